Background: an optimization exercise with open tools, aiming at small area, a short achievable clock period and few clock cycles. Do not read the settings as production practice.
In this exercise RTL edits were held to simulation tests only and were not proved equivalent to the original.
Runs are listed by start time; runs that overlapped did not see each other's results, and the first one shown may already differ from the original design.
Not every run is shown, and edits may drop behaviour that the tests do not exercise.
No activity file was given, so power comes from the tool's default toggle rates.

<file path="flow/config.mk">
export PLATFORM = sky130hd
export DESIGN_NAME = MipsProcessor
export DESIGN_NICKNAME = MipsProcessor
export VERILOG_FILES = /design/flow/design.v
export SDC_FILE = /design/flow/constraint.sdc
export NUM_CORES = 8
export LEC_CHECK = 0
export CAP_MARGIN = 20
export CORE_MARGIN = 2
export CORE_UTILIZATION = 45
export PLACE_DENSITY = 0.6
export SLEW_MARGIN = 20
</file>
<file path="flow/constraint.sdc">
create_clock -name core_clock -period 12.0 [get_ports {clk}]
set_input_delay 2.4000 -clock core_clock [delete_from_list [all_inputs] [get_ports {clk}]]
set_output_delay 2.4000 -clock core_clock [all_outputs]
set_load 0.01 [all_outputs]
</file>
<file path="flow/design.v">
module Controller(input zero, EqualFlag, input [5:0]opc, func, output reg FlushFlag, MemtoReg, toReg, MemRead, MemWrite,
				  output PCsrc, output reg RegWrite, Jal, RegDst, toPC_1, toPC_2, ALUsrc, output reg [2:0]ALUop);
	parameter [5:0] R_Type = 6'b000000, j = 6'b000001, jr = 6'b000011, jal = 6'b000111, addi = 6'b001111,
					beq = 6'b011111, slti = 6'b111111, sw = 6'b111110, lw = 6'b111100, nop = 6'b100000;
	parameter [5:0] Add = 6'b100000, Sub = 6'b010000, And = 6'b001000, Or = 6'b000100, Slt = 6'b000010;
	always @(opc, func, EqualFlag) begin
		MemtoReg = 1'b0; toReg = 1'b0; MemRead = 1'b0; MemWrite = 1'b0; RegWrite = 1'b0;
		Jal = 1'b0; RegDst = 1'b0; toPC_1 = 1'b1; toPC_2 = 1'b0; ALUsrc = 1'b0; ALUop = 3'b0; FlushFlag = 1'b0;
		case(opc)
			R_Type: begin
				RegWrite = 1'b1; toReg = 1'b1; RegDst = 1'b1; toPC_1 = 1'b1;
				case(func)
					Add: begin ALUop = 3'b010; end
					Sub: begin ALUop = 3'b110; end
					And: begin ALUop = 3'b000; end
					Or: begin ALUop = 3'b001; end
					Slt: begin ALUop = 3'b111; end
				endcase
			end
			j: begin toPC_2 = 1'b1; FlushFlag = 1'b1; end
			jr: begin toPC_2 = 1'b0; FlushFlag = 1'b1; end
			jal: begin RegWrite = 1'b1; Jal = 1'b1; toPC_2 = 1'b1; FlushFlag = 1'b1; end
			beq: begin ALUop = 3'b110; toPC_1 = 1'b1; FlushFlag = EqualFlag; end
			sw: begin MemWrite = 1'b1; ALUop = 3'b010; ALUsrc = 1'b1; toPC_1 = 1'b1; end
			lw: begin MemtoReg = 1'b1; MemRead = 1'b1; ALUop = 3'b010; ALUsrc = 1'b1; RegWrite = 1'b1; toReg = 1'b1; toPC_1 = 1'b1; end
			addi: begin ALUop = 3'b010; ALUsrc = 1'b1; RegWrite = 1'b1; toReg = 1'b1; toPC_1 = 1'b1; end
			slti: begin ALUop = 3'b111; ALUsrc = 1'b1; RegWrite = 1'b1; toReg = 1'b1; toPC_1 = 1'b1; end
			nop: begin MemtoReg = 1'b0; toReg = 1'b0; MemRead = 1'b0; MemWrite = 1'b0; RegWrite = 1'b0;
					   Jal = 1'b0; RegDst = 1'b0; toPC_1 = 1'b1; toPC_2 = 1'b0; ALUsrc = 1'b0; ALUop = 3'b0; FlushFlag = 1'b0; end
		endcase
	end
	assign PCsrc = EqualFlag ? ((opc == beq) ? 1'b1 : 1'b0) : 1'b0;
endmodule
module HazardUnit(input IDEX_MemRead, input [4:0]IDEX_Rt, IFID_Rs, IFID_Rt, output reg PCwrite, IFIDwrite, HazardSel);
	always @(IDEX_MemRead, IDEX_Rt, IFID_Rs, IFID_Rt) begin
		HazardSel = 1'b0; PCwrite = 1'b1; IFIDwrite = 1'b1;
		case(IDEX_Rt)
			IFID_Rs: begin
						if ((IDEX_MemRead == 1'b1) && (IDEX_Rt != 5'd0)) begin HazardSel = 1'b1; PCwrite = 1'b0; IFIDwrite = 1'b0; end
					 end
			IFID_Rt: begin
						if ((IDEX_MemRead == 1'b1) && (IDEX_Rt != 5'd0)) begin HazardSel = 1'b1; PCwrite = 1'b0; IFIDwrite = 1'b0; end
					 end
			default: begin HazardSel = 1'b0; PCwrite = 1'b1; IFIDwrite = 1'b1; end
		endcase
	end
endmodule
module ForwardUnit(input EXMEM_RegWrite, MEMWB_RegWrite, input [4:0]IDEX_Rt, IDEX_Rs, EXMEM_Rd, MEMWB_Rd, output reg [1:0]ForwardA, ForwardB);
	always @(EXMEM_RegWrite, MEMWB_RegWrite, IDEX_Rt, IDEX_Rs, EXMEM_Rd, MEMWB_Rd) begin
		ForwardA = ((EXMEM_RegWrite) && (EXMEM_Rd == IDEX_Rs) && (EXMEM_Rd != 5'd0)) ? 2'b01 :
							((MEMWB_RegWrite) && (MEMWB_Rd == IDEX_Rs) && (MEMWB_Rd != 5'd0)) ? 2'b10 : 2'b0;
		ForwardB = ((EXMEM_RegWrite) && (EXMEM_Rd == IDEX_Rt) && (EXMEM_Rd != 5'd0)) ? 2'b01 :
							((MEMWB_RegWrite) && (MEMWB_Rd == IDEX_Rt) && (MEMWB_Rd != 5'd0)) ? 2'b10 : 2'b0;
	end
endmodule
module DataPath (input clk, rst, HazardSel, IF_Flush, IFID_Write, PCwrite, MemtoReg, toReg, MemRead, MemWrite, PCsrc, RegWrite, Jal, RegDst, toPC_1, toPC_2, ALUsrc,
				 input [1:0]ForwardA, ForwardB, input [2:0]ALUop, output [2:0] HalaOP, output zero, equal, MemReadIDEX, RegWriteEXMEM, RegWriteMEMWB, output [31:0] imem_addr, input [31:0] imem_data, output [31:0] dmem_addr, dmem_wdata, output dmem_we, dmem_re, input [31:0] dmem_rdata, output [4:0]RsIFID, RtIFID, RsIDEX, RtIDEX, RdEXMEM, RdMEMWB, output [5:0]opc, func,
				 output [31:0] CompA, CompB, A,B,ALUout, PCinit, PC4IFID, Inst_IF, IF_Inst, PCOUTTTT, IFID_PC4, MuxPCsrcOut, Muxto_pc1out);
	wire [31:0] Inst;
	wire [31:0] PC2_PCin;
	wire [31:0] PCout;
	wire [31:0] toReg_WriteData;
	wire [31:0] RegOut1_IDEX, IDEX_RegOut1;
	wire [31:0] RegOut2_IDEX, IDEX_RegOut2;
	wire [31:0] MEMout_MEMWB, MEMWB_MEMout;
	wire [31:0] ALUresult, EXMEM_ALUresult_MEMWB, MEMWB_ALUresult;
	wire [31:0] SignEX_IDEX, IDEX_SignEX;
	wire [31:0] SHL26_PC2;
	wire [31:0] SHL32_Adder;
	wire [31:0] AdderOut1;
	wire [31:0] AdderOut2;
	wire [31:0] Mux1_4;
	wire [31:0] Mux2_8;
	wire [31:0] Mux8_7;
	wire [31:0] Mux3_ALU;
	wire [31:0] PC4_IFID, IFID_PC4_IDEX, IDEX_PC4_EXMEM, EXMEM_PC4_MEMWB, MEMWB_PC4;
	wire [31:0] Inst_IFID, IFID_Inst, InstOut, HazardInstOut;
	wire [31:0] ForwardB_Out, ForwardA_Out, EXMEM_ForwardB;
	wire [4:0] Mux6_5, Jal_EXMEM, IDEX_Rt, IDEX_Rs, IDEX_Rd, EXMEM_R_MEMWB, MEMWB_R;
	wire [2:0] IDEX_ALUop;
	wire alu_zero, CompOut;
	wire IDEX_MemtoReg_EXMEM, IDEX_toReg_EXMEM, IDEX_MemRead_EXMEM, IDEX_MemWrite_EXMEM, IDEX_RegWrite_EXMEM, IDEX_Jal, IDEX_RegDst, IDEX_ALUsrc;
	wire EXMEM_Zero_MEMWB, EXMEM_MemtoReg_MEMWB, EXMEM_toReg_MEMWB, EXMEM_MemRead, EXMEM_MemWrite, EXMEM_RegWrite_MEMWB;
	wire MEMWB_MemtoReg, MEMWB_toReg, MEMWB_RegWrite;
	assign PC4IFID = PC4_IFID;
	assign IFID_PC4 = IFID_PC4_IDEX;
	assign Inst_IF = Inst_IFID;
	assign PCinit = PC2_PCin;
	assign PCOUTTTT = PCout;
	assign opc = HazardInstOut[31:26];
	assign func = HazardInstOut[5:0];
	assign RsIFID = IFID_Inst[25:21];
	assign RtIFID = IFID_Inst[20:16];
	assign RsIDEX = IDEX_Rs;
	assign RtIDEX = IDEX_Rt;
	assign zero = alu_zero;
	assign equal = CompOut;
	assign MemReadIDEX = IDEX_MemRead_EXMEM;
	assign RegWriteEXMEM = EXMEM_RegWrite_MEMWB;
	assign RegWriteMEMWB = MEMWB_RegWrite;
	assign RdEXMEM = EXMEM_R_MEMWB;
	assign RdMEMWB = MEMWB_R;
	assign IF_Inst = IFID_Inst;
	assign MuxPCsrcOut = Mux2_8;
	assign Muxto_pc1out = Mux8_7;
	assign A = ForwardA_Out;
	assign B = Mux3_ALU;
	assign ALUout = ALUresult;
	assign HalaOP = IDEX_ALUop;
	assign CompA = RegOut1_IDEX;
	assign CompB = RegOut2_IDEX;
	HazardMux My_HazardMux(.HazardSel(HazardSel), .inst(IFID_Inst), .instOut(HazardInstOut));
	IF_ID_Reg My_IF_ID(.clk(clk), .rst(rst), .IF_Flush(IF_Flush), .IF_ID_Write(IFID_Write), .InstIn(Inst_IFID), .PC4In(PC4_IFID), .InstOut(IFID_Inst), .PC4Out(IFID_PC4_IDEX));
	ID_EX_Reg My_ID_EX(.clk(clk), .rst(rst), .MemtoRegIn(MemtoReg), .toRegIn(toReg), .MemReadIn(MemRead), .MemWriteIn(MemWrite), .RegWriteIn(RegWrite), .JalIn(Jal), .RegDstIn(RegDst), .ALUsrcIn(ALUsrc),
					   .ALUopIn(ALUop), .RtIn(HazardInstOut[20:16]), .RsIn(HazardInstOut[25:21]), .RdIn(HazardInstOut[15:11]), .ExtendedIn(SignEX_IDEX), .Data1In(RegOut1_IDEX), .Data2In(RegOut2_IDEX),
					   .PC4In(IFID_PC4_IDEX), .MemtoRegOut(IDEX_MemtoReg_EXMEM), .toRegOut(IDEX_toReg_EXMEM), .MemReadOut(IDEX_MemRead_EXMEM), .MemWriteOut(IDEX_MemWrite_EXMEM),
					   .RegWriteOut(IDEX_RegWrite_EXMEM), .JalOut(IDEX_Jal), .RegDstOut(IDEX_RegDst), .ALUsrcOut(IDEX_ALUsrc), .ALUopOut(IDEX_ALUop), .RtOut(IDEX_Rt),
					   .RsOut(IDEX_Rs), .RdOut(IDEX_Rd), .PC4Out(IDEX_PC4_EXMEM), .ExtendedOut(IDEX_SignEX), .Data1Out(IDEX_RegOut1), .Data2Out(IDEX_RegOut2));
	EX_MEM_Reg My_EX_MEM(.clk(clk), .rst(rst), .MemtoRegIn(IDEX_MemtoReg_EXMEM), .toRegIn(IDEX_toReg_EXMEM), .MemReadIn(IDEX_MemRead_EXMEM), .MemWriteIn(IDEX_MemWrite_EXMEM), .RegWriteIn(IDEX_RegWrite_EXMEM),
						 .ZeroIn(alu_zero), .RIn(Jal_EXMEM), .ALUresultIn(ALUresult), .BIn(ForwardB_Out), .PC4In(IDEX_PC4_EXMEM), .ZeroOut(EXMEM_Zero_MEMWB), .MemtoRegOut(EXMEM_MemtoReg_MEMWB),
						 .toRegOut(EXMEM_toReg_MEMWB), .MemReadOut(EXMEM_MemRead), .MemWriteOut(EXMEM_MemWrite), .RegWriteOut(EXMEM_RegWrite_MEMWB), .ROut(EXMEM_R_MEMWB), .PC4Out(EXMEM_PC4_MEMWB),
						 .ALUresultOut(EXMEM_ALUresult_MEMWB), .BOut(EXMEM_ForwardB));
	MEM_WB_Reg My_MEM_WB(.clk(clk), .rst(rst), .MemtoRegIn(EXMEM_MemtoReg_MEMWB), .toRegIn(EXMEM_toReg_MEMWB), .RegWriteIn(EXMEM_RegWrite_MEMWB), .ZeroIn(EXMEM_Zero_MEMWB), .RIn(EXMEM_R_MEMWB),
						 .ALUresultIn(EXMEM_ALUresult_MEMWB), .PC4In(EXMEM_PC4_MEMWB), .DataMemIn(MEMout_MEMWB), .MemtoRegOut(MEMWB_MemtoReg), .toRegOut(MEMWB_toReg), .RegWriteOut(MEMWB_RegWrite), .ROut(MEMWB_R),
						 .PC4Out(MEMWB_PC4), .ALUresultOut(MEMWB_ALUresult), .DataMemOut(MEMWB_MEMout));
	PC My_PC(.clk(clk), .PCwrite(PCwrite), .rst(rst), .PCin(PC2_PCin), .PCout(PCout));
	assign imem_addr = PCout;
	assign Inst_IFID = imem_data;
	RegFile My_RegFile(.clk(clk), .RegWrite(MEMWB_RegWrite), .ReadReg1(HazardInstOut[25:21]), .ReadReg2(HazardInstOut[20:16]), .WriteReg(MEMWB_R), .WriteData(toReg_WriteData), .ReadData1(RegOut1_IDEX), .ReadData2(RegOut2_IDEX));
	assign dmem_addr = EXMEM_ALUresult_MEMWB;
	assign dmem_wdata = EXMEM_ForwardB;
	assign dmem_we = EXMEM_MemWrite;
	assign dmem_re = EXMEM_MemRead;
	assign MEMout_MEMWB = EXMEM_MemRead ? dmem_rdata : 32'b0;
	ALU My_ALU(.op(IDEX_ALUop), .a(ForwardA_Out), .b(Mux3_ALU), .out(ALUresult), .zero(alu_zero));
	SignExtend My_SignExtend(.a(HazardInstOut[15:0]), .out(SignEX_IDEX));
	ShiftLeft32bit My_ShiftLeft32bit(.a(SignEX_IDEX), .out(SHL32_Adder));
	ShiftLeft26bit My_ShiftLeft26bit(.a(HazardInstOut[25:0]), .out(SHL26_PC2));
	Adder My_Adder1(.a(32'd1), .b(PCout), .out(PC4_IFID));
	Adder My_Adder2(.a(IFID_PC4_IDEX), .b(SignEX_IDEX), .out(AdderOut2));
	Comparator My_Comparator(.a(RegOut1_IDEX), .b(RegOut2_IDEX), .Equal(CompOut));
	Mux3 #(32) My_ForwardA(.s(ForwardA), .a(IDEX_RegOut1), .b(EXMEM_ALUresult_MEMWB), .c(Mux1_4), .out(ForwardA_Out));
	Mux3 #(32) My_ForwardB(.s(ForwardB), .a(IDEX_RegOut2), .b(EXMEM_ALUresult_MEMWB), .c(Mux1_4), .out(ForwardB_Out));
	Mux2 #(32) My_Mux1(.s(MEMWB_MemtoReg), .a(MEMWB_ALUresult), .b(MEMWB_MEMout), .out(Mux1_4));
	Mux2 #(32) My_Mux2(.s(PCsrc), .a(PC4_IFID), .b(AdderOut2), .out(Mux2_8));
	Mux2 #(32) My_Mux3(.s(IDEX_ALUsrc), .a(ForwardB_Out), .b(IDEX_SignEX), .out(Mux3_ALU));
	Mux2 #(32) My_Mux4(.s(MEMWB_toReg), .a(MEMWB_PC4), .b(Mux1_4), .out(toReg_WriteData));
	Mux2 #(5) My_Mux5(.s(IDEX_Jal), .a(Mux6_5), .b(5'd31), .out(Jal_EXMEM));
	Mux2 #(5) My_Mux6(.s(IDEX_RegDst), .a(IDEX_Rt), .b(IDEX_Rd), .out(Mux6_5));
	Mux2 #(32) My_Mux7(.s(toPC_2), .a(Mux8_7), .b({PCout[31:26], IFID_Inst[25:0]}), .out(PC2_PCin));
	Mux2 #(32) My_Mux8(.s(toPC_1), .a(RegOut1_IDEX), .b(Mux2_8), .out(Mux8_7));
endmodule
module Mux2 #(parameter N) (input s, input [N-1:0]a, b, output [N-1:0]out);
	assign out = s ? b : a;
endmodule
module Mux3 #(parameter N) (input [1:0]s, input [N-1:0]a, b, c, output [N-1:0]out);
	assign out = (s == 2'b10) ? c : ((s == 2'b01) ? b : a);
endmodule
module Adder (input [31:0]a, b, output [31:0]out);
	wire Cout;
	assign {Cout, out} = a + b;
endmodule
module PC (input clk, rst, PCwrite, input [31:0]PCin, output [31:0]PCout);
	reg [31:0] PCreg;
	always @(posedge clk, posedge rst) begin
		if (rst)
			PCreg <= 32'b0;
		else if (PCwrite)
			PCreg <= PCin;
	end
	assign PCout = PCreg;
endmodule
module ALU (input [2:0]op, input [31:0]a, b, output reg [31:0]out, output zero);
	always @(op, a, b) begin
		case (op)
			3'b000 : out = a & b;
			3'b001 : out = a | b;
			3'b010 : out = a + b;
			3'b110 : out = a - b;
			3'b111 : out = (b>a) ? 32'd1 : 32'd0;
			default : out = 32'b0;
		endcase
	end
	assign zero = (out == 32'b0) ? 1'b1 : 1'b0;
endmodule
module SignExtend (input [15:0]a, output [31:0]out);
	assign out = (a[15]) ? {16'b1, a} : {16'b0, a};
endmodule
module ShiftLeft32bit (input [31:0]a, output [31:0]out);
	assign out = a << 2;
endmodule
module ShiftLeft26bit (input [25:0]a, output [27:0]out);
	assign out = a << 2;
endmodule
module RegFile (input clk, RegWrite, input [4:0]ReadReg1, ReadReg2, WriteReg, input [31:0]WriteData, output [31:0]ReadData1, ReadData2);
	reg [31:0] R [0:31];
	always @(negedge clk) begin
		if ((RegWrite) & (WriteReg != 1'b0))
			R[WriteReg] <= WriteData;
	end
	assign ReadData1 = (ReadReg1 == 5'd0) ? 32'b0 : R[ReadReg1];
	assign ReadData2 = (ReadReg2 == 5'd0) ? 32'b0 : R[ReadReg2];
endmodule
module IF_ID_Reg (input clk, rst, IF_Flush, IF_ID_Write, input [31:0]InstIn, PC4In, output reg [31:0]InstOut, PC4Out);
	always @(posedge clk, posedge rst) begin
		if (rst) begin
			InstOut <= {1'b1, 31'b0};
			PC4Out <= 32'b0;
		end
		else if (IF_Flush == 1'b1) begin
			InstOut <= {1'b1, 31'b0};
			PC4Out <= PC4In;
		end
		else begin
			if (IF_ID_Write == 1'b1) begin
				InstOut <= InstIn;
				PC4Out <= PC4In;
			end
		end
	end
endmodule
module ID_EX_Reg (input clk, rst, MemtoRegIn, toRegIn, MemReadIn, MemWriteIn, RegWriteIn, JalIn, RegDstIn, ALUsrcIn, input [2:0]ALUopIn,
				  input [4:0]RtIn, RsIn, RdIn, input [31:0]ExtendedIn, Data1In, Data2In, PC4In, output reg MemtoRegOut, toRegOut, MemReadOut, MemWriteOut,
				  RegWriteOut, JalOut, RegDstOut, ALUsrcOut, output reg [2:0]ALUopOut, output reg [4:0]RtOut, RsOut, RdOut, output reg [31:0]PC4Out, ExtendedOut, Data1Out, Data2Out);
	always @(posedge clk, posedge rst) begin
		if (rst) begin
			MemReadOut <= 1'b0;
			MemWriteOut <= 1'b0;
			RegWriteOut <= 1'b0;
		end
		else begin
			MemReadOut <= MemReadIn;
			MemWriteOut <= MemWriteIn;
			RegWriteOut <= RegWriteIn;
		end
	end
	always @(posedge clk) begin
		MemtoRegOut <= MemtoRegIn;
		toRegOut <= toRegIn;
		JalOut <= JalIn;
		RegDstOut <= RegDstIn;
		ALUsrcOut <= ALUsrcIn;
		ALUopOut <= ALUopIn;
		RtOut <= RtIn;
		RsOut <= RsIn;
		RdOut <= RdIn;
		ExtendedOut <= ExtendedIn;
		Data1Out <= Data1In;
		Data2Out <= Data2In;
		PC4Out <= PC4In;
	end
endmodule
module EX_MEM_Reg (input clk, rst, MemtoRegIn, toRegIn, MemReadIn, MemWriteIn, RegWriteIn, ZeroIn, input [4:0]RIn, 
				   input [31:0] ALUresultIn, BIn, PC4In, output reg ZeroOut, MemtoRegOut, toRegOut, MemReadOut,
				   MemWriteOut, RegWriteOut, output reg [4:0]ROut, output reg [31:0]PC4Out, ALUresultOut, BOut);
	always @(posedge clk, posedge rst) begin
		if (rst) begin
			MemReadOut <= 1'b0;
			MemWriteOut <= 1'b0;
			RegWriteOut <= 1'b0;
		end
		else begin
			MemReadOut <= MemReadIn;
			MemWriteOut <= MemWriteIn;
			RegWriteOut <= RegWriteIn;
		end
	end
	always @(posedge clk) begin
		MemtoRegOut <= MemtoRegIn;
		toRegOut <= toRegIn;
		ROut <= RIn;
		BOut <= BIn;
		ALUresultOut <= ALUresultIn;
		ZeroOut <= ZeroIn;
		PC4Out <= PC4In;
	end
endmodule
module MEM_WB_Reg (input clk, rst, MemtoRegIn, toRegIn, RegWriteIn, ZeroIn, input [4:0]RIn, 
				   input [31:0] ALUresultIn, PC4In, DataMemIn, output reg MemtoRegOut, toRegOut,
				   RegWriteOut, output reg [4:0]ROut, output reg [31:0]PC4Out, ALUresultOut, DataMemOut);
	always @(posedge clk, posedge rst) begin
		if (rst)
			RegWriteOut <= 1'b0;
		else
			RegWriteOut <= RegWriteIn;
	end
	always @(posedge clk) begin
		DataMemOut <= DataMemIn;
		MemtoRegOut <= MemtoRegIn;
		toRegOut <= toRegIn;
		ROut <= RIn;
		ALUresultOut <= ALUresultIn;
		PC4Out <= PC4In;
	end
endmodule
module Comparator(input [31:0]a, b, output reg Equal);
	always @(a,b) begin
		Equal = 1'b0;
		case(a)
			b: begin Equal = 1'b1; end
			default: Equal = 1'b0;
		endcase
	end
endmodule
module HazardMux (input HazardSel, input [31:0]inst, output reg [31:0]instOut);
	always @(HazardSel, inst) begin
		instOut = (HazardSel) ? {1'b1, 31'b0} : inst;
	end
endmodule
module MipsProcessor(input clk, rst, output [31:0] imem_addr, input [31:0] imem_data, output [31:0] dmem_addr, dmem_wdata, output dmem_we, dmem_re, input [31:0] dmem_rdata);
	wire myMemtoReg, mytoReg, myMemRead, myMemWrite, myPCsrc, myRegWrite, myJal, myRegDst, mytoPC_1, mytoPC_2, myALUsrc, myzero;
	wire Hazard, Equal, Flush, IFID_write, PC_write;
	wire IDEXmemread, EXMEMregwrite, MEMWBregwrite;
	wire [1:0] myForwardA, myForwardB;
	wire [2:0] myALUop, HalaOP;
	wire [5:0] myopc, myfunc;
	wire [4:0] IFIDrs, IFIDrt, IDEXrs, IDEXrt, EXMEMrd, MEMWBrd;
	wire [31:0] CompA,CompB, PCinit, PC4IFID,IF_Inst,Inst_IF, PPCCCC, IFID_PC4, MuxPCsrcOut, Muxto_pc1out, ALUout, A,B;
	DataPath My_DataPath(.CompB(CompB), .CompA(CompA), .HalaOP(HalaOP), .A(A), .B(B), .ALUout(ALUout), .Muxto_pc1out(Muxto_pc1out), .MuxPCsrcOut(MuxPCsrcOut), .IFID_PC4(IFID_PC4), .IF_Inst(IF_Inst), .Inst_IF(Inst_IF), .PC4IFID(PC4IFID), .PCinit(PCinit),.clk(clk), .rst(rst), .PCOUTTTT(PPCCCC), .HazardSel(Hazard), .IF_Flush(Flush), .IFID_Write(IFID_write), .PCwrite(PC_write), .MemtoReg(myMemtoReg),
						 .toReg(mytoReg), .MemRead(myMemRead), .MemWrite(myMemWrite), .PCsrc(myPCsrc), .RegWrite(myRegWrite), .Jal(myJal), .RegDst(myRegDst),
						 .toPC_1(mytoPC_1), .toPC_2(mytoPC_2), .ALUsrc(myALUsrc), .ForwardA(myForwardA), .ForwardB(myForwardB), .ALUop(myALUop),
						 .zero(myzero), .equal(Equal), .MemReadIDEX(IDEXmemread), .RegWriteEXMEM(EXMEMregwrite), .RegWriteMEMWB(MEMWBregwrite), .imem_addr(imem_addr), .imem_data(imem_data), .dmem_addr(dmem_addr), .dmem_wdata(dmem_wdata), .dmem_we(dmem_we), .dmem_re(dmem_re), .dmem_rdata(dmem_rdata),
						 .RsIFID(IFIDrs), .RtIFID(IFIDrt), .RsIDEX(IDEXrs), .RtIDEX(IDEXrt), .RdEXMEM(EXMEMrd), .RdMEMWB(MEMWBrd), .opc(myopc), .func(myfunc));
	Controller My_Controller(.zero(myzero), .EqualFlag(Equal), .opc(myopc), .func(myfunc), .FlushFlag(Flush), .MemtoReg(myMemtoReg),
							 .toReg(mytoReg), .MemRead(myMemRead), .MemWrite(myMemWrite), .PCsrc(myPCsrc), .RegWrite(myRegWrite),
							 .Jal(myJal), .RegDst(myRegDst), .toPC_1(mytoPC_1), .toPC_2(mytoPC_2), .ALUsrc(myALUsrc), .ALUop(myALUop));
	HazardUnit My_HazardUnit(.IDEX_MemRead(IDEXmemread), .IDEX_Rt(IDEXrt), .IFID_Rs(IFIDrs), .IFID_Rt(IFIDrt), .PCwrite(PC_write), .IFIDwrite(IFID_write), .HazardSel(Hazard));
	ForwardUnit My_ForwardUnit(.EXMEM_RegWrite(EXMEMregwrite), .MEMWB_RegWrite(MEMWBregwrite), .IDEX_Rt(IDEXrt), .IDEX_Rs(IDEXrs),
							   .EXMEM_Rd(EXMEMrd), .MEMWB_Rd(MEMWBrd), .ForwardA(myForwardA), .ForwardB(myForwardB));
endmodule
</file>
<file path="flow/run.sh">
#!/bin/bash
# synth_recipe.tcl (not shown) runs the flow's synth.tcl, then flattens the netlist and writes it again
# the make line also repeats each setting of config.mk as NAME=value (left out here)
make -C /OpenROAD-flow-scripts/flow DESIGN_CONFIG=/design/flow/config.mk WORK_HOME=/design/flow/orfs CLKGATE_MAP_FILE= SYNTH_SCRIPT=/design/flow/synth_recipe.tcl finish
</file>
==> results of run 1 <==
## kinds of logic after synthesis
family | after synthesis
compound gates | 1482
xor+xnor | 140
fa+ha+maj | 131
buf+inv | 564
flops | 1445
mux | 697
other cells | 1
simple gates | 1187
## cells in the mapped netlist (all sizes together) (23+ instances only)
cell type and n:
nor3 84, nor4 24, inv 155, a211oi 125, o221ai 58, nor2b 61
mux2i 376, nand2 358, a311oi 25, clkbuf 195, dfrtp 102, xnor2 90
a221oi 55, nand2b 42, mux4 154, a21oi 331, a211o 24, o22ai 103
xor2 50, ha 128, and3 24, nand3 80, o211ai 66, o2111ai 23
o21ai 263, a221o 27, mux2 167, a22oi 81, a32o 24, a21o 36
or2 25, a31oi 43, buf 209, dfxtp 336, edfxtp 1006, nor2 367
and2 58
## where the power goes
group / internal, uW / leakage (uW) / total [uW] / switching, uW
Sequential: 6040 / 0.0131 / 6380 / 334
Combinational: 987 / 0.0124 / 3000 / 2020
Clock: 3650 / 0.00817 / 6740 / 3090
## layout by cell type (no fill, tap or decap), drive strengths merged, types with 27 or more instances in the layout
cell,synthesis,final
nand2,358,358
xor2,50,50
dfrtp,102,102
mux2,167,167
nand2b,42,42
o22ai,103,103
a221oi,55,55
a211oi,125,125
mux2i,376,376
nor3,84,84
a22oi,81,81
a21oi,331,331
clkbuf,195,197
o211ai,66,66
and2,58,58
a31oi,43,43
xnor2,90,90
nor2b,61,61
a221o,27,27
o221ai,58,58
nor2,367,367
clkinv,5,29
dfxtp,336,336
buf,209,222
a21o,36,36
edfxtp,1006,1006
inv,155,1186
ha,128,128
o21ai,263,263
nand3,80,80
clkdlybuf4s50,0,163
mux4,154,154
## path summary, 6_finish.rpt
kind	to	slack, ns
max in group asynchronous	My_DataPath.My_IF_ID.InstOut[23]	8.75
setup / recovery	My_DataPath.My_PC.PCreg[6]	1.12
min in group asynchronous	My_DataPath.My_PC.PCreg[14]	2.10
hold / removal	My_DataPath.My_EX_MEM.PC4Out[6]	0.31
setup reg to reg	My_DataPath.My_PC.PCreg[6]	1.12
hold reg to reg	My_DataPath.My_EX_MEM.PC4Out[6]	0.31
## flip-flops by register name (all words and copies together), names as in the netlist, 32 cells and up
| register | flops |
|---|---|
| My_DataPath.My_ID_EX.Data1Out | 32 |
| My_DataPath.My_MEM_WB.DataMemOut | 32 |
| My_DataPath.My_ID_EX.Data2Out | 32 |
| My_DataPath.My_MEM_WB.ALUresultOut | 32 |
| My_DataPath.My_EX_MEM.BOut | 32 |
| My_DataPath.My_ID_EX.PC4Out | 32 |
| My_DataPath.My_IF_ID.InstOut | 32 |
| My_DataPath.My_EX_MEM.ALUresultOut | 32 |
| My_DataPath.My_PC.PCreg | 32 |
| My_DataPath.My_EX_MEM.PC4Out | 32 |
| My_DataPath.My_RegFile.R | 1006 |
| My_DataPath.My_MEM_WB.PC4Out | 32 |
| My_DataPath.My_IF_ID.PC4Out | 32 |
## layer usage
layer / vias up / wire length [um] / track usage [%]
met4: 30 / 24200 / 27.6
met2: 5079 / 128000 / 53.4
met5: - / 209 / 0.0605
met1: 28900 / 110000 / 48.0
li1: 24000 / - / -
met3: 1271 / 43700 / 13.8
## critical path: cells and delay by family, from the launching register on
kind | cells | cell delay [ns]
compound gates | 5 | 1.85
xor+xnor | 1 | 0.44
buf+inv | 1 | 0.28
flops | 1 | 0.37
mux | 1 | 0.27
simple gates | 4 | 1.55
## final cells by class
cell class / count / area share (%)
tap: 2044 / 3.04
clock buffer: 197 / 5.35
clock inverter: 1104 / 6.00
multi-input combinational: 3651 / 33.8
inverter: 159 / 0.713
sequential: 1445 / 47.0
timing repair buffer: 385 / 4.06
antenna: 25 / 0.0744
## metrics by stage
stage          std cells  util [%]
2_1_floorplan       5660         -
3_3_place_gp        7682      48.4
3_5_place_dp        7684      48.4
4_1_cts             8984      54.6
5_1_grt             8985      54.6
6_report            9010      54.7
==> results.toml, run 1 <==
[synthesis]
netlist_instances = 5647
ys_seq_elements = 1445
synth.area.top_cells = "edfxtp_1, dfxtp_1, mux2i_1, mux4_2, dfrtp_1"
synth_compound_area_share_pct = 14.6
synth_xor_area_share_pct = 1.76
postSynthAreaPerCell_um2 = 12.3
syn_area_um2 = 69700
yosys_warnings = 13
synth.distinct_cells = 102
synth_top_area_cell = "edfxtp_1"
synth_top_area_share_pct = 43.3
synth-async-reset-ratio_pct = 7.13
synthMuxAreaShare_pct = 13.1
yosys.area_share.simple_pct = 7.87
ys_seq_area_share_pct = 56.7
synthFlopType = "edfxtp_1"
synth_top_family_by_area = "compound AO/OA/AOI/OAI gates"
synth_edf_count = 1006
synth-adder-area-share_pct = 2.38

[worst_setup_path]
cpMostUsedCell = "o22ai_1"
start_kind = "flop"
slowest_stage = "and4_1"
rr_worst_depth = 12
cp.required_ns = 12.73
worstPathArrival_ns = 11.61
critPathKind = "flop to flop"
crit_chain = "mux2_2 -> o21ai_0 -> o22ai_1 -> a311oi_1 -> o22ai_1 -> xnor2_1 -> nand4_1 -> nor3_1 -> and4_1 -> buf_4 -> nor3_2 -> a311oi_2"
cp_max_fo = 13
crit_start = "My_DataPath.My_RegFile.R[17][11]"
cpPeakStageDelay_ns = 0.94
endpoint_kind = "flop"
timing.rr.start = "My_DataPath.My_RegFile.R[17][11]"

[floorplan]
coreArea_um2 = 154000
start_util_pct = 45.3
num_rows = 144
chipWidth_um = 398
die_y_um = 398
die_area_um2 = 158000
ios = 164

[global_route]
antenna_found_initial = 34
grt_pass1_wl_mm = 420
grt_max_degree = 100
grt_use_total_pct = 38.0
grt_pass1_vias = 57200
grt-ovfl-total = 0

[place]
post-place-ws_ns = 1.33
place_congestion = 1.01
port_buffers = 163
hpwlAfterDp_mm = 191
place_area_um2 = 74500

[timing]
setup_viol_count_final = 0
relSlewSlack_pct = 13.5
hold-worst-slack_ns = 0.312
grt_setup_unrepaired = "no"
drv_slew = 0
finalSetupTns_ns = 0
fin_worst_skew_ns = 0.0648
worst_pin_slew_ns = 1.29
hold_violations = 0
worst_slack_ns = 1.12

[clock_tree]
tritoncts = "done"
cts_buffer_depth = 3
path_clk_slew_ns = 0.07
h-tree-depth = 4
post-cts-setup-buffers = 0
clock-sinks = 1445
ctsResizeCount = 0
hold_buffers = 0
insertion_delay_ns = 0.85
clockRootBuffer = "clkbuf_16"
numCtsBuffers = 163

[hold_path]
hp-class = "flop to flop"
hold_start = "My_DataPath.My_ID_EX.PC4Out[6]"
whs_path_depth = 0

[power_and_ir_drop]
p_leak_uw = 0.0337
power_density_nw_per_um2 = 192
ir_worst_vdd_v = 0.000151
p_total_uw = 16100

[cells_and_area]
n_fill_cell = 13400
seq_area_um2 = 39500
nets = 7008
stdcell_area_um2 = 84100
drive_gt1_share_pct = 14.1
syn_to_final_growth_pct = 20.7
multi_input_area_um2 = 28400

[detailed_routing]
drt-total-wl_mm = 307
via_count = 59400
routedWlPerCell_um = 34.1
drtIter0Drc = 10500
via_per_inst = 6.59
drtPass1Iterations = 9
postRouteAntennaNets = 0
drc = 0

[job]
timing.max_cap.violations = 0

[run_status]
outcome = "finished clean"
Testbench counts, summed over its fixed seeds: cycles 53,520.
==> inputs of run 2 (changes only) <==
==> flow/design.v (replaced) <==
module IfDecode(input [5:0] op, output jt, jal, jr);
	assign jt  = !op[5] && op[0] && !op[3] && (!op[1] || op[2]);    
	assign jal = !op[5] && op[2] && !op[3];
	assign jr  = !op[5] && op[1] && !op[2];
endmodule
module Controller(input [5:0] op, func, input jal, output rtype, useimm, regwrite, memread, memwrite, beq,
                  rdrs, rdrt, sub, andop, orop, slt);
	wire addi = !jal && !op[5] && op[3] && !op[4];
	wire slti = !jal && op[5] && op[0];
	wire lw   = !jal && op[5] && op[2] && !op[1];
	wire sw   = !jal && op[5] && op[1] && !op[0];
	assign beq    = !jal && !op[5] && op[4];
	assign rtype  = !jal && !op[5] && !op[0];
	assign useimm = addi || slti || lw || sw || jal;
	assign regwrite = rtype || addi || slti || lw || jal;
	assign memread  = lw;
	assign memwrite = sw;
	assign rdrs = rtype || addi || slti || lw || sw || beq;
	assign rdrt = rtype || sw || beq;
	assign sub   = rtype && func[4];
	assign andop = rtype && func[3];
	assign orop  = rtype && func[2];
	assign slt   = (rtype && func[1]) || slti;
endmodule
module HazardUnit(input d_valid, rdrs, rdrt, input [4:0] rs, rt, input e_memread, input [4:0] e_rd, output stall);
	assign stall = d_valid && e_memread && ((rdrs && rs == e_rd) || (rdrt && rt == e_rd));
endmodule
module ForwardUnit(input e_regwrite, input [4:0] e_rd, rs, rt, input jal, output fa, ft);
	assign fa = e_regwrite && (e_rd == rs) && !jal;
	assign ft = e_regwrite && (e_rd == rt);
endmodule
module RegFile(input clk, we, input [4:0] wa, input [31:0] wd, input [4:0] ra1, ra2, output reg [31:0] rd1, rd2);
	wire [32*32-1:0] q;
	assign q[31:0] = 32'd0;
	genvar k;
	generate
		for (k = 1; k < 32; k = k + 1) begin : r
			reg [31:0] v;
			always @(posedge clk)
				if (we && wa == k)
					v <= wd;
			assign q[k*32 +: 32] = v;
		end
	endgenerate
	integer i;
	always @(*) begin
		rd1 = 32'd0;
		rd2 = 32'd0;
		for (i = 1; i < 32; i = i + 1) begin
			rd1 = rd1 | ({32{ra1 == i}} & q[i*32 +: 32]);
			rd2 = rd2 | ({32{ra2 == i}} & q[i*32 +: 32]);
		end
	end
endmodule
module ALU(input [31:0] a, b, input sub, andop, orop, slt, output [31:0] out);
	wire [32:0] s = {1'b0, a} + {1'b0, b ^ {32{sub}}} + {32'd0, sub};
	wire lt = !s[32];
	assign out = andop ? (a & b) : orop ? (a | b) : slt ? {31'd0, lt} : s[31:0];
endmodule
module MipsProcessor(input clk, rst, output [31:0] imem_addr, input [31:0] imem_data,
                     output [31:0] dmem_addr, dmem_wdata, output dmem_we, dmem_re, input [31:0] dmem_rdata);
	reg  [31:0] pc;
	wire [31:0] pc1 = pc + 32'd1;
	wire [31:0] pc2 = {pc[31:1] + 31'd1, pc[0]};
	wire [5:0]  iop = imem_data[31:26];
	wire if_jt, if_jal, if_jr;
	IfDecode My_IfDecode(.op(iop), .jt(if_jt), .jal(if_jal), .jr(if_jr));
	wire stall, br_taken;
	wire [31:0] br_target;
	always @(posedge clk, posedge rst) begin
		if (rst)
			pc <= 32'd0;
		else if (!stall) begin
			if (br_taken)    pc <= br_target;
			else if (if_jt)  pc <= {pc1[31:26], imem_data[25:0]};
			else if (if_jr)  pc <= pc2;
			else             pc <= pc1;
		end
	end
	assign imem_addr = pc;
	reg        d_valid;
	reg        d_jal;
	reg [31:0] d_w;
	always @(posedge clk, posedge rst) begin
		if (rst)
			d_valid <= 1'b0;
		else if (!stall)
			d_valid <= !br_taken;
	end
	always @(posedge clk) begin
		if (!stall) begin
			d_jal <= if_jal;
			d_w   <= if_jal ? pc1 : imem_data;
		end
	end
	wire [4:0] d_rs = d_w[25:21];
	wire [4:0] d_rt = d_w[20:16];
	wire [4:0] d_rd = d_w[15:11];
	wire c_rtype, c_useimm, c_regwrite, c_memread, c_memwrite, c_beq, c_rdrs, c_rdrt, c_sub, c_and, c_or, c_slt;
	Controller My_Controller(.op(d_w[31:26]), .func(d_w[5:0]), .jal(d_jal), .rtype(c_rtype), .useimm(c_useimm),
	                         .regwrite(c_regwrite), .memread(c_memread), .memwrite(c_memwrite), .beq(c_beq),
	                         .rdrs(c_rdrs), .rdrt(c_rdrt), .sub(c_sub), .andop(c_and), .orop(c_or), .slt(c_slt));
	wire [4:0] d_dst = d_jal ? 5'd31 : (c_rtype ? d_rd : d_rt);
	wire        m_regwrite;
	wire [4:0]  m_rd;
	wire [31:0] m_wd;
	wire [31:0] rf1, rf2;
	RegFile My_RegFile(.clk(clk), .we(m_regwrite), .wa(m_rd), .wd(m_wd), .ra1(d_rs), .ra2(d_rt), .rd1(rf1), .rd2(rf2));
	wire byp1 = m_regwrite && (m_rd == d_rs);
	wire byp2 = m_regwrite && (m_rd == d_rt);
	wire [31:0] opa = d_jal ? d_w : (byp1 ? m_wd : rf1);
	wire [31:0] opb = byp2 ? m_wd : rf2;
	assign br_taken  = d_valid && c_beq && (rf1 == rf2) && !stall;
	assign br_target = pc + {15'd0, d_w[15], d_w[15:0]};
	reg        e_regwrite, e_memread, e_memwrite;
	reg [4:0]  e_rd;
	HazardUnit My_HazardUnit(.d_valid(d_valid), .rdrs(c_rdrs), .rdrt(c_rdrt), .rs(d_rs), .rt(d_rt),
	                         .e_memread(e_memread), .e_rd(e_rd), .stall(stall));
	wire fa, ft;
	ForwardUnit My_ForwardUnit(.e_regwrite(e_regwrite), .e_rd(e_rd), .rs(d_rs), .rt(d_rt), .jal(d_jal), .fa(fa), .ft(ft));
	reg [31:0] e_a, e_b;
	reg [16:0] e_imm;
	reg        e_fa, e_ra, e_fb, e_rb, e_ib, e_ft;
	reg        e_sub, e_and, e_or, e_slt;
	wire d_go = d_valid && !stall;
	always @(posedge clk, posedge rst) begin
		if (rst) begin
			e_regwrite <= 1'b0; e_memread <= 1'b0; e_memwrite <= 1'b0;
		end else begin
			e_regwrite <= d_go && c_regwrite && (d_dst != 5'd0);
			e_memread  <= d_go && c_memread;
			e_memwrite <= d_go && c_memwrite;
		end
	end
	always @(posedge clk) begin
		e_rd  <= d_dst;
		e_a   <= opa;
		e_b   <= opb;
		e_imm <= {d_w[15], d_w[15:0]};
		e_fa  <= fa;
		e_ra  <= !fa;
		e_ft  <= ft;
		e_fb  <= ft && !c_useimm;
		e_rb  <= !ft && !c_useimm;
		e_ib  <= c_useimm && !d_jal;
		e_sub <= c_sub | c_slt;
		e_and <= c_and;
		e_or  <= c_or;
		e_slt <= c_slt;
	end
	reg [31:0] m_res, m_sd;
	wire [31:0] a = ({32{e_fa}} & m_res) | ({32{e_ra}} & e_a);
	wire [31:0] b = ({32{e_fb}} & m_res) | ({32{e_rb}} & e_b) | ({32{e_ib}} & {15'd0, e_imm});
	wire [31:0] sd = e_ft ? m_res : e_b;
	wire [31:0] res;
	ALU My_ALU(.a(a), .b(b), .sub(e_sub), .andop(e_and), .orop(e_or), .slt(e_slt), .out(res));
	reg m_regwrite_r, m_memread, m_memwrite;
	reg [4:0] m_rd_r;
	always @(posedge clk, posedge rst) begin
		if (rst) begin
			m_regwrite_r <= 1'b0; m_memread <= 1'b0; m_memwrite <= 1'b0;
		end else begin
			m_regwrite_r <= e_regwrite; m_memread <= e_memread; m_memwrite <= e_memwrite;
		end
	end
	always @(posedge clk) begin
		m_rd_r <= e_rd;
		m_res  <= res;
		m_sd   <= sd;
	end
	assign m_regwrite = m_regwrite_r;
	assign m_rd = m_rd_r;
	assign m_wd = m_memread ? dmem_rdata : m_res;
	assign dmem_addr  = m_res;
	assign dmem_wdata = m_sd;
	assign dmem_we    = m_memwrite;
	assign dmem_re    = m_memread;
endmodule
==> results.toml, run 2 <==
[clock_tree]
clock-sinks = 1228
cts_buffer_depth = 3
clockRootBuffer = "clkbuf_16"
insertion_delay_ns = 0.84
path_clk_slew_ns = 0.07
h-tree-depth = 4
post-cts-setup-buffers = 0
tritoncts = "done"
ctsResizeCount = 0
numCtsBuffers = 135
hold_buffers = 0

[power_and_ir_drop]
sequentialPowerShare_pct = 42.7
switching_share_pct = 34.3
ir_worst_vdd_v = 0.000153
p_sw_uw = 4670
intPower_uw = 8940
power_density_nw_per_um2 = 204
power_frac_comb_pct = 25.6
power_frac_clock_pct = 31.8
p_leak_uw = 0.0235

[timing]
fin_crit_ns = 6.62
worst_pin_slew_ns = 1.39
hold-worst-slack_ns = 0.355
relSlewSlack_pct = 6.32
min_period_over_period_pct = 55.2
setup_viol_count_final = 0
fin_worst_skew_ns = 0.0539
finalSetupTns_ns = 0
drv_slew = 0
grt_setup_unrepaired = "no"
fmax_ghz = 0.151
hold_violations = 0

[floorplan]
die_area_um2 = 131000
ios = 164
chipWidth_um = 362
num_rows = 131
coreArea_um2 = 127000
start_util_pct = 45.2
die_y_um = 362

[cells_and_area]
n_fill_cell = 10800
regMostFlops = "My_RegFile.r.v"
largest_reg_flops = 992
drive_gt1_share_pct = 12.9
nets = 4961
multi_input_area_um2 = 21600
final_core_util_pct = 52.3
stdcell_area_um2 = 66600
layout_common_cells = "edfxtp_1, a22oi_1, and3_1"
syn_to_final_growth_pct = 15.6
seq_area_um2 = 35000
final_common_cell = "edfxtp_1"

[worst_setup_path]
cpPeakStageDelay_ns = 1.03
start_kind = "flop"
rr_worst_depth = 15
slowest_stage = "nor2_4"
critPathKind = "flop to flop"
cp.required_ns = 12.71
cpMostUsedCell = "buf_4"
worstPathArrival_ns = 7.34
endpoint_kind = "flop"
cp_max_fo = 37
crit_chain = "buf_4 -> buf_4 -> nand2_1 -> nor2_4 -> buf_4 -> a22oi_1 -> nand4_1 -> nor4_1 -> xnor2_1 -> nor4_1 -> nand4_1 -> nor4_4 -> buf_4 -> mux2_2 -> o21ai_0"
rrSetupSlack_ns = 5.38

[detailed_routing]
drtPass1Iterations = 12
via_count = 53200
via_per_inst = 7.97
drtIter0Drc = 14200
postRouteAntennaNets = 0
drc = 0
drt-total-wl_mm = 310
routedWlPerCell_um = 46.5

[place]
hpwlAfterDp_mm = 188
place_area_um2 = 61900
place_congestion = 1.04
port_buffers = 163

[synthesis]
netlist_instances = 4719
yosys_warnings = 2
ys_seq_elements = 1228
synthFlopType = "edfxtp_1"
synth.distinct_cells = 84
synth_commonest_cells = "edfxtp_1, a22oi_1, and3_1"
synth_edf_count = 1025
yosysMostFrequentCell = "edfxtp_1"
synth-async-reset-ratio_pct = 3.18
synth.area.top_cells = "edfxtp_1, a22oi_1, dfxtp_1, and3_1, mux2_2"
synth_top_area_share_pct = 53.4
synth_top_area_cell = "edfxtp_1"
syn_area_um2 = 57600
postSynthAreaPerCell_um2 = 12.2
ys_seq_area_share_pct = 60.8

[global_route]
grt_pass1_vias = 47500
grt_max_degree = 75
grt-ovfl-total = 0
grt_use_total_pct = 46.0
grt_pass1_wl_mm = 409
antenna_found_initial = 40

[job]
timing.max_cap.violations = 0

[hold_path]
hp-class = "flop to flop"
whs_path_depth = 0

[run_status]
outcome = "finished clean"
-- run 2: power groups by stage --
stage	Clock [uW]	Sequential, uW	Combinational [uW]
6_report	4320	5810	3480
5_1_grt	4450	5830	3580
4_1_cts	4280	5790	3280
3_5_place_dp	0	5880	3270
3_3_place_gp	0	5880	3260
2_1_floorplan	0	5720	1800
-- run 2: cell type report --
type / instances / area share [%]
sequential: 1228 / 52.6
multi-input combinational: 3067 / 32.5
clock buffer: 158 / 5.34
timing repair buffer: 336 / 4.42
tap: 1662 / 3.12
clock inverter: 89 / 1.40
inverter: 75 / 0.423
antenna: 59 / 0.222
-- run 2: cells by family (layout without fill, tap and decap cells) --
family | Yosys count | in the layout | share of synthesized area (%)
muxes | 151 | 151 | 2.84
AOI/OAI and AO/OA | 1272 | 1272 | 16.2
buffers and inverters | 424 | 658 | 3.05
adders and majority gates | 52 | 52 | 1.16
xor gates and xnor gates | 171 | 171 | 2.60
other | 0 | 59 | 0
DFF | 1228 | 1228 | 60.8
and+or+nand+nor | 1421 | 1421 | 13.4
-- run 2: critical path: cells and delay by family, from the launching register on --
family                    cells  cell delay (ns)
and+or+nand+nor               7             3.19
buffers and inverters         4             1.84
muxes                         1             0.39
AOI/OAI and AO/OA             2             0.33
DFF                           1             0.32
xor gates and xnor gates      1             0.32
-- run 2: per-layer routing --
layer  wire length [um]  share of wire (%)  GRT usage, %
met5                453               0.15          1.04
met4              29400                9.5          31.4
met3              56500                 18          24.0
met2             118000                 38          60.5
met1             106000                 34          57.9
-- run 2: final timing paths --
| kind | start | to |
|---|---|---|
| max in group asynchronous | rst | m_memread |
| worst min register to register | e_memwrite | m_memwrite |
| min in group asynchronous | rst | pc[16] |
| worst min-delay path | e_memwrite | m_memwrite |
| worst max-delay path | d_w[16] | pc[1] |
| worst max register to register | d_w[16] | pc[1] |
-- run 2: per-stage QoR --
step                      total power, uW  instances  worst slack (ns)
after floorplan                      7520       4719              7.24
after global placement               9140       6366              5.93
after detailed placement             9150       6367              5.87
after CTS                           13400       6614              5.83
after global routing                13900       6619              5.62
final                               13600       6674              5.38
Testbench counts for the RTL of run 2, summed over its fixed seeds: cycles 49,457.
==> inputs of run 3 (changes only) <==
--- a/flow/design.v
+++ b/flow/design.v
@@ -31,5 +31,7 @@
 endmodule
-module RegFile(input clk, we, input [4:0] wa, input [31:0] wd, input [4:0] ra1, ra2, output reg [31:0] rd1, rd2);
-	wire [32*32-1:0] q;
-	assign q[31:0] = 32'd0;
+module RegFile(input clk, we, input [4:0] wa, input [31:0] wd, input [31:1] s1, s2,
+               output [31:0] rd1_n, rd2_n);
+	wire [32*31-1:0] q;
+	wire [31:1] wsel;
+	Dec5 My_WDec(.a(wa), .en(we), .y(wsel));
 	genvar k;
@@ -39,21 +41,330 @@
 			always @(posedge clk)
-				if (we && wa == k)
+				if (wsel[k])
 					v <= wd;
-			assign q[k*32 +: 32] = v;
+			assign q[(k-1)*32 +: 32] = v;
 		end
 	endgenerate
-	integer i;
-	always @(*) begin
-		rd1 = 32'd0;
-		rd2 = 32'd0;
-		for (i = 1; i < 32; i = i + 1) begin
-			rd1 = rd1 | ({32{ra1 == i}} & q[i*32 +: 32]);
-			rd2 = rd2 | ({32{ra2 == i}} & q[i*32 +: 32]);
+	ReadPort My_RP1(.s(s1), .q(q), .y_n(rd1_n));
+	ReadPort My_RP2(.s(s2), .q(q), .y_n(rd2_n));
+endmodule
+module Dec5(input [4:0] a, input en, output [31:1] y);
+	genvar k;
+	generate
+		for (k = 1; k < 32; k = k + 1) begin : d
+			assign y[k] = en && (a == k);
 		end
-	end
+	endgenerate
+endmodule
+module ReadPort(input [31:1] s, input [32*31-1:0] q, output [31:0] y_n);
+	genvar b, g;
+	generate
+		for (b = 0; b < 32; b = b + 1) begin : bt
+			wire [10:0] n;
+			wire [2:0] t;
+			for (g = 0; g < 10; g = g + 1) begin : grp
+				C_AOI222 My_G(.a1(s[3*g+1]), .a2(q[(3*g)*32 + b]), .b1(s[3*g+2]), .b2(q[(3*g+1)*32 + b]),
+				              .c1(s[3*g+3]), .c2(q[(3*g+2)*32 + b]), .y(n[g]));
+			end
+			C_NAND2 My_G10(.a(s[31]), .b(q[30*32 + b]), .y(n[10]));
+			C_NAND4 My_T0(.a(n[0]), .b(n[1]), .c(n[2]), .d(n[3]), .y(t[0]));
+			C_NAND4 My_T1(.a(n[4]), .b(n[5]), .c(n[6]), .d(n[7]), .y(t[1]));
+			C_NAND3 My_T2(.a(n[8]), .b(n[9]), .c(n[10]), .y(t[2]));
+			C_NOR3 My_Y(.a(t[0]), .b(t[1]), .c(t[2]), .y(y_n[b]));
+		end
+	endgenerate
+endmodule
+module BrCmp(input [31:0] a_n, b_n, input go, output taken);
+	assign taken = go && (a_n == b_n);
+endmodule
+module ALU(input [31:0] m, ea, eb, input [16:0] imm, input fa, ra, fb, rb, ib, sub, ssum, andop, orop, slt,
+           output [31:0] out);
+	wire [31:0] a_n, b_n, bx_n, g0, p0, o0, s;
+	genvar i;
+	generate
+		for (i = 0; i < 32; i = i + 1) begin : op
+			C_AOI22 My_A(.a1(fa), .a2(m[i]), .b1(ra), .b2(ea[i]), .y(a_n[i]));
+			if (i < 17) begin : lo
+				C_AOI222 My_B(.a1(fb), .a2(m[i]), .b1(rb), .b2(eb[i]), .c1(ib), .c2(imm[i]), .y(b_n[i]));
+			end else begin : hi
+				C_AOI22 My_B(.a1(fb), .a2(m[i]), .b1(rb), .b2(eb[i]), .y(b_n[i]));
+			end
+			C_XOR2 My_X(.a(b_n[i]), .b(sub), .y(bx_n[i]));
+			C_NOR2 My_G(.a(a_n[i]), .b(bx_n[i]), .y(g0[i]));
+			C_XOR2 My_P(.a(a_n[i]), .b(bx_n[i]), .y(p0[i]));
+			C_NAND2 My_O(.a(a_n[i]), .b(bx_n[i]), .y(o0[i]));
+		end
+	endgenerate
+	wire pg_1;
+	C_AOI21 My_AOI21_2(.a1(p0[0]), .a2(sub), .b1(g0[0]), .y(pg_1));
+	wire pi_3;
+	C_INV My_INV_4(.a(pg_1), .y(pi_3));
+	wire pg_5;
+	C_AOI21 My_AOI21_6(.a1(p0[1]), .a2(pi_3), .b1(g0[1]), .y(pg_5));
+	wire pg_7;
+	C_AOI21 My_AOI21_8(.a1(p0[3]), .a2(g0[2]), .b1(g0[3]), .y(pg_7));
+	wire pp_9;
+	C_NAND2 My_NAND2_10(.a(p0[3]), .b(p0[2]), .y(pp_9));
+	wire pg_11;
+	C_AOI21 My_AOI21_12(.a1(p0[5]), .a2(g0[4]), .b1(g0[5]), .y(pg_11));
+	wire pp_13;
+	C_NAND2 My_NAND2_14(.a(p0[5]), .b(p0[4]), .y(pp_13));
+	wire pg_15;
+	C_AOI21 My_AOI21_16(.a1(p0[7]), .a2(g0[6]), .b1(g0[7]), .y(pg_15));
+	wire pp_17;
+	C_NAND2 My_NAND2_18(.a(p0[7]), .b(p0[6]), .y(pp_17));
+	wire pg_19;
+	C_AOI21 My_AOI21_20(.a1(p0[9]), .a2(g0[8]), .b1(g0[9]), .y(pg_19));
+	wire pp_21;
+	C_NAND2 My_NAND2_22(.a(p0[9]), .b(p0[8]), .y(pp_21));
+	wire pg_23;
+	C_AOI21 My_AOI21_24(.a1(p0[11]), .a2(g0[10]), .b1(g0[11]), .y(pg_23));
+	wire pp_25;
+	C_NAND2 My_NAND2_26(.a(p0[11]), .b(p0[10]), .y(pp_25));
+	wire pg_27;
+	C_AOI21 My_AOI21_28(.a1(p0[13]), .a2(g0[12]), .b1(g0[13]), .y(pg_27));
+	wire pp_29;
+	C_NAND2 My_NAND2_30(.a(p0[13]), .b(p0[12]), .y(pp_29));
+	wire pg_31;
+	C_AOI21 My_AOI21_32(.a1(p0[15]), .a2(g0[14]), .b1(g0[15]), .y(pg_31));
+	wire pp_33;
+	C_NAND2 My_NAND2_34(.a(p0[15]), .b(p0[14]), .y(pp_33));
+	wire pg_35;
+	C_AOI21 My_AOI21_36(.a1(p0[17]), .a2(g0[16]), .b1(g0[17]), .y(pg_35));
+	wire pp_37;
+	C_NAND2 My_NAND2_38(.a(p0[17]), .b(p0[16]), .y(pp_37));
+	wire pg_39;
+	C_AOI21 My_AOI21_40(.a1(p0[19]), .a2(g0[18]), .b1(g0[19]), .y(pg_39));
+	wire pp_41;
+	C_NAND2 My_NAND2_42(.a(p0[19]), .b(p0[18]), .y(pp_41));
+	wire pg_43;
+	C_AOI21 My_AOI21_44(.a1(p0[21]), .a2(g0[20]), .b1(g0[21]), .y(pg_43));
+	wire pp_45;
+	C_NAND2 My_NAND2_46(.a(p0[21]), .b(p0[20]), .y(pp_45));
+	wire pg_47;
+	C_AOI21 My_AOI21_48(.a1(p0[23]), .a2(g0[22]), .b1(g0[23]), .y(pg_47));
+	wire pp_49;
+	C_NAND2 My_NAND2_50(.a(p0[23]), .b(p0[22]), .y(pp_49));
+	wire pg_51;
+	C_AOI21 My_AOI21_52(.a1(p0[25]), .a2(g0[24]), .b1(g0[25]), .y(pg_51));
+	wire pp_53;
+	C_NAND2 My_NAND2_54(.a(p0[25]), .b(p0[24]), .y(pp_53));
+	wire pg_55;
+	C_AOI21 My_AOI21_56(.a1(p0[27]), .a2(g0[26]), .b1(g0[27]), .y(pg_55));
+	wire pp_57;
+	C_NAND2 My_NAND2_58(.a(p0[27]), .b(p0[26]), .y(pp_57));
+	wire pg_59;
+	C_AOI21 My_AOI21_60(.a1(p0[29]), .a2(g0[28]), .b1(g0[29]), .y(pg_59));
+	wire pp_61;
+	C_NAND2 My_NAND2_62(.a(p0[29]), .b(p0[28]), .y(pp_61));
+	wire pg_63;
+	C_AOI21 My_AOI21_64(.a1(p0[31]), .a2(g0[30]), .b1(g0[31]), .y(pg_63));
+	wire pp_65;
+	C_NAND2 My_NAND2_66(.a(p0[31]), .b(p0[30]), .y(pp_65));
+	wire pg_67;
+	C_OAI21 My_OAI21_68(.a1(pp_9), .a2(pg_5), .b1(pg_7), .y(pg_67));
+	wire pg_69;
+	C_OAI21 My_OAI21_70(.a1(pp_17), .a2(pg_11), .b1(pg_15), .y(pg_69));
+	wire pp_71;
+	C_NOR2 My_NOR2_72(.a(pp_17), .b(pp_13), .y(pp_71));
+	wire pg_73;
+	C_OAI21 My_OAI21_74(.a1(pp_25), .a2(pg_19), .b1(pg_23), .y(pg_73));
+	wire pp_75;
+	C_NOR2 My_NOR2_76(.a(pp_25), .b(pp_21), .y(pp_75));
+	wire pg_77;
+	C_OAI21 My_OAI21_78(.a1(pp_33), .a2(pg_27), .b1(pg_31), .y(pg_77));
+	wire pp_79;
+	C_NOR2 My_NOR2_80(.a(pp_33), .b(pp_29), .y(pp_79));
+	wire pg_81;
+	C_OAI21 My_OAI21_82(.a1(pp_41), .a2(pg_35), .b1(pg_39), .y(pg_81));
+	wire pp_83;
+	C_NOR2 My_NOR2_84(.a(pp_41), .b(pp_37), .y(pp_83));
+	wire pg_85;
+	C_OAI21 My_OAI21_86(.a1(pp_49), .a2(pg_43), .b1(pg_47), .y(pg_85));
+	wire pp_87;
+	C_NOR2 My_NOR2_88(.a(pp_49), .b(pp_45), .y(pp_87));
+	wire pg_89;
+	C_OAI21 My_OAI21_90(.a1(pp_57), .a2(pg_51), .b1(pg_55), .y(pg_89));
+	wire pp_91;
+	C_NOR2 My_NOR2_92(.a(pp_57), .b(pp_53), .y(pp_91));
+	wire pg_93;
+	C_OAI21 My_OAI21_94(.a1(pp_65), .a2(pg_59), .b1(pg_63), .y(pg_93));
+	wire pp_95;
+	C_NOR2 My_NOR2_96(.a(pp_65), .b(pp_61), .y(pp_95));
+	wire pg_97;
+	C_AOI21 My_AOI21_98(.a1(pp_71), .a2(pg_67), .b1(pg_69), .y(pg_97));
+	wire pg_99;
+	C_AOI21 My_AOI21_100(.a1(pp_79), .a2(pg_73), .b1(pg_77), .y(pg_99));
+	wire pp_101;
+	C_NAND2 My_NAND2_102(.a(pp_79), .b(pp_75), .y(pp_101));
+	wire pg_103;
+	C_AOI21 My_AOI21_104(.a1(pp_87), .a2(pg_81), .b1(pg_85), .y(pg_103));
+	wire pp_105;
+	C_NAND2 My_NAND2_106(.a(pp_87), .b(pp_83), .y(pp_105));
+	wire pg_107;
+	C_AOI21 My_AOI21_108(.a1(pp_95), .a2(pg_89), .b1(pg_93), .y(pg_107));
+	wire pp_109;
+	C_NAND2 My_NAND2_110(.a(pp_95), .b(pp_91), .y(pp_109));
+	wire pg_111;
+	C_OAI21 My_OAI21_112(.a1(pp_101), .a2(pg_97), .b1(pg_99), .y(pg_111));
+	wire pg_113;
+	C_OAI21 My_OAI21_114(.a1(pp_109), .a2(pg_103), .b1(pg_107), .y(pg_113));
+	wire pp_115;
+	C_NOR2 My_NOR2_116(.a(pp_109), .b(pp_105), .y(pp_115));
+	wire pg_117;
+	C_AOI21 My_AOI21_118(.a1(pp_115), .a2(pg_111), .b1(pg_113), .y(pg_117));
+	wire pi_119;
+	C_INV My_INV_120(.a(pg_111), .y(pi_119));
+	wire pg_121;
+	C_OAI21 My_OAI21_122(.a1(pp_105), .a2(pi_119), .b1(pg_103), .y(pg_121));
+	wire pi_123;
+	C_INV My_INV_124(.a(pg_97), .y(pi_123));
+	wire pg_125;
+	C_AOI21 My_AOI21_126(.a1(pp_75), .a2(pi_123), .b1(pg_73), .y(pg_125));
+	wire pg_127;
+	C_AOI21 My_AOI21_128(.a1(pp_83), .a2(pg_111), .b1(pg_81), .y(pg_127));
+	wire pg_129;
+	C_AOI21 My_AOI21_130(.a1(pp_91), .a2(pg_121), .b1(pg_89), .y(pg_129));
+	wire pi_131;
+	C_INV My_INV_132(.a(pg_67), .y(pi_131));
+	wire pg_133;
+	C_OAI21 My_OAI21_134(.a1(pp_13), .a2(pi_131), .b1(pg_11), .y(pg_133));
+	wire pg_135;
+	C_OAI21 My_OAI21_136(.a1(pp_21), .a2(pg_97), .b1(pg_19), .y(pg_135));
+	wire pg_137;
+	C_OAI21 My_OAI21_138(.a1(pp_29), .a2(pg_125), .b1(pg_27), .y(pg_137));
+	wire pg_139;
+	C_OAI21 My_OAI21_140(.a1(pp_37), .a2(pi_119), .b1(pg_35), .y(pg_139));
+	wire pg_141;
+	C_OAI21 My_OAI21_142(.a1(pp_45), .a2(pg_127), .b1(pg_43), .y(pg_141));
+	wire pi_143;
+	C_INV My_INV_144(.a(pg_121), .y(pi_143));
+	wire pg_145;
+	C_OAI21 My_OAI21_146(.a1(pp_53), .a2(pi_143), .b1(pg_51), .y(pg_145));
+	wire pg_147;
+	C_OAI21 My_OAI21_148(.a1(pp_61), .a2(pg_129), .b1(pg_59), .y(pg_147));
+	wire pi_149;
+	C_INV My_INV_150(.a(pg_5), .y(pi_149));
+	wire pg_151;
+	C_AOI21 My_AOI21_152(.a1(p0[2]), .a2(pi_149), .b1(g0[2]), .y(pg_151));
+	wire pg_153;
+	C_AOI21 My_AOI21_154(.a1(p0[4]), .a2(pg_67), .b1(g0[4]), .y(pg_153));
+	wire pg_155;
+	C_AOI21 My_AOI21_156(.a1(p0[6]), .a2(pg_133), .b1(g0[6]), .y(pg_155));
+	wire pg_157;
+	C_AOI21 My_AOI21_158(.a1(p0[8]), .a2(pi_123), .b1(g0[8]), .y(pg_157));
+	wire pg_159;
+	C_AOI21 My_AOI21_160(.a1(p0[10]), .a2(pg_135), .b1(g0[10]), .y(pg_159));
+	wire pi_161;
+	C_INV My_INV_162(.a(pg_125), .y(pi_161));
+	wire pg_163;
+	C_AOI21 My_AOI21_164(.a1(p0[12]), .a2(pi_161), .b1(g0[12]), .y(pg_163));
+	wire pg_165;
+	C_AOI21 My_AOI21_166(.a1(p0[14]), .a2(pg_137), .b1(g0[14]), .y(pg_165));
+	wire pg_167;
+	C_AOI21 My_AOI21_168(.a1(p0[16]), .a2(pg_111), .b1(g0[16]), .y(pg_167));
+	wire pg_169;
+	C_AOI21 My_AOI21_170(.a1(p0[18]), .a2(pg_139), .b1(g0[18]), .y(pg_169));
+	wire pi_171;
+	C_INV My_INV_172(.a(pg_127), .y(pi_171));
+	wire pg_173;
+	C_AOI21 My_AOI21_174(.a1(p0[20]), .a2(pi_171), .b1(g0[20]), .y(pg_173));
+	wire pg_175;
+	C_AOI21 My_AOI21_176(.a1(p0[22]), .a2(pg_141), .b1(g0[22]), .y(pg_175));
+	wire pg_177;
+	C_AOI21 My_AOI21_178(.a1(p0[24]), .a2(pg_121), .b1(g0[24]), .y(pg_177));
+	wire pg_179;
+	C_AOI21 My_AOI21_180(.a1(p0[26]), .a2(pg_145), .b1(g0[26]), .y(pg_179));
+	wire pi_181;
+	C_INV My_INV_182(.a(pg_129), .y(pi_181));
+	wire pg_183;
+	C_AOI21 My_AOI21_184(.a1(p0[28]), .a2(pi_181), .b1(g0[28]), .y(pg_183));
+	wire pg_185;
+	C_AOI21 My_AOI21_186(.a1(p0[30]), .a2(pg_147), .b1(g0[30]), .y(pg_185));
+	C_XNOR2 My_XNOR2_187(.a(p0[1]), .b(pg_1), .y(s[1]));
+	C_XNOR2 My_XNOR2_188(.a(p0[2]), .b(pg_5), .y(s[2]));
+	C_XNOR2 My_XNOR2_189(.a(p0[3]), .b(pg_151), .y(s[3]));
+	C_XOR2 My_XOR2_190(.a(p0[4]), .b(pg_67), .y(s[4]));
+	C_XNOR2 My_XNOR2_191(.a(p0[5]), .b(pg_153), .y(s[5]));
+	C_XOR2 My_XOR2_192(.a(p0[6]), .b(pg_133), .y(s[6]));
+	C_XNOR2 My_XNOR2_193(.a(p0[7]), .b(pg_155), .y(s[7]));
+	C_XNOR2 My_XNOR2_194(.a(p0[8]), .b(pg_97), .y(s[8]));
+	C_XNOR2 My_XNOR2_195(.a(p0[9]), .b(pg_157), .y(s[9]));
+	C_XOR2 My_XOR2_196(.a(p0[10]), .b(pg_135), .y(s[10]));
+	C_XNOR2 My_XNOR2_197(.a(p0[11]), .b(pg_159), .y(s[11]));
+	C_XNOR2 My_XNOR2_198(.a(p0[12]), .b(pg_125), .y(s[12]));
+	C_XNOR2 My_XNOR2_199(.a(p0[13]), .b(pg_163), .y(s[13]));
+	C_XOR2 My_XOR2_200(.a(p0[14]), .b(pg_137), .y(s[14]));
+	C_XNOR2 My_XNOR2_201(.a(p0[15]), .b(pg_165), .y(s[15]));
+	C_XOR2 My_XOR2_202(.a(p0[16]), .b(pg_111), .y(s[16]));
+	C_XNOR2 My_XNOR2_203(.a(p0[17]), .b(pg_167), .y(s[17]));
+	C_XOR2 My_XOR2_204(.a(p0[18]), .b(pg_139), .y(s[18]));
+	C_XNOR2 My_XNOR2_205(.a(p0[19]), .b(pg_169), .y(s[19]));
+	C_XNOR2 My_XNOR2_206(.a(p0[20]), .b(pg_127), .y(s[20]));
+	C_XNOR2 My_XNOR2_207(.a(p0[21]), .b(pg_173), .y(s[21]));
+	C_XOR2 My_XOR2_208(.a(p0[22]), .b(pg_141), .y(s[22]));
+	C_XNOR2 My_XNOR2_209(.a(p0[23]), .b(pg_175), .y(s[23]));
+	C_XOR2 My_XOR2_210(.a(p0[24]), .b(pg_121), .y(s[24]));
+	C_XNOR2 My_XNOR2_211(.a(p0[25]), .b(pg_177), .y(s[25]));
+	C_XOR2 My_XOR2_212(.a(p0[26]), .b(pg_145), .y(s[26]));
+	C_XNOR2 My_XNOR2_213(.a(p0[27]), .b(pg_179), .y(s[27]));
+	C_XNOR2 My_XNOR2_214(.a(p0[28]), .b(pg_129), .y(s[28]));
+	C_XNOR2 My_XNOR2_215(.a(p0[29]), .b(pg_183), .y(s[29]));
+	C_XOR2 My_XOR2_216(.a(p0[30]), .b(pg_147), .y(s[30]));
+	C_XNOR2 My_XNOR2_217(.a(p0[31]), .b(pg_185), .y(s[31]));
+	wire lt_218;
+	assign lt_218 = pg_117;
+	wire lt = lt_218;
+	C_XOR2 My_XOR2_219(.a(p0[0]), .b(sub), .y(s[0]));
+	wire [31:0] lg;
+	assign lg = ({32{andop}} & g0) | ({32{orop}} & o0);
+	generate
+		for (i = 1; i < 32; i = i + 1) begin : rs
+			C_A21O My_R(.a1(ssum), .a2(s[i]), .b1(lg[i]), .y(out[i]));
+		end
+	endgenerate
+	wire r0;
+	C_A21O My_R0(.a1(ssum), .a2(s[0]), .b1(lg[0]), .y(r0));
+	C_A21O My_R0s(.a1(slt), .a2(lt), .b1(r0), .y(out[0]));
+endmodule
+module C_INV(input a, output y);
+	assign y = !a;
 endmodule
-module ALU(input [31:0] a, b, input sub, andop, orop, slt, output [31:0] out);
-	wire [32:0] s = {1'b0, a} + {1'b0, b ^ {32{sub}}} + {32'd0, sub};
-	wire lt = !s[32];
-	assign out = andop ? (a & b) : orop ? (a | b) : slt ? {31'd0, lt} : s[31:0];
+module C_NAND2(input a, b, output y);
+	assign y = !(a && b);
+endmodule
+module C_NOR2(input a, b, output y);
+	assign y = !(a || b);
+endmodule
+module C_XOR2(input a, b, output y);
+	assign y = a ^ b;
+endmodule
+module C_XNOR2(input a, b, output y);
+	assign y = !(a ^ b);
+endmodule
+module C_NAND3(input a, b, c, output y);
+	assign y = !(a && b && c);
+endmodule
+module C_NAND4(input a, b, c, d, output y);
+	assign y = !(a && b && c && d);
+endmodule
+module C_NOR3(input a, b, c, output y);
+	assign y = !(a || b || c);
+endmodule
+module C_AOI21(input a1, a2, b1, output y);
+	assign y = !((a1 && a2) || b1);
+endmodule
+module C_OAI21(input a1, a2, b1, output y);
+	assign y = !((a1 || a2) && b1);
+endmodule
+module C_A21O(input a1, a2, b1, output y);
+	assign y = (a1 && a2) || b1;
+endmodule
+module C_AOI22(input a1, a2, b1, b2, output y);
+	assign y = !((a1 && a2) || (b1 && b2));
+endmodule
+module C_AOI222(input a1, a2, b1, b2, c1, c2, output y);
+	assign y = !((a1 && a2) || (b1 && b2) || (c1 && c2));
+endmodule
+module C_MUX2(input a0, a1, s, output y);
+	assign y = s ? a1 : a0;
 endmodule
@@ -69,2 +380,11 @@
 	wire [31:0] br_target;
+	wire [31:0] pc_seq = if_jt ? {pc1[31:26], imem_data[25:0]} : (if_jr ? pc2 : pc1);
+	wire [31:0] pc_hold = stall ? pc : pc_seq;
+	wire [31:0] pc_next;
+	genvar i;
+	generate
+		for (i = 0; i < 32; i = i + 1) begin : pcm
+			C_MUX2 My_M(.a0(pc_hold[i]), .a1(br_target[i]), .s(br_taken), .y(pc_next[i]));
+		end
+	endgenerate
 	always @(posedge clk, posedge rst) begin
@@ -72,8 +392,4 @@
 			pc <= 32'd0;
-		else if (!stall) begin
-			if (br_taken)    pc <= br_target;
-			else if (if_jt)  pc <= {pc1[31:26], imem_data[25:0]};
-			else if (if_jr)  pc <= pc2;
-			else             pc <= pc1;
-		end
+		else
+			pc <= pc_next;
 	end
@@ -86,4 +402,12 @@
 			d_valid <= 1'b0;
-		else if (!stall)
-			d_valid <= !br_taken;
+		else
+			d_valid <= !br_taken && (stall ? d_valid : 1'b1);
+	end
+	reg [31:1] d_s1, d_s2;
+	wire [31:1] n_s1, n_s2;
+	Dec5 My_SDec1(.a(stall ? d_w[25:21] : imem_data[25:21]), .en(1'b1), .y(n_s1));
+	Dec5 My_SDec2(.a(stall ? d_w[20:16] : imem_data[20:16]), .en(1'b1), .y(n_s2));
+	always @(posedge clk) begin
+		d_s1 <= n_s1;
+		d_s2 <= n_s2;
 	end
@@ -106,9 +430,9 @@
 	wire [31:0] m_wd;
-	wire [31:0] rf1, rf2;
-	RegFile My_RegFile(.clk(clk), .we(m_regwrite), .wa(m_rd), .wd(m_wd), .ra1(d_rs), .ra2(d_rt), .rd1(rf1), .rd2(rf2));
+	wire [31:0] rf1_n, rf2_n;
+	RegFile My_RegFile(.clk(clk), .we(m_regwrite), .wa(m_rd), .wd(m_wd), .s1(d_s1), .s2(d_s2), .rd1_n(rf1_n), .rd2_n(rf2_n));
 	wire byp1 = m_regwrite && (m_rd == d_rs);
 	wire byp2 = m_regwrite && (m_rd == d_rt);
-	wire [31:0] opa = d_jal ? d_w : (byp1 ? m_wd : rf1);
-	wire [31:0] opb = byp2 ? m_wd : rf2;
-	assign br_taken  = d_valid && c_beq && (rf1 == rf2) && !stall;
+	wire [31:0] opa = d_jal ? d_w : (byp1 ? m_wd : ~rf1_n);
+	wire [31:0] opb = byp2 ? m_wd : ~rf2_n;
+	BrCmp My_BrCmp(.a_n(rf1_n), .b_n(rf2_n), .go(d_valid && c_beq), .taken(br_taken));
 	assign br_target = pc + {15'd0, d_w[15], d_w[15:0]};
@@ -123,3 +447,3 @@
 	reg        e_fa, e_ra, e_fb, e_rb, e_ib, e_ft;
-	reg        e_sub, e_and, e_or, e_slt;
+	reg        e_sub, e_ssum, e_and, e_or, e_slt;
 	wire d_go = d_valid && !stall;
@@ -135,23 +459,23 @@
 	always @(posedge clk) begin
-		e_rd  <= d_dst;
-		e_a   <= opa;
-		e_b   <= opb;
-		e_imm <= {d_w[15], d_w[15:0]};
-		e_fa  <= fa;
-		e_ra  <= !fa;
-		e_ft  <= ft;
-		e_fb  <= ft && !c_useimm;
-		e_rb  <= !ft && !c_useimm;
-		e_ib  <= c_useimm && !d_jal;
-		e_sub <= c_sub | c_slt;
-		e_and <= c_and;
-		e_or  <= c_or;
-		e_slt <= c_slt;
+		e_rd   <= d_dst;
+		e_a    <= opa;
+		e_b    <= opb;
+		e_imm  <= {d_w[15], d_w[15:0]};
+		e_fa   <= fa;
+		e_ra   <= !fa;
+		e_ft   <= ft;
+		e_fb   <= ft && !c_useimm;
+		e_rb   <= !ft && !c_useimm;
+		e_ib   <= c_useimm && !d_jal;
+		e_sub  <= c_sub | c_slt;
+		e_ssum <= !(c_and | c_or | c_slt);
+		e_and  <= c_and;
+		e_or   <= c_or;
+		e_slt  <= c_slt;
 	end
 	reg [31:0] m_res, m_sd;
-	wire [31:0] a = ({32{e_fa}} & m_res) | ({32{e_ra}} & e_a);
-	wire [31:0] b = ({32{e_fb}} & m_res) | ({32{e_rb}} & e_b) | ({32{e_ib}} & {15'd0, e_imm});
 	wire [31:0] sd = e_ft ? m_res : e_b;
 	wire [31:0] res;
-	ALU My_ALU(.a(a), .b(b), .sub(e_sub), .andop(e_and), .orop(e_or), .slt(e_slt), .out(res));
+	ALU My_ALU(.m(m_res), .ea(e_a), .eb(e_b), .imm(e_imm), .fa(e_fa), .ra(e_ra), .fb(e_fb), .rb(e_rb), .ib(e_ib),
+	           .sub(e_sub), .ssum(e_ssum), .andop(e_and), .orop(e_or), .slt(e_slt), .out(res));
 	reg m_regwrite_r, m_memread, m_memwrite;
==> flow/flow/run.sh (new file) <==
#!/bin/bash
# The standard synthesis and layout (standard.sh), with:
#  - ports buffered with buf_4 instead of the library's first buffer;
#  - larger clock-tree sink clusters and no dummy clock loads.
set -o pipefail
bash standard.sh \
  SETUP_SLACK_MARGIN=8.6 \
  MATCH_CELL_FOOTPRINT=0 \
  "BUFFER_PORTS_ARGS=-buffer_cell sky130_fd_sc_hd__buf_4" \
  "CTS_ARGS=-sink_clustering_enable -repair_clock_nets -sink_clustering_size 25 -sink_clustering_max_diameter 80 -dont_use_dummy_load" \
  finish > flow_make.log 2>&1
==> flow/standard.sh (new file) <==
#!/bin/bash
# synth_recipe.tcl (not shown) runs the flow's synth.tcl, then flattens the netlist and writes it again
# the make line also repeats each setting of config.mk as NAME=value (left out here)
make -C /OpenROAD-flow-scripts/flow DESIGN_CONFIG=/design/flow/config.mk WORK_HOME=/design/flow/orfs CLKGATE_MAP_FILE= SYNTH_SCRIPT=/design/flow/synth_recipe.tcl "${@:-finish}"
--- a/flow/config.mk
+++ b/flow/config.mk
@@ -9,4 +9,5 @@
 export CORE_MARGIN = 2
-export CORE_UTILIZATION = 45
-export PLACE_DENSITY = 0.6
+export CORE_UTILIZATION = 60
+export PLACE_DENSITY = 0.7
 export SLEW_MARGIN = 20
+export SYNTH_HIERARCHICAL = 1
removed: flow/run.sh
==> results.toml, run 3 <==
[detailed_routing]
drtIter0Drc = 10800
via_per_inst = 7.99
via_count = 43500
drt-total-wl_mm = 214
routedWlPerCell_um = 39.3
postRouteAntennaNets = 0
drtPass1Iterations = 14
drc = 0

[floorplan]
coreArea_um2 = 91500
ios = 164
start_util_pct = 60.4
die_y_um = 307
chipWidth_um = 307
die_area_um2 = 94600
num_rows = 111

[worst_setup_path]
cpMostUsedCell = "nor3_4"
cp.required_ns = 12.55
worstPathArrival_ns = 4.44
start_kind = "flop"
cp_top_family = "simple AND/OR/NAND/NOR gates"
timing.rr.start = "d_s1[13]"
cp_max_fo = 32
crit_buf_inv = 3
critPathKind = "flop to flop"
crit_chain = "buf_8 -> a222oi_1 -> nand4_1 -> nor3_4 -> xor2_1 -> nor4_2 -> nand3_1 -> nor3_4 -> buf_6 -> clkbuf_16 -> mux2_4"
endpoint_kind = "flop"
crit_start = "d_s1[13]"
cpPeakStageDelay_ns = 0.60
slowest_stage = "nand4_1"

[timing]
fin_worst_skew_ns = 0.0659
drv_slew = 0
setup_viol_count_final = 0
fin_crit_ns = 3.89
min_period_over_period_pct = 32.4
grt_setup_unrepaired = "yes"
relSlewSlack_pct = 25.6
hold_violations = 0
finalSetupTns_ns = 0
worst_pin_slew_ns = 1.09
fmax_ghz = 0.257

[global_route]
grt_max_degree = 81
grt_pass1_wl_mm = 294
antenna_found_initial = 3
grt-ovfl-total = 0
grt_pass1_vias = 41300
grt_use_total_pct = 44.0

[synthesis]
postSynthAreaPerCell_um2 = 14.6
yosys_warnings = 8
synth_commonest_cells = "edfxtp_1, a222oi_1, dfxtp_1"
synthFlopType = "edfxtp_1"
ys_seq_elements = 1291
synthMuxAreaShare_pct = 3.63
synth-adder-area-share_pct = 0.466
synth.distinct_cells = 75
synth_top_area_share_pct = 55.7
ys_seq_area_share_pct = 65.7
synth.area.top_cells = "edfxtp_1, a222oi_1, dfxtp_1, xor2_1, dfrtp_1"
netlist_instances = 3774
yosys.area_share.simple_pct = 8.31
synth_top_family_by_area = "compound AO/OA/AOI/OAI gates"
synth_xor_area_share_pct = 3.55
yosysMostFrequentCell = "edfxtp_1"
syn_area_um2 = 55300
synth-async-reset-ratio_pct = 3.02
synth_top_area_cell = "edfxtp_1"
synth_compound_area_share_pct = 17.2
synth_edf_count = 1025

[cells_and_area]
layout_common_cells = "edfxtp_1, a222oi_1, buf_4"
drive_gt1_share_pct = 25.4
largest_reg_flops = 992
final_core_util_pct = 69.8
fin_cells = 5441
syn_to_final_growth_pct = 15.6
final_common_cell = "edfxtp_1"
n_fill_cell = 6230
stdcell_area_um2 = 63900
regMostFlops = "My_RegFile.r.v"
nets = 4340

[clock_tree]
tritoncts = "done"
clockRootBuffer = "clkbuf_16"
h-tree-depth = 2
hold_buffers = 0
clock-sinks = 1291
numCtsBuffers = 61
cts_buffer_depth = 3
path_clk_slew_ns = 0.10
insertion_delay_ns = 0.73

[power_and_ir_drop]
ir_worst_vdd_v = 0.000181
p_total_uw = 11300
power_density_nw_per_um2 = 177
p_leak_uw = 0.0212

[place]
port_buffers = 163
place_congestion = 0.947
place_area_um2 = 58800
dp.cells = 5161
hpwlAfterDp_mm = 119

[hold_path]
hold_start = "e_memwrite"
hp-class = "flop to flop"

[run_status]
outcome = "finished clean"

[job]
timing.max_cap.violations = 0
run 3: cell count changes after synthesis, moves of 40 or more:
| cell | previous run | this run |
|---|---|---|
| a22oi_1 | 683 | 2 |
| a222oi_1 | 35 | 657 |
| and3_1 | 356 | 17 |
| clkbuf_1 | 226 | 57 |
| nand3_1 | 201 | 92 |
| a2111oi_0 | 103 | 0 |
| xor2_1 | 74 | 146 |
| buf_2 | 83 | 15 |
| nor3_2 | 0 | 66 |
| o21ai_0 | 129 | 64 |
| dfxtp_1 | 164 | 227 |
| a22oi_2 | 0 | 47 |
| a21oi_2 | 0 | 40 |
run 3: path summary, 6_finish.rpt:
check,end,cells past startpoint,slack [ns]
worst min register to register,m_memwrite,0,0.36
worst min-delay path,m_memwrite,0,0.36
min in group asynchronous,pc[21],3,1.86
max in group asynchronous,pc[6],3,9.66
worst max-delay path,pc[17],11,8.11
worst max register to register,pc[17],11,8.11
run 3: power breakdown:
| part | internal, uW | switching [uW] | leakage [uW] |
|---|---|---|---|
| logic | 1110 | 2140 | 0.00871 |
| registers | 5590 | 241 | 0.0117 |
| clock network | 902 | 1350 | 0.000752 |
| total | 7600 | 3730 | 0.0212 |
run 3: cell families after synthesis:
| group | after synthesis |
|---|---|
| flops | 1291 |
| compound gates | 1054 |
| simple gates | 855 |
| xor+xnor | 224 |
| mux | 175 |
| buf+inv | 154 |
| fa+ha+maj | 20 |
| other cells | 1 |
run 3: worst register-to-register path, cell delays in order (launching register included):
cell and delay (ns):
dfxtp_1 0.33, buf_8 0.21, a222oi_1 0.48, nand4_1 0.60, nor3_4 0.51, xor2_1 0.16
nor4_2 0.28, nand3_1 0.17, nor3_4 0.26, buf_6 0.21, clkbuf_16 0.20, mux2_4 0.34
run 3: layout make-up:
type | instances | area [um2] | area share, %
antenna | 3 | 7.51 | 0.0117
tap | 1186 | 1480 | 2.32
sequential | 1291 | 36600 | 57.2
timing repair inverter | 23 | 160 | 0.251
inverter | 65 | 345 | 0.540
clock buffer | 61 | 1530 | 2.39
multi-input combinational | 2346 | 19500 | 30.5
timing repair buffer | 466 | 4330 | 6.78
run 3: Yosys stat by module (local to each module, per instance), excerpt:
| module | times used | area (um2) |
|---|---|---|
| Dec5 | 3 | 230 |
| ForwardUnit | 1 | 121 |
| C_MUX2 | 32 | 15.0 |
| C_AOI222 | 657 | 10.0 |
| C_AOI21 | 40 | 8.76 |
| C_XNOR2 | 21 | 8.76 |
| C_A21O | 33 | 7.51 |
| C_NAND2 | 114 | 3.75 |
| C_NOR2 | 40 | 3.75 |
run 3: per-stage QoR:
stage / hold slack (ns) / setup WS (ns)
after floorplan: 0.331 / 8.10
after global placement: 0.335 / 7.48
after detailed placement: 0.336 / 7.47
after CTS: 0.358 / 8.26
after global routing: 0.367 / 8.12
final: 0.357 / 8.11
run 3: repair_timing:
item / in CTS / in global routing
cloned: 26 / 5
gates resized for setup: 426 / 77
setup endpoints to repair: 777 / 471
pin swaps: 126 / 70
hold endpoints to repair: 0 / 0
setup buffers: 146 / 35
run 3: per-layer routing:
layer,GRT usage [%],up-vias,part of all wire [%]
met4,26.0,6,7.7
met2,62.7,4295,41
met1,56.8,21000,32
met5,1.03,-,0.13
met3,17.6,929,18
li1,-,17200,-
Testbench counts for the RTL of run 3, summed over its fixed seeds: cycles 49,457.
==> inputs of run 4 (changes only) <==
--- a/flow/design.v
+++ b/flow/design.v
@@ -31,3 +31,3 @@
 endmodule
-module RegFile(input clk, we, input [4:0] wa, input [31:0] wd, input [31:1] s1, s2,
+module RegFile(input clk, we, input [4:0] wa, input [31:0] wd_a, wd_b, input [31:1] s1, s2,
                output [31:0] rd1_n, rd2_n);
@@ -42,3 +42,3 @@
 				if (wsel[k])
-					v <= wd;
+					v <= (k < 16) ? wd_a : wd_b;
 			assign q[(k-1)*32 +: 32] = v;
@@ -75,4 +75,21 @@
 endmodule
-module BrCmp(input [31:0] a_n, b_n, input go, output taken);
-	assign taken = go && (a_n == b_n);
+module BrCmp(input [31:0] a_n, b_n, input go_n, output [4:0] taken);
+	wire [31:0] ne;
+	wire [7:0] z;
+	wire [1:0] y;
+	genvar i;
+	generate
+		for (i = 0; i < 32; i = i + 1) begin : x
+			C_XOR2 My_X(.a(a_n[i]), .b(b_n[i]), .y(ne[i]));
+		end
+		for (i = 0; i < 8; i = i + 1) begin : l1
+			C_NOR4 My_Z(.a(ne[4*i]), .b(ne[4*i+1]), .c(ne[4*i+2]), .d(ne[4*i+3]), .y(z[i]));
+		end
+		for (i = 0; i < 2; i = i + 1) begin : l2
+			C_NAND4 My_Y(.a(z[4*i]), .b(z[4*i+1]), .c(z[4*i+2]), .d(z[4*i+3]), .y(y[i]));
+		end
+		for (i = 0; i < 5; i = i + 1) begin : l3
+			C_NOR3 My_T(.a(y[0]), .b(y[1]), .c(go_n), .y(taken[i]));
+		end
+	endgenerate
 endmodule
@@ -352,2 +369,5 @@
 endmodule
+module C_NOR4(input a, b, c, d, output y);
+	assign y = !(a || b || c || d);
+endmodule
 module C_AOI21(input a1, a2, b1, output y);
@@ -373,4 +393,5 @@
 	reg  [31:0] pc;
-	wire [31:0] pc1 = pc + 32'd1;
-	wire [31:0] pc2 = {pc[31:1] + 31'd1, pc[0]};
+	wire [31:1] inc = pc[31:1] + 31'd1;
+	wire [31:0] pc1 = pc[0] ? {inc, 1'b0} : {pc[31:1], 1'b1};
+	wire [31:0] pc2 = {inc, pc[0]};
 	wire [5:0]  iop = imem_data[31:26];
@@ -378,3 +399,4 @@
 	IfDecode My_IfDecode(.op(iop), .jt(if_jt), .jal(if_jal), .jr(if_jr));
-	wire stall, br_taken;
+	wire stall;
+	wire [4:0] br_taken;    
 	wire [31:0] br_target;
@@ -386,3 +408,3 @@
 		for (i = 0; i < 32; i = i + 1) begin : pcm
-			C_MUX2 My_M(.a0(pc_hold[i]), .a1(br_target[i]), .s(br_taken), .y(pc_next[i]));
+			C_MUX2 My_M(.a0(pc_hold[i]), .a1(br_target[i]), .s(br_taken[i/8]), .y(pc_next[i]));
 		end
@@ -397,3 +419,2 @@
 	reg        d_valid;
-	reg        d_jal;
 	reg [31:0] d_w;
@@ -403,3 +424,3 @@
 		else
-			d_valid <= !br_taken && (stall ? d_valid : 1'b1);
+			d_valid <= !br_taken[4] && (stall ? d_valid : 1'b1);
 	end
@@ -414,6 +435,4 @@
 	always @(posedge clk) begin
-		if (!stall) begin
-			d_jal <= if_jal;
-			d_w   <= if_jal ? pc1 : imem_data;
-		end
+		if (!stall)
+			d_w <= {imem_data[31:26], if_jal ? pc1[25:0] : imem_data[25:0]};
 	end
@@ -422,2 +441,3 @@
 	wire [4:0] d_rd = d_w[15:11];
+	wire d_jal = !d_w[31] && d_w[28] && !d_w[29];
 	wire c_rtype, c_useimm, c_regwrite, c_memread, c_memwrite, c_beq, c_rdrs, c_rdrt, c_sub, c_and, c_or, c_slt;
@@ -429,10 +449,10 @@
 	wire [4:0]  m_rd;
-	wire [31:0] m_wd;
+	wire [31:0] m_wd, m_wd_b;
 	wire [31:0] rf1_n, rf2_n;
-	RegFile My_RegFile(.clk(clk), .we(m_regwrite), .wa(m_rd), .wd(m_wd), .s1(d_s1), .s2(d_s2), .rd1_n(rf1_n), .rd2_n(rf2_n));
+	RegFile My_RegFile(.clk(clk), .we(m_regwrite), .wa(m_rd), .wd_a(m_wd), .wd_b(m_wd_b), .s1(d_s1), .s2(d_s2), .rd1_n(rf1_n), .rd2_n(rf2_n));
 	wire byp1 = m_regwrite && (m_rd == d_rs);
 	wire byp2 = m_regwrite && (m_rd == d_rt);
-	wire [31:0] opa = d_jal ? d_w : (byp1 ? m_wd : ~rf1_n);
+	wire [31:0] opa = d_jal ? {pc[31:26], d_w[25:0]} : (byp1 ? m_wd : ~rf1_n);
 	wire [31:0] opb = byp2 ? m_wd : ~rf2_n;
-	BrCmp My_BrCmp(.a_n(rf1_n), .b_n(rf2_n), .go(d_valid && c_beq), .taken(br_taken));
+	BrCmp My_BrCmp(.a_n(rf1_n), .b_n(rf2_n), .go_n(!(d_valid && c_beq)), .taken(br_taken));
 	assign br_target = pc + {15'd0, d_w[15], d_w[15:0]};
@@ -445,3 +465,3 @@
 	reg [31:0] e_a, e_b;
-	reg [16:0] e_imm;
+	reg [15:0] e_imm;
 	reg        e_fa, e_ra, e_fb, e_rb, e_ib, e_ft;
@@ -462,3 +482,3 @@
 		e_b    <= opb;
-		e_imm  <= {d_w[15], d_w[15:0]};
+		e_imm  <= d_w[15:0];
 		e_fa   <= fa;
@@ -478,3 +498,3 @@
 	wire [31:0] res;
-	ALU My_ALU(.m(m_res), .ea(e_a), .eb(e_b), .imm(e_imm), .fa(e_fa), .ra(e_ra), .fb(e_fb), .rb(e_rb), .ib(e_ib),
+	ALU My_ALU(.m(m_res), .ea(e_a), .eb(e_b), .imm({e_imm[15], e_imm}), .fa(e_fa), .ra(e_ra), .fb(e_fb), .rb(e_rb), .ib(e_ib),
 	           .sub(e_sub), .ssum(e_ssum), .andop(e_and), .orop(e_or), .slt(e_slt), .out(res));
@@ -489,3 +509,5 @@
 	end
+	reg m_re_o;
 	always @(posedge clk) begin
+		m_re_o <= e_memread;
 		m_rd_r <= e_rd;
@@ -496,3 +518,8 @@
 	assign m_rd = m_rd_r;
-	assign m_wd = m_memread ? dmem_rdata : m_res;
+	generate
+		for (i = 0; i < 32; i = i + 1) begin : wdm
+			C_MUX2 My_WA(.a0(m_res[i]), .a1(dmem_rdata[i]), .s(m_memread), .y(m_wd[i]));
+			C_MUX2 My_WB(.a0(m_res[i]), .a1(dmem_rdata[i]), .s(m_memread), .y(m_wd_b[i]));
+		end
+	endgenerate
 	assign dmem_addr  = m_res;
@@ -500,3 +527,3 @@
 	assign dmem_we    = m_memwrite;
-	assign dmem_re    = m_memread;
+	assign dmem_re    = m_re_o;
 endmodule
--- a/flow/flow/run.sh
+++ b/flow/flow/run.sh
@@ -6,3 +6,3 @@
 bash standard.sh \
-  SETUP_SLACK_MARGIN=8.6 \
+  SETUP_SLACK_MARGIN=8.3 \
   MATCH_CELL_FOOTPRINT=0 \
==> results.toml, run 4 <==
[run_status]
outcome = "finished clean"

[global_route]
grt_pass1_vias = 39800
grt_use_total_pct = 42.4
antenna_found_initial = 8
grt_pass1_wl_mm = 284
grt_max_degree = 72
grt-ovfl-total = 0

[worst_setup_path]
timing.rr.start = "d_s2[7]"
cp_top_family = "simple AND/OR/NAND/NOR gates"
endpoint_kind = "flop"
r2r_end = "pc[21]"
start_kind = "flop"
rr_worst_depth = 11
rrSetupSlack_ns = 8.22
cp_max_fo = 18
slowest_stage = "nand4_1"
cp.required_ns = 12.53
crit_buf_inv = 3
critPathKind = "flop to flop"
cpPeakStageDelay_ns = 0.47
worstPathArrival_ns = 4.31
crit_chain = "buf_4 -> a222oi_1 -> nand4_1 -> nor3_4 -> xor2_1 -> nor4_2 -> nand4_1 -> buf_6 -> nor3_4 -> buf_12 -> mux2_4"

[synthesis]
yosys_warnings = 8
synth.area.top_cells = "edfxtp_1, a222oi_1, dfxtp_1, mux2_4, xor2_1"
netlist_instances = 3791
synth.distinct_cells = 82
synth_commonest_cells = "edfxtp_1, a222oi_1, nor2_1"
synth_top_area_share_pct = 55.4
synth-async-reset-ratio_pct = 3.02
ys_seq_elements = 1291
yosysMostFrequentCell = "edfxtp_1"
ys_seq_area_share_pct = 65.4
synthFlopType = "edfxtp_1"
synth_edf_count = 1024
synth_top_area_cell = "edfxtp_1"
postSynthAreaPerCell_um2 = 14.6
syn_area_um2 = 55500

[power_and_ir_drop]
ir_worst_vdd_v = 0.000140
power_frac_comb_pct = 24.3
intPower_uw = 7340
sequentialPowerShare_pct = 54.9
power_frac_clock_pct = 20.7
p_leak_uw = 0.0208
switching_share_pct = 31.3
p_sw_uw = 3340
power_density_nw_per_um2 = 173

[detailed_routing]
drtPass1Iterations = 15
drt-total-wl_mm = 206
routedWlPerCell_um = 38.5
via_per_inst = 7.91
postRouteAntennaNets = 0
drtIter0Drc = 9585
drc = 0
via_count = 42200

[clock_tree]
insertion_delay_ns = 0.69
tritoncts = "done"
numCtsBuffers = 60
path_clk_slew_ns = 0.09
cts_buffer_depth = 3
clockRootBuffer = "clkbuf_16"
h-tree-depth = 2
clock-sinks = 1291

[place]
port_buffers = 163
place_congestion = 0.955
hpwlAfterDp_mm = 121

[timing]
fin_crit_ns = 3.78
min_period_over_period_pct = 31.5
grt_setup_unrepaired = "yes"
drv_slew = 0
hold_violations = 0
worst_pin_slew_ns = 1.42
relSlewSlack_pct = 4.12
fin_worst_skew_ns = 0.0502
finalSetupTns_ns = 0
setup_viol_count_final = 0
fmax_ghz = 0.264

[cells_and_area]
drive_gt1_share_pct = 21.8
layout_common_cells = "edfxtp_1, a222oi_1, buf_4"
final_common_cell = "edfxtp_1"
regMostFlops = "My_RegFile.r.v"
largest_reg_flops = 992
n_fill_cell = 6506
final_core_util_pct = 67.3
syn_to_final_growth_pct = 11.3
nets = 4230

[floorplan]
chipWidth_um = 308
die_y_um = 308
coreArea_um2 = 91700
num_rows = 111
ios = 164
start_util_pct = 60.5
die_area_um2 = 94900

[hold_path]
hp-class = "flop to flop"
whs_path_depth = 0
whs_endpoint = "m_memwrite"
hold_start = "e_memwrite"

[job]
timing.max_cap.violations = 0
-- run 4: changes by cell type in the layout (fill, tap and decap cells not counted), sizes merged, moves of 24 or more --
cell | before | now
a21oi | 121 | 145
buf | 462 | 356
clkinvlp | 48 | 0
mux2 | 108 | 134
mux2i | 67 | 9
nand2 | 197 | 233
nor2 | 211 | 243
o21ai | 87 | 122
-- run 4: power groups by stage --
stage,registers [uW],clock network (uW),logic [uW]
CTS,5850,2200,2460
detailed placement,5990,0,2280
floorplan,5880,0,1360
global route,5890,2340,2710
global placement,5990,0,2250
finish,5870,2210,2600
-- run 4: cell type report --
cell class	instances	area (um2)	area share, %
sequential	1291	36500	59.1
antenna	4	10.0	0.0162
timing repair buffer	360	2950	4.77
inverter	32	120	0.195
multi-input combinational	2400	19200	31.1
clock buffer	60	1500	2.43
tap	1186	1480	2.40
-- run 4: what timing repair did --
action	4_1_cts	5_1_grt
hold endpoints to repair	0	0
resized for setup	109	50
hold buffers	0	0
setup endpoints to repair	171	53
pin swaps	19	44
gates cloned	1	2
buffers inserted	52	24
-- run 4: how the worst max path moves through the flow --
| stage | to | slack (ns) | cells past startpoint | from |
|---|---|---|---|---|
| after floorplan | pc[19] | 8.14 | 11 | imem_data[28] |
| after global placement | pc[23] | 7.27 | 9 | d_s2[7] |
| after detailed placement | pc[21] | 7.18 | 9 | d_s2[7] |
| after CTS | imem_addr[0] | 8.26 | 2 | pc[0] |
| after global routing | pc[22] | 8.22 | 11 | d_s1[4] |
| final | pc[21] | 8.22 | 11 | d_s2[7] |
-- run 4: per-module statistics from Yosys (local to each module, per instance), excerpt --
module	flip-flops and latches	cells	times used	cell area (um2)
C_INV	0	1	9	3.75
IfDecode	0	5	1	35.0
C_A21O	0	1	33	7.51
Controller	0	27	1	170
C_AOI22	0	1	47	12.5
ALU	0	38	1	350
Dec5	0	46	3	230
HazardUnit	0	15	1	119
C_NAND2	0	1	114	3.75
C_NOR2	0	1	40	3.75
C_AOI222	0	1	657	10.0
-- run 4: routing by layer --
metal	up-vias	wire length, um	global-route usage [%]	part of all wire, %
li1	17000	-	-	-
met2	3992	86500	61.9	42
met4	14	17300	27.7	8.4
met1	20300	66700	53.1	32
met3	847	34800	15.7	17
met5	-	215	0	0.10
-- run 4: stage by stage --
stage	setup slack (ns)	hold slack [ns]	power, uW	cells	cell area, um2
5_1_grt	8.22	0.378	10900	5329	61700
3_5_place_dp	7.18	0.336	8270	5189	59100
6_report	8.22	0.370	10700	5333	61700
2_1_floorplan	8.14	0.331	7240	3806	55600
4_1_cts	8.26	0.371	10500	5302	61300
3_3_place_gp	7.27	0.351	8240	5189	59100
-- run 4: cells by family after synthesis --
logic type	after synthesis	synth area share [%]
multiplexers	143	3.53
flip-flops	1291	65.4
buffers and inverters	115	0.898
AO/OA/AOI/OAI	1097	17.5
XOR/XNOR	223	3.52
AND/OR/NAND/NOR	902	8.73
adder cells (fa/ha/maj)	19	0.442
other	1	0.00676
Testbench counts for the RTL of run 4, summed over its fixed seeds: cycles 49,457.
==> inputs of run 5 (changes only) <==
==> flow/flow/run.sh (replaced) <==
#!/bin/bash
# The standard synthesis and layout (standard.sh), with:
#  - ports buffered with buf_4 instead of the library's first buffer;
#  - larger clock-tree sink clusters and no dummy clock loads;
#  - after global routing, cells with ample slack are downsized (flow/downsize.tcl).
set -o pipefail
bash standard.sh \
  SETUP_SLACK_MARGIN=8.45 \
  MATCH_CELL_FOOTPRINT=0 \
  "BUFFER_PORTS_ARGS=-buffer_cell sky130_fd_sc_hd__buf_4" \
  "CTS_ARGS=-sink_clustering_enable -repair_clock_nets -sink_clustering_size 25 -sink_clustering_max_diameter 80 -dont_use_dummy_load" \
  POST_GLOBAL_ROUTE_TCL=$PWD/flow/post_grt.tcl \
  finish > flow_make.log 2>&1
==> flow/flow/downsize.tcl (new file) <==
# Area recovery: replace cells by smaller sizes of the same function where the
# timing through them stays well above the design's worst setup slack.
# Runs inside ORFS (after global route repair); parasitics from global routing.
proc ds_smaller_cells { lc } {
  set name [get_property $lc name]
  if {![regexp {^(sky130_fd_sc_hd__[a-z0-9]+)_([0-9]+)$} $name -> base sz]} { return {} }
  set a [get_property $lc area]
  set out {}
  foreach c [get_lib_cells */${base}_*] {
    set cn [get_property $c name]
    if {[get_property $c dont_use]} continue
    set ca [get_property $c area]
    if {$ca < $a} { lappend out [list $ca $c] }
  }
  return [lsort -real -index 0 $out]
}
proc ds_inst_slack { inst } {
  set sl 1e9
  foreach p [get_pins -of $inst] {
    set s [get_property $p slack_max]
    if {$s ne "INF" && $s < $sl} { set sl $s }
  }
  return $sl
}
proc ds_viol {} {
  return [expr {[sta::max_slew_violation_count] + [sta::max_capacitance_violation_count]}]
}
proc downsize_all { guard } {
  set wns [worst_slack -max]
  set v0 [ds_viol]
  set thr [expr {$wns + $guard}]
  puts "downsize: worst slack $wns, keeping instance slack above $thr"
  set saved 0; set n 0
  set cands {}
  foreach inst [get_cells *] {
    set lc [get_lib_cells -of $inst]
    if {$lc eq "NULL" || $lc eq ""} continue
    set cn [get_property $lc name]
    if {[string match "*clkbuf*" $cn] || [string match "*clkinv*" $cn] || [string match "*tap*" $cn] || [string match "*fill*" $cn] || [string match "*decap*" $cn] || [string match "*dly*" $cn]} continue
    set sm [ds_smaller_cells $lc]
    if {[llength $sm] == 0} continue
    set sl [ds_inst_slack $inst]
    if {$sl < $thr + 0.05} continue
    lappend cands [list $sl $inst]
  }
  # most slack first
  foreach c [lsort -real -decreasing -index 0 $cands] {
    set inst [lindex $c 1]
    set lc [get_lib_cells -of $inst]
    set a0 [get_property $lc area]
    foreach s [ds_smaller_cells $lc] {
      set nc [lindex $s 1]
      replace_cell $inst $nc
      if {[ds_inst_slack $inst] >= $thr && [worst_slack -max] >= $wns - 1e-4 && [ds_viol] <= $v0} {
        set saved [expr {$saved + $a0 - [lindex $s 0]}]
        incr n
        break
      } else {
        replace_cell $inst $lc
      }
    }
  }
  puts "downsize: resized $n instances, saved [format %.1f $saved] um2, worst slack now [worst_slack -max]"
}
==> flow/flow/post_grt.tcl (new file) <==
# After the global-route timing repair: recover area from cells on paths
# with ample slack (see downsize.tcl).
source [file join [file dirname [info script]] downsize.tcl]
downsize_all 0.10
==> results.toml, run 5 <==
[run_status]
outcome = "finished with violations"
check.faults = "capacitance limit, slew limit"

[detailed_routing]
routedWlPerCell_um = 39.1
postRouteAntennaNets = 0
wl_met3_mm = 34.8
drtPass1Iterations = 17
wl_met2_mm = 88.3
via_count = 42800
drtIter0Drc = 9875
drc = 0
routed.top_layer = "met5"
met1_length_mm = 69.0
drt-total-wl_mm = 210
via_per_inst = 7.96

[synthesis]
netlist_instances = 3791
syn_area_um2 = 55500
postSynthAreaPerCell_um2 = 14.6
synthFlopType = "edfxtp_1"
synth_edf_count = 1024
synth_commonest_cells = "edfxtp_1, a222oi_1, nor2_1"
ys_seq_elements = 1291
synth-async-reset-ratio_pct = 3.02
synth_top_area_share_pct = 55.4
yosys_warnings = 8
synth.area.top_cells = "edfxtp_1, a222oi_1, dfxtp_1, mux2_4, xor2_1"
yosysMostFrequentCell = "edfxtp_1"
synth_top_area_cell = "edfxtp_1"
synth.distinct_cells = 82
ys_seq_area_share_pct = 65.4

[worst_setup_path]
r2r_end = "m_res[31]"
timing.rr.start = "e_fa"
cp_max_fo = 32
rr_worst_depth = 16
rrSetupSlack_ns = 6.84
worstPathArrival_ns = 5.77
critPathCapture = "m_res[31]"
critPathKind = "flop to flop"
start_kind = "flop"
cp.required_ns = 12.61
crit_start = "e_fa"
endpoint_kind = "flop"

[timing]
worst_slack_ns = 6.84
worst_pin_slew_ns = 2.16
relSlewSlack_pct = -44.2
fin_crit_ns = 5.16
hold_violations = 0
min_period_over_period_pct = 43.0
drv_slew = 106
setup_viol_count_final = 0
fmax_ghz = 0.194
finalSetupTns_ns = 0
hold-worst-slack_ns = 0.366
fin_worst_skew_ns = 0.105

[cells_and_area]
syn_to_final_growth_pct = 6.87
largest_reg_flops = 992
regMostFlops = "My_RegFile.r.v"
nets = 4273
drive_gt1_share_pct = 8.05
seq_area_um2 = 36400
n_fill_cell = 7114
final_common_cell = "edfxtp_1"
multi_input_area_um2 = 17600
fin_cells = 5376
layout_common_cells = "edfxtp_1, a222oi_1, buf_1"

[clock_tree]
hold_buffers = 0
insertion_delay_ns = 0.75
numCtsBuffers = 60
clockRootBuffer = "clkbuf_16"
cts_buffer_depth = 3
ctsResizeCount = 298
tritoncts = "done"
path_clk_slew_ns = 0.09
post-cts-setup-buffers = 103
clock-sinks = 1291
h-tree-depth = 2

[place]
post-place-ws_ns = 7.30
dp.cells = 5186
port_buffers = 163
hpwlAfterDp_mm = 122
place_congestion = 0.950

[job]
timing.max_cap.violations = 3

[floorplan]
chipWidth_um = 308
die_area_um2 = 94900
num_rows = 111
ios = 164
start_util_pct = 60.5
coreArea_um2 = 91700
die_y_um = 308

[power_and_ir_drop]
switching_share_pct = 32.1
power_density_nw_per_um2 = 177
power_frac_comb_pct = 23.1
ir_worst_vdd_v = 0.000143
p_leak_uw = 0.0197
power_frac_clock_pct = 21.4
sequentialPowerShare_pct = 55.5
intPower_uw = 7110
p_sw_uw = 3360

[global_route]
grt-ovfl-total = 0
grt_max_degree = 72
grt_pass1_wl_mm = 291
grt_use_total_pct = 43.4
antenna_found_initial = 9
grt_pass1_vias = 40500

[hold_path]
hp-class = "flop to flop"
==> run 5: area by class of cell <==
class | instances | share of cell area (%)
Antenna cell | 4 | 0.0169
Tap cell | 1186 | 2.50
Inverter | 32 | 0.203
Timing Repair Buffer | 403 | 3.68
Multi-Input combinational cell | 2400 | 29.7
Sequential cell | 1291 | 61.3
Clock buffer | 60 | 2.53
==> run 5: critical path, cell delays in order, from the launching register on <==
cell and delay, ns:
dfxtp_1 0.31, buf_1 1.34, a22oi_1 0.39, xor2_1 0.31, a21oi_1 0.13, inv_1 0.13, a21oi_4 0.07, o21ai_2 0.28
a21oi_4 0.12, o21ai_0 0.43, inv_1 0.15, o21ai_0 0.45, a21oi_2 0.16, o21ai_0 0.30, a21oi_1 0.15, xnor2_1 0.16
a21o_1 0.16
==> run 5: worst min-delay path by stage <==
| stage | startpoint | end | slack [ns] | cells after the start |
|---|---|---|---|---|
| after floorplan | e_memwrite | m_memwrite | 0.33 | 0 |
| after global placement | e_memwrite | m_memwrite | 0.34 | 0 |
| after detailed placement | e_memwrite | m_memwrite | 0.35 | 0 |
| after CTS | e_memwrite | m_memwrite | 0.38 | 0 |
| final | e_memwrite | m_memwrite | 0.37 | 0 |
==> run 5: per-module statistics from Yosys (local to each module, per instance), excerpt <==
module	copies in the design	cells inside	flops+latches	cell area [um2]
C_NOR2	40	1	0	3.75
C_NOR3	69	1	0	10.0
C_INV	9	1	0	3.75
ALU	1	38	0	350
C_NAND3	64	1	0	5.00
IfDecode	1	5	0	35.0
==> run 5: logic make-up after synthesis <==
family	synth area share [%]
other cells	0.00676
mux	3.53
compound gates	17.5
buf+inv	0.898
xor+xnor	3.52
fa+ha+maj	0.442
flops	65.4
simple gates	8.73
==> run 5: per-layer routing <==
layer | GRT usage [%] | up-vias
li1 | - | 17100
met1 | 55.2 | 20700
met2 | 63.1 | 4128
met3 | 15.2 | 908
met4 | 28.4 | 10
met5 | 0 | -
==> run 5: metrics by stage <==
stage | power, uW | utilization [%] | cell area, um2
2_1_floorplan | 7240 | - | 55600
3_3_place_gp | 8230 | 64.4 | 59000
3_5_place_dp | 8270 | 64.4 | 59000
4_1_cts | 10700 | 68.0 | 62300
6_report | 10500 | 64.7 | 59300
==> run 5: power groups by stage <==
stage,clock [uW],sequential [uW],combinational [uW]
after detailed placement,0,6030,2240
final,2240,5810,2420
after CTS,2230,5830,2680
after global placement,0,6020,2210
after floorplan,0,5880,1360
==> inputs of run 6 (changes only) <==
--- a/flow/design.v
+++ b/flow/design.v
@@ -75,6 +75,8 @@
 endmodule
-module BrCmp(input [31:0] a_n, b_n, input go_n, output [4:0] taken);
+module BrCmp(input [31:0] a_n, b_n, input go_n, output [3:0] taken, ntaken);
 	wire [31:0] ne;
-	wire [7:0] z;
-	wire [1:0] y;
+	wire [15:0] e2;
+	wire [7:0] d4;
+	wire [3:0] e8;
+	wire [1:0] d16;
 	genvar i;
@@ -84,10 +86,17 @@
 		end
-		for (i = 0; i < 8; i = i + 1) begin : l1
-			C_NOR4 My_Z(.a(ne[4*i]), .b(ne[4*i+1]), .c(ne[4*i+2]), .d(ne[4*i+3]), .y(z[i]));
+		for (i = 0; i < 16; i = i + 1) begin : l1
+			C_NOR2 My_E(.a(ne[2*i]), .b(ne[2*i+1]), .y(e2[i]));
 		end
-		for (i = 0; i < 2; i = i + 1) begin : l2
-			C_NAND4 My_Y(.a(z[4*i]), .b(z[4*i+1]), .c(z[4*i+2]), .d(z[4*i+3]), .y(y[i]));
+		for (i = 0; i < 8; i = i + 1) begin : l2
+			C_NAND2 My_D(.a(e2[2*i]), .b(e2[2*i+1]), .y(d4[i]));
 		end
-		for (i = 0; i < 5; i = i + 1) begin : l3
-			C_NOR3 My_T(.a(y[0]), .b(y[1]), .c(go_n), .y(taken[i]));
+		for (i = 0; i < 4; i = i + 1) begin : l3
+			C_NOR2 My_E(.a(d4[2*i]), .b(d4[2*i+1]), .y(e8[i]));
+		end
+		for (i = 0; i < 2; i = i + 1) begin : l4
+			C_NAND2 My_D(.a(e8[2*i]), .b(e8[2*i+1]), .y(d16[i]));
+		end
+		for (i = 0; i < 4; i = i + 1) begin : l5
+			C_NOR3 My_T(.a(d16[0]), .b(d16[1]), .c(go_n), .y(taken[i]));
+			C_OR3 My_N(.a(d16[0]), .b(d16[1]), .c(go_n), .y(ntaken[i]));
 		end
@@ -372,2 +381,5 @@
 endmodule
+module C_OR3(input a, b, c, output y);
+	assign y = a || b || c;
+endmodule
 module C_AOI21(input a1, a2, b1, output y);
@@ -400,3 +412,3 @@
 	wire stall;
-	wire [4:0] br_taken;    
+	wire [3:0] br_taken, br_ntaken;    
 	wire [31:0] br_target;
@@ -408,3 +420,6 @@
 		for (i = 0; i < 32; i = i + 1) begin : pcm
-			C_MUX2 My_M(.a0(pc_hold[i]), .a1(br_target[i]), .s(br_taken[i/8]), .y(pc_next[i]));
+			wire t_n, h_n;
+			C_NAND2 My_T(.a(br_taken[i/8]), .b(br_target[i]), .y(t_n));
+			C_NAND2 My_H(.a(br_ntaken[i/8]), .b(pc_hold[i]), .y(h_n));
+			C_NAND2 My_M(.a(t_n), .b(h_n), .y(pc_next[i]));
 		end
@@ -424,3 +439,3 @@
 		else
-			d_valid <= !br_taken[4] && (stall ? d_valid : 1'b1);
+			d_valid <= br_ntaken[3] && (stall ? d_valid : 1'b1);
 	end
@@ -454,5 +469,21 @@
 	wire byp2 = m_regwrite && (m_rd == d_rt);
-	wire [31:0] opa = d_jal ? {pc[31:26], d_w[25:0]} : (byp1 ? m_wd : ~rf1_n);
-	wire [31:0] opb = byp2 ? m_wd : ~rf2_n;
-	BrCmp My_BrCmp(.a_n(rf1_n), .b_n(rf2_n), .go_n(!(d_valid && c_beq)), .taken(br_taken));
+	wire sa_jal = d_jal;
+	wire sa_rd  = !d_jal && byp1 && m_memread;
+	wire sa_res = !d_jal && byp1 && !m_memread;
+	wire sa_rf_n = d_jal || byp1;
+	wire sb_rd  = byp2 && m_memread;
+	wire sb_res = byp2 && !m_memread;
+	wire sb_rf_n = byp2;
+	wire [31:0] jalv = {pc[31:26], d_w[25:0]};
+	wire [31:0] opa, opb;
+	generate
+		for (i = 0; i < 32; i = i + 1) begin : byp
+			wire ya, yb;
+			C_AOI222 My_YA(.a1(sa_rd), .a2(dmem_rdata[i]), .b1(sa_res), .b2(m_res[i]), .c1(sa_jal), .c2(jalv[i]), .y(ya));
+			C_OAI21 My_A(.a1(sa_rf_n), .a2(rf1_n[i]), .b1(ya), .y(opa[i]));
+			C_AOI22 My_YB(.a1(sb_rd), .a2(dmem_rdata[i]), .b1(sb_res), .b2(m_res[i]), .y(yb));
+			C_OAI21 My_B(.a1(sb_rf_n), .a2(rf2_n[i]), .b1(yb), .y(opb[i]));
+		end
+	endgenerate
+	BrCmp My_BrCmp(.a_n(rf1_n), .b_n(rf2_n), .go_n(!(d_valid && c_beq)), .taken(br_taken), .ntaken(br_ntaken));
 	assign br_target = pc + {15'd0, d_w[15], d_w[15:0]};
==> flow/flow/run.sh (replaced) <==
#!/bin/bash
# The standard synthesis and layout (standard.sh), with:
#  - ports buffered with buf_4 instead of the library's first buffer;
#  - larger clock-tree sink clusters and no dummy clock loads.
set -o pipefail
bash standard.sh \
  SETUP_SLACK_MARGIN=8.3 \
  MATCH_CELL_FOOTPRINT=0 \
  "BUFFER_PORTS_ARGS=-buffer_cell sky130_fd_sc_hd__buf_4" \
  "CTS_ARGS=-sink_clustering_enable -repair_clock_nets -sink_clustering_size 25 -sink_clustering_max_diameter 80 -dont_use_dummy_load" \
  finish > flow_make.log 2>&1
removed: flow/flow/downsize.tcl
removed: flow/flow/post_grt.tcl
==> results.toml, run 6 <==
[global_route]
grt-ovfl-total = 0
grt_pass1_vias = 41200
grt_use_total_pct = 44.9
grt_pass1_wl_mm = 300
antenna_found_initial = 5
grt_max_degree = 58

[worst_setup_path]
crit_start = "pc[28]"
cpPeakStageDelay_ns = 0.47
worstPathArrival_ns = 1.33
critPathKind = "flop to output pin"
rr_worst_depth = 12
start_kind = "flop"
cp_max_fo = 2
cp_top_family = "flip-flops"
cp.required_ns = 9.60
worst-path-stages = 1
slowest_stage = "dfrtp_2"
timing.rr.start = "d_s2[11]"
crit_chain = "buf_6"
crit_buf_inv = 1
endpoint_kind = "output pin"

[synthesis]
synth.distinct_cells = 81
synth_top_area_cell = "edfxtp_1"
ys_seq_elements = 1291
synth_edf_count = 1024
netlist_instances = 3815
yosys_warnings = 8
synth_top_area_share_pct = 55.3
yosysMostFrequentCell = "edfxtp_1"
postSynthAreaPerCell_um2 = 14.6
synth.area.top_cells = "edfxtp_1, a222oi_1, dfxtp_1, xor2_1, nand2_1"
synth_commonest_cells = "edfxtp_1, a222oi_1, nand2_1"
synthFlopType = "edfxtp_1"
ys_seq_area_share_pct = 65.2
syn_area_um2 = 55600
synth-async-reset-ratio_pct = 3.02

[cells_and_area]
regMostFlops = "My_RegFile.r.v"
nets = 4306
largest_reg_flops = 992
drive_gt1_share_pct = 21.5
syn_to_final_growth_pct = 12.2
layout_common_cells = "edfxtp_1, a222oi_1, buf_4"
final_common_cell = "edfxtp_1"
final_core_util_pct = 68.0

[floorplan]
die_y_um = 309
coreArea_um2 = 91800
num_rows = 111
die_area_um2 = 95200
start_util_pct = 60.6
ios = 164
chipWidth_um = 309

[place]
port_buffers = 163
hpwlAfterDp_mm = 124
place_congestion = 0.960

[clock_tree]
cts_buffer_depth = 3
h-tree-depth = 2
path_clk_slew_ns = 0.10
clock-sinks = 1291
clockRootBuffer = "clkbuf_16"
hold_buffers = 0
tritoncts = "done"
numCtsBuffers = 60
insertion_delay_ns = 0.74

[hold_path]
whs_path_depth = 0
hold_start = "e_memwrite"
hp-class = "flop to flop"

[detailed_routing]
wl_met3_mm = 39.6
drt-total-wl_mm = 217
drtPass1Iterations = 13
routedWlPerCell_um = 39.8
met1_length_mm = 70.5
drc = 0
routed.top_layer = "met5"
wl_met2_mm = 89.0
via_count = 43700
via_per_inst = 8.00
drtIter0Drc = 11000
postRouteAntennaNets = 0

[timing]
hold_violations = 0
finalSetupTns_ns = 0
setup_viol_count_final = 0
min_period_over_period_pct = 31.1
relSlewSlack_pct = 28.1
fmax_ghz = 0.268
fin_crit_ns = 3.73
drv_slew = 0
grt_setup_unrepaired = "yes"
worst_pin_slew_ns = 1.08
fin_worst_skew_ns = 0.0652

[power_and_ir_drop]
ir_worst_vdd_v = 0.000166
p_leak_uw = 0.0210
power_density_nw_per_um2 = 173

[run_status]
outcome = "finished clean"

[job]
timing.max_cap.violations = 0
[run 6: cell types whose count changed in the layout (fill, tap and decap cells not counted), moves of 39 or more]
cell and change:
buf_4 +304, nor2_1 -39, a21oi_1 -69, buf_1 -247
mux2_1 -87, mux2_4 +61, o21ai_1 +55, nand2_1 +49
nor3_4 +46, a22oi_1 -49, nor3_1 -62, a22oi_2 +79
o21ai_0 -62, buf_2 -69
[run 6: timing repair]
| action | in CTS | in global routing |
|---|---|---|
| resized for setup | 168 | 63 |
| setup buffers | 73 | 35 |
| gates cloned | 0 | 2 |
| hold endpoints to repair | 0 | 0 |
| pin swaps | 24 | 61 |
| setup endpoints to repair | 107 | 81 |
[run 6: final timing paths]
check / endpoint / slack [ns]
hold / removal: m_memwrite / 0.37
setup reg to reg: pc[17] / 8.30
hold reg to reg: m_memwrite / 0.37
max in group asynchronous: pc[11] / 9.65
min in group asynchronous: pc[13] / 1.83
setup / recovery: imem_addr[28] / 8.27
[run 6: Yosys stat by module (local to each module, per instance), a selection]
module | flops+latches | cells | area [um2]
MipsProcessor | 299 | 918 | 10500
ALU | 0 | 38 | 350
C_A21O | 0 | 1 | 7.51
C_OR3 | 0 | 1 | 6.26
C_OAI21 | 0 | 1 | 5.00
C_INV | 0 | 1 | 3.75
[run 6: cell families after synthesis]
logic type / synth area share (%)
other cells: 0.00674
flops: 65.2
simple gates: 8.83
compound gates: 18.4
mux: 2.66
xor+xnor: 3.48
fa+ha+maj: 0.441
buf+inv: 0.953
[run 6: stage by stage]
step	cell area (um2)	hold slack (ns)	total power, uW	worst slack, ns	instances
final	62400	0.366	10800	8.27	5467
after detailed placement	59200	0.339	8190	7.31	5292
after floorplan	55700	0.331	7180	8.23	3830
after global routing	62400	0.371	11000	8.26	5462
after CTS	61800	0.367	10600	8.23	5425
after global placement	59200	0.338	8160	7.34	5292
[run 6: layout make-up]
cell class	count	area, um2
Antenna cell	5	12.5
Clock buffer	60	1500
Fill cell	6488	29400
Inverter	36	139
Multi-Input combinational cell	2444	19600
Sequential cell	1291	36500
Tap cell	1243	1560
Timing Repair Buffer	388	3120
[run 6: metal layers]
layer,track usage (%),up-vias
met5,0.910,-
met4,29.4,4
met3,18.9,914
met2,62.7,4365
met1,57.3,21100
li1,-,17300
[run 6: report_power, final]
part	switching [uW]	leakage (uW)	internal (uW)	total, uW
combinational	1830	0.00852	921	2750
sequential	236	0.0117	5560	5800
clock	1370	0.000739	889	2260
total	3440	0.0210	7370	10800
Testbench counts for the RTL of run 6, summed over its fixed seeds: cycles 49,457.
==> inputs of run 7 (changes only) <==
==> flow/flow/run.sh (replaced) <==
#!/bin/bash
# The standard synthesis and layout (standard.sh), with:
#  - ports buffered with buf_4 instead of the library's first buffer;
#  - larger clock-tree sink clusters and no dummy clock loads;
#  - after global routing, cells with ample slack are downsized (flow/downsize.tcl).
set -o pipefail
bash standard.sh \
  SETUP_SLACK_MARGIN=8.45 \
  MATCH_CELL_FOOTPRINT=0 \
  "BUFFER_PORTS_ARGS=-buffer_cell sky130_fd_sc_hd__buf_4" \
  "CTS_ARGS=-sink_clustering_enable -repair_clock_nets -sink_clustering_size 25 -sink_clustering_max_diameter 80 -dont_use_dummy_load" \
  POST_GLOBAL_ROUTE_TCL=$PWD/flow/post_grt.tcl \
  finish > flow_make.log 2>&1
==> flow/flow/downsize.tcl (new file) <==
# Area recovery: replace cells by smaller sizes of the same function where the
# timing through them stays well above the design's worst setup slack.
# Runs inside ORFS (after global route repair); parasitics from global routing.
proc ds_smaller_cells { lc } {
  set name [get_property $lc name]
  if {![regexp {^(sky130_fd_sc_hd__[a-z0-9]+)_([0-9]+)$} $name -> base sz]} { return {} }
  set a [get_property $lc area]
  set out {}
  foreach c [get_lib_cells */${base}_*] {
    set cn [get_property $c name]
    if {[get_property $c dont_use]} continue
    set ca [get_property $c area]
    if {$ca < $a} { lappend out [list $ca $c] }
  }
  return [lsort -real -index 0 $out]
}
proc ds_inst_slack { inst } {
  set sl 1e9
  foreach p [get_pins -of $inst] {
    set s [get_property $p slack_max]
    if {$s ne "INF" && $s < $sl} { set sl $s }
  }
  return $sl
}
proc ds_drv_ok { rs rc } {
  # worst max-slew and max-capacitance slack, relative to the limit
  return [expr {[sta::max_slew_check_slack_limit] >= $rs && [sta::max_capacitance_check_slack_limit] >= $rc}]
}
proc downsize_all { guard } {
  set wns [worst_slack -max]
  set rs [expr {min(0.2, [sta::max_slew_check_slack_limit])}]
  set rc [expr {min(0.2, [sta::max_capacitance_check_slack_limit])}]
  puts "downsize: slew and capacitance margins kept at $rs $rc"
  set thr [expr {$wns + $guard}]
  puts "downsize: worst slack $wns, keeping instance slack above $thr"
  set saved 0; set n 0
  set cands {}
  foreach inst [get_cells *] {
    set lc [get_lib_cells -of $inst]
    if {$lc eq "NULL" || $lc eq ""} continue
    set cn [get_property $lc name]
    if {[string match "*clkbuf*" $cn] || [string match "*clkinv*" $cn] || [string match "*tap*" $cn] || [string match "*fill*" $cn] || [string match "*decap*" $cn] || [string match "*dly*" $cn]} continue
    set sm [ds_smaller_cells $lc]
    if {[llength $sm] == 0} continue
    set sl [ds_inst_slack $inst]
    if {$sl < $thr + 0.05} continue
    lappend cands [list $sl $inst]
  }
  # most slack first
  foreach c [lsort -real -decreasing -index 0 $cands] {
    set inst [lindex $c 1]
    set lc [get_lib_cells -of $inst]
    set a0 [get_property $lc area]
    foreach s [ds_smaller_cells $lc] {
      set nc [lindex $s 1]
      replace_cell $inst $nc
      if {[ds_inst_slack $inst] >= $thr && [worst_slack -max] >= $wns - 1e-4 && [ds_drv_ok $rs $rc]} {
        set saved [expr {$saved + $a0 - [lindex $s 0]}]
        incr n
        break
      } else {
        replace_cell $inst $lc
      }
    }
  }
  puts "downsize: resized $n instances, saved [format %.1f $saved] um2, worst slack now [worst_slack -max]"
}
==> flow/flow/post_grt.tcl (new file) <==
# After the global-route timing repair: recover area from cells on paths
# with ample slack (see downsize.tcl). The estimated parasitics are written
# to SPEF and read back so that they stay attached to the nets while cells
# are swapped.
source [file join [file dirname [info script]] downsize.tcl]
set ds_spef [file join $::env(RESULTS_DIR) 5_1_grt_est.spef]
estimate_parasitics -global_routing -spef_file $ds_spef
read_spef $ds_spef
downsize_all 0.30
==> results.toml, run 7 <==
[run_status]
outcome = "finished clean"

[place]
place_congestion = 0.983
place_area_um2 = 59300
hpwlAfterDp_mm = 126
port_buffers = 163
dp.cells = 5293

[detailed_routing]
routedWlPerCell_um = 39.4
drc = 0
postRouteAntennaNets = 0
drtIter0Drc = 11300
via_per_inst = 7.98
drtPass1Iterations = 13
via_count = 44400
drt-total-wl_mm = 219

[timing]
fin_worst_skew_ns = 0.0855
finalSetupTns_ns = 0
worst_pin_slew_ns = 1.33
fin_crit_ns = 3.74
setup_viol_count_final = 0
hold_violations = 0
relSlewSlack_pct = 11.1
min_period_over_period_pct = 31.2
drv_slew = 0
fmax_ghz = 0.267

[floorplan]
chipWidth_um = 309
ios = 164
num_rows = 111
die_y_um = 309
die_area_um2 = 95200
start_util_pct = 60.6
coreArea_um2 = 91800

[clock_tree]
insertion_delay_ns = 0.74
numCtsBuffers = 60
clockRootBuffer = "clkbuf_16"
h-tree-depth = 2
hold_buffers = 0
ctsResizeCount = 230
cts_buffer_depth = 3
tritoncts = "done"
post-cts-setup-buffers = 104
path_clk_slew_ns = 0.10
clock-sinks = 1291

[synthesis]
yosysMostFrequentCell = "edfxtp_1"
ys_seq_area_share_pct = 65.2
synth.area.top_cells = "edfxtp_1, a222oi_1, dfxtp_1, xor2_1, nand2_1"
syn_area_um2 = 55600
synth-async-reset-ratio_pct = 3.02
synthFlopType = "edfxtp_1"
postSynthAreaPerCell_um2 = 14.6
netlist_instances = 3815
synth_top_area_share_pct = 55.3
synth_edf_count = 1024
synth_top_area_cell = "edfxtp_1"
yosys_warnings = 8
synth.distinct_cells = 81
ys_seq_elements = 1291
synth_commonest_cells = "edfxtp_1, a222oi_1, nand2_1"

[hold_path]
hp-class = "flop to flop"
whs_path_depth = 0
hold_start = "e_memwrite"
whs_endpoint = "m_memwrite"

[worst_setup_path]
endpoint_kind = "output pin"
start_kind = "flop"
rr_worst_depth = 5
rrSetupSlack_ns = 8.34
timing.rr.start = "m_memread"
r2r_end = "e_a[19]"
cp_max_fo = 2
worstPathArrival_ns = 1.34
cp.required_ns = 9.60
critPathKind = "flop to output pin"

[global_route]
grt-ovfl-total = 0
grt_pass1_vias = 40900
grt_use_total_pct = 44.9
grt_max_degree = 59
antenna_found_initial = 7
grt_pass1_wl_mm = 300

[power_and_ir_drop]
p_leak_uw = 0.0206
ir_worst_vdd_v = 0.000132
power_density_nw_per_um2 = 173
p_total_uw = 10600

[cells_and_area]
largest_reg_flops = 992
syn_to_final_growth_pct = 10.6
drive_gt1_share_pct = 14.3
n_fill_cell = 6911
final_core_util_pct = 67.0
regMostFlops = "My_RegFile.r.v"
stdcell_area_um2 = 61500
seq_area_um2 = 36500
layout_common_cells = "edfxtp_1, a222oi_1, nand2_1"
nets = 4387
multi_input_area_um2 = 18500
fin_cells = 5557
final_common_cell = "edfxtp_1"

[job]
timing.max_cap.violations = 0
-- run 7: cell counts after synthesis --
Identical to the previous run, type by type.
-- run 7: kinds of logic (layout without fill, tap and decap cells) --
kind of cell / count (synthesis) / after routing / synth area share (%)
flops: 1291 / 1291 / 65.2
compound gates: 1128 / 1128 / 18.4
simple gates: 947 / 952 / 8.83
xor+xnor: 221 / 221 / 3.48
mux: 111 / 111 / 2.66
buf+inv: 97 / 562 / 0.953
fa+ha+maj: 19 / 19 / 0.441
other cells: 1 / 30 / 0.00674
-- run 7: layout make-up --
cell class / count / area share (%)
multi-input combinational: 2447 / 30.1
timing repair buffer: 465 / 5.35
antenna: 14 / 0.0569
inverter: 36 / 0.226
sequential: 1291 / 59.3
clock buffer: 60 / 2.44
timing repair inverter: 1 / 0.00813
tap: 1243 / 2.53
-- run 7: worst max-delay path by stage --
stage	startpoint	endpoint
2_1_floorplan	imem_data[28]	pc[27]
3_3_place_gp	imem_data[31]	pc[27]
3_5_place_dp	imem_data[31]	pc[27]
4_1_cts	pc[0]	imem_addr[0]
6_report	pc[0]	imem_addr[0]
-- run 7: critical path: stages, from the launching register on --
cell	delay, ns
dfrtp_2	0.44
buf_12	0.13
buf_6	0.11
-- run 7: modules after synthesis (local to each module, per instance), excerpt --
module,flops+latches,cells
Controller,0,27
ALU,0,38
IfDecode,0,5
C_XNOR2,0,1
C_A21O,0,1
ForwardUnit,0,14
C_NOR2,0,1
C_MUX2,0,1
C_OAI21,0,1
C_NAND3,0,1
C_NOR3,0,1
C_INV,0,1
RegFile,992,992
C_AOI21,0,1
MipsProcessor,299,918
C_OR3,0,1
-- run 7: metal layers --
layer / part of all wire (%) / global-route usage, % / up-vias
met1: 32 / 57.0 / 21400
met2: 41 / 62.7 / 4432
met5: 0.076 / 0.455 / -
met4: 8.3 / 28.4 / 6
met3: 18 / 19.9 / 964
li1: - / - / 17500
-- run 7: stage by stage --
step	hold WS, ns	setup WS, ns
after floorplan	0.331	8.34
after global placement	0.341	7.65
final	0.373	8.26
after CTS	0.373	8.26
after detailed placement	0.343	7.64
-- run 7: power breakdown --
part           leakage, uW  total, uW  internal [uW]  switching, uW
clock network     0.000739       2250            888           1360
logic              0.00809       2600            794           1810
registers           0.0117       5800           5570            225
total               0.0206      10600           7250           3390
==> inputs of run 8 (changes only) <==
--- a/flow/design.v
+++ b/flow/design.v
@@ -86,3 +86,4 @@
 		end
-		for (i = 0; i < 16; i = i + 1) begin : l1
+		C_NOR3 My_E0(.a(ne[0]), .b(ne[1]), .c(go_n), .y(e2[0]));
+		for (i = 1; i < 16; i = i + 1) begin : l1
 			C_NOR2 My_E(.a(ne[2*i]), .b(ne[2*i+1]), .y(e2[i]));
@@ -99,4 +100,4 @@
 		for (i = 0; i < 4; i = i + 1) begin : l5
-			C_NOR3 My_T(.a(d16[0]), .b(d16[1]), .c(go_n), .y(taken[i]));
-			C_OR3 My_N(.a(d16[0]), .b(d16[1]), .c(go_n), .y(ntaken[i]));
+			C_NOR2 My_T(.a(d16[0]), .b(d16[1]), .y(taken[i]));
+			C_NAND4 My_N(.a(e8[0]), .b(e8[1]), .c(e8[2]), .d(e8[3]), .y(ntaken[i]));
 		end
@@ -384,2 +385,5 @@
 endmodule
+module C_OR2(input a, b, output y);
+	assign y = a || b;
+endmodule
 module C_AOI21(input a1, a2, b1, output y);
@@ -409,4 +413,6 @@
 	wire [5:0]  iop = imem_data[31:26];
-	wire if_jt, if_jal, if_jr;
+	wire if_jt, if_jal, if_jr, if_jal_a, if_jal_b, nc_a1, nc_a2, nc_b1, nc_b2;
 	IfDecode My_IfDecode(.op(iop), .jt(if_jt), .jal(if_jal), .jr(if_jr));
+	IfDecode My_IfDecodeA(.op(iop), .jt(nc_a1), .jal(if_jal_a), .jr(nc_a2));
+	IfDecode My_IfDecodeB(.op(iop), .jt(nc_b1), .jal(if_jal_b), .jr(nc_b2));
 	wire stall;
@@ -432,3 +438,3 @@
 	end
-	assign imem_addr = pc;
+	OutRegR My_PcOut(.clk(clk), .rst(rst), .d(pc_next), .q(imem_addr));
 	reg        d_valid;
@@ -451,3 +457,3 @@
 		if (!stall)
-			d_w <= {imem_data[31:26], if_jal ? pc1[25:0] : imem_data[25:0]};
+			d_w <= {imem_data[31:26], if_jal_b ? pc1[25:13] : imem_data[25:13], if_jal_a ? pc1[12:0] : imem_data[12:0]};
 	end
@@ -480,7 +486,12 @@
 		for (i = 0; i < 32; i = i + 1) begin : byp
-			wire ya, yb;
-			C_AOI222 My_YA(.a1(sa_rd), .a2(dmem_rdata[i]), .b1(sa_res), .b2(m_res[i]), .c1(sa_jal), .c2(jalv[i]), .y(ya));
-			C_OAI21 My_A(.a1(sa_rf_n), .a2(rf1_n[i]), .b1(ya), .y(opa[i]));
-			C_AOI22 My_YB(.a1(sb_rd), .a2(dmem_rdata[i]), .b1(sb_res), .b2(m_res[i]), .y(yb));
-			C_OAI21 My_B(.a1(sb_rf_n), .a2(rf2_n[i]), .b1(yb), .y(opb[i]));
+			wire na_rd, na_res, na_jal, na_rf, nb_rd, nb_res, nb_rf;
+			C_NAND2 My_ARd(.a(sa_rd), .b(dmem_rdata[i]), .y(na_rd));
+			C_NAND2 My_ARes(.a(sa_res), .b(m_res[i]), .y(na_res));
+			C_NAND2 My_AJal(.a(sa_jal), .b(jalv[i]), .y(na_jal));
+			C_OR2 My_ARf(.a(sa_rf_n), .b(rf1_n[i]), .y(na_rf));
+			C_NAND4 My_A(.a(na_rd), .b(na_res), .c(na_jal), .d(na_rf), .y(opa[i]));
+			C_NAND2 My_BRd(.a(sb_rd), .b(dmem_rdata[i]), .y(nb_rd));
+			C_NAND2 My_BRes(.a(sb_res), .b(m_res[i]), .y(nb_res));
+			C_OR2 My_BRf(.a(sb_rf_n), .b(rf2_n[i]), .y(nb_rf));
+			C_NAND3 My_B(.a(nb_rd), .b(nb_res), .c(nb_rf), .y(opb[i]));
 		end
@@ -529,2 +540,3 @@
 	wire [31:0] res;
+	OutReg My_AddrOut(.clk(clk), .d(res), .q(dmem_addr));
 	ALU My_ALU(.m(m_res), .ea(e_a), .eb(e_b), .imm({e_imm[15], e_imm}), .fa(e_fa), .ra(e_ra), .fb(e_fb), .rb(e_rb), .ib(e_ib),
@@ -555,3 +567,2 @@
 	endgenerate
-	assign dmem_addr  = m_res;
 	assign dmem_wdata = m_sd;
@@ -560 +571,12 @@
 endmodule
+module OutReg(input clk, input [31:0] d, output reg [31:0] q);
+	always @(posedge clk)
+		q <= d;
+endmodule
+module OutRegR(input clk, rst, input [31:0] d, output reg [31:0] q);
+	always @(posedge clk, posedge rst)
+		if (rst)
+			q <= 32'd0;
+		else
+			q <= d;
+endmodule
--- a/flow/flow/run.sh
+++ b/flow/flow/run.sh
@@ -7,3 +7,3 @@
 bash standard.sh \
-  SETUP_SLACK_MARGIN=8.45 \
+  SETUP_SLACK_MARGIN=8.6 \
   MATCH_CELL_FOOTPRINT=0 \
--- a/flow/flow/downsize.tcl
+++ b/flow/flow/downsize.tcl
@@ -24,2 +24,13 @@
 }
+proc ds_max_out_cap { inst } {
+  # largest total capacitance driven by an output of the instance (pF)
+  set mx 0
+  foreach p [get_pins -of $inst -filter "direction==output"] {
+    set net [get_nets -quiet -of $p]
+    if {$net eq ""} continue
+    set c [sta::Net_capacitance $net [sta::cmd_scene] max]
+    if {$c > $mx} { set mx $c }
+  }
+  return [expr {$mx * 1e12}]
+}
 proc ds_drv_ok { rs rc } {
@@ -46,2 +57,5 @@
     if {$sl < $thr + 0.05} continue
+    # a weak driver on a long or heavily loaded net is left alone: its delay
+    # depends most on parasitics that change after detailed routing
+    if {[ds_max_out_cap $inst] > 0.02} continue
     lappend cands [list $sl $inst]
==> results.toml, run 8 <==
[run_status]
outcome = "finished clean"

[worst_setup_path]
cp_max_fo = 1
critPathKind = "flop to output pin"
timing.rr.start = "d_s2[12]"
worstPathArrival_ns = 1.27
crit_chain = "buf_6"
r2r_end = "My_PcOut.q[20]"
rrSetupSlack_ns = 8.41
crit_buf_inv = 1
cp.required_ns = 9.60
cp_top_family = "flip-flops"
cpPeakStageDelay_ns = 0.45
endpoint_kind = "output pin"
start_kind = "flop"
slowest_stage = "dfrtp_1"
rr_worst_depth = 14

[power_and_ir_drop]
sequentialPowerShare_pct = 56.2
intPower_uw = 7710
power_frac_clock_pct = 21.8
switching_share_pct = 30.9
ir_worst_vdd_v = 0.000119
power_frac_comb_pct = 21.9
power_density_nw_per_um2 = 174
p_sw_uw = 3460
p_leak_uw = 0.0218

[detailed_routing]
drtIter0Drc = 11500
drtPass1Iterations = 14
drc = 0
via_count = 44600
drt-total-wl_mm = 217
via_per_inst = 7.80
postRouteAntennaNets = 0
routedWlPerCell_um = 38.0

[cells_and_area]
drive_gt1_share_pct = 16.8
largest_reg_flops = 992
fin_cells = 5723
final_core_util_pct = 67.5
nets = 4539
final_common_cell = "edfxtp_1"
regMostFlops = "My_RegFile.r.v"
layout_common_cells = "edfxtp_1, a222oi_1, nand2_1"
stdcell_area_um2 = 64100
syn_to_final_growth_pct = 11.7

[global_route]
grt_pass1_vias = 41600
grt-ovfl-total = 0
grt_pass1_wl_mm = 297
grt_use_total_pct = 42.7
grt_max_degree = 55
antenna_found_initial = 6

[hold_path]
whs_endpoint = "m_memwrite"
hold_start = "e_memwrite"
whs_path_depth = 0
hp-class = "flop to flop"

[clock_tree]
insertion_delay_ns = 0.70
post-cts-setup-buffers = 22
h-tree-depth = 3
ctsResizeCount = 215
clockRootBuffer = "clkbuf_16"
path_clk_slew_ns = 0.09
hold_buffers = 0
tritoncts = "done"
cts_buffer_depth = 3
numCtsBuffers = 67
clock-sinks = 1355

[place]
place_congestion = 0.988
hpwlAfterDp_mm = 129
dp.cells = 5547
port_buffers = 163
place_area_um2 = 61200
post-place-ws_ns = 7.36

[floorplan]
die_y_um = 313
die_area_um2 = 98200
chipWidth_um = 313
coreArea_um2 = 95000
num_rows = 113
ios = 164
start_util_pct = 60.5

[synthesis]
syn_area_um2 = 57400
postSynthAreaPerCell_um2 = 14.2
yosys_warnings = 10
netlist_instances = 4043

[timing]
fin_crit_ns = 3.67
fmax_ghz = 0.272
finalSetupTns_ns = 0
setup_viol_count_final = 0
min_period_over_period_pct = 30.6
worst_pin_slew_ns = 0.997
fin_worst_skew_ns = 0.0811
relSlewSlack_pct = 33.5
worst_slack_ns = 8.33
hold_violations = 0
drv_slew = 0

[job]
timing.max_cap.violations = 0
[run 8: cell types whose count changed in the layout (fill, tap and decap cells not counted), sizes merged, moves of 8 or more]
cell / change
nand2: +159
buf: -77
or2: +63
o21ai: -62
nand3: +45
nand4: +34
a222oi: -32
dfrtp: +32
dfxtp: +32
a22oi: -31
nor3: -13
xnor2: +9
diode: -8
xor2: -8
[run 8: cell type report]
cell class	instances	area (um2)
Tap cell	1265	1580
Clock buffer	67	1680
Fill cell	6877	30900
Inverter	32	124
Multi-Input combinational cell	2610	19500
Timing Repair Buffer	388	3430
Sequential cell	1355	37800
Antenna cell	6	15.0
[run 8: metrics by stage]
stage / hold WS [ns] / total power, uW
2_1_floorplan: 0.331 / 7540
3_3_place_gp: 0.336 / 8520
3_5_place_dp: 0.341 / 8560
4_1_cts: 0.361 / 11000
6_report: 0.358 / 11200
[run 8: how the worst max path moves through the flow]
stage / slack [ns] / startpoint / cells after the start / to
final: 8.33 / My_PcOut.q[31] / 1 / imem_addr[31]
after CTS: 8.32 / My_PcOut.q[30] / 1 / imem_addr[30]
after detailed placement: 7.36 / imem_data[28] / 9 / pc[24]
after global placement: 7.43 / d_s1[10] / 12 / My_PcOut.q[10]
after floorplan: 8.30 / imem_data[28] / 10 / My_PcOut.q[18]
[run 8: power groups by stage]
stage               Combinational (uW)  Clock (uW)  Sequential [uW]
finish                            2450        2440             6280
CTS                               2340        2420             6270
detailed placement                2210           0             6340
global placement                  2190           0             6330
floorplan                         1330           0             6200
[run 8: worst register-to-register path: cells and delay by family, from the launching register on]
kind	cells	cell delay, ns
buffers and inverters	4	0.70
xor gates and xnor gates	1	0.14
AOI/OAI and AO/OA	1	0.38
and+or+nand+nor	8	1.79
DFF	1	0.39
[run 8: metal layers]
layer  up-vias  part of all wire [%]  global-route usage [%]
li1      17900                     -                       -
met1     21600                    32                    54.5
met2      4307                    42                    61.7
met3       881                    18                    17.8
met4         6                   7.1                    23.7
met5         -                 0.083                    1.16
Testbench counts for the RTL of run 8, summed over its fixed seeds: cycles 49,457.
==> inputs of run 9 (changes only) <==
--- a/flow/flow/run.sh
+++ b/flow/flow/run.sh
@@ -7,3 +7,3 @@
 bash standard.sh \
-  SETUP_SLACK_MARGIN=8.6 \
+  SETUP_SLACK_MARGIN=8.45 \
   MATCH_CELL_FOOTPRINT=0 \
--- a/flow/flow/post_grt.tcl
+++ b/flow/flow/post_grt.tcl
@@ -8,2 +8,2 @@
 read_spef $ds_spef
-downsize_all 0.30
+downsize_all 0.25
==> results.toml, run 9 <==
[detailed_routing]
drtIter0Drc = 11000
drt-total-wl_mm = 217
drc = 0
via_count = 44400
drtPass1Iterations = 13
via_per_inst = 7.87
postRouteAntennaNets = 0
routedWlPerCell_um = 38.3

[timing]
drv_slew = 0
fmax_ghz = 0.271
fin_crit_ns = 3.69
finalSetupTns_ns = 0
relSlewSlack_pct = 30.8
worst_pin_slew_ns = 1.04
min_period_over_period_pct = 30.7
hold_violations = 0
setup_viol_count_final = 0
fin_worst_skew_ns = 0.0761

[cells_and_area]
fin_cells = 5651
largest_reg_flops = 992
regMostFlops = "My_RegFile.r.v"
seq_area_um2 = 37800
final_common_cell = "edfxtp_1"
final_core_util_pct = 66.2
nets = 4467
syn_to_final_growth_pct = 9.49
n_fill_cell = 6977
layout_common_cells = "edfxtp_1, a222oi_1, nand2_1"
drive_gt1_share_pct = 13.7
multi_input_area_um2 = 19200

[global_route]
grt_pass1_wl_mm = 301
grt_pass1_vias = 42000
grt_max_degree = 55
antenna_found_initial = 5
grt_use_total_pct = 43.2
grt-ovfl-total = 0

[clock_tree]
ctsResizeCount = 84
cts_buffer_depth = 3
tritoncts = "done"
path_clk_slew_ns = 0.10
post-cts-setup-buffers = 14
hold_buffers = 0
clock-sinks = 1355
insertion_delay_ns = 0.69
h-tree-depth = 3
numCtsBuffers = 66
clockRootBuffer = "clkbuf_16"

[place]
place_congestion = 0.971
dp.cells = 5533
port_buffers = 163
hpwlAfterDp_mm = 128

[floorplan]
ios = 164
num_rows = 113
coreArea_um2 = 95000
chipWidth_um = 313
start_util_pct = 60.5
die_area_um2 = 98200
die_y_um = 313

[power_and_ir_drop]
sequentialPowerShare_pct = 56.8
switching_share_pct = 30.9
intPower_uw = 7620
ir_worst_vdd_v = 0.000158
p_sw_uw = 3400
power_frac_comb_pct = 21.3
p_leak_uw = 0.0213
power_frac_clock_pct = 21.9
p_total_uw = 11000
power_density_nw_per_um2 = 175

[worst_setup_path]
cpPeakStageDelay_ns = 0.47
worstPathArrival_ns = 1.29
rrSetupSlack_ns = 8.32
r2r_end = "pc[14]"
timing.rr.start = "d_s2[7]"
cp.required_ns = 9.60
crit_chain = "buf_6"
cp_max_fo = 1
critPathKind = "flop to output pin"
endpoint_kind = "output pin"
rr_worst_depth = 13
crit_buf_inv = 1
cp_top_family = "flip-flops"
start_kind = "flop"
slowest_stage = "dfrtp_1"

[run_status]
outcome = "finished clean"

[hold_path]
hp-class = "flop to flop"
whs_endpoint = "m_memwrite"
whs_path_depth = 0
hold_start = "e_memwrite"

[synthesis]
yosys_warnings = 10
syn_area_um2 = 57400
netlist_instances = 4043
postSynthAreaPerCell_um2 = 14.2

[job]
timing.max_cap.violations = 0
## run 9: changes by cell type in the layout (fill, tap and decap cells not counted), moves of 7 or more
cell / before / now
buf_4: 182 / 228
clkbuf_16: 73 / 66
dfxtp_2: 65 / 6
buf_1: 61 / 36
buf_6: 123 / 42
nand2_2: 23 / 3
nand2_4: 11 / 1
o21ai_0: 26 / 35
nand2_1: 411 / 441
dfxtp_1: 189 / 248
## run 9: power by group through the flow
stage | combinational, uW | sequential, uW | clock, uW
after floorplan | 1330 | 6200 | 0
after CTS | 2260 | 6250 | 2400
after global placement | 2190 | 6350 | 0
final | 2350 | 6260 | 2410
after detailed placement | 2200 | 6350 | 0
## run 9: how the worst max path moves through the flow
| stage | from | end | slack, ns | cells after the start |
|---|---|---|---|---|
| floorplan | imem_data[28] | My_PcOut.q[21] | 8.34 | 9 |
| detailed placement | imem_data[29] | My_PcOut.q[25] | 7.39 | 9 |
| CTS | My_PcOut.q[31] | imem_addr[31] | 8.31 | 1 |
| finish | My_PcOut.q[31] | imem_addr[31] | 8.31 | 1 |
| global placement | imem_data[29] | My_PcOut.q[21] | 7.46 | 10 |
## run 9: cell type report
type / count / area share, %
repair buffers: 317 / 4.01
flip-flops and latches: 1355 / 60.1
inverters: 32 / 0.197
diodes: 6 / 0.0239
clock buffers: 66 / 2.63
well taps: 1265 / 2.52
multi-input cells: 2610 / 30.6
## run 9: layer usage
metal  routed length [um]  track usage (%)  vias up  share of wire (%)
met3                39000             18.5      945                 18
met4                16900             26.4        6                7.8
li1                     -                -    17700                  -
met1                70700             54.7    21300                 33
met5                  374            0.580        -               0.17
met2                89600             61.4     4423                 41
## run 9: metrics by stage
step,worst slack (ns),hold WS [ns],area (um2)
after floorplan,8.34,0.331,57600
after global placement,7.46,0.347,61100
after detailed placement,7.39,0.346,61100
after CTS,8.31,0.366,63200
final,8.31,0.364,62900
==> inputs of run 10 (changes only) <==
--- a/flow/design.v
+++ b/flow/design.v
@@ -32,3 +32,3 @@
 module RegFile(input clk, we, input [4:0] wa, input [31:0] wd_a, wd_b, input [31:1] s1, s2,
-               output [31:0] rd1_n, rd2_n);
+               output [31:0] rd1_n, rd2_n, rc1_n, rc2_n);
 	wire [32*31-1:0] q;
@@ -46,4 +46,4 @@
 	endgenerate
-	ReadPort My_RP1(.s(s1), .q(q), .y_n(rd1_n));
-	ReadPort My_RP2(.s(s2), .q(q), .y_n(rd2_n));
+	ReadPort My_RP1(.s(s1), .q(q), .y_n(rd1_n), .c_n(rc1_n));
+	ReadPort My_RP2(.s(s2), .q(q), .y_n(rd2_n), .c_n(rc2_n));
 endmodule
@@ -57,3 +57,3 @@
 endmodule
-module ReadPort(input [31:1] s, input [32*31-1:0] q, output [31:0] y_n);
+module ReadPort(input [31:1] s, input [32*31-1:0] q, output [31:0] y_n, c_n);
 	genvar b, g;
@@ -72,2 +72,3 @@
 			C_NOR3 My_Y(.a(t[0]), .b(t[1]), .c(t[2]), .y(y_n[b]));
+			C_NOR3 My_C(.a(t[0]), .b(t[1]), .c(t[2]), .y(c_n[b]));
 		end
@@ -471,4 +472,4 @@
 	wire [31:0] m_wd, m_wd_b;
-	wire [31:0] rf1_n, rf2_n;
-	RegFile My_RegFile(.clk(clk), .we(m_regwrite), .wa(m_rd), .wd_a(m_wd), .wd_b(m_wd_b), .s1(d_s1), .s2(d_s2), .rd1_n(rf1_n), .rd2_n(rf2_n));
+	wire [31:0] rf1_n, rf2_n, rc1_n, rc2_n;
+	RegFile My_RegFile(.clk(clk), .we(m_regwrite), .wa(m_rd), .wd_a(m_wd), .wd_b(m_wd_b), .s1(d_s1), .s2(d_s2), .rd1_n(rf1_n), .rd2_n(rf2_n), .rc1_n(rc1_n), .rc2_n(rc2_n));
 	wire byp1 = m_regwrite && (m_rd == d_rs);
@@ -498,3 +499,3 @@
 	endgenerate
-	BrCmp My_BrCmp(.a_n(rf1_n), .b_n(rf2_n), .go_n(!(d_valid && c_beq)), .taken(br_taken), .ntaken(br_ntaken));
+	BrCmp My_BrCmp(.a_n(rc1_n), .b_n(rc2_n), .go_n(!(d_valid && c_beq)), .taken(br_taken), .ntaken(br_ntaken));
 	assign br_target = pc + {15'd0, d_w[15], d_w[15:0]};
==> results.toml, run 10 <==
[clock_tree]
clock-sinks = 1355
h-tree-depth = 3
post-cts-setup-buffers = 28
tritoncts = "done"
clockRootBuffer = "clkbuf_16"
path_clk_slew_ns = 0.10
cts_buffer_depth = 3
hold_buffers = 0
insertion_delay_ns = 0.68
numCtsBuffers = 66
ctsResizeCount = 63

[worst_setup_path]
cpPeakStageDelay_ns = 0.46
start_kind = "flop"
worstPathArrival_ns = 1.25
cp_top_family = "flip-flops"
cp_max_fo = 1
crit_chain = "buf_6"
critPathKind = "flop to output pin"
crit_buf_inv = 1
slowest_stage = "dfrtp_2"
cp.required_ns = 9.60
endpoint_kind = "output pin"

[place]
port_buffers = 163
hpwlAfterDp_mm = 128
place_congestion = 0.934
place_area_um2 = 61800

[detailed_routing]
via_per_inst = 7.79
drtPass1Iterations = 15
drc = 0
routedWlPerCell_um = 37.4
postRouteAntennaNets = 0
drt-total-wl_mm = 216
via_count = 45000
drtIter0Drc = 9991

[synthesis]
syn_area_um2 = 58100
yosys_warnings = 10
postSynthAreaPerCell_um2 = 14.1
netlist_instances = 4107

[cells_and_area]
nets = 4583
largest_reg_flops = 992
layout_common_cells = "edfxtp_1, a222oi_1, nand2_1"
final_core_util_pct = 65.8
multi_input_area_um2 = 19400
seq_area_um2 = 37700
n_fill_cell = 7164
drive_gt1_share_pct = 14.0
stdcell_area_um2 = 63300
syn_to_final_growth_pct = 9.00
regMostFlops = "My_RegFile.r.v"
final_common_cell = "edfxtp_1"

[floorplan]
die_y_um = 315
start_util_pct = 60.3
coreArea_um2 = 96300
num_rows = 114
chipWidth_um = 315
ios = 164
die_area_um2 = 99300

[global_route]
grt_pass1_wl_mm = 299
antenna_found_initial = 11
grt_use_total_pct = 42.7
grt_pass1_vias = 42400
grt_max_degree = 55
grt-ovfl-total = 0

[timing]
worst_pin_slew_ns = 1.13
fin_worst_skew_ns = 0.0545
setup_viol_count_final = 0
relSlewSlack_pct = 24.1
min_period_over_period_pct = 30.4
fmax_ghz = 0.274
finalSetupTns_ns = 0
drv_slew = 0
fin_crit_ns = 3.65
hold_violations = 0

[power_and_ir_drop]
ir_worst_vdd_v = 0.000123
power_density_nw_per_um2 = 174
p_leak_uw = 0.0215
p_total_uw = 11000

[run_status]
outcome = "finished clean"

[hold_path]
hp-class = "flop to flop"

[job]
timing.max_cap.violations = 0
## run 10: changes by cell type in the layout (fill, tap and decap cells not counted), moves of 7 or more
cell / previous run / this run
nor3_2: 31 / 52
buf_1: 36 / 49
buf_4: 228 / 280
nor3_1: 28 / 88
xor2_2: 7 / 0
nor3_4: 18 / 1
xor2_1: 138 / 145
## run 10: final cells by class
| class | instances | area share [%] |
|---|---|---|
| diodes | 10 | 0.0395 |
| clock buffers | 66 | 2.61 |
| inverters | 32 | 0.198 |
| multi-input cells | 2674 | 30.7 |
| flip-flops and latches | 1355 | 59.6 |
| well taps | 1276 | 2.52 |
| repair buffers | 369 | 4.33 |
## run 10: metrics by stage
stage | setup slack [ns] | hold WS, ns | std cells
2_1_floorplan | 8.34 | 0.331 | 4122
3_3_place_gp | 7.44 | 0.338 | 5611
3_5_place_dp | 7.41 | 0.337 | 5611
4_1_cts | 8.34 | 0.358 | 5706
6_report | 8.35 | 0.356 | 5782
## run 10: path summary, 6_finish.rpt
kind / from / end / slack [ns] / depth (start not counted)
min in group asynchronous: rst / My_PcOut.q[27] / 1.87 / 3
worst max register to register: d_s2[8] / pc[9] / 8.41 / 13
worst min-delay path: e_memwrite / m_memwrite / 0.36 / 0
max in group asynchronous: rst / m_memread / 9.51 / 2
worst min register to register: e_memwrite / m_memwrite / 0.36 / 0
worst max-delay path: My_PcOut.q[24] / imem_addr[24] / 8.35 / 1
## run 10: routing by layer
layer	vias up	global-route usage [%]	share of wire [%]	wire length [um]
met5	-	1.35	0.12	249
li1	18100	-	-	-
met2	4272	60.0	41	89100
met4	12	26.7	7.4	16000
met1	21800	54.8	33	71600
met3	808	17.5	18	39200
## run 10: report_power, final
group	switching (uW)	leakage, uW	internal, uW
registers	411	0.0124	5820
logic	1570	0.00826	806
clock network	1420	0.000813	989
Testbench counts for the RTL of run 10, summed over its fixed seeds: cycles 49,457.
==> inputs of run 11 (changes only) <==
--- a/flow/design.v
+++ b/flow/design.v
@@ -32,3 +32,3 @@
 module RegFile(input clk, we, input [4:0] wa, input [31:0] wd_a, wd_b, input [31:1] s1, s2,
-               output [31:0] rd1_n, rd2_n, rc1_n, rc2_n);
+               output [31:0] rd1_n, rd2_n);
 	wire [32*31-1:0] q;
@@ -46,4 +46,4 @@
 	endgenerate
-	ReadPort My_RP1(.s(s1), .q(q), .y_n(rd1_n), .c_n(rc1_n));
-	ReadPort My_RP2(.s(s2), .q(q), .y_n(rd2_n), .c_n(rc2_n));
+	ReadPort My_RP1(.s(s1), .q(q), .y_n(rd1_n));
+	ReadPort My_RP2(.s(s2), .q(q), .y_n(rd2_n));
 endmodule
@@ -57,3 +57,3 @@
 endmodule
-module ReadPort(input [31:1] s, input [32*31-1:0] q, output [31:0] y_n, c_n);
+module ReadPort(input [31:1] s, input [32*31-1:0] q, output [31:0] y_n);
 	genvar b, g;
@@ -72,3 +72,2 @@
 			C_NOR3 My_Y(.a(t[0]), .b(t[1]), .c(t[2]), .y(y_n[b]));
-			C_NOR3 My_C(.a(t[0]), .b(t[1]), .c(t[2]), .y(c_n[b]));
 		end
@@ -389,2 +388,5 @@
 endmodule
+module C_OAI211(input a1, a2, b1, c1, output y);
+	assign y = !((a1 || a2) && b1 && c1);
+endmodule
 module C_AOI21(input a1, a2, b1, output y);
@@ -439,3 +441,3 @@
 	end
-	OutRegR My_PcOut(.clk(clk), .rst(rst), .d(pc_next), .q(imem_addr));
+	assign imem_addr = pc;
 	reg        d_valid;
@@ -472,4 +474,4 @@
 	wire [31:0] m_wd, m_wd_b;
-	wire [31:0] rf1_n, rf2_n, rc1_n, rc2_n;
-	RegFile My_RegFile(.clk(clk), .we(m_regwrite), .wa(m_rd), .wd_a(m_wd), .wd_b(m_wd_b), .s1(d_s1), .s2(d_s2), .rd1_n(rf1_n), .rd2_n(rf2_n), .rc1_n(rc1_n), .rc2_n(rc2_n));
+	wire [31:0] rf1_n, rf2_n;
+	RegFile My_RegFile(.clk(clk), .we(m_regwrite), .wa(m_rd), .wd_a(m_wd), .wd_b(m_wd_b), .s1(d_s1), .s2(d_s2), .rd1_n(rf1_n), .rd2_n(rf2_n));
 	wire byp1 = m_regwrite && (m_rd == d_rs);
@@ -487,15 +489,12 @@
 		for (i = 0; i < 32; i = i + 1) begin : byp
-			wire na_rd, na_res, na_jal, na_rf, nb_rd, nb_res, nb_rf;
+			wire na_rd, na_oth, nb_rd, nb_res;
 			C_NAND2 My_ARd(.a(sa_rd), .b(dmem_rdata[i]), .y(na_rd));
-			C_NAND2 My_ARes(.a(sa_res), .b(m_res[i]), .y(na_res));
-			C_NAND2 My_AJal(.a(sa_jal), .b(jalv[i]), .y(na_jal));
-			C_OR2 My_ARf(.a(sa_rf_n), .b(rf1_n[i]), .y(na_rf));
-			C_NAND4 My_A(.a(na_rd), .b(na_res), .c(na_jal), .d(na_rf), .y(opa[i]));
+			C_AOI22 My_AOth(.a1(sa_res), .a2(m_res[i]), .b1(sa_jal), .b2(jalv[i]), .y(na_oth));
+			C_OAI211 My_A(.a1(sa_rf_n), .a2(rf1_n[i]), .b1(na_rd), .c1(na_oth), .y(opa[i]));
 			C_NAND2 My_BRd(.a(sb_rd), .b(dmem_rdata[i]), .y(nb_rd));
 			C_NAND2 My_BRes(.a(sb_res), .b(m_res[i]), .y(nb_res));
-			C_OR2 My_BRf(.a(sb_rf_n), .b(rf2_n[i]), .y(nb_rf));
-			C_NAND3 My_B(.a(nb_rd), .b(nb_res), .c(nb_rf), .y(opb[i]));
+			C_OAI211 My_B(.a1(sb_rf_n), .a2(rf2_n[i]), .b1(nb_rd), .c1(nb_res), .y(opb[i]));
 		end
 	endgenerate
-	BrCmp My_BrCmp(.a_n(rc1_n), .b_n(rc2_n), .go_n(!(d_valid && c_beq)), .taken(br_taken), .ntaken(br_ntaken));
+	BrCmp My_BrCmp(.a_n(rf1_n), .b_n(rf2_n), .go_n(!(d_valid && c_beq)), .taken(br_taken), .ntaken(br_ntaken));
 	assign br_target = pc + {15'd0, d_w[15], d_w[15:0]};
@@ -541,3 +540,2 @@
 	wire [31:0] res;
-	OutReg My_AddrOut(.clk(clk), .d(res), .q(dmem_addr));
 	ALU My_ALU(.m(m_res), .ea(e_a), .eb(e_b), .imm({e_imm[15], e_imm}), .fa(e_fa), .ra(e_ra), .fb(e_fb), .rb(e_rb), .ib(e_ib),
@@ -568,2 +566,3 @@
 	endgenerate
+	assign dmem_addr  = m_res;
 	assign dmem_wdata = m_sd;
@@ -572,12 +571 @@
 endmodule
-module OutReg(input clk, input [31:0] d, output reg [31:0] q);
-	always @(posedge clk)
-		q <= d;
-endmodule
-module OutRegR(input clk, rst, input [31:0] d, output reg [31:0] q);
-	always @(posedge clk, posedge rst)
-		if (rst)
-			q <= 32'd0;
-		else
-			q <= d;
-endmodule
--- a/flow/flow/downsize.tcl
+++ b/flow/flow/downsize.tcl
@@ -59,3 +59,3 @@
     # depends most on parasitics that change after detailed routing
-    if {[ds_max_out_cap $inst] > 0.02} continue
+    if {[ds_max_out_cap $inst] > 0.04} continue
     lappend cands [list $sl $inst]
--- a/flow/flow/post_grt.tcl
+++ b/flow/flow/post_grt.tcl
@@ -8,2 +8,2 @@
 read_spef $ds_spef
-downsize_all 0.25
+downsize_all 0.30
==> results.toml, run 11 <==
[power_and_ir_drop]
power_frac_comb_pct = 23.7
power_frac_clock_pct = 21.2
p_sw_uw = 3170
p_leak_uw = 0.0201
p_total_uw = 10500
intPower_uw = 7320
switching_share_pct = 30.2
ir_worst_vdd_v = 0.000124
power_density_nw_per_um2 = 172
sequentialPowerShare_pct = 55.1

[cells_and_area]
largest_reg_flops = 992
regMostFlops = "My_RegFile.r.v"
syn_to_final_growth_pct = 8.81
layout_common_cells = "edfxtp_1, a222oi_1, nand2_1"
final_common_cell = "edfxtp_1"
nets = 4358
drive_gt1_share_pct = 14.4

[global_route]
grt-ovfl-total = 0
grt_pass1_vias = 40500
grt_use_total_pct = 39.9
grt_pass1_wl_mm = 275
antenna_found_initial = 6
grt_max_degree = 55

[worst_setup_path]
cp.required_ns = 9.60
rr_worst_depth = 12
start_kind = "flop"
critPathKind = "flop to output pin"
worstPathArrival_ns = 1.39
endpoint_kind = "output pin"
cp_max_fo = 2
r2r_end = "pc[25]"
timing.rr.start = "d_s2[1]"
rrSetupSlack_ns = 8.25

[detailed_routing]
drt-total-wl_mm = 196
drtIter0Drc = 9266
postRouteAntennaNets = 0
via_per_inst = 7.68
drtPass1Iterations = 14
drc = 0
routedWlPerCell_um = 35.5
via_count = 42500

[hold_path]
hold_start = "e_memwrite"
whs_path_depth = 0
whs_endpoint = "m_memwrite"
hp-class = "flop to flop"

[synthesis]
netlist_instances = 3882
yosys_warnings = 8
postSynthAreaPerCell_um2 = 14.5
syn_area_um2 = 56200

[clock_tree]
path_clk_slew_ns = 0.11
numCtsBuffers = 60
insertion_delay_ns = 0.75
post-cts-setup-buffers = 77
clockRootBuffer = "clkbuf_16"
cts_buffer_depth = 3
clock-sinks = 1291
h-tree-depth = 2
ctsResizeCount = 226
tritoncts = "done"
hold_buffers = 0

[floorplan]
num_rows = 112
coreArea_um2 = 93000
chipWidth_um = 310
die_y_um = 310
start_util_pct = 60.4
die_area_um2 = 96100
ios = 164

[timing]
relSlewSlack_pct = 34.3
setup_viol_count_final = 0
worst_slack_ns = 8.21
min_period_over_period_pct = 31.6
hold_violations = 0
finalSetupTns_ns = 0
fin_worst_skew_ns = 0.0766
worst_pin_slew_ns = 0.984
fmax_ghz = 0.264
fin_crit_ns = 3.79
drv_slew = 0
hold-worst-slack_ns = 0.357

[run_status]
outcome = "finished clean"

[place]
post-place-ws_ns = 7.39
port_buffers = 163
hpwlAfterDp_mm = 120
place_congestion = 1.00

[job]
timing.max_cap.violations = 0
-- run 11: changes by cell type in the layout (fill, tap and decap cells not counted), sizes merged, moves of 64 or more --
cell,delta
o211ai,+64
nand2,-64
or2,-64
nor3,-64
-- run 11: through the flow --
| stage | cell area (um2) | instances | utilization [%] |
|---|---|---|---|
| 2_1_floorplan | 56400 | 3897 | - |
| 3_3_place_gp | 59900 | 5367 | 64.4 |
| 3_5_place_dp | 59900 | 5367 | 64.4 |
| 4_1_cts | 62700 | 5508 | 67.4 |
| 6_report | 61200 | 5532 | 65.7 |
-- run 11: routing by layer --
metal | wire length [um] | global-route usage [%] | share of wire (%)
met5 | 28 | 0 | 0.014
met4 | 14900 | 24.6 | 7.6
met3 | 30300 | 10.1 | 15
met2 | 86400 | 60.1 | 44
met1 | 64600 | 52.3 | 33
-- run 11: worst max-delay path by stage --
stage | endpoint | start | depth (start not counted)
floorplan | pc[21] | imem_data[28] | 9
global placement | pc[4] | imem_data[28] | 10
detailed placement | pc[4] | imem_data[28] | 10
CTS | imem_addr[26] | pc[26] | 2
finish | imem_addr[26] | pc[26] | 2
-- run 11: final cells by class --
type | count | area, um2
Antenna cell | 7 | 17.5
Sequential cell | 1291 | 36500
Tap cell | 1254 | 1570
Multi-Input combinational cell | 2514 | 18600
Clock buffer | 60 | 1500
Timing Repair inverter | 2 | 12.5
Timing Repair Buffer | 373 | 2790
Inverter | 31 | 124
Fill cell | 7072 | 31900
-- run 11: critical path, cell delays in order, from the launching register on --
cell and delay, ns:
dfrtp_1 0.40, buf_8 0.15, buf_6 0.13
-- run 11: power by group through the flow --
stage	combinational [uW]	sequential [uW]	clock [uW]
floorplan	1330	5910	0
global placement	2130	6010	0
detailed placement	2160	6020	0
CTS	2570	5780	2220
finish	2490	5790	2220
Testbench counts for the RTL of run 11, summed over its fixed seeds: cycles 49,457.
==> inputs of run 12 (changes only) <==
--- a/flow/flow/run.sh
+++ b/flow/flow/run.sh
@@ -8,2 +8,3 @@
   SETUP_SLACK_MARGIN=8.45 \
+  TNS_END_PERCENT=5 \
   MATCH_CELL_FOOTPRINT=0 \
==> results.toml, run 12 <==
[timing]
min_period_over_period_pct = 31.5
worst_pin_slew_ns = 1.02
fmax_ghz = 0.265
fin_worst_skew_ns = 0.0740
drv_slew = 0
fin_crit_ns = 3.78
hold-worst-slack_ns = 0.380
hold_violations = 0
relSlewSlack_pct = 31.9
finalSetupTns_ns = 0
setup_viol_count_final = 0

[worst_setup_path]
critPathKind = "flop to output pin"
endpoint_kind = "output pin"
start_kind = "flop"
slowest_stage = "dfrtp_1"
crit_chain = "buf_8 -> buf_6"
cp.required_ns = 9.60
worstPathArrival_ns = 1.38
cpPeakStageDelay_ns = 0.40
cp_max_fo = 2

[power_and_ir_drop]
power_density_nw_per_um2 = 171
p_leak_uw = 0.0199
p_total_uw = 10400
intPower_uw = 7220
ir_worst_vdd_v = 0.000125
sequentialPowerShare_pct = 57.1
switching_share_pct = 30.2
power_frac_clock_pct = 21.8
power_frac_comb_pct = 21.1
p_sw_uw = 3130

[detailed_routing]
postRouteAntennaNets = 0
drtIter0Drc = 9122
drtPass1Iterations = 13
via_per_inst = 7.71
drt-total-wl_mm = 194
routedWlPerCell_um = 35.6
drc = 0
via_count = 42100

[global_route]
grt_max_degree = 55
grt_pass1_wl_mm = 274
grt_use_total_pct = 39.6
grt-ovfl-total = 0
antenna_found_initial = 6
grt_pass1_vias = 40500

[place]
place_congestion = 1.00
hpwlAfterDp_mm = 121
dp.cells = 5365
port_buffers = 163

[cells_and_area]
final_core_util_pct = 65.1
layout_common_cells = "edfxtp_1, a222oi_1, nand2_1"
final_common_cell = "edfxtp_1"
n_fill_cell = 7076
nets = 4291
fin_cells = 5463
regMostFlops = "My_RegFile.r.v"
drive_gt1_share_pct = 14.0
largest_reg_flops = 992
syn_to_final_growth_pct = 7.75

[run_status]
outcome = "finished clean"

[clock_tree]
clockRootBuffer = "clkbuf_16"
cts_buffer_depth = 3
h-tree-depth = 2
insertion_delay_ns = 0.73
hold_buffers = 0
ctsResizeCount = 99
post-cts-setup-buffers = 20
path_clk_slew_ns = 0.09
tritoncts = "done"
clock-sinks = 1291
numCtsBuffers = 61

[floorplan]
coreArea_um2 = 93000
num_rows = 112
die_area_um2 = 96100
chipWidth_um = 310
start_util_pct = 60.4
ios = 164
die_y_um = 310

[synthesis]
yosys_warnings = 8
syn_area_um2 = 56200
netlist_instances = 3882
postSynthAreaPerCell_um2 = 14.5

[job]
timing.max_cap.violations = 0

[hold_path]
hp-class = "flop to flop"
-- run 12: per-layer routing --
metal / track usage [%] / share of wire, %
met5: 0 / 0.044
met4: 25.5 / 7.4
met3: 8.27 / 15
met2: 59.3 / 44
met1: 52.8 / 34
-- run 12: layout make-up --
| cell class | count | area, um2 | share of cell area, % |
|---|---|---|---|
| diodes | 5 | 12.5 | 0.0207 |
| multi-input cells | 2513 | 18800 | 31.1 |
| inverters | 31 | 120 | 0.198 |
| flip-flops and latches | 1291 | 36400 | 60.1 |
| clock buffers | 61 | 1530 | 2.52 |
| well taps | 1254 | 1570 | 2.59 |
| repair buffers | 308 | 2120 | 3.50 |
-- run 12: power groups by stage --
stage / registers (uW) / clock network, uW / logic, uW
floorplan: 5910 / 0 / 1320
global placement: 6020 / 0 / 2110
detailed placement: 6030 / 0 / 2140
CTS: 5930 / 2250 / 2210
finish: 5910 / 2250 / 2190
-- run 12: worst max-delay path: cells and delay by family, from the launching register on --
family,cells,cell delay [ns]
flip-flops,1,0.40
buffers and inverters,2,0.27
-- run 12: path summary, 6_finish.rpt --
| check | startpoint | end | slack (ns) | cells after the start |
|---|---|---|---|---|
| worst max-delay path | pc[27] | imem_addr[27] | 8.22 | 2 |
| worst min-delay path | e_memwrite | m_memwrite | 0.38 | 0 |
| worst max register to register | d_s1[10] | pc[17] | 8.31 | 12 |
| worst min register to register | e_memwrite | m_memwrite | 0.38 | 0 |
| max in group asynchronous | rst | pc[5] | 9.34 | 2 |
| min in group asynchronous | rst | d_valid | 1.92 | 2 |
-- run 12: through the flow --
| stage | area (um2) | setup slack, ns |
|---|---|---|
| floorplan | 56300 | 7.86 |
| finish | 60600 | 8.22 |
| CTS | 61700 | 8.22 |
| global placement | 59800 | 7.37 |
| detailed placement | 59800 | 7.36 |
==> inputs of run 13 (changes only) <==
--- a/flow/flow/run.sh
+++ b/flow/flow/run.sh
@@ -7,3 +7,3 @@
 bash standard.sh \
-  SETUP_SLACK_MARGIN=8.45 \
+  SETUP_SLACK_MARGIN=8.6 \
   TNS_END_PERCENT=5 \
==> results.toml, run 13 <==
[clock_tree]
cts_buffer_depth = 3
numCtsBuffers = 60
hold_buffers = 0
path_clk_slew_ns = 0.10
clock-sinks = 1291
h-tree-depth = 2
insertion_delay_ns = 0.73
ctsResizeCount = 124
clockRootBuffer = "clkbuf_16"
tritoncts = "done"
post-cts-setup-buffers = 36

[timing]
relSlewSlack_pct = 29.2
worst_pin_slew_ns = 1.05
hold_violations = 0
min_period_over_period_pct = 31.4
fmax_ghz = 0.266
drv_slew = 0
setup_viol_count_final = 0
finalSetupTns_ns = 0
fin_worst_skew_ns = 0.0652
fin_crit_ns = 3.76

[global_route]
grt_pass1_wl_mm = 274
grt_pass1_vias = 40100
grt-ovfl-total = 0
grt_max_degree = 55
antenna_found_initial = 8
grt_use_total_pct = 39.7

[detailed_routing]
via_per_inst = 7.68
drtIter0Drc = 9340
drt-total-wl_mm = 194
postRouteAntennaNets = 0
via_count = 42100
drc = 0
drtPass1Iterations = 11
routedWlPerCell_um = 35.5

[floorplan]
die_area_um2 = 96100
chipWidth_um = 310
ios = 164
coreArea_um2 = 93000
die_y_um = 310
start_util_pct = 60.4
num_rows = 112

[hold_path]
hold_start = "e_memwrite"
whs_endpoint = "m_memwrite"
hp-class = "flop to flop"
whs_path_depth = 0

[worst_setup_path]
rrSetupSlack_ns = 8.37
cpPeakStageDelay_ns = 0.53
r2r_end = "pc[19]"
crit_buf_inv = 1
start_kind = "flop"
slowest_stage = "dfrtp_4"
worstPathArrival_ns = 1.36
cp_max_fo = 2
cp_top_family = "flip-flops"
cp.required_ns = 9.60
rr_worst_depth = 12
timing.rr.start = "d_s2[4]"
crit_chain = "buf_6"
critPathKind = "flop to output pin"
endpoint_kind = "output pin"

[place]
place_congestion = 0.963
place_area_um2 = 59900
port_buffers = 163
hpwlAfterDp_mm = 120

[power_and_ir_drop]
p_total_uw = 10300
p_leak_uw = 0.0200
ir_worst_vdd_v = 0.000122
power_density_nw_per_um2 = 170

[cells_and_area]
stdcell_area_um2 = 60600
drive_gt1_share_pct = 13.9
layout_common_cells = "edfxtp_1, a222oi_1, nand2_1"
regMostFlops = "My_RegFile.r.v"
final_common_cell = "edfxtp_1"
nets = 4308
largest_reg_flops = 992
syn_to_final_growth_pct = 7.75

[synthesis]
yosys_warnings = 8
postSynthAreaPerCell_um2 = 14.5
syn_area_um2 = 56200
netlist_instances = 3882

[run_status]
outcome = "finished clean"

[job]
timing.max_cap.violations = 0
-- run 13: layout make-up --
cell class	count	area [um2]
inverter	31	128
clock buffer	60	1500
sequential	1291	36400
antenna	1	2.50
timing repair buffer	325	2280
fill	7073	32500
multi-input combinational	2514	18700
tap	1254	1570
-- run 13: stage by stage --
| stage | instances | util [%] | setup slack, ns | hold slack [ns] |
|---|---|---|---|---|
| after floorplan | 3897 | - | 8.39 | 0.331 |
| after global placement | 5370 | 64.4 | 7.49 | 0.349 |
| after detailed placement | 5370 | 64.4 | 7.48 | 0.348 |
| after CTS | 5468 | 66.7 | 8.23 | 0.370 |
| final | 5476 | 65.1 | 8.24 | 0.362 |
-- run 13: worst max path at each step --
stage	from	endpoint	depth (start not counted)
after global placement	imem_data[29]	pc[21]	10
after floorplan	imem_data[28]	pc[21]	9
final	pc[27]	imem_addr[27]	1
after CTS	pc[27]	imem_addr[27]	1
after detailed placement	imem_data[29]	pc[21]	10
-- run 13: power by group --
part / total [uW] / leakage [uW] / internal [uW] / switching [uW]
registers: 5880 / 0.0117 / 5560 / 322
clock network: 2230 / 0.000739 / 889 / 1340
logic: 2210 / 0.00751 / 766 / 1440
total: 10300 / 0.0200 / 7210 / 3100
-- run 13: per-layer routing --
layer | wire length (um) | GRT usage (%) | part of all wire (%)
met3 | 29100 | 8.33 | 15
met2 | 85800 | 60.1 | 44
met4 | 15200 | 25.3 | 7.8
met1 | 64000 | 52.5 | 33
met5 | 94 | 0 | 0.048
==> inputs of run 14 (changes only) <==
--- a/flow/design.v
+++ b/flow/design.v
@@ -5,2 +5,10 @@
 endmodule
+module PcSel(input [5:0] op, input stall, output sj, s2, s1, sh);
+	wire jt, jal, jr;
+	IfDecode My_D(.op(op), .jt(jt), .jal(jal), .jr(jr));
+	assign sj = jt && !stall;
+	assign s2 = jr && !stall;
+	assign s1 = !jt && !jr && !stall;
+	assign sh = stall;
+endmodule
 module Controller(input [5:0] op, func, input jal, output rtype, useimm, regwrite, memread, memwrite, beq,
@@ -416,4 +424,3 @@
 	wire [5:0]  iop = imem_data[31:26];
-	wire if_jt, if_jal, if_jr, if_jal_a, if_jal_b, nc_a1, nc_a2, nc_b1, nc_b2;
-	IfDecode My_IfDecode(.op(iop), .jt(if_jt), .jal(if_jal), .jr(if_jr));
+	wire if_jal_a, if_jal_b, nc_a1, nc_a2, nc_b1, nc_b2;
 	IfDecode My_IfDecodeA(.op(iop), .jt(nc_a1), .jal(if_jal_a), .jr(nc_a2));
@@ -423,7 +430,18 @@
 	wire [31:0] br_target;
-	wire [31:0] pc_seq = if_jt ? {pc1[31:26], imem_data[25:0]} : (if_jr ? pc2 : pc1);
-	wire [31:0] pc_hold = stall ? pc : pc_seq;
-	wire [31:0] pc_next;
+	wire [3:0] sj, s2, s1, sh;
+	wire [31:0] pc_hold;
 	genvar i;
 	generate
+		for (i = 0; i < 4; i = i + 1) begin : psel
+			PcSel My_S(.op(iop), .stall(stall), .sj(sj[i]), .s2(s2[i]), .s1(s1[i]), .sh(sh[i]));
+		end
+		for (i = 0; i < 32; i = i + 1) begin : pch
+			wire ya, yb;
+			C_AOI22 My_A(.a1(sj[i/8]), .a2((i < 26) ? imem_data[i] : pc1[i]), .b1(s2[i/8]), .b2(pc2[i]), .y(ya));
+			C_AOI22 My_B(.a1(s1[i/8]), .a2(pc1[i]), .b1(sh[i/8]), .b2(pc[i]), .y(yb));
+			C_NAND2 My_H(.a(ya), .b(yb), .y(pc_hold[i]));
+		end
+	endgenerate
+	wire [31:0] pc_next;
+	generate
 		for (i = 0; i < 32; i = i + 1) begin : pcm
==> results.toml, run 14 <==
[worst_setup_path]
rrSetupSlack_ns = 8.38
critPathKind = "flop to output pin"
rr_worst_depth = 8
cpPeakStageDelay_ns = 0.50
worstPathArrival_ns = 1.38
cp_top_family = "flip-flops"
slowest_stage = "dfxtp_1"
r2r_end = "e_b[28]"
endpoint_kind = "output pin"
cp_max_fo = 1
start_kind = "flop"
timing.rr.start = "d_w[20]"
crit_chain = "buf_4"
cp.required_ns = 9.60
crit_buf_inv = 1

[cells_and_area]
final_common_cell = "edfxtp_1"
largest_reg_flops = 992
regMostFlops = "My_RegFile.r.v"
drive_gt1_share_pct = 14.6
layout_common_cells = "edfxtp_1, a222oi_1, nand2_1"
multi_input_area_um2 = 18900
nets = 4298
n_fill_cell = 7016
syn_to_final_growth_pct = 7.65
seq_area_um2 = 36400

[global_route]
grt_use_total_pct = 42.6
antenna_found_initial = 6
grt_max_degree = 42
grt-ovfl-total = 0
grt_pass1_wl_mm = 295
grt_pass1_vias = 42100

[synthesis]
netlist_instances = 3843
yosys_warnings = 8
postSynthAreaPerCell_um2 = 14.7
syn_area_um2 = 56600

[detailed_routing]
postRouteAntennaNets = 0
via_per_inst = 7.88
wl_met2_mm = 89.3
drtIter0Drc = 9413
drt-total-wl_mm = 212
routedWlPerCell_um = 38.8
drc = 0
routed.top_layer = "met5"
wl_met3_mm = 37.0
drtPass1Iterations = 14
met1_length_mm = 67.4
via_count = 43100

[timing]
fin_crit_ns = 3.78
worst_pin_slew_ns = 1.19
fin_worst_skew_ns = 0.0566
min_period_over_period_pct = 31.5
finalSetupTns_ns = 0
drv_slew = 0
relSlewSlack_pct = 19.9
fmax_ghz = 0.265
hold_violations = 0
setup_viol_count_final = 0

[clock_tree]
hold_buffers = 0
insertion_delay_ns = 0.72
clock-sinks = 1291
tritoncts = "done"
clockRootBuffer = "clkbuf_16"
ctsResizeCount = 127
numCtsBuffers = 60
post-cts-setup-buffers = 35
cts_buffer_depth = 3
path_clk_slew_ns = 0.10
h-tree-depth = 2

[power_and_ir_drop]
switching_share_pct = 30.3
power_density_nw_per_um2 = 170
p_sw_uw = 3140
p_leak_uw = 0.0204
sequentialPowerShare_pct = 56.8
ir_worst_vdd_v = 0.000133
intPower_uw = 7230
power_frac_comb_pct = 21.7
p_total_uw = 10400
power_frac_clock_pct = 21.5

[hold_path]
whs_path_depth = 0
hp-class = "flop to flop"
hold_start = "e_memwrite"
whs_endpoint = "m_memwrite"

[floorplan]
coreArea_um2 = 93500
die_y_um = 311
num_rows = 112
die_area_um2 = 96900
chipWidth_um = 311
start_util_pct = 60.6
ios = 164

[run_status]
outcome = "finished clean"

[place]
hpwlAfterDp_mm = 123
port_buffers = 163
place_congestion = 0.958

[job]
timing.max_cap.violations = 0
## run 14: worst max path at each step
stage                     cells after the start              to  slack, ns           from
after floorplan                               7          pc[16]       8.46  imem_data[28]
final                                         1  dmem_wdata[14]       8.22       m_sd[14]
after CTS                                     2    imem_addr[0]       8.22          pc[0]
after global placement                       16       m_res[31]       7.43           e_fb
after detailed placement                     16       m_res[31]       7.34           e_fb
## run 14: power by group through the flow
stage	combinational (uW)	sequential, uW	clock [uW]
3_5_place_dp	2200	6000	0
2_1_floorplan	1340	5930	0
4_1_cts	2280	5910	2230
3_3_place_gp	2160	6000	0
6_report	2240	5890	2230
## run 14: final cells by class
class / count / area share, %
diodes: 8 / 0.0328
clock buffers: 60 / 2.46
inverters: 23 / 0.148
multi-input cells: 2490 / 31.1
flip-flops and latches: 1291 / 59.7
well taps: 1254 / 2.57
repair buffers: 347 / 4.03
## run 14: per-layer routing
layer	GRT usage [%]	vias up
met5	0.445	-
met4	30.1	12
met3	15.2	880
met2	62.4	4223
met1	52.5	20700
li1	-	17300
## run 14: per-stage QoR
step	util [%]	cells	worst slack (ns)	hold slack (ns)	area (um2)
after global placement	64.7	5345	7.43	0.338	60500
after floorplan	-	3858	8.46	0.331	56800
after CTS	67.1	5442	8.22	0.375	62700
after detailed placement	64.7	5345	7.34	0.352	60500
final	65.2	5473	8.22	0.377	61000
Testbench counts for the RTL of run 14, summed over its fixed seeds: cycles 49,457.
==> inputs of run 15 (changes only) <==
--- a/flow/design.v
+++ b/flow/design.v
@@ -5,10 +5,2 @@
 endmodule
-module PcSel(input [5:0] op, input stall, output sj, s2, s1, sh);
-	wire jt, jal, jr;
-	IfDecode My_D(.op(op), .jt(jt), .jal(jal), .jr(jr));
-	assign sj = jt && !stall;
-	assign s2 = jr && !stall;
-	assign s1 = !jt && !jr && !stall;
-	assign sh = stall;
-endmodule
 module Controller(input [5:0] op, func, input jal, output rtype, useimm, regwrite, memread, memwrite, beq,
@@ -424,3 +416,4 @@
 	wire [5:0]  iop = imem_data[31:26];
-	wire if_jal_a, if_jal_b, nc_a1, nc_a2, nc_b1, nc_b2;
+	wire if_jt, if_jal, if_jr, if_jal_a, if_jal_b, nc_a1, nc_a2, nc_b1, nc_b2;
+	IfDecode My_IfDecode(.op(iop), .jt(if_jt), .jal(if_jal), .jr(if_jr));
 	IfDecode My_IfDecodeA(.op(iop), .jt(nc_a1), .jal(if_jal_a), .jr(nc_a2));
@@ -430,17 +423,6 @@
 	wire [31:0] br_target;
-	wire [3:0] sj, s2, s1, sh;
-	wire [31:0] pc_hold;
-	genvar i;
-	generate
-		for (i = 0; i < 4; i = i + 1) begin : psel
-			PcSel My_S(.op(iop), .stall(stall), .sj(sj[i]), .s2(s2[i]), .s1(s1[i]), .sh(sh[i]));
-		end
-		for (i = 0; i < 32; i = i + 1) begin : pch
-			wire ya, yb;
-			C_AOI22 My_A(.a1(sj[i/8]), .a2((i < 26) ? imem_data[i] : pc1[i]), .b1(s2[i/8]), .b2(pc2[i]), .y(ya));
-			C_AOI22 My_B(.a1(s1[i/8]), .a2(pc1[i]), .b1(sh[i/8]), .b2(pc[i]), .y(yb));
-			C_NAND2 My_H(.a(ya), .b(yb), .y(pc_hold[i]));
-		end
-	endgenerate
+	wire [31:0] pc_seq = if_jt ? {pc1[31:26], imem_data[25:0]} : (if_jr ? pc2 : pc1);
+	wire [31:0] pc_hold = stall ? pc : pc_seq;
 	wire [31:0] pc_next;
+	genvar i;
 	generate
--- a/flow/flow/post_grt.tcl
+++ b/flow/flow/post_grt.tcl
@@ -8,2 +8,2 @@
 read_spef $ds_spef
-downsize_all 0.30
+downsize_all 0.20
==> results.toml, run 15 <==
[hold_path]
hp-class = "flop to flop"
whs_path_depth = 0
whs_endpoint = "m_memwrite"
hold_start = "e_memwrite"

[clock_tree]
hold_buffers = 0
post-cts-setup-buffers = 36
path_clk_slew_ns = 0.10
clockRootBuffer = "clkbuf_16"
h-tree-depth = 2
clock-sinks = 1291
ctsResizeCount = 124
numCtsBuffers = 60
cts_buffer_depth = 3
insertion_delay_ns = 0.73
tritoncts = "done"

[floorplan]
die_area_um2 = 96100
chipWidth_um = 310
die_y_um = 310
coreArea_um2 = 93000
ios = 164
start_util_pct = 60.4
num_rows = 112

[detailed_routing]
postRouteAntennaNets = 0
drtPass1Iterations = 14
via_per_inst = 7.68
drtIter0Drc = 9066
drt-total-wl_mm = 194
drc = 0
via_count = 42100
routedWlPerCell_um = 35.5

[worst_setup_path]
rrSetupSlack_ns = 8.25
cp_top_family = "flip-flops"
crit_buf_inv = 1
endpoint_kind = "output pin"
critPathKind = "flop to output pin"
worstPathArrival_ns = 1.35
start_kind = "flop"
cp.required_ns = 9.60
cpPeakStageDelay_ns = 0.52
cp_max_fo = 2
crit_chain = "buf_6"
r2r_end = "pc[9]"
slowest_stage = "dfrtp_4"
timing.rr.start = "d_s1[4]"
rr_worst_depth = 12

[timing]
finalSetupTns_ns = 0
fin_worst_skew_ns = 0.0745
setup_viol_count_final = 0
min_period_over_period_pct = 31.3
fin_crit_ns = 3.75
worst_pin_slew_ns = 1.04
hold-worst-slack_ns = 0.362
fmax_ghz = 0.267
drv_slew = 0
hold_violations = 0
worst_slack_ns = 8.25
relSlewSlack_pct = 29.8

[place]
port_buffers = 163
hpwlAfterDp_mm = 120
post-place-ws_ns = 7.48
place_congestion = 0.963

[global_route]
grt_max_degree = 55
antenna_found_initial = 8
grt-ovfl-total = 0
grt_pass1_vias = 40100
grt_use_total_pct = 39.7
grt_pass1_wl_mm = 274

[run_status]
outcome = "finished clean"

[cells_and_area]
n_fill_cell = 7110
largest_reg_flops = 992
layout_common_cells = "edfxtp_1, a222oi_1, nand2_1"
final_common_cell = "edfxtp_1"
final_core_util_pct = 64.8
syn_to_final_growth_pct = 7.35
drive_gt1_share_pct = 12.9
nets = 4308
regMostFlops = "My_RegFile.r.v"

[power_and_ir_drop]
p_leak_uw = 0.0199
intPower_uw = 7200
power_frac_comb_pct = 21.3
power_density_nw_per_um2 = 171
ir_worst_vdd_v = 0.000124
power_frac_clock_pct = 21.7
sequentialPowerShare_pct = 57.1
switching_share_pct = 30.1
p_sw_uw = 3100

[job]
timing.max_cap.violations = 0

[synthesis]
syn_area_um2 = 56200
netlist_instances = 3882
yosys_warnings = 8
postSynthAreaPerCell_um2 = 14.5
## run 15: metal layers
metal / GRT usage, % / wire [um] / vias to the layer above
li1: - / - / 17400
met1: 52.5 / 64100 / 20300
met2: 60.1 / 86000 / 3654
met3: 8.33 / 29000 / 740
met4: 25.3 / 15000 / 14
met5: 0 / 94 / -
## run 15: how the worst max path moves through the flow
| stage | endpoint | start | slack, ns | cells past startpoint |
|---|---|---|---|---|
| after floorplan | pc[21] | imem_data[28] | 8.39 | 9 |
| after global placement | pc[21] | imem_data[29] | 7.49 | 10 |
| after detailed placement | pc[21] | imem_data[29] | 7.48 | 10 |
| after CTS | imem_addr[27] | pc[27] | 8.23 | 1 |
| final | imem_addr[27] | pc[27] | 8.25 | 1 |
## run 15: cell type report
class | count | area (um2) | share of cell area (%)
inverters | 31 | 128 | 0.212
clock buffers | 60 | 1500 | 2.49
diodes | 1 | 2.50 | 0.00415
repair buffers | 325 | 2250 | 3.73
multi-input cells | 2514 | 18500 | 30.6
well taps | 1254 | 1570 | 2.60
flip-flops and latches | 1291 | 36400 | 60.4
## run 15: metrics by stage
stage	power, uW	instance area, um2	instances
finish	10300	60300	5476
CTS	10400	62000	5468
detailed placement	8160	59900	5370
global placement	8130	59900	5370
floorplan	7240	56300	3897
## run 15: power by group through the flow
stage / Clock, uW / Combinational (uW) / Sequential (uW)
after CTS: 2230 / 2250 / 5900
after global placement: 0 / 2120 / 6010
after detailed placement: 0 / 2150 / 6010
after floorplan: 0 / 1330 / 5910
final: 2230 / 2190 / 5880
Testbench counts for the RTL of run 15, summed over its fixed seeds: cycles 49,457.
==> inputs of run 16 (changes only) <==
--- a/flow/design.v
+++ b/flow/design.v
@@ -31,3 +31,3 @@
 endmodule
-module RegFile(input clk, we, input [4:0] wa, input [31:0] wd_a, wd_b, input [31:1] s1, s2,
+module RegFile(input clk, we, input [4:0] wa, input [31:0] wd, input [31:1] s1, s2,
                output [31:0] rd1_n, rd2_n);
@@ -42,3 +42,3 @@
 				if (wsel[k])
-					v <= (k < 16) ? wd_a : wd_b;
+					v <= wd;
 			assign q[(k-1)*32 +: 32] = v;
@@ -473,5 +473,5 @@
 	wire [4:0]  m_rd;
-	wire [31:0] m_wd, m_wd_b;
+	wire [31:0] m_wd;
 	wire [31:0] rf1_n, rf2_n;
-	RegFile My_RegFile(.clk(clk), .we(m_regwrite), .wa(m_rd), .wd_a(m_wd), .wd_b(m_wd_b), .s1(d_s1), .s2(d_s2), .rd1_n(rf1_n), .rd2_n(rf2_n));
+	RegFile My_RegFile(.clk(clk), .we(m_regwrite), .wa(m_rd), .wd(m_wd), .s1(d_s1), .s2(d_s2), .rd1_n(rf1_n), .rd2_n(rf2_n));
 	wire byp1 = m_regwrite && (m_rd == d_rs);
@@ -562,4 +562,3 @@
 		for (i = 0; i < 32; i = i + 1) begin : wdm
-			C_MUX2 My_WA(.a0(m_res[i]), .a1(dmem_rdata[i]), .s(m_memread), .y(m_wd[i]));
-			C_MUX2 My_WB(.a0(m_res[i]), .a1(dmem_rdata[i]), .s(m_memread), .y(m_wd_b[i]));
+			C_MUX2 My_W(.a0(m_res[i]), .a1(dmem_rdata[i]), .s(m_memread), .y(m_wd[i]));
 		end
--- a/flow/flow/post_grt.tcl
+++ b/flow/flow/post_grt.tcl
@@ -8,2 +8,2 @@
 read_spef $ds_spef
-downsize_all 0.20
+downsize_all 0.30
==> results.toml, run 16 <==
[power_and_ir_drop]
p_total_uw = 10200
power_frac_comb_pct = 20.5
sequentialPowerShare_pct = 57.7
power_frac_clock_pct = 21.8
p_sw_uw = 3070
power_density_nw_per_um2 = 170
ir_worst_vdd_v = 0.000139
p_leak_uw = 0.0197
intPower_uw = 7130
switching_share_pct = 30.1

[place]
place_congestion = 0.947
port_buffers = 163
dp.cells = 5323
hpwlAfterDp_mm = 120

[timing]
fin_crit_ns = 3.80
drv_slew = 0
fmax_ghz = 0.263
relSlewSlack_pct = 34.6
min_period_over_period_pct = 31.7
worst_pin_slew_ns = 0.972
fin_worst_skew_ns = 0.0670
hold_violations = 0
finalSetupTns_ns = 0
setup_viol_count_final = 0

[detailed_routing]
postRouteAntennaNets = 0
drt-total-wl_mm = 194
via_count = 41800
routedWlPerCell_um = 35.5
drtPass1Iterations = 13
via_per_inst = 7.67
drc = 0
drtIter0Drc = 9028

[clock_tree]
path_clk_slew_ns = 0.10
numCtsBuffers = 60
clockRootBuffer = "clkbuf_16"
tritoncts = "done"
insertion_delay_ns = 0.72
hold_buffers = 0
clock-sinks = 1291
ctsResizeCount = 116
cts_buffer_depth = 3
h-tree-depth = 2
post-cts-setup-buffers = 29

[job]
timing.max_cap.violations = 0

[global_route]
grt_pass1_vias = 39900
antenna_found_initial = 5
grt_use_total_pct = 39.9
grt-ovfl-total = 0
grt_pass1_wl_mm = 275
grt_max_degree = 55

[cells_and_area]
regMostFlops = "My_RegFile.r.v"
syn_to_final_growth_pct = 7.64
drive_gt1_share_pct = 12.4
layout_common_cells = "edfxtp_1, a222oi_1, nand2_1"
seq_area_um2 = 36400
final_common_cell = "edfxtp_1"
nets = 4292
multi_input_area_um2 = 18200
largest_reg_flops = 992
fin_cells = 5454
n_fill_cell = 6907

[worst_setup_path]
rrSetupSlack_ns = 8.33
endpoint_kind = "output pin"
cpPeakStageDelay_ns = 0.44
cp_max_fo = 2
worstPathArrival_ns = 1.40
critPathCapture = "imem_addr[30]"
slowest_stage = "dfrtp_2"
rr_worst_depth = 13
r2r_end = "pc[11]"
start_kind = "flop"
cp.required_ns = 9.60
timing.rr.start = "d_s1[19]"
critPathKind = "flop to output pin"
crit_start = "pc[30]"
crit_chain = "buf_12 -> buf_6"

[floorplan]
die_area_um2 = 95300
chipWidth_um = 309
coreArea_um2 = 91800
die_y_um = 309
start_util_pct = 60.7
ios = 164
num_rows = 111

[synthesis]
yosys_warnings = 8
syn_area_um2 = 55700
netlist_instances = 3850
postSynthAreaPerCell_um2 = 14.5

[run_status]
outcome = "finished clean"

[hold_path]
hp-class = "flop to flop"
-- run 16: stage by stage --
stage               setup slack [ns]  utilization, %  hold slack (ns)  cell area (um2)
floorplan                       8.39               -            0.331            55900
global placement                7.47            64.7            0.359            59400
detailed placement              7.50            64.7            0.358            59400
CTS                             8.20            67.0            0.379            61500
finish                          8.20            65.3            0.379            60000
-- run 16: worst max-delay path, delay by kind of cell, from the launching register on --
kind     cells  cell delay, ns
flops        1            0.44
buf+inv      2            0.27
-- run 16: cell type report --
type                       instances  area share (%)
sequential                      1291            60.6
multi-input combinational       2482            30.3
antenna                            6          0.0250
timing repair buffer             341            3.76
inverter                          31           0.207
clock buffer                      60            2.50
tap                             1243            2.59
-- run 16: power by group through the flow --
stage | clock network [uW] | logic (uW) | registers (uW)
after floorplan | 0 | 1270 | 5900
after CTS | 2220 | 2150 | 5900
after global placement | 0 | 2040 | 5990
final | 2220 | 2090 | 5880
after detailed placement | 0 | 2070 | 6000
-- run 16: worst min-delay path by stage --
stage	startpoint	endpoint	slack, ns	cells after the start
after floorplan	e_memwrite	m_memwrite	0.33	0
after global placement	e_memwrite	m_memwrite	0.36	0
after detailed placement	e_memwrite	m_memwrite	0.36	0
after CTS	e_memwrite	m_memwrite	0.38	0
final	e_memwrite	m_memwrite	0.38	0
-- run 16: routing by layer --
metal / track usage (%) / part of all wire, % / vias up
li1: - / - / 17300
met1: 54.1 / 33 / 20200
met2: 58.3 / 43 / 3771
met3: 10.3 / 16 / 619
met4: 23.9 / 7.0 / 6
met5: 0 / 0.019 / -
Testbench counts for the RTL of run 16, summed over its fixed seeds: cycles 49,457.
==> inputs of run 17 (changes only) <==
--- a/flow/config.mk
+++ b/flow/config.mk
@@ -9,4 +9,4 @@
 export CORE_MARGIN = 2
-export CORE_UTILIZATION = 60
-export PLACE_DENSITY = 0.7
+export CORE_UTILIZATION = 68
+export PLACE_DENSITY = 0.75
 export SLEW_MARGIN = 20
==> results.toml, run 17 <==
[run_status]
outcome = "finished clean"

[clock_tree]
numCtsBuffers = 60
h-tree-depth = 2
path_clk_slew_ns = 0.09
ctsResizeCount = 142
clock-sinks = 1291
insertion_delay_ns = 0.73
tritoncts = "done"
post-cts-setup-buffers = 57
clockRootBuffer = "clkbuf_16"
hold_buffers = 0
cts_buffer_depth = 3

[worst_setup_path]
worstPathArrival_ns = 1.30
rr_worst_depth = 12
start_kind = "flop"
cp.required_ns = 9.60
cp_max_fo = 2
endpoint_kind = "output pin"
critPathKind = "flop to output pin"

[timing]
fin_crit_ns = 3.70
drv_slew = 0
fmax_ghz = 0.270
min_period_over_period_pct = 30.8
hold_violations = 0
finalSetupTns_ns = 0
setup_viol_count_final = 0
fin_worst_skew_ns = 0.102
hold-worst-slack_ns = 0.363
worst_pin_slew_ns = 1.23
relSlewSlack_pct = 17.5

[global_route]
grt_pass1_wl_mm = 289
grt-ovfl-total = 0
antenna_found_initial = 5
grt_use_total_pct = 47.3
grt_max_degree = 55
grt_pass1_vias = 42600

[power_and_ir_drop]
power_density_nw_per_um2 = 172
ir_worst_vdd_v = 0.000145
p_total_uw = 10400
p_leak_uw = 0.0200

[hold_path]
whs_path_depth = 0
hp-class = "flop to flop"

[floorplan]
num_rows = 104
die_y_um = 290
coreArea_um2 = 80800
chipWidth_um = 290
die_area_um2 = 84300
ios = 164
start_util_pct = 69.0

[synthesis]
postSynthAreaPerCell_um2 = 14.5
syn_area_um2 = 55700
yosys_warnings = 8
netlist_instances = 3850

[detailed_routing]
drtPass1Iterations = 19
via_count = 44100
routedWlPerCell_um = 38.8
drc = 0
postRouteAntennaNets = 0
via_per_inst = 8.33
drtIter0Drc = 10900
drt-total-wl_mm = 205

[cells_and_area]
final_common_cell = "edfxtp_1"
nets = 4324
fin_cells = 5301
final_core_util_pct = 74.9
syn_to_final_growth_pct = 8.60
largest_reg_flops = 992
drive_gt1_share_pct = 14.0
regMostFlops = "My_RegFile.r.v"
layout_common_cells = "edfxtp_1, a222oi_1, nand2_1"

[place]
place_congestion = 0.962
port_buffers = 163
hpwlAfterDp_mm = 122
dp.cells = 5136

[job]
timing.max_cap.violations = 0
==> run 17: cell types whose count changed in the layout (fill, tap and decap cells not counted), sizes merged <==
cell / delta
buf: +30
clkbuf: +2
clkinv: +1
clkinvlp: +1
diode: -2
inv: -2
==> run 17: report_power, final <==
| part | switching [uW] | leakage (uW) | total (uW) | internal (uW) |
|---|---|---|---|---|
| Clock | 1330 | 0.000739 | 2210 | 888 |
| Sequential | 319 | 0.0117 | 5880 | 5560 |
| Combinational | 1600 | 0.00758 | 2330 | 730 |
==> run 17: area by class of cell <==
type                    instances  area, um2
fillers                      5163      20300
diodes                          4       10.0
inverters                      31        128
multi-input cells            2482      18500
flip-flops and latches       1291      36400
clock buffers                  60       1500
well taps                    1060       1330
repair buffers                373       2650
==> run 17: worst paths after layout <==
kind	slack, ns	endpoint	startpoint
max	8.30	imem_addr[0]	pc[0]
min	0.36	m_memwrite	e_memwrite
max reg2reg	8.34	pc[9]	d_s1[23]
min reg2reg	0.36	m_memwrite	e_memwrite
max in group asynchronous	9.65	pc[8]	rst
min in group asynchronous	1.87	pc[22]	rst
==> run 17: worst max-delay path, cell delays in order (launching register included) <==
cell	delay, ns
dfrtp_2	0.43
buf_12	0.13
buf_6	0.11
==> run 17: routing by layer <==
layer	GRT usage (%)	routed length, um	up-vias
li1	-	-	17300
met1	57.6	61300	20800
met2	69.6	87100	4748
met3	19.1	37800	1208
met4	31.8	19000	6
met5	2.27	307	-
==> run 17: metrics by stage <==
| stage | cell area (um2) | setup WS (ns) |
|---|---|---|
| after floorplan | 55900 | 8.39 |
| after global placement | 59100 | 7.43 |
| after detailed placement | 59100 | 7.45 |
| after CTS | 61600 | 8.30 |
| final | 60500 | 8.30 |
==> inputs of run 18 (changes only) <==
--- a/flow/design.v
+++ b/flow/design.v
@@ -441,3 +441,3 @@
 	end
-	assign imem_addr = pc;
+	OutRegR My_PcOut(.clk(clk), .rst(rst), .d(pc_next), .q(imem_addr));
 	reg        d_valid;
@@ -540,2 +540,3 @@
 	wire [31:0] res;
+	OutReg My_AddrOut(.clk(clk), .d(res), .q(dmem_addr));
 	ALU My_ALU(.m(m_res), .ea(e_a), .eb(e_b), .imm({e_imm[15], e_imm}), .fa(e_fa), .ra(e_ra), .fb(e_fb), .rb(e_rb), .ib(e_ib),
@@ -565,3 +566,2 @@
 	endgenerate
-	assign dmem_addr  = m_res;
 	assign dmem_wdata = m_sd;
@@ -570 +570,12 @@
 endmodule
+module OutReg(input clk, input [31:0] d, output reg [31:0] q);
+	always @(posedge clk)
+		q <= d;
+endmodule
+module OutRegR(input clk, rst, input [31:0] d, output reg [31:0] q);
+	always @(posedge clk, posedge rst)
+		if (rst)
+			q <= 32'd0;
+		else
+			q <= d;
+endmodule
--- a/flow/config.mk
+++ b/flow/config.mk
@@ -9,4 +9,4 @@
 export CORE_MARGIN = 2
-export CORE_UTILIZATION = 68
-export PLACE_DENSITY = 0.75
+export CORE_UTILIZATION = 60
+export PLACE_DENSITY = 0.7
 export SLEW_MARGIN = 20
==> results.toml, run 18 <==
[run_status]
outcome = "finished clean"

[timing]
hold_violations = 0
worst_pin_slew_ns = 0.924
finalSetupTns_ns = 0
fmax_ghz = 0.275
min_period_over_period_pct = 30.3
worst_slack_ns = 8.36
hold-worst-slack_ns = 0.391
fin_worst_skew_ns = 0.0601
drv_slew = 0
relSlewSlack_pct = 37.8
fin_crit_ns = 3.64
setup_viol_count_final = 0

[place]
place_area_um2 = 60800
place_congestion = 0.958
post-place-ws_ns = 7.28
hpwlAfterDp_mm = 122
dp.cells = 5409
port_buffers = 163

[detailed_routing]
routedWlPerCell_um = 36.5
via_count = 43000
postRouteAntennaNets = 0
drtIter0Drc = 9876
drc = 0
via_per_inst = 7.76
drtPass1Iterations = 13
drt-total-wl_mm = 202

[power_and_ir_drop]
power_density_nw_per_um2 = 174
p_leak_uw = 0.0206
ir_worst_vdd_v = 0.000101

[cells_and_area]
drive_gt1_share_pct = 12.5
final_common_cell = "edfxtp_1"
regMostFlops = "My_RegFile.r.v"
largest_reg_flops = 992
nets = 4360
layout_common_cells = "edfxtp_1, a222oi_1, nand2_1"
stdcell_area_um2 = 62000
n_fill_cell = 7029
fin_cells = 5542
syn_to_final_growth_pct = 8.44

[global_route]
grt_use_total_pct = 40.4
grt-ovfl-total = 0
grt_busiest_layer = "met2"
grt_max_degree = 55
gr-usage-met3_pct = 11.2
grt_pass1_wl_mm = 286
grt_pass1_vias = 41800
antenna_found_initial = 0
use_met1_pct = 52.9
grt.met2_usage_pct = 59.6

[floorplan]
die_y_um = 313
ios = 164
die_area_um2 = 97800
chipWidth_um = 313
num_rows = 113
start_util_pct = 60.3
coreArea_um2 = 94700

[clock_tree]
clock-sinks = 1355
path_clk_slew_ns = 0.10
post-cts-setup-buffers = 25
cts_buffer_depth = 3
tritoncts = "done"
numCtsBuffers = 67
ctsResizeCount = 62
insertion_delay_ns = 0.67
clockRootBuffer = "clkbuf_16"
h-tree-depth = 3
hold_buffers = 0

[worst_setup_path]
crit_buf_inv = 1
cp.required_ns = 9.60
slowest_stage = "dfrtp_1"
rrSetupSlack_ns = 8.40
cp_max_fo = 1
worstPathArrival_ns = 1.24
start_kind = "flop"
crit_chain = "buf_6"
critPathKind = "flop to output pin"
cpPeakStageDelay_ns = 0.44
endpoint_kind = "output pin"
cp_top_family = "flip-flops"

[synthesis]
netlist_instances = 3915
syn_area_um2 = 57200
postSynthAreaPerCell_um2 = 14.6
yosys_warnings = 10

[job]
timing.max_cap.violations = 0

[hold_path]
hp-class = "flop to flop"
[run 18: per-stage QoR]
| stage | util (%) | power (uW) |
|---|---|---|
| final | 65.4 | 10800 |
| after CTS | 66.5 | 10800 |
| after global placement | 64.2 | 8370 |
| after floorplan | - | 7490 |
| after detailed placement | 64.2 | 8410 |
[run 18: cell type report]
cell class | instances | area, um2 | area share [%]
inverter | 32 | 128 | 0.206
antenna | 4 | 10.0 | 0.0161
clock buffer | 67 | 1680 | 2.70
timing repair buffer | 337 | 2220 | 3.57
multi-input combinational | 2482 | 18600 | 30.1
sequential | 1355 | 37700 | 60.9
tap | 1265 | 1580 | 2.55
[run 18: metal layers]
metal,part of all wire [%],vias up,wire length (um)
met4,7.4,2,14900
met1,33,20900,67300
met5,0.052,-,106
met2,43,3929,87700
li1,-,17400,-
met3,16,734,31900
[run 18: worst paths after layout]
| check | from | end | cells after the start |
|---|---|---|---|
| max in group asynchronous | rst | pc[25] | 3 |
| min reg2reg | e_memwrite | m_memwrite | 0 |
| max | My_PcOut.q[5] | imem_addr[5] | 1 |
| min in group asynchronous | rst | My_PcOut.q[5] | 3 |
| min | e_memwrite | m_memwrite | 0 |
| max reg2reg | d_s1[22] | pc[15] | 12 |
[run 18: power breakdown]
group / switching (uW) / leakage [uW] / internal [uW]
Combinational: 1470 / 0.00737 / 709
Sequential: 329 / 0.0124 / 5830
Clock: 1420 / 0.000826 / 1000
Testbench counts for the RTL of run 18, summed over its fixed seeds: cycles 49,457.

-- separate check: timing with driven ports --
Ports are ideal in the flow. The routed layouts listed here were re-timed in OpenROAD.
Step 1, drivers: a clkbuf_16 drives clk and a buf_2 each remaining input, both assumed.
Step 2 adds t to the input delays and takes it off the output delays; t is the mean of the earliest and latest rising clock arrival at the registers after step 1. Input paths then give back, and output paths get back, about the clock's delay inside the block.
Three values: no drivers, after step 1, after step 2; two values: the first two.
run	t (ns)	setup WS [ns]	slew at the worst register clock pin (ns)	worst slew at a driven data input, ns	cell pins on the clock port's net
run 2	0.889	5.379 / 5.379 / 5.379	0.07 / 0.07	0.12	1
run 3	0.765	8.111 / 8.111 / 7.519	0.10 / 0.10	0.05	1
run 4	0.739	8.219 / 8.203 / 7.564	0.10 / 0.10	0.05	1
run 5	0.773	6.839 / 6.839 / 6.839	0.11 / 0.11	0.04	1
run 6	0.785	8.272 / 8.197 / 7.582	0.11 / 0.11	0.06	1
run 7	0.770	8.257 / 8.181 / 7.556	0.10 / 0.10	0.04	1
run 8	0.728	8.330 / 8.261 / 7.914	0.10 / 0.10	0.07	1
run 9	0.723	8.310 / 8.243 / 7.828	0.10 / 0.10	0.08	1
run 10	0.726	8.353 / 8.284 / 7.807	0.10 / 0.10	0.07	1
run 11	0.792	8.206 / 8.128 / 7.727	0.11 / 0.11	0.10	1
run 12	0.774	8.224 / 8.143 / 7.734	0.10 / 0.10	0.14	1
run 13	0.766	8.237 / 8.166 / 7.643	0.11 / 0.11	0.12	1
run 14	0.767	8.220 / 8.142 / 7.938	0.10 / 0.10	0.14	1
run 15	0.768	8.248 / 8.176 / 7.617	0.11 / 0.11	0.12	1
run 16	0.762	8.201 / 8.124 / 7.770	0.10 / 0.10	0.09	1
run 17	0.752	8.302 / 8.229 / 7.745	0.11 / 0.11	0.04	1
run 18	0.722	8.362 / 8.283 / 7.788	0.10 / 0.10	0.08	1
The setup slack of run 7, which loses most, moves by -0.076 ns with the drivers and by -0.701 ns with both steps.
